Source: an optimization exercise on an open RTL-to-GDS flow (aim: small area, a short achievable clock period and few clock cycles per item). Production flows keep margins and buffers that such runs may drop.
At most, simulation tests tie the RTL to the original design; equivalence was not proved.
The runs stand in the order in which they began. Some may have run side by side, so a run need not build on the results above it, and the first need not be the original design.
Not every run is shown, and edits may drop behaviour that the tests do not exercise.
The RTL of runs 2, 3, 5, 9 and 15 was laid out without a check of its function.

[flow/config.mk]
export PLATFORM = sky130hd
export DESIGN_NAME = sneva_alu
export DESIGN_NICKNAME = sneva_alu
export VERILOG_FILES = /design/flow/design.v
export SDC_FILE = /design/flow/constraint.sdc
export NUM_CORES = 4
export LEC_CHECK = 0
export CAP_MARGIN = 20
export CORE_MARGIN = 2
export CORE_UTILIZATION = 40
export SLEW_MARGIN = 20
[flow/constraint.sdc]
create_clock -name core_clock -period 85.0 [get_ports {clk}]
set_input_delay 17.0000 -clock core_clock [delete_from_list [all_inputs] [get_ports {clk}]]
set_output_delay 17.0000 -clock core_clock [all_outputs]
set_load 0.01 [all_outputs]
[flow/design.v]
module add32 (
    input  wire [31:0] a,
    input  wire [31:0] b,
    input  wire        cin,
    output wire [31:0] s,
    output wire        cout
);
  wire [32:0] c;
  assign c[0] = cin;
  genvar i;
  generate
    for (i = 0; i < 32; i = i + 1) begin : g_bit
      assign s[i]   = a[i] ^ b[i] ^ c[i];
      assign c[i+1] = (a[i] & b[i]) | (c[i] & (a[i] ^ b[i]));
    end
  endgenerate
  assign cout = c[32];
endmodule
module carry32 (
    input  wire [31:0] a,
    input  wire [31:0] b,
    output wire        cout
);
  wire [32:0] c;
  assign c[0] = 1'b0;
  genvar i;
  generate
    for (i = 0; i < 32; i = i + 1) begin : g_bit
      assign c[i+1] = (a[i] & b[i]) | (c[i] & (a[i] | b[i]));
    end
  endgenerate
  assign cout = c[32];
endmodule
module sneva_alu (
    input  wire        clk,
    input  wire        rst_n,        
    input  wire        in_valid,
    output wire        in_ready,
    input  wire [3:0]  in_op,
    input  wire [31:0] in_a,
    input  wire [31:0] in_b,
    output reg         out_valid,
    output wire [31:0] out_result,
    output reg         out_carry
);
  reg        rdy;         
  reg        s_valid;     
  reg        busy;        
  reg        div2;        
  reg [3:0]  op;
  reg [31:0] x;           
  reg [32:0] y;           
  reg        yb;          
  reg [5:0]  cnt;         
  reg [31:0] z;           
  assign in_ready   = rdy;
  assign out_result = z;
  wire op_mul = (op == 4'd2);
  wire op_div = (op == 4'd3);
  wire active = s_valid | busy;
  wire bm1 = y[0] ^ yb;
  wire bm2 = (y[1] & ~y[0] & ~yb) | (~y[1] & y[0] & yb);
  reg sel_y, sel_x1, sel_x2, inv, cin;
  always @(*) begin
    sel_y = 1'b0; sel_x1 = 1'b0; sel_x2 = 1'b0; inv = 1'b0; cin = 1'b0;
    case (op)
      4'd0:  begin sel_y = 1'b1; end
      4'd2:  begin sel_x1 = bm1; sel_x2 = bm2; inv = y[1]; cin = y[1]; end
      4'd4:  begin sel_x1 = 1'b1; end
      4'd6:  begin sel_x1 = 1'b1; cin = x[31]; end
      default: begin sel_y = 1'b1; inv = 1'b1; cin = 1'b1; end   
    endcase
  end
  wire [31:0] a_in = op_mul ? (s_valid ? 32'd0 : z) : x;
  wire [31:0] b_in = (({32{sel_y}} & y[31:0]) | ({32{sel_x1}} & x) |
                      ({32{sel_x2}} & {x[30:0], 1'b0})) ^ {32{inv}};
  wire [31:0] sum;
  wire        cout;
  add32 u_add (.a(a_in), .b(b_in), .cin(cin), .s(sum), .cout(cout));
  wire cy;
  carry32 u_cy (.a(x), .b(y[31:0]), .cout(cy));
  wire mul_term  = (y[31:1] == 31'd0) | (x[29:0] == 30'd0);   
  wire mul_term2 = (y[31:3] == 29'd0) | (x[27:0] == 28'd0);   
  wire ge        = cout & ~y[32];                             
  wire go        = ge & ~cnt[5];                              
  wire cnt_is1   = (cnt == 6'd1);
  wire mulact = active & op_mul;
  wire divact = active & op_div;
  wire done_mul = mulact & mul_term;
  wire done_div = divact & (div2 ? cnt_is1 : (~go & (cnt == 6'd0)));
  wire done = (s_valid & ~op_mul & ~op_div) | done_mul | done_div;
  wire final_next = (mulact & ~mul_term & mul_term2) |
                    (divact & ~div2 & ~go & cnt_is1) |
                    (divact & div2 & (cnt == 6'd2));
  reg [31:0] logic_r;
  always @(*) begin
    case (op[2:0])
      3'd0: logic_r = x & y[31:0];
      3'd1: logic_r = x | y[31:0];
      3'd2: logic_r = x ^ y[31:0];
      3'd3: logic_r = ~(x | y[31:0]);
      3'd4: logic_r = ~(x & y[31:0]);
      default: logic_r = ~(x ^ y[31:0]);
    endcase
  end
  reg [31:0] z_next;
  always @(*) begin
    case (op)
      4'd3:  z_next = div2 ? {z[30:0], ge} : 32'd0;
      4'd5:  z_next = {1'b0, x[31:1]};
      4'd7:  z_next = {x[0], x[31:1]};
      4'd8, 4'd9, 4'd10, 4'd11, 4'd12, 4'd13: z_next = logic_r;
      4'd14: z_next = {31'd0, ~cout};
      4'd15: z_next = {31'd0, x == y[31:0]};
      default: z_next = sum;   
    endcase
  end
  always @(posedge clk or negedge rst_n) begin
    if (!rst_n) begin
      rdy       <= 1'b1;
      s_valid   <= 1'b0;
      busy      <= 1'b0;
      div2      <= 1'b0;
      out_valid <= 1'b0;
    end else begin
      s_valid   <= in_valid & rdy;
      busy      <= (mulact | divact) & ~done;
      div2      <= divact & ~done & (div2 | ~go);
      out_valid <= done;
      if (rdy) rdy <= ~(in_valid & (in_op[3:1] == 3'b001));
      else     rdy <= done | final_next;
    end
  end
  always @(posedge clk) begin
    op <= rdy ? in_op : op;
    if (rdy) begin
      x   <= in_a;
      y   <= {1'b0, in_b};
      yb  <= 1'b0;
      cnt <= 6'd0;
    end else if (op[0]) begin   
      if (div2 & ge) x <= sum;
      y   <= (~div2 & go) ? {y[31:0], 1'b0} : {1'b0, y[32:1]};
      cnt <= (~div2 & go) ? cnt + 6'd1 : (div2 ? cnt - 6'd1 : cnt);
    end else begin              
      x  <= {x[29:0], 2'b00};
      y  <= {2'b00, y[32:2]};
      yb <= y[1];
    end
    z <= z_next;
    if (s_valid) out_carry <= cy;
  end
endmodule
[flow/run.sh]
#!/bin/bash
# synth_recipe.tcl (not shown) runs the flow's synth.tcl, then flattens the netlist and writes it again
# the make line also repeats each setting of config.mk as NAME=value (left out here)
make -C /OpenROAD-flow-scripts/flow DESIGN_CONFIG=/design/flow/config.mk WORK_HOME=/design/flow/orfs CLKGATE_MAP_FILE= SYNTH_SCRIPT=/design/flow/synth_recipe.tcl finish
==> results.txt, run 1 <==
The run finished with no timing, DRC or antenna violations. Top flip-flop cell by instance count after synthesis: sky130_fd_sc_hd__dfxtp_1. Counting flops with an async set or reset pin after synthesis yields a share of 4.39%. The final route contains 9,887 vias. After detailed routing, the number of vias per cell comes to 5.98. The critical path goes through clkdlybuf4s50_1. Setup slack closes at 65.89 ns. The clock root buffer master is sky130_fd_sc_hd__clkbuf_16. The type of the setup path with the least slack is reg -> out. On the critical path the largest part of the delay comes from flip-flops. For this run the aggregate overflow at the end of global routing stands at 0.

The logs give 2.11 ns for the critical path data arrival time and 9,398 for the number of global-route vias before repair. The die height is 164 um, and the number of nets at the end of the flow is 1,481. Number of flip-flops and latches in the synthesized netlist: 114.

The number of warning messages in the yosys log is 1. Cells fill 47.6% of the core in the end. The number of remaining DRC errors came out at 0.

After detailed routing, the total wire length is 32,900 um. A synthesized cell averages 8.04 um2. The area fraction of the dominant cell type after synthesis is 14.1%. The slowest stage of the critical path is the sky130_fd_sc_hd__dfstp_4 cell. The tools report the count of pins on the block boundary as 106. The share of the clock period used by the worst path was 22.5%.

The worst setup path is launched from a register. Prior to clock tree synthesis, the placed netlist has a worst setup slack of 66.30 ns. In this run the worst setup path begins at rdy. Fill cells in the final layout number 2,493. The count of instances resized after the clock tree is built was 0; the timing-limited maximum frequency was 52.3 MHz. STA classifies the critical path endpoint as an output port. The die outline width is 164 um. For this configuration, the core starts out at a cell density of 40.7%. The pre-antenna-repair detailed-routing pass consisted of 9 iterations. The largest single stage delay on the critical path is 1.02 ns.

Setup repair after global routing left no endpoint under its margin. First-pass GRT wire length: 52,100 um. The clock-pin transition on the worst setup and hold timing paths was 0.06 ns; the headroom to the max-slew limit was 34.3%. The later pin in the worst-skew pair is clocked with a latency of 0.44 ns. 0 antenna diodes ended up in the layout. Once layout is done, the placed cells without fillers occupy 12,000 um2. The longest clock path from root to sink contains 2 buffers. For this run, the register share of the synthesized area comes to 26.2%. Number of max-slew violations in the final report: 0. The run gives 4 as the number of levels the H-tree was split into.

Compared with the post-synthesis result, the final layout area differs by 17.0%. For this block, the initial DRC count from the detailed router was 1,048. After detailed routing, the average wire length per cell comes to 19.9 um. Of all cell types, the one taking the most synthesized area is sky130_fd_sc_hd__dfxtp_1.

Counting flops with a built-in enable in the synthesized netlist gives 37. At the worst endpoint, the required time is 68.00 ns. Number of placement rows: 58. The run gives 0 as the post-CTS setup buffer count. After synthesis, the most frequently instantiated cells are 162 x sky130_fd_sc_hd__o21ai_0, 137 x sky130_fd_sc_hd__nand2_1, 108 x sky130_fd_sc_hd__a21oi_1. The clock period could shrink to 19.11 ns. Clock skew on the completed layout was measured at 0.0103 ns. The source of the worst hold timing path was cnt[5]. The tools report the number of CTS-inserted buffers as 17.

In the post-synthesis netlist, the biggest area contributors are sky130_fd_sc_hd__dfxtp_1 14%, sky130_fd_sc_hd__edfxtp_1 11%, sky130_fd_sc_hd__ha_1 8.4%, sky130_fd_sc_hd__o21ai_0 7.9%, sky130_fd_sc_hd__fa_1 6.3%. CTS saw 114 sinks. By instance count, the leading cell after synthesis is sky130_fd_sc_hd__o21ai_0. The number of buffer and inverter stages on the critical path works out to 1. The highest fanout seen on the critical path came out at 79. The detail route stage leaves a number of antenna-violating nets equal to 0. The tools report the total global routing track utilization as 24.8%. Cells with a size suffix above 1 make up 4.99% of the layout. The critical register-to-register path startpoint was op[0]. The synthesized netlist net count was 1,446; the maximum number of pins on one net before global-route repair was 120.

The final hold violation count is 0. The number of distinct library cell variants in the gate-level netlist after synthesis is 52, and the final HPWL from detailed placement is 21,700 um. The number of buffer cells added on primary ports was 105. The min-delay analysis places its worst path in the category reg -> reg. The run gives 1,274 as the cell count after synthesis. TritonCTS built the clock tree. For the setup violation total in the final timing report, the log shows 0. Slew at the pin closest to its max-slew limit: 0.983 ns. Full die area: 26,900 um2.

After synthesis the cells add up to 10,200 um2. The count of maximum capacitance violations came out at 0. The logs give 11,400 um2 for the cell area after placement and 0 for the number of antenna violations at the first check in global routing.

The logs give 0.883 for the weighted congestion at the end of routability-driven global placement and 25,200 um2 for the core area. After clock tree synthesis, the flow added hold-fix buffers numbering 0. Setup total negative slack on the finished layout was measured at 0 ns.
==> routing by layer <==
metal  vias up  wire length (um)  track usage (%)
met5         -                 0                0
met4         0               646             8.81
met3        48              2070             3.33
met2       359             15300             39.8
met1      4766             14900             34.2
li1       4714                 -                -
==> cells by family after synthesis <==
group                      after synthesis  share of synthesized area (%)
xor gates and xnor gates                70                           5.99
buffers and inverters                  191                           7.82
AOI/OAI and AO/OA                      467                           28.7
DFF                                    114                           26.2
adders and majority gates              101                           14.7
muxes                                    4                          0.391
and+or+nand+nor                        327                           16.3
==> registers in the layout, indices dropped and copies added (netlist names) <==
| signal | flops |
|---|---|
| y | 33 |
| yb | 1 |
| out_carry | 1 |
| busy | 1 |
| rdy | 1 |
| out_valid | 1 |
| op | 4 |
| x | 32 |
| s_valid | 1 |
| z | 32 |
| cnt | 6 |
| div2 | 1 |
==> final timing paths <==
kind                              to  slack, ns  depth (start not counted)
min in group asynchronous  out_valid      16.78                          1
setup / recovery            in_ready      65.89                          1
max in group asynchronous        rdy      67.97                          1
hold / removal                cnt[5]       0.53                          2
setup reg to reg               x[13]      67.09                         41
hold reg to reg               cnt[5]       0.53                          2
==> area by class of cell <==
cell class              count  area [um2]  share of cell area, %
flip-flops and latches    114        2680                   22.4
multi-input cells         969        6800                   56.7
clock buffers              22         474                   3.96
clock inverters            10         106                  0.887
inverters                  82         308                   2.57
well taps                 330         413                   3.44
repair buffers            125        1200                   10.1
==> worst reg2reg max path: cells and delay by family, from the launching register on <==
kind	cells	cell delay [ns]
fa+ha+maj	30	13.35
xor+xnor	1	0.14
compound gates	2	1.15
flops	1	0.32
buf+inv	5	1.97
simple gates	3	0.64
==> through the flow <==
step,hold slack [ns],std cells
floorplan,0.449,1274
global placement,0.502,1620
detailed placement,0.520,1620
CTS,0.531,1652
global route,0.552,1652
finish,0.526,1652
==> cells in the final DEF, fill, tap and decap left out, types with 19 or more instances in the layout <==
cell type / n
sky130_fd_sc_hd__fa_1: 32
sky130_fd_sc_hd__nand2_1: 137
sky130_fd_sc_hd__o211ai_1: 32
sky130_fd_sc_hd__a221oi_1: 33
sky130_fd_sc_hd__o21ai_0: 162
sky130_fd_sc_hd__edfxtp_1: 37
sky130_fd_sc_hd__a22oi_1: 31
sky130_fd_sc_hd__clkdlybuf4s50_1: 105
sky130_fd_sc_hd__nor2b_1: 33
sky130_fd_sc_hd__a21oi_1: 108
sky130_fd_sc_hd__ha_1: 69
sky130_fd_sc_hd__a211oi_1: 33
sky130_fd_sc_hd__nor2_1: 26
sky130_fd_sc_hd__nor3b_1: 30
sky130_fd_sc_hd__dfxtp_1: 72
sky130_fd_sc_hd__inv_1: 82
sky130_fd_sc_hd__and3_1: 28
sky130_fd_sc_hd__nor4_1: 24
sky130_fd_sc_hd__buf_4: 19
sky130_fd_sc_hd__xor2_1: 63
sky130_fd_sc_hd__a222oi_1: 31
Testbench counts, summed over its fixed seeds: cycles 77,895, items 32,000.
Power of run 1 is not shown: the default activity estimate is doubtful for this run.
==> run 2, diff against run 1 <==
--- a/flow/design.v
+++ b/flow/design.v
@@ -44,6 +44,7 @@
     output reg         out_carry
 );
   reg        rdy;         
+  reg        rdy_n;       
   reg        s_valid;     
   reg        busy;        
   reg        div2;        
@@ -53,7 +54,7 @@
   reg        yb;          
   reg [5:0]  cnt;         
   reg [31:0] z;           
-  assign in_ready   = rdy;
+  assign in_ready   = ~rdy_n;
   assign out_result = z;
   wire op_mul = (op == 4'd2);
   wire op_div = (op == 4'd3);
@@ -92,17 +93,24 @@
   wire final_next = (mulact & ~mul_term & mul_term2) |
                     (divact & ~div2 & ~go & cnt_is1) |
                     (divact & div2 & (cnt == 6'd2));
-  reg [31:0] logic_r;
+  reg [3:0] tt;   
   always @(*) begin
     case (op[2:0])
-      3'd0: logic_r = x & y[31:0];
-      3'd1: logic_r = x | y[31:0];
-      3'd2: logic_r = x ^ y[31:0];
-      3'd3: logic_r = ~(x | y[31:0]);
-      3'd4: logic_r = ~(x & y[31:0]);
-      default: logic_r = ~(x ^ y[31:0]);
+      3'd0: tt = 4'b1000;   
+      3'd1: tt = 4'b1110;   
+      3'd2: tt = 4'b0110;   
+      3'd3: tt = 4'b0001;   
+      3'd4: tt = 4'b0111;   
+      default: tt = 4'b1001;   
     endcase
   end
+  wire [31:0] logic_r;
+  genvar gi;
+  generate
+    for (gi = 0; gi < 32; gi = gi + 1) begin : g_logic
+      assign logic_r[gi] = x[gi] ? (y[gi] ? tt[3] : tt[2]) : (y[gi] ? tt[1] : tt[0]);
+    end
+  endgenerate
   reg [31:0] z_next;
   always @(*) begin
     case (op)
@@ -111,13 +119,15 @@
       4'd7:  z_next = {x[0], x[31:1]};
       4'd8, 4'd9, 4'd10, 4'd11, 4'd12, 4'd13: z_next = logic_r;
       4'd14: z_next = {31'd0, ~cout};
-      4'd15: z_next = {31'd0, x == y[31:0]};
+      4'd15: z_next = {31'd0, sum == 32'd0};   
       default: z_next = sum;   
     endcase
   end
+  wire rdy_next = rdy ? ~(in_valid & (in_op[3:1] == 3'b001)) : (done | final_next);
   always @(posedge clk or negedge rst_n) begin
     if (!rst_n) begin
       rdy       <= 1'b1;
+      rdy_n     <= 1'b0;
       s_valid   <= 1'b0;
       busy      <= 1'b0;
       div2      <= 1'b0;
@@ -127,8 +137,8 @@
       busy      <= (mulact | divact) & ~done;
       div2      <= divact & ~done & (div2 | ~go);
       out_valid <= done;
-      if (rdy) rdy <= ~(in_valid & (in_op[3:1] == 3'b001));
-      else     rdy <= done | final_next;
+      rdy       <= rdy_next;
+      rdy_n     <= ~rdy_next;
     end
   end
   always @(posedge clk) begin
--- a/flow/config.mk
+++ b/flow/config.mk
@@ -8,4 +8,7 @@
 export CAP_MARGIN = 20
 export CORE_MARGIN = 2
 export CORE_UTILIZATION = 40
+export CTS_BUF_LIST = sky130_fd_sc_hd__clkbuf_8
+export CTS_CLUSTER_DIAMETER = 100
+export CTS_CLUSTER_SIZE = 30
 export SLEW_MARGIN = 20
==> run 2 against run 1 <==
Effect of this change: area after synthesis down 1.9%; final cell count is 0.42% lower; non-clock buffer count fell by 4; core utilization down 0.76 points; first-iteration DRC count increased by 28%; clock skew down 0.00072 ns; synthesized cell count is 4.9% higher; cell area is 4.4% lower; via count rose by 3.9%; clock-buffer cell count decreased by 2; sequential cell count up 1; routed wire length increased by 1.8%; critical path type unchanged.
==> results.txt, run 2 <==
The depth of the most critical reg-to-reg path came out at 48 (+17%). Setup repair after global routing left no endpoint under its margin. For the setup violation total in the final timing report, the log shows 0 (unchanged).

sky130_fd_sc_hd__o21ai_1 is the most common cell in the netlist. The die outline width is 162 um (-0.95%). More flip-flops sit in one register than any other, and that register is y. The post-CTS setup buffer count was 0 (unchanged); the antenna violation net count after detailed routing was 0 (unchanged). The longest individual stage delay on the worst path is 0.57 ns (-0.45 ns). The top cell types in the final layout, fill and taps aside, are 202 x sky130_fd_sc_hd__o21ai_1, 174 x sky130_fd_sc_hd__nand2_1, 128 x sky130_fd_sc_hd__a21oi_1. Cell count after synthesis: 1,337 (+4.9%). Ranked by total cell area, the synthesized netlist is headed by sky130_fd_sc_hd__dfxtp_1 14%, sky130_fd_sc_hd__edfxtp_1 11%, sky130_fd_sc_hd__o21ai_1 10%, sky130_fd_sc_hd__nand2_1 6.5%, sky130_fd_sc_hd__a21oi_1 6.4%. STA classifies the critical path startpoint as a register. Traced cell by cell, the critical path runs through clkdlybuf4s50_1. For the synthesized netlist net count, the log shows 1,445 (-0.069%). The data required time at the worst endpoint came out at 68.00 ns (about the same). The final cell count without fillers is 1,645 (-0.42%), and the final HPWL from detailed placement is 21,600 um (-0.44%). The tools report the first-pass GRT wire length as 53,600 um (+2.8%). The tools report the kind of end point of the critical path as an output port. The overall routed net length is 33,500 um (+1.8%), and the number of antenna violations at the first check in global routing is 0 (unchanged).

Post-synthesis cell type with the largest combined area: sky130_fd_sc_hd__dfxtp_1. The number of warning messages in the yosys log is 1 (unchanged). The type of the setup path with the least slack was reg -> out. The worst register-to-register path begins at op[0]. The length of the first detailed-routing pass in iterations came out at 8 (-1). The full die area is 26,400 um2 (-1.9%), and the total global routing track utilization is 25.6% (+0.80 points). The slowest stage of the critical path belongs to the cell sky130_fd_sc_hd__clkdlybuf4s50_1. The run gives 2,443 (-2.0%) as the layout filler cell count. The die height was 162 um (-0.95%). The number of CTS-inserted buffers was 17 (unchanged).

The run gives 0.47 ns (+0.03 ns) as the clock insertion delay at the later pin of the skew report. The highest fanout seen on the critical path is 3 (-96%). The count of instances resized after the clock tree is built was 0 (unchanged); the total negative slack for setup checks was 0 ns (unchanged). The min-delay analysis places its worst path in the category reg -> reg. The run gives 10.3k (+3.9%) as the via count. The core area was 24,500 um2 (-2.9%); the weighted congestion at the end of routability-driven global placement was 0.900 (+1.9%). The logs give 41.1% (+0.38 points) for the effective utilization at floorplan and 0 (unchanged) for the number of max-slew violations in the final report. For the number of distinct library cell variants in the gate-level netlist after synthesis, the log shows 61 (+17%). The endpoint identified for the worst register-to-register timing path is cnt[4]. The minimum clock period was 18.47 ns (-0.639 ns); the CTS sink count was 115 (+0.88%). The DRC violation total after the first TritonRoute iteration was 1,344 (+28%). Detailed-route vias per instance: 6.25 (+4.4%). The count of pins on the block boundary is 106 (unchanged).

TritonCTS built the clock tree. The final hold violation count came out at 0 (unchanged). The logs give 2 (unchanged) for the maximum clock insertion buffer count and 26.9% (+0.77 points) for the fraction of the yosys area taken by sequential cells. The number of global-route vias before repair is 9,470 (+0.77%), and the clock tree skew after final layout is 0.00963 ns (-0.000721 ns). The share of the clock period used by the worst path is 21.7% (-0.75 points). Source of the worst hold timing path: cnt[4]. The number of synthesized flops with an enable pin is 37 (unchanged), and the area growth from synthesis to layout is 14.1%.

The tools report the clock root buffer master as sky130_fd_sc_hd__clkbuf_8. The number of flip-flops and latches in the synthesized netlist came out at 115 (+0.88%). The area of the mapped netlist is 10,000 um2 (-1.9%). The run gives 54.1 MHz (+3.5%) as the timing-limited maximum frequency. The number of buffer and inverter stages on the critical path works out to 1 (unchanged). The critical path data arrival time came out at 1.47 ns (-0.64 ns).

The number of levels the H-tree was split into is 4 (unchanged). The number of placement rows is 57 (-1.7%), and the number of flip-flops in the largest register is 33 (unchanged). The logs give 0 (unchanged) for the total congestion overflow after global routing and 239 (+99%) for the maximum number of pins on one net before global-route repair. By count the netlist is led by 202 x sky130_fd_sc_hd__o21ai_1, 174 x sky130_fd_sc_hd__nand2_1, 143 x sky130_fd_sc_hd__clkbuf_1. The largest registers in the layout are y x33, x x32, z x32.

The fraction of layout cells with a size suffix above 1 is 4.69% (-0.30 points). The worst hold path terminates at cnt[4]. The synthesized area per cell is 7.51 um2 (-6.6%). The clock-pin transition on the worst setup and hold timing paths was 0.08 ns (+0.02 ns); the slew at the pin closest to its max-slew limit was 1.01 ns (+0.0260 ns). Grouping stages by cell kind, the critical path spends the most delay in buffers and inverters.

The leading cell type in the layout, fill and taps excluded was sky130_fd_sc_hd__o21ai_1. The flow ran to the end and the layout has no timing, DRC or antenna violations. The area fraction of the dominant cell type after synthesis is 14.3% (+0.28 points), and the number of remaining DRC errors is 0 (unchanged). The total of hold buffers inserted after clock tree synthesis is 0 (unchanged), and the worst hold path depth is 2 (unchanged).

The logs give 67.07 ns (-0.02 ns) for the setup slack of the most critical reg-to-reg path and 1,416 (-4.4%) for the number of nets at the end of the flow. The top flip-flop cell by instance count after synthesis is sky130_fd_sc_hd__dfxtp_1. The number of buffer cells added on primary ports is 105 (unchanged), and the share of synthesized flip-flops with an asynchronous set or reset is 5.22% (+0.83 points).

Count of maximum capacitance violations: 0 (unchanged). The antenna diode count was 0 (unchanged); the wire length per cell was 20.4 um (+2.2%). For the headroom to the max-slew limit, the log shows 32.7% (-1.6 points). The tools report the cell total after placement as 1,612 (-0.49%).
[run 2: cell count changes after synthesis, moves of 38 or more]
| cell | change |
|---|---|
| sky130_fd_sc_hd__o21ai_1 | +192 |
| sky130_fd_sc_hd__inv_1 | -73 |
| sky130_fd_sc_hd__buf_2 | -38 |
| sky130_fd_sc_hd__nand3_1 | +58 |
| sky130_fd_sc_hd__o21ai_0 | -129 |
| sky130_fd_sc_hd__clkbuf_1 | +90 |
| sky130_fd_sc_hd__ha_1 | -64 |
[run 2: cell families (layout without fill, tap and decap cells)]
| group | count (synthesis) | in the layout | share of synthesized area, % |
|---|---|---|---|
| compound gates | 507 | 507 | 30.2 |
| xor+xnor | 70 | 70 | 6.10 |
| fa+ha+maj | 44 | 44 | 7.70 |
| buf+inv | 182 | 166 | 6.98 |
| flops | 115 | 115 | 26.9 |
| mux | 33 | 33 | 3.29 |
| simple gates | 386 | 386 | 18.8 |
[run 2: final cells by class]
class | count | area, um2 | share of cell area (%)
multi-input combinational | 1040 | 6670 | 58.2
sequential | 115 | 2710 | 23.6
clock inverter | 12 | 161 | 1.41
tap | 324 | 405 | 3.54
inverter | 13 | 48.8 | 0.426
clock buffer | 20 | 275 | 2.40
timing repair buffer | 121 | 1190 | 10.4
[run 2: metrics by stage]
step	setup WS, ns	hold slack [ns]	utilization [%]	area (um2)
after floorplan	67.58	0.449	-	10000
after detailed placement	66.89	0.531	45.0	11000
after global placement	67.03	0.515	45.0	11000
after CTS	66.51	0.549	46.8	11400
after global routing	66.21	0.600	46.8	11500
final	66.53	0.551	46.8	11500
[run 2: worst min-delay path: stages, from the launching register on]
cell and delay (ns):
sky130_fd_sc_hd__dfxtp_1 0.36, sky130_fd_sc_hd__xor2_1 0.08, sky130_fd_sc_hd__nor2_1 0.07
[run 2: worst max-delay path by stage]
stage	from	end	cells past startpoint
after global routing	op[0]	cnt[4]	48
final	z[0]	out_result[0]	1
after CTS	z[0]	out_result[0]	1
after floorplan	rdy_n	in_ready	1
after global placement	z[0]	out_result[0]	1
after detailed placement	op[0]	cnt[4]	47
[run 2: metal layers]
layer	up-vias	wire, um	global-route usage (%)	part of all wire, %
met3	56	2680	3.95	8.0
met4	0	755	8.65	2.3
met5	-	0	0	0
met2	458	15100	39.6	45
li1	4863	-	-	-
met1	4897	14900	36.5	45
Power of run 2 is not shown: the default activity estimate is doubtful for this run.
==> run 3, diff against run 2 <==
==> flow/flow/run.sh (new file) <==
#!/bin/bash
# Standard layout, with the port buffers made from the smallest plain buffer.
set -e
export BUFFER_PORTS_ARGS="-buffer_cell sky130_fd_sc_hd__buf_1"
bash standard.sh > standard.log 2>&1
==> flow/standard.sh (new file) <==
#!/bin/bash
# synth_recipe.tcl (not shown) runs the flow's synth.tcl, then flattens the netlist and writes it again
# the make line also repeats each setting of config.mk as NAME=value (left out here)
make -C /OpenROAD-flow-scripts/flow DESIGN_CONFIG=/design/flow/config.mk WORK_HOME=/design/flow/orfs CLKGATE_MAP_FILE= SYNTH_SCRIPT=/design/flow/synth_recipe.tcl "${@:-finish}"
removed: flow/run.sh
==> run 3 against run 2 <==
Effect of this change: fmax about the same; area after synthesis unchanged; first-iteration DRC count decreased by 2.4%; synthesized cell count unchanged; sequential share of layout area increased by 1.6 points; clock skew increased by 0.0064 ns; core utilization decreased by 2.9 points; worst hold slack improved by 0.0025 ns; die area unchanged; global-route usage decreased by 1.3 points; sequential cell count unchanged; still clean; critical path depth increased by 44.
==> results.txt, run 3 <==
Highest fanout seen on the critical path: 59 (+56). The class of the most critical hold timing path was reg -> reg. Setup repair after global routing left no endpoint under its margin. In the synthesized netlist, the cells that appear most often are 202 x sky130_fd_sc_hd__o21ai_1, 174 x sky130_fd_sc_hd__nand2_1, 143 x sky130_fd_sc_hd__clkbuf_1. The count of pins on the block boundary is 106 (unchanged), and the detailed-route vias per instance is 6.17 (-1.2%). The clock root buffer master was sky130_fd_sc_hd__clkbuf_8. The longest individual stage delay on the worst path was 0.67 ns (+0.10 ns). The run gives 32,300 um (-3.6%) as the overall routed net length.

sky130_fd_sc_hd__dfxtp_1 takes more of the synthesized area than any other cell. The minimum clock period is 18.46 ns (-0.0144 ns). The number of distinct library cell variants in the gate-level netlist after synthesis is 61 (unchanged), and the area of the mapped netlist is 10,000 um2 (unchanged). The cell count after synthesis is 1,337 (unchanged). The tools report the capturing point of the worst reg2reg path as x[11]. The number of flip-flops and latches in the synthesized netlist is 115 (unchanged). In the layout the commonest cells are 202 x sky130_fd_sc_hd__o21ai_1, 174 x sky130_fd_sc_hd__nand2_1, 128 x sky130_fd_sc_hd__a21oi_1. The run gives 26.9% (unchanged) as the fraction of the yosys area taken by sequential cells. The worst hold path depth was 2 (unchanged); the post-route core utilization was 44.0% (-2.9 points). The logs give 0 (unchanged) for the total of hold buffers inserted after clock tree synthesis and 1,416 (unchanged) for the number of nets at the end of the flow.

The worst setup path is launched from a register. The critical path starts at op[1]. The die outline width is 162 um (unchanged), and the number of global-route vias before repair is 8,974 (-5.2%).

Number of synthesized flops with an enable pin: 37 (unchanged). The number of remaining DRC errors is 0 (unchanged), and the post-CTS setup buffer count is 0 (unchanged). The run gives 4 (unchanged) as the number of levels the H-tree was split into. The weighted congestion at the end of routability-driven global placement came out at 0.840 (-6.7%). The area fraction of the dominant cell type after synthesis works out to 14.3% (unchanged). The layout filler cell count is 2,500 (+2.3%). Critical register-to-register path startpoint: op[1].

Number of flip-flops in the largest register: 33 (unchanged). Leading cell type in the layout, fill and taps excluded: sky130_fd_sc_hd__o21ai_1. The CTS sink count was 115 (unchanged); the maximum clock insertion buffer count was 2 (unchanged). The run gives 0 ns (unchanged) as the total negative slack for setup checks. The via count came out at 10.1k (-1.2%).

The timing-limited maximum frequency was 54.2 MHz (about the same). Yosys instantiated no cell more often than sky130_fd_sc_hd__o21ai_1. The maximum number of pins on one net before global-route repair is 221 (-7.5%), and the antenna violation net count after detailed routing is 0 (unchanged).

The logs give 0.47 ns (about the same) for the clock insertion delay at the later pin of the skew report and 9 (+1) for the length of the first detailed-routing pass in iterations. The slowest stage of the critical path belongs to the cell sky130_fd_sc_hd__a21o_1. The share of synthesized flip-flops with an asynchronous set or reset works out to 5.22% (unchanged).

The run gives 0 (unchanged) as the number of max-slew violations in the final report. The critical path is of the reg -> reg type. The fraction of layout cells with a size suffix above 1 was 4.92% (+0.23 points); the full die area was 26,400 um2 (unchanged). In the final layout, the registers with the most flip-flops are y x33, x x32, z x32. The depth of the most critical reg-to-reg path was 45 (-6.3%). The DRC violation total after the first TritonRoute iteration came out at 1,312 (-2.4%). Number of warning messages in the yosys log: 1 (unchanged). The run finished with no timing, DRC or antenna violations. The number of buffer cells added on primary ports was 105 (unchanged). In the synthesized netlist the dominant register cell turns out to be sky130_fd_sc_hd__dfxtp_1. Compared with the post-synthesis result, the final layout area differs by 7.04%.

The number of antenna violations at the first check in global routing came out at 0 (unchanged). By area the synthesized netlist is led by sky130_fd_sc_hd__dfxtp_1 14%, sky130_fd_sc_hd__edfxtp_1 11%, sky130_fd_sc_hd__o21ai_1 10%, sky130_fd_sc_hd__nand2_1 6.5%, sky130_fd_sc_hd__a21oi_1 6.4%. The library cell appearing most often on the critical path was sky130_fd_sc_hd__fa_1. The wire length per cell is 19.6 um (-3.6%).

The slew at the pin closest to its max-slew limit is 1.09 ns (+0.0857 ns). The total congestion overflow after global routing was 0 (unchanged); the core area was 24,500 um2 (unchanged). The clock-pin transition on the worst setup and hold timing paths was 0.08 ns (about the same). The total global routing track utilization was 24.3% (-1.3 points). Share of the clock period used by the worst path: 21.7% (about the same). TritonCTS built the clock tree.

The synthesized area per cell is 7.51 um2 (unchanged). The tools report the clock tree skew after final layout as 0.0160 ns (+0.00637 ns). The setup slack of the most critical reg-to-reg path is 66.54 ns (-0.53 ns). The logs give 41.1% (unchanged) for the effective utilization at floorplan and 17 (unchanged) for the number of CTS-inserted buffers. Largest register by flop count: y. The synthesized netlist net count is 1,445 (unchanged). The run gives 26.8% (-5.9 points) as the headroom to the max-slew limit. The logs give 21,000 um (-2.8%) for the final HPWL from detailed placement and 0 (unchanged) for the antenna diode count. The first-pass GRT wire length came out at 51,000 um (-4.8%). The count of maximum capacitance violations was 0 (unchanged); the setup violation total in the final timing report was 0 (unchanged).

The kind of end point of the critical path is a register. The data required time at the worst endpoint is 85.14 ns (+17.14 ns). The logs give 57 (unchanged) for the number of placement rows and 0 (unchanged) for the final hold violation count. The tools report the count of instances resized after the clock tree is built as 0 (unchanged).

In this run the most critical hold path is launched from cnt[4]. Die height: 162 um (unchanged). The worst hold endpoint was cnt[4]. The run gives 18.60 ns (+17.13 ns) as the critical path data arrival time.
-- run 3: area by class of cell --
cell class	count	area (um2)	area share [%]
tap	324	405	3.77
sequential	115	2710	25.2
clock buffer	17	234	2.18
multi-input combinational	1040	6670	62.0
timing repair buffer	121	527	4.90
clock inverter	15	159	1.48
inverter	13	48.8	0.454
-- run 3: routing by layer --
metal / global-route usage (%) / up-vias / wire length [um]
met3: 4.46 / 33 / 2460
met5: 0 / - / 0
met2: 38.9 / 418 / 14900
li1: - / 4858 / -
met4: 6.40 / 0 / 447
met1: 33.9 / 4837 / 14600
-- run 3: worst max-delay path: cells and delay by family (launching register included) --
family	cells	cell delay, ns
fa+ha+maj	31	13.87
simple gates	4	0.85
xor+xnor	1	0.25
flops	1	0.33
buf+inv	7	1.95
compound gates	2	0.81
-- run 3: how the worst max path moves through the flow --
stage / to / cells after the start / slack [ns]
after floorplan: in_ready / 1 / 67.58
after global placement: x[16] / 43 / 66.73
after global routing: x[7] / 45 / 65.61
after detailed placement: x[10] / 43 / 66.49
after CTS: x[11] / 43 / 66.40
final: x[11] / 45 / 66.54
-- run 3: cell families (layout without fill, tap and decap cells) --
kind of cell             count (synthesis)  after routing  synth area share, %
multiplexers                            33             33                 3.29
AO/OA/AOI/OAI                          507            507                 30.2
AND/OR/NAND/NOR                        386            386                 18.8
flip-flops                             115            115                 26.9
buffers and inverters                  182            166                 6.98
XOR/XNOR                                70             70                 6.10
adder cells (fa/ha/maj)                 44             44                 7.70
-- run 3: metrics by stage --
step,cell area [um2],hold WS [ns],std cells,setup WS (ns)
final,10800,0.553,1645,66.54
after global routing,10800,0.589,1645,65.61
after CTS,10800,0.562,1645,66.40
after detailed placement,10400,0.537,1613,66.49
after global placement,10400,0.519,1613,66.73
after floorplan,10000,0.449,1337,67.58
Power of run 3 is not shown: the default activity estimate is doubtful for this run.
==> run 4, diff against run 3 <==
--- a/flow/design.v
+++ b/flow/design.v
@@ -51,7 +51,6 @@
   reg [3:0]  op;
   reg [31:0] x;           
   reg [32:0] y;           
-  reg        yb;          
   reg [5:0]  cnt;         
   reg [31:0] z;           
   assign in_ready   = ~rdy_n;
@@ -59,22 +58,17 @@
   wire op_mul = (op == 4'd2);
   wire op_div = (op == 4'd3);
   wire active = s_valid | busy;
-  wire bm1 = y[0] ^ yb;
-  wire bm2 = (y[1] & ~y[0] & ~yb) | (~y[1] & y[0] & yb);
-  reg sel_y, sel_x1, sel_x2, inv, cin;
-  always @(*) begin
-    sel_y = 1'b0; sel_x1 = 1'b0; sel_x2 = 1'b0; inv = 1'b0; cin = 1'b0;
-    case (op)
-      4'd0:  begin sel_y = 1'b1; end
-      4'd2:  begin sel_x1 = bm1; sel_x2 = bm2; inv = y[1]; cin = y[1]; end
-      4'd4:  begin sel_x1 = 1'b1; end
-      4'd6:  begin sel_x1 = 1'b1; cin = x[31]; end
-      default: begin sel_y = 1'b1; inv = 1'b1; cin = 1'b1; end   
-    endcase
-  end
-  wire [31:0] a_in = op_mul ? (s_valid ? 32'd0 : z) : x;
-  wire [31:0] b_in = (({32{sel_y}} & y[31:0]) | ({32{sel_x1}} & x) |
-                      ({32{sel_x2}} & {x[30:0], 1'b0})) ^ {32{inv}};
+  reg c_ax;     
+  reg c_az;     
+  reg c_y;      
+  reg c_x1;     
+  reg c_x2;     
+  reg c_inv;    
+  reg c_rot;    
+  wire [31:0] a_in = ({32{c_ax}} & x) | ({32{c_az}} & z);
+  wire [31:0] b_in = (({32{c_y}} & y[31:0]) | ({32{c_x1}} & x) |
+                      ({32{c_x2}} & {x[30:0], 1'b0})) ^ {32{c_inv}};
+  wire        cin  = c_inv | (c_rot & x[31]);
   wire [31:0] sum;
   wire        cout;
   add32 u_add (.a(a_in), .b(b_in), .cin(cin), .s(sum), .cout(cout));
@@ -123,6 +117,13 @@
       default: z_next = sum;   
     endcase
   end
+  wire nb_y1 = rdy ? in_b[1] : y[3];
+  wire nb_y0 = rdy ? in_b[0] : y[2];
+  wire nb_yb = rdy ? 1'b0    : y[1];
+  wire nb_m1 = nb_y0 ^ nb_yb;
+  wire nb_m2 = (nb_y1 & ~nb_y0 & ~nb_yb) | (~nb_y1 & nb_y0 & nb_yb);
+  wire in_mul = (in_op == 4'd2);
+  wire in_sh  = (in_op == 4'd4) | (in_op == 4'd6);
   wire rdy_next = rdy ? ~(in_valid & (in_op[3:1] == 3'b001)) : (done | final_next);
   always @(posedge clk or negedge rst_n) begin
     if (!rst_n) begin
@@ -146,7 +147,6 @@
     if (rdy) begin
       x   <= in_a;
       y   <= {1'b0, in_b};
-      yb  <= 1'b0;
       cnt <= 6'd0;
     end else if (op[0]) begin   
       if (div2 & ge) x <= sum;
@@ -155,9 +155,21 @@
     end else begin              
       x  <= {x[29:0], 2'b00};
       y  <= {2'b00, y[32:2]};
-      yb <= y[1];
     end
     z <= z_next;
+    if (rdy) begin
+      c_ax  <= ~in_mul;
+      c_y   <= ~in_mul & ~in_sh;
+      c_x1  <= in_sh | (in_mul & nb_m1);
+      c_x2  <= in_mul & nb_m2;
+      c_inv <= (in_mul & nb_y1) | ~(in_mul | in_sh | (in_op == 4'd0));
+      c_rot <= (in_op == 4'd6);
+    end else if (op_mul) begin
+      c_x1  <= nb_m1;
+      c_x2  <= nb_m2;
+      c_inv <= nb_y1;
+    end
+    c_az <= mulact & ~done;
     if (s_valid) out_carry <= cy;
   end
 endmodule
--- a/flow/config.mk
+++ b/flow/config.mk
@@ -5,6 +5,7 @@
 export SDC_FILE = /design/flow/constraint.sdc
 export NUM_CORES = 4
 export LEC_CHECK = 0
+export ABC_AREA = 1
 export CAP_MARGIN = 20
 export CORE_MARGIN = 2
 export CORE_UTILIZATION = 40
==> run 4 against run 3 <==
Effect of this change: worst hold slack got worse by 0.059 ns; first-iteration DRC count fell by 30%; die area shrank 11%; routed wire length decreased by 4.4%; critical path depth is 44 lower; clock-buffer cell count grew 1; critical endpoint is now out_result[3].
==> results.txt, run 4 <==
The run gives 2 (unchanged) as the maximum clock insertion buffer count. Routing usage on met2: 40.8% (+1.9 points). The number of placement rows came out at 54 (-5.3%).

Number of flip-flops and latches in the synthesized netlist: 121 (+5.2%). The longest individual stage delay on the worst path was 0.44 ns (-0.23 ns); the antenna diode count was 0 (unchanged). The critical path starts at z[3]. The weighted congestion at the end of routability-driven global placement was 0.870 (+3.6%); the first-pass GRT wire length was 49,400 um (-3.2%). The CTS sink count is 121 (+5.2%). The class of the most critical hold timing path is reg -> reg. For the antenna violation net count after detailed routing, the log shows 0 (unchanged).

The number of warning messages in the yosys log came out at 1 (unchanged). The area of the mapped netlist came out at 8940 um2 (-11%). Traced cell by cell, the critical path runs through buf_1.

The basic-gate share of the synthesized area counting and, or, nand and nor cells came out at 18.9% (+0.15 points). The fraction of the yosys area taken by sequential cells came out at 32.3% (+5.3 points). By area, the combinational part of the netlist is dominated by compound AO/OA/AOI/OAI gates. The slew at the pin closest to its max-slew limit is 1.07 ns (-0.0212 ns), and the length of the first detailed-routing pass in iterations is 6 (-3). The area fraction of the dominant cell type after synthesis is 16.1% (+1.8 points), and the data required time at the worst endpoint is 68.00 ns (-17.14 ns).

The effective utilization at floorplan is 40.8% (-0.23 points), and the setup violation total in the final timing report is 0 (unchanged). Post-synthesis cell type with the largest combined area: sky130_fd_sc_hd__dfxtp_1. The adder and majority cell fraction of the synthesized area was 7.87% (+0.17 points). The met3 track demand over resource in global routing came out at 5.47% (+1.0 points). The library cells used most frequently in the layout, excluding fill and tap cells, are 213 x sky130_fd_sc_hd__nand2_1, 193 x sky130_fd_sc_hd__a21oi_1, 143 x sky130_fd_sc_hd__nor2_1. The tools report the number of remaining DRC errors as 0 (unchanged). The slowest cell on the critical path is sky130_fd_sc_hd__dfxtp_1. The most common cell in the synthesized netlist is sky130_fd_sc_hd__nand2_1.

The clock-pin transition on the worst setup and hold timing paths was 0.08 ns (about the same). The top flip-flop cell by instance count after synthesis was sky130_fd_sc_hd__dfxtp_1. The kind of end point of the critical path is an output port. The count of instances resized after the clock tree is built is 0 (unchanged). The number of CTS-inserted buffers came out at 17 (unchanged).

Final hold violation count: 0 (unchanged). For the full die area, the log shows 23,600 um2 (-11%). The run gives 0.0129 ns (-0.00304 ns) as the clock tree skew after final layout. Overall routed net length: 30,900 um (-4.4%). The number of max-slew violations in the final report was 0 (unchanged); the cell count after synthesis was 1,247 (-6.7%). The xor/xnor share of the synthesized area is 3.23% (-2.9 points). The number of buffer cells added on primary ports works out to 105 (unchanged). The number of levels the H-tree was split into came out at 4 (unchanged).

The tools report the post-CTS setup buffer count as 0 (unchanged). Sorting the synthesized cells by how often they occur yields 213 x sky130_fd_sc_hd__nand2_1, 194 x sky130_fd_sc_hd__a21oi_1, 146 x sky130_fd_sc_hd__nor2_1. The number of flip-flops in the largest register came out at 33 (unchanged).

Ranked by total cell area, the synthesized netlist is headed by sky130_fd_sc_hd__dfxtp_1 16%, sky130_fd_sc_hd__edfxtp_1 14%, sky130_fd_sc_hd__a21oi_1 11%, sky130_fd_sc_hd__nand2_1 8.9%, sky130_fd_sc_hd__fa_1 7.2%. For the clock insertion delay at the later pin of the skew report, the log shows 0.47 ns (about the same). The core area was 21,900 um2 (-11%). The largest registers in the layout are y x33, x x32, z x32. The run gives 0 (unchanged) as the number of antenna violations at the first check in global routing.

For the number of nets at the end of the flow, the log shows 1,420 (+0.28%). The run gives 2880 um2 (+6.5%) as the register area. The timing-limited maximum frequency was 55.3 MHz (+2.1%); the die height was 153 um (-5.5%). The logs give 106 (unchanged) for the count of pins on the block boundary and 87 (-61%) for the maximum number of pins on one net before global-route repair.

The worst hold path begins at cnt[5]. Fraction of layout cells with a size suffix above 1: 5.36% (+0.44 points). The number of distinct library cell variants in the gate-level netlist after synthesis came out at 41 (-33%). The highest fanout seen on the critical path was 3 (-95%). The headroom to the max-slew limit came out at 28.0% (+1.1 points). The flow ran to the end and the layout has no timing, DRC or antenna violations. The critical path data arrival time is 1.08 ns (-17.52 ns), and the via count is 9,432 (-7.0%). The number of global-route vias before repair came out at 8,947 (-0.30%). Cell type group with the largest total delay on the critical path: flip-flops.

The number of synthesized flops with an enable pin was 43 (+16%); the area growth from synthesis to layout was 12.4%. The share of synthesized flip-flops with an asynchronous set or reset was 4.96% (-0.26 points); the total congestion overflow after global routing was 0 (unchanged). Total negative slack for setup checks: 0 ns (unchanged).

The share of synthesized area spent on multiplexers works out to 0% (-3.3 points). The met1 capacity usage during global routing is 36.7% (+2.8 points). The global routing stage identified its most utilized layer as met2. The sort of element at the start of the critical path is a register. The critical register-to-register path startpoint was c_x1. The tools report the DRC violation total after the first TritonRoute iteration as 916 (-30%). The minimum clock period was 18.08 ns (-0.382 ns); the post-route core utilization was 45.9% (+2.0 points). The total global routing track utilization was 26.2% (+1.8 points). Setup repair after global routing left no endpoint under its margin. The total of hold buffers inserted after clock tree synthesis is 0 (unchanged), and the synthesized area per cell is 7.17 um2 (-4.6%).

The tree is rooted in a sky130_fd_sc_hd__clkbuf_8. The final HPWL from detailed placement is 20,900 um (-0.56%), and the layout filler cell count is 2,355 (-5.8%). The share of the clock period used by the worst path was 21.3% (-0.45 points).

The wire length per cell came out at 19.2 um (-2.0%). The number of buffer and inverter stages on the critical path is 1 (-6). The leading cell type in the layout, fill and taps excluded was sky130_fd_sc_hd__nand2_1. The die outline width works out to 153 um (-5.5%).

TritonCTS built the clock tree. The compound-gate portion of the synthesized area is 28.0% (-2.2 points). The count of maximum capacitance violations was 0 (unchanged); the total area of multi-input combinational cells was 5220 um2 (-22%). The largest register by flop count is y. The detailed-route vias per instance is 5.88 (-4.7%). The setup path with the least slack is of type reg -> out.

The tools report the synthesized netlist net count as 1,355 (-6.2%).
[run 4: cell count changes in the layout (fill, tap and decap cells not counted), moves of 31 or more]
cell / delta
sky130_fd_sc_hd__nor3b_1: -31
sky130_fd_sc_hd__nand3_1: -49
sky130_fd_sc_hd__o21ai_1: -190
sky130_fd_sc_hd__nand2_1: +39
sky130_fd_sc_hd__mux2i_1: -33
sky130_fd_sc_hd__and3_1: -31
sky130_fd_sc_hd__inv_1: +132
sky130_fd_sc_hd__xor2_1: -34
sky130_fd_sc_hd__a222oi_1: -36
sky130_fd_sc_hd__nor2_1: +116
sky130_fd_sc_hd__o221ai_1: +32
sky130_fd_sc_hd__o21ai_0: +33
sky130_fd_sc_hd__a21oi_1: +65
[run 4: final timing paths]
check | end | slack [ns] | cells past startpoint
setup / recovery | out_result[3] | 66.92 | 1
hold / removal | cnt[5] | 0.49 | 2
setup reg to reg | y[1] | 67.34 | 46
hold reg to reg | cnt[5] | 0.49 | 2
max in group asynchronous | rdy | 68.34 | 1
min in group asynchronous | rdy_n | 16.38 | 1
[run 4: cells by family after synthesis]
group / count (synthesis)
fa+ha+maj: 37
buf+inv: 230
simple gates: 416
compound gates: 410
flops: 121
xor+xnor: 33
[run 4: layout make-up]
| cell class | count | area share [%] |
|---|---|---|
| multi-input combinational | 896 | 51.9 |
| sequential | 121 | 28.7 |
| inverter | 154 | 5.75 |
| timing repair buffer | 122 | 5.39 |
| tap | 280 | 3.49 |
| clock buffer | 18 | 2.47 |
| clock inverter | 14 | 2.28 |
[run 4: layer usage]
metal / vias to the layer above / part of all wire (%)
li1: 4457 / -
met1: 4489 / 45
met2: 433 / 45
met3: 53 / 8.4
met4: 0 / 1.7
met5: - / 0
[run 4: through the flow]
| step | hold slack, ns | instance area (um2) | setup slack, ns | instances |
|---|---|---|---|---|
| after global placement | 0.476 | 9550 | 66.99 | 1572 |
| after floorplan | 0.455 | 8940 | 67.22 | 1247 |
| after global routing | 0.516 | 10000 | 66.68 | 1605 |
| after CTS | 0.496 | 10000 | 66.92 | 1605 |
| after detailed placement | 0.484 | 9570 | 66.97 | 1573 |
| final | 0.495 | 10000 | 66.92 | 1605 |
Testbench counts for the RTL of run 4, summed over its fixed seeds: cycles 77,895, items 32,000.
Power of run 4 is not shown: the default activity estimate is doubtful for this run.
==> run 5, diff against run 4 <==
--- a/flow/design.v
+++ b/flow/design.v
@@ -58,17 +58,26 @@
   wire op_mul = (op == 4'd2);
   wire op_div = (op == 4'd3);
   wire active = s_valid | busy;
-  reg c_ax;     
-  reg c_az;     
-  reg c_y;      
-  reg c_x1;     
-  reg c_x2;     
-  reg c_inv;    
-  reg c_rot;    
+  reg       c_ax;    
+  reg       c_az;    
+  reg [3:0] c_t;     
+  reg       c_x2;    
+  reg       c_cin;   
+  reg       c_rot;   
   wire [31:0] a_in = ({32{c_ax}} & x) | ({32{c_az}} & z);
-  wire [31:0] b_in = (({32{c_y}} & y[31:0]) | ({32{c_x1}} & x) |
-                      ({32{c_x2}} & {x[30:0], 1'b0})) ^ {32{c_inv}};
-  wire        cin  = c_inv | (c_rot & x[31]);
+  wire [31:0] b_in;
+  genvar gi;
+  generate
+    for (gi = 0; gi < 32; gi = gi + 1) begin : g_bin
+      wire lut = x[gi] ? (y[gi] ? c_t[3] : c_t[2]) : (y[gi] ? c_t[1] : c_t[0]);
+      if (gi == 0) begin : g0
+        assign b_in[gi] = lut;
+      end else begin : gn
+        assign b_in[gi] = lut ^ (c_x2 & x[gi-1]);
+      end
+    end
+  endgenerate
+  wire        cin  = c_cin | (c_rot & x[31]);
   wire [31:0] sum;
   wire        cout;
   add32 u_add (.a(a_in), .b(b_in), .cin(cin), .s(sum), .cout(cout));
@@ -87,31 +96,12 @@
   wire final_next = (mulact & ~mul_term & mul_term2) |
                     (divact & ~div2 & ~go & cnt_is1) |
                     (divact & div2 & (cnt == 6'd2));
-  reg [3:0] tt;   
-  always @(*) begin
-    case (op[2:0])
-      3'd0: tt = 4'b1000;   
-      3'd1: tt = 4'b1110;   
-      3'd2: tt = 4'b0110;   
-      3'd3: tt = 4'b0001;   
-      3'd4: tt = 4'b0111;   
-      default: tt = 4'b1001;   
-    endcase
-  end
-  wire [31:0] logic_r;
-  genvar gi;
-  generate
-    for (gi = 0; gi < 32; gi = gi + 1) begin : g_logic
-      assign logic_r[gi] = x[gi] ? (y[gi] ? tt[3] : tt[2]) : (y[gi] ? tt[1] : tt[0]);
-    end
-  endgenerate
   reg [31:0] z_next;
   always @(*) begin
     case (op)
       4'd3:  z_next = div2 ? {z[30:0], ge} : 32'd0;
       4'd5:  z_next = {1'b0, x[31:1]};
       4'd7:  z_next = {x[0], x[31:1]};
-      4'd8, 4'd9, 4'd10, 4'd11, 4'd12, 4'd13: z_next = logic_r;
       4'd14: z_next = {31'd0, ~cout};
       4'd15: z_next = {31'd0, sum == 32'd0};   
       default: z_next = sum;   
@@ -158,16 +148,26 @@
     end
     z <= z_next;
     if (rdy) begin
-      c_ax  <= ~in_mul;
-      c_y   <= ~in_mul & ~in_sh;
-      c_x1  <= in_sh | (in_mul & nb_m1);
+      c_ax  <= ~in_mul & ~in_op[3] | (in_op[3:1] == 3'b111);   
       c_x2  <= in_mul & nb_m2;
-      c_inv <= (in_mul & nb_y1) | ~(in_mul | in_sh | (in_op == 4'd0));
+      c_cin <= (in_mul & nb_y1) | ~(in_mul | in_sh | (in_op == 4'd0) | (in_op[3] & ~(in_op[3:1] == 3'b111)));
       c_rot <= (in_op == 4'd6);
+      case (in_op)
+        4'd0, 4'd5, 4'd7: c_t <= 4'b1010;                
+        4'd2:  c_t <= {{2{nb_m1 ^ nb_y1}}, {2{nb_y1}}};   
+        4'd4, 4'd6: c_t <= 4'b1100;                      
+        4'd8:  c_t <= 4'b1000;                           
+        4'd9:  c_t <= 4'b1110;                           
+        4'd10: c_t <= 4'b0110;                           
+        4'd11: c_t <= 4'b0001;                           
+        4'd12: c_t <= 4'b0111;                           
+        4'd13: c_t <= 4'b1001;                           
+        default: c_t <= 4'b0101;                         
+      endcase
     end else if (op_mul) begin
-      c_x1  <= nb_m1;
+      c_t   <= {{2{nb_m1 ^ nb_y1}}, {2{nb_y1}}};
       c_x2  <= nb_m2;
-      c_inv <= nb_y1;
+      c_cin <= nb_y1;
     end
     c_az <= mulact & ~done;
     if (s_valid) out_carry <= cy;
==> run 5 against run 4 <==
Effect of this change: fmax shrank 1.2%; still clean; critical path type is now in -> reg; clock skew is 0.0021 ns lower; register-to-register slack improved by 0.09 ns; highest routed layer unchanged; worst setup slack got worse by 0.23 ns; area after synthesis shrank 1.8%; non-clock buffer count is 2 lower; global-route usage shrank 1.0 points; worst hold slack improved by 0.015 ns; critical endpoint is now c_t[2].
==> results.txt, run 5 <==
The leading cell type in the layout, fill and taps excluded is sky130_fd_sc_hd__nand2_1. The run gives 0 (unchanged) as the total of hold buffers inserted after clock tree synthesis. For the number of distinct library cell variants in the gate-level netlist after synthesis, the log shows 40 (-2.4%).

The setup path with the least slack is of type in -> reg. The die height was 152 um (-0.89%). The run gives 33.5% (+1.3 points) as the fraction of the yosys area taken by sequential cells. Worst hold path depth: 1 (-1). For the area of the mapped netlist, the log shows 8780 um2 (-1.8%). The run gives 34.6% (-2.2 points) as the met1 capacity usage during global routing.

The sort of element at the start of the critical path is an input port. CTS sink count: 123 (+1.7%). The tools report the met3 track demand over resource in global routing as 4.88% (-0.59 points).

Number of antenna violations at the first check in global routing: 0 (unchanged). The clock insertion delay at the later pin of the skew report was 0.46 ns (about the same). The clock-pin transition on the worst setup and hold timing paths is 0.09 ns (about the same). The number of synthesized flops with an enable pin is 45 (+4.7%), and the clock tree skew after final layout is 0.0108 ns (-0.00213 ns).

The number of remaining DRC errors is 0 (unchanged). For the number of global-route vias before repair, the log shows 8,586 (-4.0%). The run gives 106 (unchanged) as the count of pins on the block boundary. The run finished with no timing, DRC or antenna violations.

For the weighted congestion at the end of routability-driven global placement, the log shows 0.862 (-0.91%). The tools report the number of warning messages in the yosys log as 1 (unchanged). The number of levels the H-tree was split into came out at 4 (unchanged).

The maximum number of pins on one net before global-route repair is 92 (+5.7%), and the number of CTS-inserted buffers is 17 (unchanged). The effective utilization at floorplan is 40.5% (-0.37 points), and the final HPWL from detailed placement is 19,700 um (-5.7%). The minimum clock period was 18.31 ns (+0.227 ns); the wire length per cell was 18.1 um (-5.8%). The critical path data arrival time came out at 18.52 ns (+17.44 ns). The register area is 2940 um2 (+2.1%).

The share of the clock period used by the worst path was 21.5% (+0.27 points); the slew at the pin closest to its max-slew limit was 1.07 ns (-0.00515 ns). The antenna violation net count after detailed routing is 0 (unchanged), and the number of flip-flops and latches in the synthesized netlist is 123 (+1.7%). TritonCTS built the clock tree.

For the post-CTS setup buffer count, the log shows 0 (unchanged). The slowest cell on the critical path was sky130_fd_sc_hd__o32ai_1. The synthesized area per cell came out at 7.06 um2 (-1.5%). The root buffer cell chosen for the clock tree is sky130_fd_sc_hd__clkbuf_8. The kind of end point of the critical path is a register. The run gives 0 (unchanged) as the count of instances resized after the clock tree is built. The logs give 1,420 (unchanged) for the number of nets at the end of the flow and 0 (unchanged) for the total congestion overflow after global routing.

The post-synthesis cell type with the largest combined area is sky130_fd_sc_hd__dfxtp_1. Leaving out fill and tap cells, the most frequent cells in the layout are 220 x sky130_fd_sc_hd__nand2_1, 156 x sky130_fd_sc_hd__a21oi_1, 153 x sky130_fd_sc_hd__nor2_1. For the core area, the log shows 21,700 um2 (-0.93%). The class of the most critical hold timing path is reg -> reg. The area growth from synthesis to layout works out to 12.0%. The data required time at the worst endpoint was 85.21 ns (+17.21 ns); the fraction of layout cells with a size suffix above 1 was 5.13% (-0.23 points).

Largest register by flop count: y. The number of flip-flops in the largest register was 33 (unchanged); the number of max-slew violations in the final report was 0 (unchanged). The via count is 9,147 (-3.0%).

The largest registers in the layout are y x33, x x32, z x32. The count of maximum capacitance violations is 0 (unchanged). The antenna diode count is 0 (unchanged). The share of synthesized flip-flops with an asynchronous set or reset is 4.88% (-0.081 points). The depth of the most critical reg-to-reg path is 48 (+4.3%), and the final hold violation count is 0 (unchanged). The run gives 39.5% (-1.3 points) as the routing usage on met2. The detailed-route vias per instance is 5.70 (-3.0%), and the total negative slack for setup checks is 0 ns (unchanged). The area fraction of the dominant cell type after synthesis works out to 16.4% (+0.30 points).

The tools report the number of placement rows as 54 (unchanged). The longest individual stage delay on the worst path came out at 0.34 ns (-0.10 ns). The peak-usage layer in the global routing report is met2. The die outline width was 152 um (-0.89%).

The library cell appearing most often on the critical path was sky130_fd_sc_hd__nand2_1. The first-pass GRT wire length came out at 46,700 um (-5.4%). Cell count after synthesis: 1,243 (-0.32%). Ranked by total cell area, the synthesized netlist is headed by sky130_fd_sc_hd__dfxtp_1 16%, sky130_fd_sc_hd__edfxtp_1 15%, sky130_fd_sc_hd__nand2_1 9.4%, sky130_fd_sc_hd__a21oi_1 8.9%, sky130_fd_sc_hd__o21ai_0 8.2%.

The maximum clock insertion buffer count was 2 (unchanged). Counting instances in the post-synthesis netlist gives the leading cell types as 220 x sky130_fd_sc_hd__nand2_1, 156 x sky130_fd_sc_hd__a21oi_1, 156 x sky130_fd_sc_hd__nor2_1. The number of buffer cells added on primary ports is 105 (unchanged), and the highest fanout seen on the critical path is 4 (+1). The run gives 54.6 MHz (-1.2%) as the timing-limited maximum frequency. Setup repair after global routing left no endpoint under its margin. The run gives 23,100 um2 (-1.8%) as the full die area. The logs give 904 (-1.3%) for the DRC violation total after the first TritonRoute iteration and 1,351 (-0.30%) for the synthesized netlist net count. The run gives 5 (-1) as the length of the first detailed-routing pass in iterations. The setup violation total in the final timing report was 0 (unchanged); the overall routed net length was 29,100 um (-5.8%). Walking the worst path, the cells encountered are buf_1, nand2_1, nand2_1, and3_1, or2_2, xor2_1, nand2_1, o21ai_0, o32ai_1, inv_1.

The setup slack of the most critical reg-to-reg path is 67.43 ns (+0.09 ns). The top flip-flop cell by instance count after synthesis is sky130_fd_sc_hd__dfxtp_1. The tools report the total area of multi-input combinational cells as 5120 um2 (-2.0%). The headroom to the max-slew limit is 28.8% (+0.79 points). The most common cell in the synthesized netlist was sky130_fd_sc_hd__nand2_1. The run gives 2,283 (-3.1%) as the layout filler cell count. The total global routing track utilization came out at 25.1% (-1.0 points).
-- run 5: cell types whose count changed after synthesis, sizes merged, moves of 28 or more --
cell,delta
o221ai,-31
xnor2,+28
a21oi,-38
o21ai,+66
o22ai,+42
a221oi,-53
inv,-33
-- run 5: final timing paths --
kind | start | to
min in group asynchronous | rst_n | out_valid
min reg2reg | cnt[0] | cnt[0]
min | cnt[0] | cnt[0]
max reg2reg | c_ax | cnt[4]
max | in_b[1] | c_t[2]
max in group asynchronous | rst_n | rdy
-- run 5: cell type report --
type	instances	area share (%)
Timing Repair Buffer	120	5.23
Tap cell	280	3.57
Sequential cell	123	30.0
Clock inverter	14	1.96
Clock buffer	18	2.52
Multi-Input combinational cell	931	52.1
Inverter	119	4.69
-- run 5: routing by layer --
layer	up-vias	part of all wire [%]	wire length, um
met5	-	0	0
met4	0	2.7	799
met3	58	7.5	2200
met2	403	45	13100
met1	4303	45	13000
li1	4383	-	-
-- run 5: critical path, delay by kind of cell --
family	cells	cell delay (ns)
AND/OR/NAND/NOR	5	0.72
buffers and inverters	2	0.14
AO/OA/AOI/OAI	2	0.47
XOR/XNOR	1	0.18
-- run 5: logic make-up (layout without fill, tap and decap cells) --
family | after synthesis | count (layout) | share of synthesized area, %
compound gates | 403 | 403 | 25.6
xor+xnor | 34 | 34 | 3.39
fa+ha+maj | 37 | 37 | 8.01
buf+inv | 189 | 271 | 8.24
flops | 123 | 123 | 33.5
simple gates | 457 | 457 | 21.2
-- run 5: stage by stage --
step / worst slack (ns) / util, % / cells / instance area (um2) / hold slack (ns)
floorplan: 66.62 / - / 1243 / 8780 / 0.451
global placement: 66.41 / 43.2 / 1572 / 9370 / 0.493
detailed placement: 66.28 / 43.2 / 1572 / 9370 / 0.497
CTS: 66.76 / 45.2 / 1604 / 9810 / 0.515
global route: 66.56 / 45.3 / 1605 / 9830 / 0.542
finish: 66.69 / 45.3 / 1605 / 9830 / 0.510
Power of run 5 is not shown: the default activity estimate is doubtful for this run.
==> run 6, diff against run 5 <==
--- a/flow/design.v
+++ b/flow/design.v
@@ -107,9 +107,9 @@
       default: z_next = sum;   
     endcase
   end
-  wire nb_y1 = rdy ? in_b[1] : y[3];
-  wire nb_y0 = rdy ? in_b[0] : y[2];
-  wire nb_yb = rdy ? 1'b0    : y[1];
+  wire nb_y1 = y[3];
+  wire nb_y0 = y[2];
+  wire nb_yb = y[1];
   wire nb_m1 = nb_y0 ^ nb_yb;
   wire nb_m2 = (nb_y1 & ~nb_y0 & ~nb_yb) | (~nb_y1 & nb_y0 & nb_yb);
   wire in_mul = (in_op == 4'd2);
@@ -149,12 +149,12 @@
     z <= z_next;
     if (rdy) begin
       c_ax  <= ~in_mul & ~in_op[3] | (in_op[3:1] == 3'b111);   
-      c_x2  <= in_mul & nb_m2;
-      c_cin <= (in_mul & nb_y1) | ~(in_mul | in_sh | (in_op == 4'd0) | (in_op[3] & ~(in_op[3:1] == 3'b111)));
+      c_x2  <= in_mul & in_b[1] & ~in_b[0];
+      c_cin <= (in_mul & in_b[1]) | ~(in_mul | in_sh | (in_op == 4'd0) | (in_op[3] & ~(in_op[3:1] == 3'b111)));
       c_rot <= (in_op == 4'd6);
       case (in_op)
         4'd0, 4'd5, 4'd7: c_t <= 4'b1010;                
-        4'd2:  c_t <= {{2{nb_m1 ^ nb_y1}}, {2{nb_y1}}};   
+        4'd2:  c_t <= {{2{in_b[0] ^ in_b[1]}}, {2{in_b[1]}}};   
         4'd4, 4'd6: c_t <= 4'b1100;                      
         4'd8:  c_t <= 4'b1000;                           
         4'd9:  c_t <= 4'b1110;                           
--- a/flow/config.mk
+++ b/flow/config.mk
@@ -9,7 +9,7 @@
 export CAP_MARGIN = 20
 export CORE_MARGIN = 2
 export CORE_UTILIZATION = 40
-export CTS_BUF_LIST = sky130_fd_sc_hd__clkbuf_8
-export CTS_CLUSTER_DIAMETER = 100
-export CTS_CLUSTER_SIZE = 30
+export CTS_BUF_LIST = sky130_fd_sc_hd__clkbuf_4 sky130_fd_sc_hd__clkbuf_8
+export CTS_CLUSTER_DIAMETER = 500
+export CTS_CLUSTER_SIZE = 100
 export SLEW_MARGIN = 20
==> run 6 against run 5 <==
Effect of this change: clock-buffer cell count did not move; sequential share of layout area rose by 0.28 points; die area fell by 0.12%; cell area fell by 0.93%; final cell count fell by 1.2%; via count fell by 0.89%; worst setup slack improved by 0.24 ns; sequential cell count did not move; synthesized cell count fell by 1.5%; area after synthesis fell by 0.13%; global-route usage fell by 0.45 points; fmax rose by 1.3%.
==> results.txt, run 6 <==
For the count of instances resized after the clock tree is built, the log shows 0 (unchanged). The fraction of layout cells with a size suffix above 1 is 5.44% (+0.30 points), and the die outline width is 152 um (about the same). The commonest cells after synthesis are 195 x sky130_fd_sc_hd__nand2_1, 157 x sky130_fd_sc_hd__nor2_1, 156 x sky130_fd_sc_hd__a21oi_1. The timing-limited maximum frequency came out at 55.4 MHz (+1.3%).

The tools report the total of hold buffers inserted after clock tree synthesis as 0 (unchanged). More flip-flops sit in one register than any other, and that register is y. For the count of maximum capacitance violations, the log shows 0 (unchanged). The number of buffer cells added on primary ports works out to 105 (unchanged). The clock tree skew after final layout was 0.0152 ns (+0.00436 ns). TritonCTS built the clock tree.

On the critical path, the stage with the largest delay is an instance of sky130_fd_sc_hd__dfxtp_1. Number of flip-flops and latches in the synthesized netlist: 123 (unchanged). The data required time at the worst endpoint is 68.00 ns (-17.21 ns), and the share of the clock period used by the worst path is 21.3% (-0.28 points). The number of placement rows was 54 (unchanged); the clock-pin transition on the worst setup and hold timing paths was 0.08 ns (about the same). The logs give 1 (unchanged) for the number of warning messages in the yosys log and 0 (unchanged) for the setup violation total in the final timing report.

The run gives 33.6% (+0.043 points) as the fraction of the yosys area taken by sequential cells. The highest fanout seen on the critical path was 3 (-1); the number of flip-flops in the largest register was 33 (unchanged). The longest individual stage delay on the worst path is 0.44 ns (+0.10 ns), and the slew at the pin closest to its max-slew limit is 1.15 ns (+0.0823 ns). The run gives 46,100 um (-1.3%) as the first-pass GRT wire length. Critical path data arrival time: 1.06 ns (-17.46 ns). The type of the setup path with the least slack is reg -> out. The tools report the headroom to the max-slew limit as 23.3% (-5.5 points). For the cell count after synthesis, the log shows 1,224 (-1.5%).

The wire length per cell was 18.0 um (-0.51%). The number of CTS-inserted buffers was 17 (unchanged); the area fraction of the dominant cell type after synthesis was 16.4% (+0.021 points). For the maximum number of pins on one net before global-route repair, the log shows 89 (-3.3%). The synthesized netlist net count was 1,333 (-1.3%). The number of buffer and inverter stages on the critical path came out at 1 (-1). The post-synthesis cell type with the largest combined area was sky130_fd_sc_hd__dfxtp_1. The most common cell in the synthesized netlist is sky130_fd_sc_hd__nand2_1. Sort of element at the start of the critical path: a register.

In the layout the commonest cells are 195 x sky130_fd_sc_hd__nand2_1, 156 x sky130_fd_sc_hd__a21oi_1, 155 x sky130_fd_sc_hd__nor2_1. Relative to the synthesized area, the layout overhead comes to 11.1%. The detailed-route vias per instance came out at 5.72 (+0.30%). The run gives 123 (unchanged) as the CTS sink count.

The core area is 21,700 um2 (unchanged). Setup repair after global routing left no endpoint under its margin. The antenna diode count is 0 (unchanged).

In the synthesized netlist the dominant register cell turns out to be sky130_fd_sc_hd__dfxtp_1. The number of nets at the end of the flow is 1,402 (-1.3%). The tools report the area of the mapped netlist as 8760 um2 (-0.13%). Number of antenna violations at the first check in global routing: 0 (unchanged). The class of the most critical hold timing path is reg -> reg. The share of synthesized flip-flops with an asynchronous set or reset works out to 4.88% (unchanged). The tools report the clock root buffer master as sky130_fd_sc_hd__clkbuf_8.

The run finished with no timing, DRC or antenna violations. Number of max-slew violations in the final report: 0 (unchanged). Kind of end point of the critical path: an output port. The run gives 0 (unchanged) as the antenna violation net count after detailed routing. The length of the first detailed-routing pass in iterations came out at 6 (+1).

Cell type group with the largest total delay on the critical path: flip-flops. The total global routing track utilization is 24.7% (-0.45 points), and the via count is 9,066 (-0.89%). Final hold violation count: 0 (unchanged). The number of synthesized flops with an enable pin is 45 (unchanged), and the DRC violation total after the first TritonRoute iteration is 981 (+8.5%). The logs give 2 (unchanged) for the maximum clock insertion buffer count and 0 (unchanged) for the total congestion overflow after global routing. Effective utilization at floorplan: 40.4% (-0.052 points). The minimum clock period was 18.06 ns (-0.242 ns); the overall routed net length was 28,600 um (-1.7%). The run gives 0.46 ns (about the same) as the clock insertion delay at the later pin of the skew report.

The run gives 106 (unchanged) as the count of pins on the block boundary. After synthesis, the cell types taking the most area are sky130_fd_sc_hd__dfxtp_1 16%, sky130_fd_sc_hd__edfxtp_1 15%, sky130_fd_sc_hd__a21oi_1 8.9%, sky130_fd_sc_hd__nand2_1 8.4%, sky130_fd_sc_hd__o21ai_0 8.1%. Weighted congestion at the end of routability-driven global placement: 0.861 (about the same). Traced cell by cell, the critical path runs through buf_1.

The die height works out to 152 um (about the same). The largest registers in the layout are y x33, x x32, z x32. For the full die area, the log shows 23,100 um2 (-0.12%). For the number of remaining DRC errors, the log shows 0 (unchanged).

The synthesized area per cell is 7.16 um2 (+1.4%), and the post-CTS setup buffer count is 0 (unchanged). The logs give 4 (unchanged) for the number of levels the H-tree was split into and 19,700 um (about the same) for the final HPWL from detailed placement. Leaving out fill and tap cells, the most frequent cell in the layout is sky130_fd_sc_hd__nand2_1. The tools report the number of global-route vias before repair as 8,423 (-1.9%). The number of distinct library cell variants in the gate-level netlist after synthesis was 46 (+15%). Total negative slack for setup checks: 0 ns (unchanged).
[run 6: worst paths after layout]
path                         start        endpoint  slack, ns  cells after the start
setup reg to reg              c_ax           y[19]      67.53                     47
hold reg to reg            s_valid       out_carry       0.52                      0
max in group asynchronous    rst_n             rdy      68.33                      1
setup / recovery             z[27]  out_result[27]      66.94                      1
min in group asynchronous    rst_n           rdy_n      16.39                      1
hold / removal             s_valid       out_carry       0.52                      0
[run 6: kinds of logic after synthesis]
family,count (synthesis),synth area share (%)
and+or+nand+nor,436,20.5
AOI/OAI and AO/OA,408,26.1
buffers and inverters,184,8.08
DFF,123,33.6
adders and majority gates,38,8.17
xor gates and xnor gates,35,3.50
[run 6: final cells by class]
type,count,area [um2]
clock buffer,18,241
clock inverter,14,123
fill,2271,12000
inverter,113,438
multi-input combinational,917,5120
sequential,123,2940
tap,280,350
timing repair buffer,121,514
[run 6: layer usage]
layer	track usage [%]	vias up	part of all wire, %
met3	5.02	43	7.5
met2	38.2	384	45
li1	-	4366	-
met1	34.7	4273	45
met4	8.14	0	2.1
met5	0	-	0
[run 6: metrics by stage]
step	hold WS [ns]	setup slack, ns	instance area, um2	cells	utilization (%)
after floorplan	0.456	67.14	8760	1224	-
after global placement	0.479	66.83	9370	1554	43.2
after detailed placement	0.504	66.77	9370	1554	43.2
after CTS	0.524	66.92	9730	1586	44.9
after global routing	0.538	66.80	9730	1586	44.9
final	0.517	66.94	9730	1586	44.9
Testbench counts for the RTL of run 6, summed over its fixed seeds: cycles 77,895, items 32,000.
Power of run 6 is not shown: the default activity estimate is doubtful for this run.
==> run 7, diff against run 6 <==
--- a/flow/config.mk
+++ b/flow/config.mk
@@ -9,7 +9,7 @@
 export CAP_MARGIN = 20
 export CORE_MARGIN = 2
 export CORE_UTILIZATION = 40
-export CTS_BUF_LIST = sky130_fd_sc_hd__clkbuf_4 sky130_fd_sc_hd__clkbuf_8
-export CTS_CLUSTER_DIAMETER = 500
-export CTS_CLUSTER_SIZE = 100
+export CTS_BUF_LIST = sky130_fd_sc_hd__clkbuf_8
+export CTS_CLUSTER_DIAMETER = 100
+export CTS_CLUSTER_SIZE = 30
 export SLEW_MARGIN = 20
==> run 7 against run 6 <==
Effect of this change: via count about the same; sequential cell count unchanged; non-clock buffer count unchanged; final cell count unchanged; clock-buffer cell count decreased by 1; sequential share of layout area about the same; fmax about the same; core utilization about the same; worst hold slack about the same; routed wire length about the same; clock skew decreased by 0.0016 ns; largest cell class unchanged; critical path depth unchanged.
==> results.txt, run 7 <==
The kind of cell with the highest combined delay along the critical path is flip-flops. Top flip-flop cell by instance count after synthesis: sky130_fd_sc_hd__dfxtp_1. The area fraction of the dominant cell type after synthesis came out at 16.4% (unchanged). The tools report the clock insertion delay at the later pin of the skew report as 0.46 ns (about the same). The worst hold path depth is 0 (unchanged). The path class of the tightest hold or removal check is reg -> reg. The run gives 0 (unchanged) as the count of maximum capacitance violations. The largest register by flop count is y.

The depth of the most critical reg-to-reg path was 47 (unchanged). The tools report the count of pins on the block boundary as 106 (unchanged). Antenna diode count: 0 (unchanged). The library cells used most frequently in the layout, excluding fill and tap cells, are 195 x sky130_fd_sc_hd__nand2_1, 156 x sky130_fd_sc_hd__a21oi_1, 155 x sky130_fd_sc_hd__nor2_1. The number of warning messages in the yosys log is 1 (unchanged). The endpoint identified for the worst register-to-register timing path is y[19]. The sort of element at the start of the critical path was a register. The final HPWL from detailed placement was 19,700 um (unchanged).

For the effective utilization at floorplan, the log shows 40.4% (unchanged). The core area is 21,700 um2 (unchanged), and the number of levels the H-tree was split into is 4 (unchanged). Leading cell type in the layout, fill and taps excluded: sky130_fd_sc_hd__nand2_1. The detailed-route vias per instance was 5.72 (about the same); the total of hold buffers inserted after clock tree synthesis was 0 (unchanged). The critical register-to-register path startpoint was c_ax.

The antenna violation net count after detailed routing was 0 (unchanged). Walking the worst path, the cells encountered are buf_1. The run gives 1,402 (unchanged) as the number of nets at the end of the flow. The flow ran to the end and the layout has no timing, DRC or antenna violations. The logs give 0 (unchanged) for the post-CTS setup buffer count and 0.517 ns (+0.000137 ns) for the worst hold margin. The number of synthesized flops with an enable pin was 45 (unchanged); the number of remaining DRC errors was 0 (unchanged). The area growth from synthesis to layout came out at 11.0% (about the same). Setup repair after global routing left no endpoint under its margin.

The total area of multi-input combinational cells was 5120 um2 (unchanged). The fraction of layout cells with a size suffix above 1 was 5.36% (-0.077 points). Yosys attributes the largest share of cell area to sky130_fd_sc_hd__dfxtp_1 16%, sky130_fd_sc_hd__edfxtp_1 15%, sky130_fd_sc_hd__a21oi_1 8.9%, sky130_fd_sc_hd__nand2_1 8.4%, sky130_fd_sc_hd__o21ai_0 8.1%.

The logs give 1,333 (unchanged) for the synthesized netlist net count and 68.00 ns (about the same) for the data required time at the worst endpoint. The path with the worst hold slack has its endpoint at out_carry. The critical path data arrival time was 1.07 ns (about the same).

For the final hold violation count, the log shows 0 (unchanged). The total global routing track utilization is 24.7% (unchanged), and the number of CTS-inserted buffers is 17 (unchanged). The logs give 8,423 (unchanged) for the number of global-route vias before repair and 46 (unchanged) for the number of distinct library cell variants in the gate-level netlist after synthesis. The slew at the pin closest to its max-slew limit was 1.16 ns (+0.00949 ns). The tools report the fraction of the yosys area taken by sequential cells as 33.6% (unchanged). The cell total after placement is 1,554 (unchanged), and the area of the mapped netlist is 8760 um2 (unchanged). The run gives 0 (unchanged) as the number of max-slew violations in the final report. TritonCTS built the clock tree.

The first-pass GRT wire length is 46,100 um (unchanged). The longest individual stage delay on the worst path came out at 0.45 ns (about the same). The full die area is 23,100 um2 (unchanged). The tools report the kind of end point of the critical path as an output port.

The wire length per cell was 18.0 um (about the same); the number of buffer and inverter stages on the critical path was 1 (unchanged). The number of buffer cells added on primary ports is 105 (unchanged), and the headroom to the max-slew limit is 22.6% (-0.63 points). Most common cell in the synthesized netlist: sky130_fd_sc_hd__nand2_1. For the register area, the log shows 2940 um2 (unchanged). The worst hold path begins at s_valid. The maximum number of pins on one net before global-route repair was 89 (unchanged).

The final cell count without fillers was 1,586 (unchanged). In the synthesized netlist, the cells that appear most often are 195 x sky130_fd_sc_hd__nand2_1, 157 x sky130_fd_sc_hd__nor2_1, 156 x sky130_fd_sc_hd__a21oi_1. The worst setup path is of the reg -> out kind.

In this run the clock root is driven by a sky130_fd_sc_hd__clkbuf_8. The die height is 152 um (unchanged). The number of placement rows was 54 (unchanged).

The overall routed net length was 28,600 um (about the same); the die outline width was 152 um (unchanged). The minimum clock period is 18.07 ns (+0.0102 ns), and the total congestion overflow after global routing is 0 (unchanged). The run gives 5 (-1) as the length of the first detailed-routing pass in iterations. For the setup slack of the most critical reg-to-reg path, the log shows 67.52 ns (about the same). The count of instances resized after the clock tree is built came out at 0 (unchanged).

The post-route core utilization was 44.9% (about the same). The total negative slack for setup checks was 0 ns (unchanged); the synthesized area per cell was 7.16 um2 (unchanged). The setup violation total in the final timing report was 0 (unchanged); the DRC violation total after the first TritonRoute iteration was 981 (unchanged).

The clock-pin transition on the worst setup and hold timing paths works out to 0.08 ns (about the same). The number of flip-flops in the largest register was 33 (unchanged). Weighted congestion at the end of routability-driven global placement: 0.861 (unchanged). The share of synthesized flip-flops with an asynchronous set or reset came out at 4.88% (unchanged). The number of flip-flops and latches in the synthesized netlist was 123 (unchanged); the cell count after synthesis was 1,224 (unchanged).

The share of the clock period used by the worst path came out at 21.3% (about the same). For the timing-limited maximum frequency, the log shows 55.3 MHz (about the same). The slowest stage of the critical path belongs to the cell sky130_fd_sc_hd__dfxtp_1.

Of all cell types, the one taking the most synthesized area is sky130_fd_sc_hd__dfxtp_1. In the final layout, the registers with the most flip-flops are y x33, x x32, z x32. The highest fanout seen on the critical path is 3 (unchanged), and the layout filler cell count is 2,271 (unchanged). The maximum clock insertion buffer count was 2 (unchanged); the clock tree skew after final layout was 0.0136 ns (-0.00157 ns). The run gives 9,067 (+0.011%) as the via count.

The CTS sink count is 123 (unchanged), and the number of antenna violations at the first check in global routing is 0 (unchanged).
==> run 7: worst max path at each step <==
| stage | to | startpoint | cells after the start | slack, ns |
|---|---|---|---|---|
| 2_1_floorplan | c_t[1] | in_op[2] | 6 | 67.14 |
| 3_3_place_gp | c_t[3] | in_op[2] | 7 | 66.83 |
| 3_5_place_dp | c_t[1] | in_op[3] | 7 | 66.77 |
| 4_1_cts | out_result[27] | z[27] | 1 | 66.92 |
| 5_1_grt | y[19] | c_ax | 47 | 66.80 |
| 6_report | out_result[27] | z[27] | 1 | 66.93 |
==> run 7: cell type report <==
type | instances | area share, %
timing repair buffer | 121 | 5.28
sequential | 123 | 30.3
inverter | 113 | 4.50
clock buffer | 17 | 2.40
tap | 280 | 3.60
multi-input combinational | 917 | 52.7
clock inverter | 15 | 1.30
==> run 7: cells by family after synthesis <==
logic type | after synthesis | share of synthesized area (%)
xor+xnor | 35 | 3.50
simple gates | 436 | 20.5
flops | 123 | 33.6
buf+inv | 184 | 8.08
fa+ha+maj | 38 | 8.17
compound gates | 408 | 26.1
==> run 7: through the flow <==
stage | cell area (um2) | setup WS (ns)
2_1_floorplan | 8760 | 67.14
3_3_place_gp | 9370 | 66.83
3_5_place_dp | 9370 | 66.77
4_1_cts | 9730 | 66.92
5_1_grt | 9730 | 66.80
6_report | 9730 | 66.93
==> run 7: routing by layer <==
| metal | global-route usage (%) | vias to the layer above | share of wire [%] |
|---|---|---|---|
| met5 | 0 | - | 0 |
| met4 | 8.14 | 0 | 2.2 |
| met3 | 5.02 | 43 | 7.6 |
| met2 | 38.2 | 399 | 45 |
| met1 | 34.7 | 4260 | 45 |
| li1 | - | 4365 | - |
Power of run 7 is not shown: the default activity estimate is doubtful for this run.
==> run 8, diff against run 7 <==
--- a/flow/config.mk
+++ b/flow/config.mk
@@ -6,10 +6,11 @@
 export NUM_CORES = 4
 export LEC_CHECK = 0
 export ABC_AREA = 1
-export CAP_MARGIN = 20
+export CAP_MARGIN = 5
 export CORE_MARGIN = 2
 export CORE_UTILIZATION = 40
 export CTS_BUF_LIST = sky130_fd_sc_hd__clkbuf_8
 export CTS_CLUSTER_DIAMETER = 100
 export CTS_CLUSTER_SIZE = 30
-export SLEW_MARGIN = 20
+export GPL_TIMING_DRIVEN = 0
+export SLEW_MARGIN = 5
==> run 8 against run 7 <==
Effect of this change: clock skew is essentially flat; sequential cell count is the same; die area is the same; routed wire length grew 21%; final cell count grew 3.5%; fmax shrank 0.12%; worst hold slack lost 0.018 ns; cell area grew 1.8%; sequential share of layout area shrank 0.54 points; first-iteration DRC count grew 8.9%; via count grew 5.9%; critical path depth is the same; largest cell class unchanged.
==> results.txt, run 8 <==
The flow ran to the end and the layout has no timing, DRC or antenna violations. The maximum clock insertion buffer count is 2 (unchanged). The post-synthesis cell type with the largest combined area was sky130_fd_sc_hd__dfxtp_1. Among all flip-flop cells after synthesis, the most frequent one is sky130_fd_sc_hd__dfxtp_1. The tools report the core area as 21,700 um2 (unchanged). The die height is 152 um (unchanged), and the share of the clock period used by the worst path is 21.3% (+0.026 points). The maximum number of pins on one net before global-route repair was 18 (-80%); the setup violation total in the final timing report was 0 (unchanged). The share of synthesized flip-flops with an asynchronous set or reset works out to 4.88% (unchanged). The length of the first detailed-routing pass in iterations came out at 6 (+1). The count of instances resized after the clock tree is built was 0 (unchanged). The number of warning messages in the yosys log was 1 (unchanged); the die outline width was 152 um (unchanged).

The synthesized area per cell was 7.16 um2 (unchanged); the longest individual stage delay on the worst path was 0.45 ns (about the same). The run gives 0 (unchanged) as the total of hold buffers inserted after clock tree synthesis. The logs give 0 (unchanged) for the total congestion overflow after global routing and 0.0139 ns (+0.000259 ns) for the clock tree skew after final layout. The cell count after synthesis was 1,224 (unchanged). For the number of placement rows, the log shows 54 (unchanged). The highest metal layer carrying signal wires in the routed design is met4. The highest fanout seen on the critical path came out at 3 (unchanged). The critical path is of the reg -> out type.

The run gives 68.00 ns (about the same) as the data required time at the worst endpoint. TritonCTS built the clock tree. Ranked by total cell area, the synthesized netlist is headed by sky130_fd_sc_hd__dfxtp_1 16%, sky130_fd_sc_hd__edfxtp_1 15%, sky130_fd_sc_hd__a21oi_1 8.9%, sky130_fd_sc_hd__nand2_1 8.4%, sky130_fd_sc_hd__o21ai_0 8.1%. The commonest cells after synthesis are 195 x sky130_fd_sc_hd__nand2_1, 157 x sky130_fd_sc_hd__nor2_1, 156 x sky130_fd_sc_hd__a21oi_1.

The kind of end point of the critical path is an output port. The number of antenna violations at the first check in global routing is 0 (unchanged), and the total negative slack for setup checks is 0 ns (unchanged). The class of the most critical hold timing path was reg -> reg. The number of buffer and inverter stages on the critical path works out to 1 (unchanged). The fraction of layout cells with a size suffix above 1 works out to 3.67% (-1.7 points). For the number of levels the H-tree was split into, the log shows 4 (unchanged). The largest registers in the layout are y x33, x x32, z x32. The number of distinct library cell variants in the gate-level netlist after synthesis came out at 46 (unchanged). The clock-pin transition on the worst setup and hold timing paths works out to 0.07 ns (about the same).

Number of global-route vias before repair: 9,185 (+9.0%). The tools report the post-route worst setup slack as 66.90 ns (-0.0221 ns). Most common cell in the synthesized netlist: sky130_fd_sc_hd__nand2_1. The tools report the clock root buffer master as sky130_fd_sc_hd__clkbuf_8. The logs give 66.75 ns (-0.0242 ns) for the pre-CTS worst setup slack and 40.4% (unchanged) for the effective utilization at floorplan. The area of the mapped netlist was 8760 um2 (unchanged). The first-pass GRT wire length was 52,600 um (+14%). The antenna violation net count after detailed routing was 0 (unchanged). The slew at the pin closest to its max-slew limit is 0.999 ns (-0.161 ns), and the post-CTS setup buffer count is 0 (unchanged).

Number of remaining DRC errors: 0 (unchanged). The via count was 9,606 (+5.9%); the area growth from synthesis to layout was 13.0%. Number of buffer cells added on primary ports: 105 (unchanged). The largest register by flop count is y.

The cell type group with the largest total delay on the critical path was flip-flops. Routed wire length on met2: 15,500 um (+19%). Leaving out fill and tap cells, the most frequent cells in the layout are 194 x sky130_fd_sc_hd__nand2_1, 157 x sky130_fd_sc_hd__nor2_1, 156 x sky130_fd_sc_hd__a21oi_1.

Number of synthesized flops with an enable pin: 45 (unchanged). Area fraction of the dominant cell type after synthesis: 16.4% (unchanged). The count of maximum capacitance violations is 0 (unchanged), and the minimum clock period is 18.10 ns (+0.0221 ns).

Detailed-route vias per instance: 5.85 (+2.3%). Slowest cell on the critical path: sky130_fd_sc_hd__dfxtp_1. For the number of CTS-inserted buffers, the log shows 17 (unchanged). The run gives 1,333 (unchanged) as the synthesized netlist net count. The tools report the final HPWL from detailed placement as 25,600 um (+30%). The signal on the critical path passes through buf_1. The critical path data arrival time was 1.10 ns (+0.03 ns).

The CTS sink count was 123 (unchanged). The final hold violation count came out at 0 (unchanged). The count of pins on the block boundary is 106 (unchanged). The weighted congestion at the end of routability-driven global placement was 0.989 (+15%). Setup repair after global routing left no endpoint under its margin.

Number of flip-flops in the largest register: 33 (unchanged). The tools report the total global routing track utilization as 29.4% (+4.7 points). Leading cell type in the layout, fill and taps excluded: sky130_fd_sc_hd__nand2_1.

The wire length on met1 is 14,700 um (+15%). The number of flip-flops and latches in the synthesized netlist works out to 123 (unchanged). The logs give 33.6% (unchanged) for the fraction of the yosys area taken by sequential cells and 2960 um (+37%) for the routed wire length on met3. The wire length per cell was 21.1 um (+17%); the full die area was 23,100 um2 (unchanged).

The DRC violation total after the first TritonRoute iteration is 1,068 (+8.9%), and the antenna diode count is 0 (unchanged). For the headroom to the max-slew limit, the log shows 32.8% (+10 points). Sort of element at the start of the critical path: a register. The clock insertion delay at the later pin of the skew report is 0.47 ns (about the same).

The number of max-slew violations in the final report was 0 (unchanged). For the timing-limited maximum frequency, the log shows 55.3 MHz (-0.12%). The logs give 34,600 um (+21%) for the overall routed net length and 1,458 (+4.0%) for the number of nets at the end of the flow.
run 8: cell counts after synthesis:
No cell type changed its count.
run 8: final timing paths:
path	slack (ns)	endpoint	start	cells after the start
hold reg to reg	0.50	cnt[2]	cnt[2]	1
min in group asynchronous	16.39	rdy_n	rst_n	1
max in group asynchronous	68.33	rdy	rst_n	1
setup reg to reg	67.01	y[24]	c_ax	49
hold / removal	0.50	cnt[2]	cnt[2]	1
setup / recovery	66.90	out_result[29]	z[29]	1
run 8: metal layers:
metal / up-vias / track usage, %
met4: 0 / 13.8
li1: 4476 / -
met1: 4559 / 39.3
met5: - / 0
met3: 92 / 6.42
met2: 479 / 45.4
run 8: metrics by stage:
step / std cells / instance area, um2 / hold WS [ns] / utilization [%]
6_report: 1642 / 9910 / 0.499 / 45.7
2_1_floorplan: 1224 / 8760 / 0.456 / -
5_1_grt: 1642 / 9910 / 0.536 / 45.7
4_1_cts: 1642 / 9910 / 0.504 / 45.7
3_5_place_dp: 1610 / 9550 / 0.486 / 44.0
3_3_place_gp: 1609 / 9510 / 0.479 / 43.8
run 8: kinds of logic after synthesis:
group	Yosys count	share of synthesized area, %
XOR/XNOR	35	3.50
AO/OA/AOI/OAI	408	26.1
adder cells (fa/ha/maj)	38	8.17
buffers and inverters	184	8.08
AND/OR/NAND/NOR	436	20.5
flip-flops	123	33.6
run 8: cell type report:
type	count	area [um2]
multi-input cells	917	5120
flip-flops and latches	123	2940
fillers	2351	11800
plain buffers	71	270
well taps	280	350
inverters	113	438
clock buffers	18	248
repair buffers	106	422
clock inverters	14	115
Power of run 8 is not shown: the default activity estimate is doubtful for this run.
==> run 9, diff against run 8 <==
--- a/flow/design.v
+++ b/flow/design.v
@@ -19,10 +19,11 @@
 module carry32 (
     input  wire [31:0] a,
     input  wire [31:0] b,
+    input  wire        cin,
     output wire        cout
 );
   wire [32:0] c;
-  assign c[0] = 1'b0;
+  assign c[0] = cin;
   genvar i;
   generate
     for (i = 0; i < 32; i = i + 1) begin : g_bit
@@ -82,24 +83,29 @@
   wire        cout;
   add32 u_add (.a(a_in), .b(b_in), .cin(cin), .s(sum), .cout(cout));
   wire cy;
-  carry32 u_cy (.a(x), .b(y[31:0]), .cout(cy));
+  carry32 u_cy (.a(x), .b(busy ? ~{y[30:0], 1'b0} : y[31:0]), .cin(busy), .cout(cy));
   wire mul_term  = (y[31:1] == 31'd0) | (x[29:0] == 30'd0);   
   wire mul_term2 = (y[31:3] == 29'd0) | (x[27:0] == 28'd0);   
   wire ge        = cout & ~y[32];                             
-  wire go        = ge & ~cnt[5];                              
+  wire ge2       = cy & ~y[32] & ~y[31];                      
   wire cnt_is1   = (cnt == 6'd1);
+  wire d1     = busy & op_div & ~div2;
+  wire sh2    = d1 & ge2 & ~cnt[5] & ~(&cnt[4:0]);             
+  wire sh1end = d1 & ~sh2 & ge & ~cnt[5];                      
+  wire back   = d1 & ~sh2 & ~sh1end;
+  wire qstep  = div2 | sh1end;                                 
   wire mulact = active & op_mul;
   wire divact = active & op_div;
   wire done_mul = mulact & mul_term;
-  wire done_div = divact & (div2 ? cnt_is1 : (~go & (cnt == 6'd0)));
+  wire done_div = divact & (s_valid ? ~ge : (div2 & cnt_is1));
   wire done = (s_valid & ~op_mul & ~op_div) | done_mul | done_div;
   wire final_next = (mulact & ~mul_term & mul_term2) |
-                    (divact & ~div2 & ~go & cnt_is1) |
+                    ((sh1end | back) & cnt_is1) |
                     (divact & div2 & (cnt == 6'd2));
   reg [31:0] z_next;
   always @(*) begin
     case (op)
-      4'd3:  z_next = div2 ? {z[30:0], ge} : 32'd0;
+      4'd3:  z_next = qstep ? {z[30:0], ge} : 32'd0;
       4'd5:  z_next = {1'b0, x[31:1]};
       4'd7:  z_next = {x[0], x[31:1]};
       4'd14: z_next = {31'd0, ~cout};
@@ -126,7 +132,7 @@
     end else begin
       s_valid   <= in_valid & rdy;
       busy      <= (mulact | divact) & ~done;
-      div2      <= divact & ~done & (div2 | ~go);
+      div2      <= divact & ~done & (div2 | sh1end | back);
       out_valid <= done;
       rdy       <= rdy_next;
       rdy_n     <= ~rdy_next;
@@ -139,9 +145,9 @@
       y   <= {1'b0, in_b};
       cnt <= 6'd0;
     end else if (op[0]) begin   
-      if (div2 & ge) x <= sum;
-      y   <= (~div2 & go) ? {y[31:0], 1'b0} : {1'b0, y[32:1]};
-      cnt <= (~div2 & go) ? cnt + 6'd1 : (div2 ? cnt - 6'd1 : cnt);
+      if (qstep & ge) x <= sum;
+      y   <= s_valid ? {y[31:0], 1'b0} : (sh2 ? {y[30:0], 2'b00} : {1'b0, y[32:1]});
+      cnt <= s_valid ? 6'd1 : (sh2 ? cnt + 6'd2 : (div2 ? cnt - 6'd1 : cnt));
     end else begin              
       x  <= {x[29:0], 2'b00};
       y  <= {2'b00, y[32:2]};
==> flow/flow/run.sh (replaced) <==
#!/bin/bash
# Standard layout, with two changes: the port buffers are the smallest plain
# buffer, and synthesis maps with an ABC area script (flow/abc_area.script)
# that leaves out ABC's buffering and gate upsizing.
set -e
rm -rf scripts_abc
cp -r "$FLOW_HOME/scripts" scripts_abc
cp flow/abc_area.script scripts_abc/abc_area.script
export SCRIPTS_DIR="$PWD/scripts_abc"
export BUFFER_PORTS_ARGS="-buffer_cell sky130_fd_sc_hd__buf_1"
bash standard.sh > standard.log 2>&1
==> flow/flow/abc_area.script (new file) <==
strash
dc2
dch -f
&get -n
&nf -R 1000
&put
topo
--- a/flow/config.mk
+++ b/flow/config.mk
@@ -6,11 +6,10 @@
 export NUM_CORES = 4
 export LEC_CHECK = 0
 export ABC_AREA = 1
-export CAP_MARGIN = 5
+export CAP_MARGIN = 20
 export CORE_MARGIN = 2
 export CORE_UTILIZATION = 40
 export CTS_BUF_LIST = sky130_fd_sc_hd__clkbuf_8
 export CTS_CLUSTER_DIAMETER = 100
 export CTS_CLUSTER_SIZE = 30
-export GPL_TIMING_DRIVEN = 0
-export SLEW_MARGIN = 5
+export SLEW_MARGIN = 20
==> run 9 against run 8 <==
Effect of this change: still clean; non-clock buffer count is 56 lower; critical path depth stayed put; synthesized cell count is 22% lower; sequential share of layout area is 0.76 points lower; die area is 1.1% higher; fmax is 0.25% higher.
==> results.txt, run 9 <==
The flow ran to the end and the layout has no timing, DRC or antenna violations. The share of the clock period used by the worst path was 21.2% (-0.054 points); the number of nets at the end of the flow was 1,203 (-17%). The run gives 13,200 um (-15%) as the routed wire length on met2. The depth of the most critical reg-to-reg path works out to 42 (-14%). The antenna violation net count after detailed routing came out at 0 (unchanged). Total of hold buffers inserted after clock tree synthesis: 0 (unchanged).

The layout filler cell count is 2,137 (-9.1%). The run gives 0.46 ns (about the same) as the clock insertion delay at the later pin of the skew report. In the post-synthesis netlist, the biggest area contributors are sky130_fd_sc_hd__dfxtp_1 16%, sky130_fd_sc_hd__edfxtp_1 15%, sky130_fd_sc_hd__mux4_2 8.1%, sky130_fd_sc_hd__fa_1 7.2%, sky130_fd_sc_hd__nand2_1 6.2%. Timing-limited maximum frequency: 55.4 MHz (+0.25%). Type of the setup path with the least slack: reg -> out.

Cell type group with the largest total delay on the critical path: flip-flops. The logs give 68.00 ns (about the same) for the data required time at the worst endpoint and 1660 um (-44%) for the routed wire length on met3. The wire length on met1 was 12,100 um (-18%); the CTS sink count was 123 (unchanged). The worst setup path is launched from a register. The wire length per cell works out to 19.8 um (-6.2%). The worst setup path is captured at an output port. The run gives 0 (unchanged) as the post-CTS setup buffer count.

The critical path goes through buf_1. The number of flip-flops and latches in the synthesized netlist works out to 123 (unchanged). The area growth from synthesis to layout is 14.8%. The number of remaining DRC errors was 0 (unchanged); the number of flip-flops in the largest register was 33 (unchanged). The minimum clock period was 18.05 ns (-0.0459 ns). In this run the clock root is driven by a sky130_fd_sc_hd__clkbuf_8.

The logs give 4 (unchanged) for the number of levels the H-tree was split into and 5 (-1) for the length of the first detailed-routing pass in iterations. Headroom to the max-slew limit: 30.2% (-2.6 points). The run gives 952 (-22%) as the cell count after synthesis. The logs give 23.5% (-5.9 points) for the total global routing track utilization and 0.0168 ns (+0.00295 ns) for the clock tree skew after final layout.

The maximum number of pins on one net before global-route repair was 79 (+61); the final hold violation count was 0 (unchanged). The clock-pin transition on the worst setup and hold timing paths is 0.08 ns (about the same), and the antenna diode count is 0 (unchanged). The detailed-route vias per instance was 6.03 (+3.1%); the fraction of layout cells with a size suffix above 1 was 7.78% (+4.1 points). The run gives 7,950 (-13%) as the number of global-route vias before repair. The number of CTS-inserted buffers was 17 (unchanged); the number of distinct library cell variants in the gate-level netlist after synthesis was 48 (+4.3%). The run gives 18,100 um (-29%) as the final HPWL from detailed placement. The tools report the full die area as 23,400 um2 (+1.1%). The number of buffer and inverter stages on the critical path was 1 (unchanged); the count of instances resized after the clock tree is built was 0 (unchanged).

The synthesized netlist net count was 1,063 (-20%); the area of the mapped netlist was 8860 um2 (+1.1%). Total negative slack for setup checks: 0 ns (unchanged). The core area is 21,800 um2 (+0.31%), and the number of max-slew violations in the final report is 0 (unchanged). The top flip-flop cell by instance count after synthesis is sky130_fd_sc_hd__dfxtp_1. The first-pass GRT wire length was 44,200 um (-16%).

The area fraction of the dominant cell type after synthesis was 16.3% (-0.18 points); the overall routed net length was 27,400 um (-21%). The highest signal layer in the routed design was met4. The run gives 54 (unchanged) as the number of placement rows. TritonCTS built the clock tree. The library cells used most frequently in the layout, excluding fill and tap cells, are 146 x sky130_fd_sc_hd__nand2_1, 108 x sky130_fd_sc_hd__a21oi_1, 105 x sky130_fd_sc_hd__buf_1. The number of synthesized flops with an enable pin was 45 (unchanged); the slew at the pin closest to its max-slew limit was 1.05 ns (+0.0474 ns). The leading cell type in the layout, fill and taps excluded was sky130_fd_sc_hd__nand2_1.

Die outline width: 153 um (+0.55%). The largest registers in the layout are y x33, x x32, z x32. The class of the most critical hold timing path is reg -> reg. The setup violation total in the final timing report came out at 0 (unchanged). The share of synthesized flip-flops with an asynchronous set or reset was 4.88% (unchanged); the cell area after placement was 9760 um2 (+2.2%). Synthesized area per cell: 9.31 um2 (+30%). Among all stages on the critical path, the largest delay is contributed by sky130_fd_sc_hd__dfxtp_1. Ranked by flip-flop count, first place goes to y. The worst hold path depth was 2 (+1).

Setup repair after global routing left no endpoint under its margin. The die height is 153 um (+0.55%). The number of antenna violations at the first check in global routing was 0 (unchanged); the maximum clock insertion buffer count was 2 (unchanged). The weighted congestion at the end of routability-driven global placement is 0.798 (-19%), and the highest fanout seen on the critical path is 3 (unchanged). The final cell area excluding filler cells was 10,200 um2 (+2.7%). The tools report the effective utilization at floorplan as 40.7% (+0.33 points). The tools report the critical path data arrival time as 1.05 ns (-0.05 ns).

sky130_fd_sc_hd__dfxtp_1 takes more of the synthesized area than any other cell. Total congestion overflow after global routing: 0 (unchanged). The count of pins on the block boundary is 106 (unchanged), and the worst hold margin is 0.491 ns (-0.00789 ns). The tools report the DRC violation total after the first TritonRoute iteration as 731 (-32%).

Sorting the synthesized cells by how often they occur yields 146 x sky130_fd_sc_hd__nand2_1, 108 x sky130_fd_sc_hd__a21oi_1, 98 x sky130_fd_sc_hd__o21ai_0. The number of buffer cells added on primary ports came out at 105 (unchanged). The fraction of the yosys area taken by sequential cells is 33.2% (-0.37 points), and the count of maximum capacitance violations is 0 (unchanged). The cell count along the critical path was 1 (unchanged); the via count was 8,353 (-13%). The most common cell in the synthesized netlist is sky130_fd_sc_hd__nand2_1. The longest individual stage delay on the worst path works out to 0.42 ns (-0.03 ns).

The tools report the number of warning messages in the yosys log as 1 (unchanged).
## run 9: changes by cell type after synthesis, moves of 45 or more
cell	delta
sky130_fd_sc_hd__inv_1	-100
sky130_fd_sc_hd__clkbuf_1	-65
sky130_fd_sc_hd__a21oi_1	-48
sky130_fd_sc_hd__nand2_1	-49
sky130_fd_sc_hd__mux2i_1	+45
sky130_fd_sc_hd__nor2_1	-106
sky130_fd_sc_hd__clkinv_1	+48
## run 9: worst paths after layout
check | start | end | slack [ns]
worst max-delay path | z[30] | out_result[30] | 66.95
worst min-delay path | z[11] | z[12] | 0.49
worst max register to register | c_t[0] | x[11] | 67.33
worst min register to register | z[11] | z[12] | 0.49
max in group asynchronous | rst_n | rdy | 68.29
min in group asynchronous | rst_n | out_valid | 16.41
## run 9: stage by stage
stage / setup slack, ns / std cells / utilization (%)
after global placement: 66.65 / 1353 / 44.8
after global routing: 66.63 / 1385 / 46.8
after floorplan: 67.07 / 952 / -
after detailed placement: 66.64 / 1353 / 44.8
after CTS: 66.92 / 1385 / 46.7
final: 66.95 / 1385 / 46.8
## run 9: area by class of cell
cell class                      instances  area, um2  share of cell area [%]
Clock buffer                           18        248                    2.44
Clock inverter                         14        163                    1.60
Inverter                               49        184                    1.81
Multi-Input combinational cell        780       5770                    56.7
Sequential cell                       123       2950                    29.0
Tap cell                              280        350                    3.44
Timing Repair Buffer                  121        514                    5.05
## run 9: layer usage
layer,up-vias,global-route usage (%)
met5,-,0
met3,33,4.79
met1,4104,32.1
li1,3935,-
met2,281,38.3
met4,0,6.26
## run 9: cell families after synthesis
kind of cell	synth area share, %
flops	33.2
compound gates	22.7
fa+ha+maj	11.6
simple gates	13.8
buf+inv	2.08
mux	13.2
xor+xnor	3.36
Power of run 9 is not shown: the default activity estimate is doubtful for this run.
==> run 10, diff against run 9 <==
==> flow/design.v: back to that of run 6 <==
==> run 10 against run 9 <==
Effect of this change: highest routed layer unchanged; still clean on timing, DRC and antenna; sequential share of layout area is 2.6 points higher; critical path type unchanged; via count is 12% lower; global-route usage is 0.84 points lower; critical path depth stayed put.
==> results.txt, run 10 <==
The tools report the post-CTS setup buffer count as 0 (unchanged). The tools report the maximum number of pins on one net before global-route repair as 89 (+13%). The number of flip-flops and latches in the synthesized netlist works out to 123 (unchanged). Traced cell by cell, the critical path runs through buf_1. The area growth from synthesis to layout was 16.0%; the total negative slack for setup checks was 0 ns (unchanged). The run gives 19,600 um2 (-10%) as the core area. The timing-limited maximum frequency came out at 55.4 MHz (about the same).

By count the netlist is led by 162 x sky130_fd_sc_hd__nand2_1, 77 x sky130_fd_sc_hd__o21ai_0, 76 x sky130_fd_sc_hd__a21oi_1. The cell total after placement was 1,210 (-11%). The compound-gate portion of the synthesized area was 22.6% (about the same). The run gives 0.46 ns (about the same) as the clock insertion delay at the later pin of the skew report.

The number of flip-flops in the largest register came out at 33 (unchanged). The xor/xnor share of the synthesized area was 3.70% (+0.34 points). The most common cell in the synthesized netlist is sky130_fd_sc_hd__nand2_1. Of all cell types, the one taking the most synthesized area is sky130_fd_sc_hd__dfxtp_1.

The final hold violation count was 0 (unchanged); the number of buffer cells added on primary ports was 105 (unchanged). The share of synthesized flip-flops with an asynchronous set or reset is 4.88% (unchanged). The via count was 7,352 (-12%); the full die area was 21,300 um2 (-8.9%).

The cell count along the critical path was 1 (unchanged); the count of pins on the block boundary was 106 (unchanged). Number of warning messages in the yosys log: 1 (unchanged). The number of buffer and inverter stages on the critical path was 1 (unchanged); the wire length per cell was 19.3 um (-2.4%).

The detailed-route vias per instance was 5.92 (-1.8%); the share of synthesized area spent on multiplexers was 12.8% (-0.39 points). The minimum clock period is 18.07 ns (+0.0164 ns). Largest register by flop count: y.

Number of remaining DRC errors: 0 (unchanged). The clock tree skew after final layout is 0.0164 ns (-0.000383 ns). The highest fanout seen on the critical path is 3 (unchanged), and the maximum clock insertion buffer count is 2 (unchanged). The final cell count without fillers was 1,242 (-10%).

The slowest stage of the critical path is the sky130_fd_sc_hd__dfxtp_1 cell. The synthesized netlist net count was 937 (-12%). Setup repair after global routing left no endpoint under its margin. The run gives 38,600 um (-13%) as the first-pass GRT wire length. Weighted congestion at the end of routability-driven global placement: 0.864 (+8.4%). The clock-pin transition on the worst setup and hold timing paths came out at 0.08 ns (about the same).

The effective utilization at floorplan came out at 41.1% (+0.36 points). The run finished with no timing, DRC or antenna violations. The worst hold path depth is 1 (-1), and the length of the first detailed-routing pass in iterations is 8 (+3). The adder and majority cell fraction of the synthesized area is 8.89% (-2.7 points).

The basic-gate share of the synthesized area counting and, or, nand and nor cells works out to 13.3% (-0.56 points). The share of the clock period used by the worst path is 21.3% (about the same), and the synthesized area per cell is 9.72 um2 (+4.4%). The tools report the DRC violation total after the first TritonRoute iteration as 791 (+8.2%). Number of placement rows: 51 (-5.6%). The setup violation total in the final timing report came out at 0 (unchanged).

The library cell used most frequently in the layout, excluding fill and tap cells, is sky130_fd_sc_hd__nand2_1. By startpoint and endpoint, the worst setup path is classified as reg -> out. Number of antenna violations at the first check in global routing: 0 (unchanged). For the worst hold margin, the log shows 0.510 ns (+0.0185 ns). The number of synthesized flops with an enable pin is 45 (unchanged). Data required time at the worst endpoint: 68.00 ns (about the same). The slew at the pin closest to its max-slew limit came out at 1.04 ns (-0.00634 ns). The die outline width is 146 um (-4.6%), and the CTS sink count is 123 (unchanged). Number of distinct library cell variants in the gate-level netlist after synthesis: 50 (+4.2%). The die height is 146 um (-4.6%), and the number of levels the H-tree was split into is 4 (unchanged). The tools report the count of instances resized after the clock tree is built as 0 (unchanged). TritonCTS built the clock tree.

In the final layout, the registers with the most flip-flops are y x33, x x32, z x32. The number of global-route vias before repair came out at 7,073 (-11%). The final cell area excluding filler cells is 9340 um2 (-8.2%), and the number of nets at the end of the flow is 1,073 (-11%).

The cell type group with the largest total delay on the critical path was flip-flops. The total global routing track utilization is 22.7% (-0.84 points), and the number of CTS-inserted buffers is 17 (unchanged). The area of the mapped netlist was 8050 um2 (-9.2%). Sorting the synthesized cells by area gives the leading types as sky130_fd_sc_hd__dfxtp_1 18%, sky130_fd_sc_hd__edfxtp_1 17%, sky130_fd_sc_hd__mux4_2 9.0%, sky130_fd_sc_hd__fa_1 8.0%, sky130_fd_sc_hd__nand2_1 7.6%. The longest individual stage delay on the worst path was 0.43 ns (about the same).

STA classifies the critical path startpoint as a register. The fraction of layout cells with a size suffix above 1 works out to 8.39% (+0.61 points). In the layout the commonest cells are 161 x sky130_fd_sc_hd__nand2_1, 105 x sky130_fd_sc_hd__buf_1, 77 x sky130_fd_sc_hd__o21ai_0. The count of maximum capacitance violations was 0 (unchanged); the depth of the most critical reg-to-reg path was 41 (-2.4%). The area fraction of the dominant cell type after synthesis is 17.9% (+1.6 points). In this run the clock root is driven by a sky130_fd_sc_hd__clkbuf_8. The kind of end point of the critical path is an output port. The most used flip-flop cell after synthesis is sky130_fd_sc_hd__dfxtp_1. The cell count after synthesis was 828 (-13%).

The critical path data arrival time is 1.07 ns (+0.02 ns). The class of the most critical hold timing path is reg -> reg. For the antenna violation net count after detailed routing, the log shows 0 (unchanged). Total of hold buffers inserted after clock tree synthesis: 0 (unchanged). Overall routed net length: 24,000 um (-12%). The cell area after placement is 8880 um2 (-9.0%). The total congestion overflow after global routing was 0 (unchanged); the layout filler cell count was 1,905 (-11%). The fraction of the yosys area taken by sequential cells was 36.6% (+3.3 points); the antenna diode count was 0 (unchanged).

The main combinational cell family by area after synthesis was compound AO/OA/AOI/OAI gates. The headroom to the max-slew limit is 30.7% (+0.42 points), and the final HPWL from detailed placement is 16,400 um (-9.8%). The number of max-slew violations in the final report is 0 (unchanged).
==> run 10: path summary, 6_finish.rpt <==
path | start | endpoint | slack, ns
setup / recovery | z[30] | out_result[30] | 66.93
hold / removal | cnt[4] | cnt[4] | 0.51
setup reg to reg | c_t[3] | x[5] | 67.57
hold reg to reg | cnt[4] | cnt[4] | 0.51
max in group asynchronous | rst_n | rdy | 68.31
min in group asynchronous | rst_n | out_valid | 16.40
==> run 10: layer usage <==
| layer | wire length, um | GRT usage, % | vias up | share of wire [%] |
|---|---|---|---|---|
| met1 | 10600 | 31.2 | 3552 | 44 |
| li1 | - | - | 3492 | - |
| met2 | 11300 | 36.5 | 274 | 47 |
| met5 | 0 | 0 | - | 0 |
| met4 | 418 | 6.47 | 0 | 1.7 |
| met3 | 1600 | 4.58 | 34 | 6.7 |
==> run 10: area by class of cell <==
cell class,instances,area (um2),area share [%]
clock buffer,17,234,2.50
clock inverter,15,223,2.38
inverter,45,169,1.81
multi-input combinational,660,4950,53.0
sequential,123,2950,31.6
tap,265,332,3.55
timing repair buffer,117,484,5.18
==> run 10: kinds of logic (layout without fill, tap and decap cells) <==
kind of cell,after synthesis,count (layout)
compound gates,277,277
xor+xnor,34,34
buf+inv,45,194
flops,123,123
fa+ha+maj,38,38
mux,63,63
simple gates,248,248
==> run 10: stage by stage <==
step                      worst slack, ns  utilization (%)
after floorplan                     67.09                -
after global placement              66.68             45.3
after detailed placement            66.58             45.3
after CTS                           66.93             47.7
after global routing                66.78             47.7
final                               66.93             47.7
Testbench counts for the RTL of run 10, summed over its fixed seeds: cycles 77,895, items 32,000.
Power of run 10 is not shown: the default activity estimate is doubtful for this run.
==> run 11, diff against run 10 <==
==> flow/flow/abc_area.script (replaced) <==
strash
&get -n
&st
&syn2
&dch
&nf -R 1000
&put
topo
--- a/flow/config.mk
+++ b/flow/config.mk
@@ -8,7 +8,7 @@
 export ABC_AREA = 1
 export CAP_MARGIN = 20
 export CORE_MARGIN = 2
-export CORE_UTILIZATION = 40
+export CORE_UTILIZATION = 65
 export CTS_BUF_LIST = sky130_fd_sc_hd__clkbuf_8
 export CTS_CLUSTER_DIAMETER = 100
 export CTS_CLUSTER_SIZE = 30
==> run 11 against run 10 <==
Effect of this change: still clean; register-to-register slack got worse by 0.34 ns; first-iteration DRC count rose by 13%; fmax hardly changed; non-clock buffer count is 1 higher; clock skew is 0.0035 ns lower; routed wire length fell by 0.58%; die area decreased by 36%; critical path depth did not move; synthesized cell count increased by 8.3%; largest cell class unchanged.
==> results.txt, run 11 <==
The count of instances resized after the clock tree is built is 0 (unchanged). The tools report the sort of element at the start of the critical path as a register. The area of the mapped netlist came out at 8240 um2 (+2.3%). Highest signal layer in the routed design: met4.

The logs give 13,600 um2 (-36%) for the full die area and 0.45 ns (about the same) for the clock insertion delay at the later pin of the skew report. The count of maximum capacitance violations was 0 (unchanged); the final HPWL from detailed placement was 15,900 um (-2.8%). Traced cell by cell, the critical path runs through buf_1. The tools report the total congestion overflow after global routing as 0 (unchanged). The clock tree skew after final layout came out at 0.0130 ns (-0.00345 ns). The logs give 8970 um2 (+0.97%) for the cell area after placement and 55.4 MHz (about the same) for the timing-limited maximum frequency. The type of the setup path with the least slack was reg -> out. On the critical path the largest part of the delay comes from flip-flops. The tools report the setup slack of the most critical reg-to-reg path as 67.23 ns (-0.34 ns). The cell count along the critical path was 1 (unchanged); the total global routing track utilization was 35.7% (+13 points).

The maximum number of pins on one net before global-route repair was 131 (+47%); the total negative slack for setup checks was 0 ns (unchanged). The run gives 0.530 ns (+0.0204 ns) as the worst hold margin. The slew at the pin closest to its max-slew limit came out at 1.11 ns (+0.0660 ns).

The overall routed net length is 23,900 um (-0.58%), and the clock-pin transition on the worst setup and hold timing paths is 0.07 ns (about the same). The longest individual stage delay on the worst path came out at 0.41 ns (-0.02 ns). The antenna violation net count after detailed routing came out at 0 (unchanged). The number of flip-flops in the largest register was 33 (unchanged); the number of antenna violations at the first check in global routing was 0 (unchanged). The number of buffer and inverter stages on the critical path was 1 (unchanged).

Yosys instantiated no cell more often than sky130_fd_sc_hd__nand2_1. Ranked by flip-flop count, first place goes to y. The logs give 969 (-49%) for the layout filler cell count and 12,500 um2 (-36%) for the core area. The wire length per cell is 19.6 um (+1.3%), and the data required time at the worst endpoint is 68.00 ns (about the same).

The maximum clock insertion buffer count is 2 (unchanged), and the number of buffer cells added on primary ports is 105 (unchanged). The most used flip-flop cell after synthesis is sky130_fd_sc_hd__dfxtp_1. The first-pass GRT wire length was 37,800 um (-2.0%); the number of warning messages in the yosys log was 1 (unchanged).

The worst setup path is captured at an output port. The top cell types in the final layout, fill and taps aside, are 169 x sky130_fd_sc_hd__nand2_1, 105 x sky130_fd_sc_hd__buf_1, 87 x sky130_fd_sc_hd__nor2_1. The length of the first detailed-routing pass in iterations was 5 (-3); the final cell count without fillers was 1,219 (-1.9%). The minimum clock period was 18.06 ns (-0.00880 ns). The startpoint identified for the worst hold timing path is cnt[4]. Number of levels the H-tree was split into: 4 (unchanged). The logs give 1,187 (-1.9%) for the cell total after placement and 0 (unchanged) for the number of remaining DRC errors. Setup repair after global routing left no endpoint under its margin.

The effective utilization at floorplan was 65.8% (+25 points); the die outline width was 117 um (-20%). The share of synthesized flip-flops with an asynchronous set or reset was 4.88% (unchanged). The run gives 9400 um2 (+0.64%) as the final cell area excluding filler cells. The run gives 106 (unchanged) as the count of pins on the block boundary.

The flow ran to the end and the layout has no timing, DRC or antenna violations. The via count was 8,150 (+11%). Yosys attributes the largest share of cell area to sky130_fd_sc_hd__dfxtp_1 17%, sky130_fd_sc_hd__edfxtp_1 16%, sky130_fd_sc_hd__mux4_2 8.7%, sky130_fd_sc_hd__fa_1 7.8%, sky130_fd_sc_hd__nand2_1 7.7%. The share of the clock period used by the worst path was 21.2% (about the same). Wire length on met1: 9380 um (-12%).

For the post-CTS setup buffer count, the log shows 0 (unchanged). The library cell used most frequently in the layout, excluding fill and tap cells, is sky130_fd_sc_hd__nand2_1. Number of distinct library cell variants in the gate-level netlist after synthesis: 49 (-2.0%). The slowest stage of the critical path belongs to the cell sky130_fd_sc_hd__dfxtp_1. The depth of the most critical reg-to-reg path is 46 (+12%), and the weighted congestion at the end of routability-driven global placement is 0.902 (+4.4%). The final hold violation count was 0 (unchanged).

For the CTS sink count, the log shows 123 (unchanged). The tools report the cell count after synthesis as 897 (+8.3%). The area fraction of the dominant cell type after synthesis is 17.5% (-0.40 points). For the routed wire length on met2, the log shows 11,800 um (+4.1%). In the final layout, the registers with the most flip-flops are y x33, x x32, z x32.

The tree is rooted in a sky130_fd_sc_hd__clkbuf_8. The total of hold buffers inserted after clock tree synthesis is 0 (unchanged). Routed wire length on met3: 1990 um (+24%). TritonCTS built the clock tree.

The number of flip-flops and latches in the synthesized netlist came out at 123 (unchanged). For the number of global-route vias before repair, the log shows 7,515 (+6.2%). The highest fanout seen on the critical path was 3 (unchanged).

The tightest min-delay check is of the reg -> reg type. Fraction of the yosys area taken by sequential cells: 35.7% (-0.82 points). The number of nets at the end of the flow was 1,143 (+6.5%). The number of CTS-inserted buffers was 17 (unchanged). The number of placement rows was 41 (-20%).

Of all cell types, the one taking the most synthesized area is sky130_fd_sc_hd__dfxtp_1. The setup violation total in the final timing report was 0 (unchanged). The startpoint identified for the worst register-to-register timing path is c_t[0]. Critical path data arrival time: 1.06 ns (about the same). The area growth from synthesis to layout is 14.2%. The antenna diode count is 0 (unchanged), and the fraction of layout cells with a size suffix above 1 is 7.93% (-0.47 points).

The die height came out at 117 um (-20%). The worst hold path depth is 1 (unchanged). The synthesized area per cell is 9.18 um2 (-5.6%), and the detailed-route vias per instance is 6.69 (+13%).

Worst hold endpoint: cnt[4]. Number of max-slew violations in the final report: 0 (unchanged). The capturing point of the worst reg2reg path was cnt[4].

Number of synthesized flops with an enable pin: 45 (unchanged). Ranked by instance count, the synthesized netlist is headed by 170 x sky130_fd_sc_hd__nand2_1, 88 x sky130_fd_sc_hd__nor2_1, 84 x sky130_fd_sc_hd__o21ai_0. The headroom to the max-slew limit came out at 26.2% (-4.4 points). For the synthesized netlist net count, the log shows 1,006 (+7.4%).

The tools report the DRC violation total after the first TritonRoute iteration as 893 (+13%).
## run 11: cell count changes in the layout (fill, tap and decap cells not counted), moves of 4 or more
cell	delta
sky130_fd_sc_hd__nor2_1	+62
sky130_fd_sc_hd__a21oi_1	-30
sky130_fd_sc_hd__a222oi_1	-30
sky130_fd_sc_hd__clkinv_1	-30
sky130_fd_sc_hd__nor2b_1	+30
sky130_fd_sc_hd__a22oi_1	+29
sky130_fd_sc_hd__mux2i_1	-27
sky130_fd_sc_hd__o31ai_1	+27
sky130_fd_sc_hd__nand3_1	+20
sky130_fd_sc_hd__nand2_1	+8
sky130_fd_sc_hd__o21ai_0	+6
sky130_fd_sc_hd__and3_1	-4
## run 11: worst register-to-register path, delay by kind of cell, from the launching register on
family,cells,cell delay [ns]
compound gates,3,0.27
fa+ha+maj,32,14.31
buf+inv,4,0.32
flops,1,0.81
mux,1,0.63
simple gates,6,1.30
## run 11: per-layer routing
metal / vias up / global-route usage [%]
met1: 3942 / 46.8
li1: 3680 / -
met2: 456 / 59.2
met3: 72 / 7.63
met5: - / 0
met4: 0 / 12.9
## run 11: worst max-delay path by stage
stage,to,startpoint,slack (ns)
2_1_floorplan,c_x2,in_op[2],67.20
3_3_place_gp,c_t[1],in_op[1],66.87
3_5_place_dp,c_t[2],in_op[3],66.78
4_1_cts,cnt[4],c_t[0],66.91
5_1_grt,cnt[4],c_t[1],66.49
6_report,out_result[0],z[0],66.94
## run 11: cell families (layout without fill, tap and decap cells)
group                    Yosys count  in the layout  share of synthesized area [%]
AO/OA/AOI/OAI                    275            275                           21.6
buffers and inverters             14            164                          0.638
XOR/XNOR                          37             37                           3.93
flip-flops                       123            123                           35.7
multiplexers                      35             35                           9.11
adder cells (fa/ha/maj)           39             39                           8.81
AND/OR/NAND/NOR                  374            374                           20.2
## run 11: layout make-up
class | instances | area (um2) | share of cell area [%]
Clock buffer | 18 | 248 | 2.63
Clock inverter | 14 | 173 | 1.84
Inverter | 14 | 52.6 | 0.559
Multi-Input combinational cell | 760 | 5270 | 56.1
Sequential cell | 123 | 2950 | 31.4
Tap cell | 172 | 215 | 2.29
Timing Repair Buffer | 118 | 495 | 5.27
## run 11: stage by stage
| step | setup WS [ns] | util, % |
|---|---|---|
| after global routing | 66.49 | 75.1 |
| after detailed placement | 66.78 | 71.7 |
| after global placement | 66.87 | 71.7 |
| after CTS | 66.91 | 75.0 |
| final | 66.94 | 75.1 |
| after floorplan | 67.20 | - |
Power of run 11 is not shown: the default activity estimate is doubtful for this run.
==> run 12, diff against run 11 <==
==> flow/flow/abc_area.script (replaced) <==
strash
&get -n
&dch
&nf -R 1000
&put
topo
==> run 12 against run 11 <==
Effect of this change: via count shrank 4.1%; clock skew shrank 0.0033 ns; clock-buffer cell count grew 5; fmax is essentially flat; critical path depth is the same; final cell count shrank 5.5%; critical path type unchanged; largest cell class unchanged.
==> results.txt, run 12 <==
The die height was 116 um (about the same); the minimum clock period was 18.04 ns (-0.0163 ns). The cell type group with the largest total delay on the critical path is flip-flops. Top flip-flop cell by instance count after synthesis: sky130_fd_sc_hd__dfxtp_1. The clock root buffer master is sky130_fd_sc_hd__clkbuf_8.

The area fraction of the dominant cell type after synthesis works out to 17.5% (+0.029 points). For the via count, the log shows 7,813 (-4.1%). The tightest min-delay check is of the reg -> reg type.

For the count of instances resized after the clock tree is built, the log shows 0 (unchanged). The number of buffer cells added on primary ports is 105 (unchanged). For the post-CTS setup buffer count, the log shows 0 (unchanged).

The headroom to the max-slew limit was 29.5% (+3.3 points). The detailed-route vias per instance came out at 6.78 (+1.4%). For the total global routing track utilization, the log shows 35.6% (-0.13 points). STA classifies the critical path endpoint as an output port.

The tools report the full die area as 13,600 um2 (-0.16%). In the post-synthesis netlist, the biggest area contributors are sky130_fd_sc_hd__dfxtp_1 18%, sky130_fd_sc_hd__edfxtp_1 16%, sky130_fd_sc_hd__mux4_2 8.8%, sky130_fd_sc_hd__fa_1 7.8%, sky130_fd_sc_hd__nand2_1 6.3%. The largest registers in the layout are y x33, x x32, z x32. The number of distinct library cell variants in the gate-level netlist after synthesis is 46 (-6.1%).

The number of warning messages in the yosys log is 1 (unchanged). Clock-pin transition on the worst setup and hold timing paths: 0.07 ns (about the same). The routing usage on met2 came out at 56.8% (-2.4 points). The most common cell in the synthesized netlist was sky130_fd_sc_hd__nand2_1. For the number of CTS-inserted buffers, the log shows 17 (unchanged). CTS sink count: 123 (unchanged). The length of the first detailed-routing pass in iterations was 6 (+1). The logs give 8220 um2 (-0.17%) for the area of the mapped netlist and 879 (-1.6%) for the DRC violation total after the first TritonRoute iteration. The overall routed net length is 23,500 um (-1.6%), and the antenna diode count is 0 (unchanged). The synthesized netlist net count was 939 (-6.7%).

The share of the clock period used by the worst path came out at 21.2% (about the same). The share of synthesized flip-flops with an asynchronous set or reset came out at 4.88% (unchanged). Post-synthesis cell type with the largest combined area: sky130_fd_sc_hd__dfxtp_1. In the layout the commonest cells are 138 x sky130_fd_sc_hd__nand2_1, 105 x sky130_fd_sc_hd__buf_1, 82 x sky130_fd_sc_hd__o21ai_0.

The layout filler cell count was 952 (-1.8%); the highest fanout seen on the critical path was 3 (unchanged). The type of the setup path with the least slack was reg -> out. The count of maximum capacitance violations came out at 0 (unchanged). The maximum number of pins on one net before global-route repair was 72 (-45%).

The signal on the critical path passes through buf_1. Relative to the synthesized area, the layout overhead comes to 13.0%. The number of flip-flops and latches in the synthesized netlist was 123 (unchanged); the total negative slack for setup checks was 0 ns (unchanged). The weighted congestion at the end of routability-driven global placement came out at 0.883 (-2.2%). The number of remaining DRC errors is 0 (unchanged), and the slew at the pin closest to its max-slew limit is 1.06 ns (-0.0484 ns). Die outline width: 116 um (about the same).

The flow ran to the end and the layout has no timing, DRC or antenna violations. Counting instances in the post-synthesis netlist gives the leading cell types as 138 x sky130_fd_sc_hd__nand2_1, 82 x sky130_fd_sc_hd__o21ai_0, 72 x sky130_fd_sc_hd__dfxtp_1. Setup repair after global routing left no endpoint under its margin. The cell area after placement came out at 8940 um2 (-0.32%). The clock tree skew after final layout was 0.00970 ns (-0.00328 ns); the longest individual stage delay on the worst path was 0.41 ns (about the same). The run gives 41 (unchanged) as the number of placement rows. Count of pins on the block boundary: 106 (unchanged).

The setup violation total in the final timing report came out at 0 (unchanged). Timing-limited maximum frequency: 55.4 MHz (about the same). The largest register by flop count was y.

The worst setup path is launched from a register. The number of levels the H-tree was split into is 4 (unchanged), and the total of hold buffers inserted after clock tree synthesis is 0 (unchanged). Number of max-slew violations in the final report: 0 (unchanged). The wire length per cell was 20.4 um (+4.2%); the number of synthesized flops with an enable pin was 45 (unchanged).

The tools report the core area as 12,500 um2 (-0.41%). Leading cell type in the layout, fill and taps excluded: sky130_fd_sc_hd__nand2_1. The run gives 0 (unchanged) as the antenna violation net count after detailed routing. The met1 capacity usage during global routing is 47.7% (+0.85 points), and the fraction of layout cells with a size suffix above 1 is 7.35% (-0.58 points). The synthesized area per cell is 9.91 um2 (+7.9%), and the total congestion overflow after global routing is 0 (unchanged).

Fraction of the yosys area taken by sequential cells: 35.8% (+0.060 points). met2 is the most crowded layer. The logs give 1,076 (-5.9%) for the number of nets at the end of the flow and 830 (-7.5%) for the cell count after synthesis.

The tools report the final HPWL from detailed placement as 15,600 um (-1.9%). Number of buffer and inverter stages on the critical path: 1 (unchanged). The number of flip-flops in the largest register is 33 (unchanged), and the clock insertion delay at the later pin of the skew report is 0.45 ns (about the same).

The number of antenna violations at the first check in global routing was 0 (unchanged). For the final cell area excluding filler cells, the log shows 9290 um2 (-1.2%). The run gives 66.0% (+0.16 points) as the effective utilization at floorplan.

The critical path data arrival time is 1.04 ns (-0.02 ns). TritonCTS built the clock tree. The slowest stage of the critical path is the sky130_fd_sc_hd__dfxtp_1 cell. The logs give 7,257 (-3.4%) for the number of global-route vias before repair and 7.58% (-0.052 points) for the met3 track demand over resource in global routing. The maximum clock insertion buffer count was 2 (unchanged); the data required time at the worst endpoint was 68.00 ns (about the same). The logs give 0 (unchanged) for the final hold violation count and 37,200 um (-1.5%) for the first-pass GRT wire length.
==> run 12: cell type report <==
type                       instances  area, um2  area share, %
multi-input combinational        667       5140           55.3
timing repair buffer             118        492           5.29
tap                              172        215           2.32
inverter                          40        150           1.62
sequential                       123       2950           31.7
clock buffer                      23        317           3.41
clock inverter                     9       35.0          0.377
==> run 12: worst paths after layout <==
path | from | endpoint | slack [ns] | cells past startpoint
worst min register to register | s_valid | out_carry | 0.55 | 0
worst min-delay path | s_valid | out_carry | 0.55 | 0
worst max-delay path | z[22] | out_result[22] | 66.96 | 1
worst max register to register | c_t[2] | rdy | 67.18 | 46
min in group asynchronous | rst_n | rdy_n | 16.40 | 1
max in group asynchronous | rst_n | rdy | 68.32 | 1
==> run 12: kinds of logic after synthesis <==
family                   count (synthesis)  share of synthesized area (%)
multiplexers                            89                           16.1
buffers and inverters                   40                           1.83
AO/OA/AOI/OAI                          246                           19.8
adder cells (fa/ha/maj)                 40                           8.95
XOR/XNOR                                36                           3.83
AND/OR/NAND/NOR                        256                           13.6
flip-flops                             123                           35.8
==> run 12: stage by stage <==
step / cells / util, % / worst slack, ns / hold slack, ns
global route: 1152 / 74.5 / 66.44 / 0.562
global placement: 1120 / 71.7 / 66.76 / 0.513
detailed placement: 1120 / 71.7 / 66.67 / 0.512
CTS: 1152 / 74.5 / 66.95 / 0.537
finish: 1152 / 74.5 / 66.96 / 0.546
floorplan: 830 / - / 67.13 / 0.483
==> run 12: layer usage <==
metal | wire [um] | part of all wire [%]
met1 | 9420 | 40
met2 | 11100 | 47
met5 | 0 | 0
met3 | 2370 | 10
met4 | 600 | 2.6
Power of run 12 is not shown: the default activity estimate is doubtful for this run.
==> run 13, diff against run 12 <==
==> flow/flow/abc_area.script (replaced) <==
strash
dc2
dch -f
&get -n
&nf -R 1000
&put
topo
==> run 13 against run 12 <==
Effect of this change: highest routed layer unchanged; register-to-register slack better by 0.52 ns; clock-buffer cell count fell by 6; first-iteration DRC count is 15% higher; clock skew increased by 0.0011 ns; fmax hardly changed; still clean; worst setup slack lost 0.0062 ns; worst hold slack got worse by 0.039 ns; critical path depth is the same; global-route usage is 0.070 points higher; core utilization is 1.7 points higher.
==> results.txt, run 13 <==
The tools report the synthesized netlist net count as 937 (-0.21%). Count of pins on the block boundary: 106 (unchanged). The most common cell in the synthesized netlist is sky130_fd_sc_hd__nand2_1.

Detailed-route vias per instance: 6.76 (-0.37%). The tools report the number of nets at the end of the flow as 1,075 (-0.093%). The weighted congestion at the end of routability-driven global placement is 0.890 (+0.84%), and the CTS sink count is 123 (unchanged). The number of flip-flops in the largest register was 33 (unchanged). The sort of element at the start of the critical path was a register.

The number of buffer cells added on primary ports is 105 (unchanged), and the share of the clock period used by the worst path is 21.2% (about the same). The antenna violation net count after detailed routing is 0 (unchanged). The clock root buffer master is sky130_fd_sc_hd__clkbuf_8. The final HPWL from detailed placement was 15,100 um (-3.2%); the number of CTS-inserted buffers was 17 (unchanged). The tools report the maximum number of pins on one net before global-route repair as 84 (+17%). The area growth from synthesis to layout is 14.2%.

The tools report the DRC violation total after the first TritonRoute iteration as 1,012 (+15%). Post-route core utilization: 76.2% (+1.7 points). Overall routed net length: 22,900 um (-2.6%). The largest total area in the synthesized netlist belongs to sky130_fd_sc_hd__dfxtp_1.

The antenna diode count is 0 (unchanged), and the total global routing track utilization is 35.7% (+0.070 points). The logs give 0 (unchanged) for the count of instances resized after the clock tree is built and 0 (unchanged) for the number of max-slew violations in the final report. After synthesis, the most frequently instantiated cells are 162 x sky130_fd_sc_hd__nand2_1, 77 x sky130_fd_sc_hd__o21ai_0, 76 x sky130_fd_sc_hd__a21oi_1. Walking the worst path, the cells encountered are buf_1. The tools report the length of the first detailed-routing pass in iterations as 6 (unchanged). The area fraction of the dominant cell type after synthesis works out to 17.9% (+0.37 points).

The number of buffer and inverter stages on the critical path was 1 (unchanged); the via count was 7,750 (-0.81%). The total congestion overflow after global routing was 0 (unchanged); the timing-limited maximum frequency was 55.4 MHz (about the same). The run gives 43.9% (+14 points) as the headroom to the max-slew limit.

For the maximum clock insertion buffer count, the log shows 2 (unchanged). The number of flip-flops and latches in the synthesized netlist was 123 (unchanged); the final hold violation count was 0 (unchanged). The run gives 1 (unchanged) as the number of warning messages in the yosys log. The number of synthesized flops with an enable pin is 45 (unchanged), and the total of hold buffers inserted after clock tree synthesis is 0 (unchanged).

The fraction of layout cells with a size suffix above 1 works out to 8.48% (+1.1 points). The number of antenna violations at the first check in global routing is 0 (unchanged). The final cell count without fillers is 1,147 (-0.43%), and the number of distinct library cell variants in the gate-level netlist after synthesis is 50 (+8.7%).

Setup violation total in the final timing report: 0 (unchanged). Leading cell type in the layout, fill and taps excluded: sky130_fd_sc_hd__nand2_1. Clock insertion delay at the later pin of the skew report: 0.46 ns (about the same). The largest registers in the layout are y x33, x x32, z x32. The effective utilization at floorplan came out at 66.8% (+0.79 points).

The slowest stage of the critical path is the sky130_fd_sc_hd__dfxtp_1 cell. The layout filler cell count was 917 (-3.7%). The kind of cell with the highest combined delay along the critical path is flip-flops. The top cell types in the final layout, fill and taps aside, are 161 x sky130_fd_sc_hd__nand2_1, 105 x sky130_fd_sc_hd__buf_1, 77 x sky130_fd_sc_hd__o21ai_0.

For the number of placement rows, the log shows 40 (-2.4%). The highest fanout seen on the critical path is 3 (unchanged). The post-CTS setup buffer count is 0 (unchanged), and the fraction of the yosys area taken by sequential cells is 36.6% (+0.76 points). The critical path data arrival time is 1.05 ns (about the same). Clock-pin transition on the worst setup and hold timing paths: 0.08 ns (about the same). The flow ran to the end and the layout has no timing, DRC or antenna violations. The logs give 0 (unchanged) for the number of remaining DRC errors and 8050 um2 (-2.1%) for the area of the mapped netlist.

The minimum clock period was 18.05 ns (+0.00620 ns). The number of levels the H-tree was split into came out at 4 (unchanged). First-pass GRT wire length: 37,100 um (-0.43%). TritonCTS built the clock tree.

STA classifies the critical path endpoint as an output port. The cell count after synthesis came out at 828 (-0.24%). The largest register by flop count is y.

The slew at the pin closest to its max-slew limit is 0.837 ns (-0.221 ns), and the full die area is 13,300 um2 (-2.0%). For this run, the leading register cell type out of synthesis is sky130_fd_sc_hd__dfxtp_1. The count of maximum capacitance violations is 0 (unchanged). Sorting the synthesized cells by area gives the leading types as sky130_fd_sc_hd__dfxtp_1 18%, sky130_fd_sc_hd__edfxtp_1 17%, sky130_fd_sc_hd__mux4_2 9.0%, sky130_fd_sc_hd__fa_1 8.0%, sky130_fd_sc_hd__nand2_1 7.6%. The total negative slack for setup checks is 0 ns (unchanged), and the synthesized area per cell is 9.72 um2 (-1.8%).

Setup repair after global routing left no endpoint under its margin. The cell total after placement was 1,115 (-0.45%); the wire length per cell was 19.9 um (-2.2%). The clock tree skew after final layout is 0.0108 ns (+0.00108 ns). The tightest min-delay check is of the reg -> reg type. For the core area, the log shows 12,100 um2 (-3.2%). The die outline width came out at 115 um (-1.0%). The longest individual stage delay on the worst path came out at 0.40 ns (about the same). The critical path in this run is classified as reg -> out.

The share of synthesized flip-flops with an asynchronous set or reset is 4.88% (unchanged). The die height is 115 um (-1.0%), and the number of global-route vias before repair is 7,327 (+0.96%). The data required time at the worst endpoint was 68.00 ns (about the same).
[run 13: changes by cell type in the layout (fill, tap and decap cells not counted), sizes merged, moves of 6 or more]
cell / previous run / this run
a21oi: 22 / 76
a32oi: 32 / 1
a222oi: 0 / 30
mux2: 29 / 1
o22ai: 39 / 11
nor2: 53 / 26
nand2: 138 / 162
clkinv: 43 / 50
clkbuf: 23 / 17
[run 13: final cells by class]
type / count / area [um2] / area share (%)
Tap cell: 168 / 210 / 2.29
Multi-Input combinational cell: 660 / 4950 / 53.9
Inverter: 45 / 169 / 1.84
Sequential cell: 123 / 2950 / 32.1
Clock buffer: 17 / 234 / 2.55
Clock inverter: 15 / 176 / 1.92
Timing Repair Buffer: 119 / 499 / 5.43
[run 13: cells by family (layout without fill, tap and decap cells)]
family          Yosys count  after routing  share of synthesized area [%]
compound gates          277            277                           22.6
xor+xnor                 34             34                           3.70
fa+ha+maj                38             38                           8.89
buf+inv                  45            196                           2.10
flops                   123            123                           36.6
mux                      63             63                           12.8
simple gates            248            248                           13.3
[run 13: metrics by stage]
stage / instance area, um2 / setup slack [ns] / hold WS (ns)
2_1_floorplan: 8050 / 67.09 / 0.455
5_1_grt: 9190 / 66.90 / 0.533
3_5_place_dp: 8780 / 66.59 / 0.494
3_3_place_gp: 8780 / 66.73 / 0.475
6_report: 9190 / 66.95 / 0.507
4_1_cts: 9190 / 66.94 / 0.503
[run 13: final timing paths]
path	from	endpoint	slack [ns]	cells past startpoint
hold / removal	s_valid	out_carry	0.51	0
setup / recovery	z[0]	out_result[0]	66.95	1
min in group asynchronous	rst_n	busy	16.39	1
setup reg to reg	c_t[3]	x[18]	67.70	42
max in group asynchronous	rst_n	rdy	68.32	1
hold reg to reg	s_valid	out_carry	0.51	0
[run 13: routing by layer]
layer | wire length [um] | global-route usage (%)
met3 | 2020 | 8.59
met1 | 9050 | 46.5
met2 | 11100 | 58.2
met4 | 667 | 13.8
met5 | 0 | 0
Power of run 13 is not shown: the default activity estimate is doubtful for this run.
==> run 14, diff against run 13 <==
--- a/flow/flow/run.sh
+++ b/flow/flow/run.sh
@@ -1,7 +1,8 @@
 #!/bin/bash
 # Standard layout, with two changes: the port buffers are the smallest plain
 # buffer, and synthesis maps with an ABC area script (flow/abc_area.script)
-# that leaves out ABC's buffering and gate upsizing.
+# that restructures with &deepsyn and maps for area, leaving out ABC's buffering
+# and gate upsizing.
 set -e
 rm -rf scripts_abc
 cp -r "$FLOW_HOME/scripts" scripts_abc
==> flow/flow/abc_area.script (replaced) <==
strash
&get -n
&deepsyn -I 4 -J 50
&put
dch -f
&get -n
&nf -R 1000
&put
topo
==> run 14 against run 13 <==
Effect of this change: clock skew about the same; clock-buffer cell count increased by 1; die area decreased by 4.9%; largest cell class unchanged; cell area decreased by 5.1%; routed wire length increased by 1.7%.
==> results.txt, run 14 <==
After synthesis, the cell types taking the most area are sky130_fd_sc_hd__dfxtp_1 19%, sky130_fd_sc_hd__edfxtp_1 18%, sky130_fd_sc_hd__mux4_2 9.4%, sky130_fd_sc_hd__fa_1 8.4%, sky130_fd_sc_hd__a222oi_1 5.9%. The run gives 55.2 MHz (-0.36%) as the timing-limited maximum frequency. The logs give 85.19 ns (+17.19 ns) for the data required time at the worst endpoint and 26.2% (-18 points) for the headroom to the max-slew limit.

The worst hold margin came out at 0.472 ns (-0.0343 ns). The run gives 0 (unchanged) as the number of antenna violations at the first check in global routing. The fraction of the yosys area taken by sequential cells is 38.5% (+1.9 points). The number of max-slew violations in the final report was 0 (unchanged).

Kind of end point of the critical path: a register. The logs give 1,047 (-8.7%) for the final cell count without fillers and 1,314 (+30%) for the DRC violation total after the first TritonRoute iteration. For the final hold violation count, the log shows 0 (unchanged). For the count of pins on the block boundary, the log shows 106 (unchanged).

In the post-synthesis netlist, the cell with the most instances is sky130_fd_sc_hd__nor2_1. The run gives 1 (unchanged) as the number of warning messages in the yosys log. The run gives 123 (unchanged) as the CTS sink count.

The flow ran to the end and the layout has no timing, DRC or antenna violations. The antenna diode count came out at 0 (unchanged). The signal on the critical path passes through buf_1, clkinv_1, a41oi_1, o21ai_0, a21oi_1, nor2_1.

The clock insertion delay at the later pin of the skew report was 0.45 ns (about the same). The number of flip-flops and latches in the synthesized netlist came out at 123 (unchanged). The highest fanout seen on the critical path works out to 7 (+4).

The effective utilization at floorplan was 66.7% (-0.076 points). The library cell used most frequently in the layout, excluding fill and tap cells, is sky130_fd_sc_hd__nor2_1. The largest registers in the layout are y x33, x x32, z x32.

Minimum clock period: 18.11 ns (+0.0659 ns). The synthesized area per cell is 10.2 um2 (+4.4%), and the area of the mapped netlist is 7650 um2 (-5.0%). The number of distinct library cell variants in the gate-level netlist after synthesis is 46 (-8.0%), and the first-pass GRT wire length is 37,400 um (+0.86%). The logs give 15,000 um (-0.48%) for the final HPWL from detailed placement and 1,000 (-7.0%) for the number of nets at the end of the flow. The tools report the number of CTS-inserted buffers as 17 (unchanged). The area fraction of the dominant cell type after synthesis works out to 18.9% (+0.95 points). The logs give 59.6% (+1.4 points) for the routing usage on met2 and 862 (-8.0%) for the synthesized netlist net count.

The tools report the critical path data arrival time as 18.30 ns (+17.25 ns). The tightest min-delay check is of the reg -> reg type. The run gives 0 (unchanged) as the total of hold buffers inserted after clock tree synthesis. The logs give 37.9% (+2.2 points) for the total global routing track utilization and 0 (unchanged) for the antenna violation net count after detailed routing. The number of levels the H-tree was split into was 4 (unchanged); the detailed-route vias per instance was 7.16 (+6.0%). STA classifies the critical path startpoint as an input port. The number of buffer cells added on primary ports is 105 (unchanged). For the total negative slack for setup checks, the log shows 0 ns (unchanged). Counting instances in the post-synthesis netlist gives the leading cell types as 114 x sky130_fd_sc_hd__nor2_1, 77 x sky130_fd_sc_hd__nand2_1, 72 x sky130_fd_sc_hd__dfxtp_1.

The longest individual stage delay on the worst path is 0.40 ns (about the same), and the weighted congestion at the end of routability-driven global placement is 0.911 (+2.4%). The clock-pin transition on the worst setup and hold timing paths was 0.08 ns (about the same); the fraction of layout cells with a size suffix above 1 was 8.41% (-0.071 points). The clock tree skew after final layout was 0.0113 ns (+0.000482 ns); the wire length per cell was 22.2 um (+11%). The area growth from synthesis to layout is 14.1% (about the same), and the die outline width is 112 um (-2.5%). In the layout the commonest cells are 112 x sky130_fd_sc_hd__nor2_1, 105 x sky130_fd_sc_hd__buf_1, 77 x sky130_fd_sc_hd__nand2_1. Slowest cell on the critical path: sky130_fd_sc_hd__a41oi_1.

The top flip-flop cell by instance count after synthesis was sky130_fd_sc_hd__dfxtp_1. The run gives 51 (-39%) as the maximum number of pins on one net before global-route repair. Setup violation total in the final timing report: 0 (unchanged). Setup repair after global routing left no endpoint under its margin. Number of flip-flops in the largest register: 33 (unchanged). Slew at the pin closest to its max-slew limit: 1.11 ns (+0.270 ns).

The share of synthesized flip-flops with an asynchronous set or reset came out at 4.88% (unchanged). The logs give 753 (-9.1%) for the cell count after synthesis and 0 (unchanged) for the post-CTS setup buffer count. The length of the first detailed-routing pass in iterations was 9 (+3).

Largest register by flop count: y. The die height works out to 112 um (-2.5%). The number of synthesized flops with an enable pin was 45 (unchanged); the maximum clock insertion buffer count was 2 (unchanged). Full die area: 12,600 um2 (-4.9%). The critical path is of the in -> reg type.

The post-route core utilization was 76.1% (-0.13 points). The number of placement rows was 39 (-2.5%); the core area was 11,500 um2 (-4.9%). The number of global-route vias before repair is 7,184 (-2.0%). TritonCTS built the clock tree. The tree is rooted in a sky130_fd_sc_hd__clkbuf_8. The peak-usage layer in the global routing report was met2. The overall routed net length is 23,300 um (+1.7%). The count of instances resized after the clock tree is built came out at 0 (unchanged). The met3 track demand over resource in global routing is 7.29% (-1.3 points), and the number of remaining DRC errors is 0 (unchanged).

The share of the clock period used by the worst path is 21.3% (+0.078 points). The total congestion overflow after global routing was 0 (unchanged); the cell total after placement was 1,014 (-9.1%). Post-synthesis cell type with the largest combined area: sky130_fd_sc_hd__dfxtp_1. Via count: 7,501 (-3.2%).

The run gives 51.7% (+5.3 points) as the met1 capacity usage during global routing. For the count of maximum capacitance violations, the log shows 0 (unchanged).
==> run 14: changes by cell type in the layout (fill, tap and decap cells not counted), sizes merged, moves of 6 or more <==
cell | previous run | this run
a21oi | 76 | 21
a222oi | 30 | 45
mux2i | 30 | 1
nand2 | 162 | 77
nor2 | 26 | 114
nor2b | 0 | 6
nor3 | 8 | 17
o21ai | 77 | 17
o22ai | 11 | 56
==> run 14: path summary, 6_finish.rpt <==
check	startpoint	end	slack, ns	depth (start not counted)
setup / recovery	in_op[3]	c_t[1]	66.89	6
hold / removal	y[32]	y[30]	0.47	2
setup reg to reg	c_t[3]	y[1]	67.55	43
hold reg to reg	y[32]	y[30]	0.47	2
max in group asynchronous	rst_n	rdy	68.32	1
min in group asynchronous	rst_n	div2	16.40	1
==> run 14: stage by stage <==
stage	cell area, um2	setup slack [ns]
detailed placement	8320	66.55
global placement	8320	66.67
finish	8720	66.89
CTS	8710	66.93
floorplan	7650	67.06
global route	8720	66.86
==> run 14: cell families (layout without fill, tap and decap cells) <==
logic type,count (synthesis),in the layout,synth area share (%)
AOI/OAI and AO/OA,219,219,21.7
xor gates and xnor gates,33,33,3.78
adders and majority gates,38,38,9.36
buffers and inverters,46,197,2.26
DFF,123,123,38.5
muxes,33,33,9.56
and+or+nand+nor,261,261,14.9
==> run 14: layer usage <==
metal  share of wire [%]  vias to the layer above
li1                    -                     3267
met1                  37                     3566
met2                  48                      601
met3                  12                       67
met4                 2.9                        0
met5                   0                        -
==> run 14: critical path, delay by kind of cell <==
kind | cells | cell delay, ns
compound gates | 3 | 0.79
simple gates | 1 | 0.05
buf+inv | 2 | 0.46
==> run 14: layout make-up <==
cell class,count,area [um2]
Timing Repair Buffer,119,507
Clock buffer,18,248
Fill cell,859,2740
Inverter,46,173
Sequential cell,123,2940
Tap cell,143,179
Clock inverter,14,139
Multi-Input combinational cell,584,4530
Power of run 14 is not shown: the default activity estimate is doubtful for this run.
==> run 15, diff against run 14 <==
--- a/flow/design.v
+++ b/flow/design.v
@@ -65,19 +65,23 @@
   reg       c_cin;   
   reg       c_rot;   
   wire [31:0] a_in = ({32{c_ax}} & x) | ({32{c_az}} & z);
+  wire       mfirst = s_valid & op_mul;
+  wire [3:0] t_e    = mfirst ? {{2{y[0] ^ y[1]}}, {2{y[1]}}} : c_t;
+  wire       x2_e   = mfirst ? (y[1] & ~y[0]) : c_x2;
+  wire       cin_e  = mfirst ? y[1] : c_cin;
   wire [31:0] b_in;
   genvar gi;
   generate
     for (gi = 0; gi < 32; gi = gi + 1) begin : g_bin
-      wire lut = x[gi] ? (y[gi] ? c_t[3] : c_t[2]) : (y[gi] ? c_t[1] : c_t[0]);
+      wire lut = x[gi] ? (y[gi] ? t_e[3] : t_e[2]) : (y[gi] ? t_e[1] : t_e[0]);
       if (gi == 0) begin : g0
         assign b_in[gi] = lut;
       end else begin : gn
-        assign b_in[gi] = lut ^ (c_x2 & x[gi-1]);
+        assign b_in[gi] = lut ^ (x2_e & x[gi-1]);
       end
     end
   endgenerate
-  wire        cin  = c_cin | (c_rot & x[31]);
+  wire        cin  = cin_e | (c_rot & x[31]);
   wire [31:0] sum;
   wire        cout;
   add32 u_add (.a(a_in), .b(b_in), .cin(cin), .s(sum), .cout(cout));
@@ -149,12 +153,11 @@
     z <= z_next;
     if (rdy) begin
       c_ax  <= ~in_mul & ~in_op[3] | (in_op[3:1] == 3'b111);   
-      c_x2  <= in_mul & in_b[1] & ~in_b[0];
-      c_cin <= (in_mul & in_b[1]) | ~(in_mul | in_sh | (in_op == 4'd0) | (in_op[3] & ~(in_op[3:1] == 3'b111)));
+      c_x2  <= 1'b0;
+      c_cin <= ~(in_mul | in_sh | (in_op == 4'd0) | (in_op[3] & ~(in_op[3:1] == 3'b111)));
       c_rot <= (in_op == 4'd6);
       case (in_op)
         4'd0, 4'd5, 4'd7: c_t <= 4'b1010;                
-        4'd2:  c_t <= {{2{in_b[0] ^ in_b[1]}}, {2{in_b[1]}}};   
         4'd4, 4'd6: c_t <= 4'b1100;                      
         4'd8:  c_t <= 4'b1000;                           
         4'd9:  c_t <= 4'b1110;                           
==> run 15 against run 14 <==
Effect of this change: core utilization up 1.6 points; first-iteration DRC count up 11%; routed wire length up 1.0%; via count up 0.45%; highest routed layer unchanged; sequential cell count unchanged; cell area up 2.6%; critical endpoint is now rdy; non-clock buffer count down 3; worst setup slack worse by 0.90 ns; worst hold slack better by 0.0069 ns; area after synthesis up 1.3%.
==> results.txt, run 15 <==
The run gives 0 ns (unchanged) as the total negative slack for setup checks. For the maximum number of pins on one net before global-route repair, the log shows 57 (+12%). The cell area after placement was 8440 um2 (+1.5%).

The number of max-slew violations in the final report came out at 0 (unchanged). Slowest cell on the critical path: sky130_fd_sc_hd__edfxtp_1. The weighted congestion at the end of routability-driven global placement came out at 0.918 (+0.78%).

The die height was 113 um (+0.61%); the overall routed net length was 23,500 um (+1.0%). The number of flip-flops and latches in the synthesized netlist is 123 (unchanged). The post-route worst setup slack was 65.99 ns (-0.895 ns); the DRC violation total after the first TritonRoute iteration was 1,455 (+11%). Maximum clock insertion buffer count: 2 (unchanged). Longest individual stage delay on the worst path: 0.77 ns (+0.37 ns). The tools report the sort of element at the start of the critical path as a register. The run gives 0.479 ns (+0.00688 ns) as the worst hold margin.

The leading cell type in the layout, fill and taps excluded was sky130_fd_sc_hd__nand2_1. The tools report the clock root buffer master as sky130_fd_sc_hd__clkbuf_8. For the antenna diode count, the log shows 0 (unchanged). The number of synthesized flops with an enable pin was 44 (-2.2%).

The logs give 7740 um2 (+1.3%) for the area of the mapped netlist and 0.46 ns (about the same) for the clock insertion delay at the later pin of the skew report. The run gives 52.6 MHz (-4.7%) as the timing-limited maximum frequency. Of all cell types, the one taking the most synthesized area is sky130_fd_sc_hd__dfxtp_1.

The synthesized netlist net count was 883 (+2.4%); the die outline width was 113 um (+0.61%). The wire length per cell works out to 22.2 um (-0.11%). Share of synthesized flip-flops with an asynchronous set or reset: 4.88% (unchanged). The most common cell in the synthesized netlist was sky130_fd_sc_hd__nand2_1. Class of the most critical hold timing path: reg -> reg. The number of buffer and inverter stages on the critical path came out at 7 (+5). The logs give 1,018 (+1.8%) for the number of nets at the end of the flow and 37.1% (-0.85 points) for the total global routing track utilization.

Final HPWL from detailed placement: 15,500 um (+3.1%). The number of buffer cells added on primary ports is 105 (unchanged). The logs give 37.9% (-0.61 points) for the fraction of the yosys area taken by sequential cells and 1 (unchanged) for the number of warning messages in the yosys log. The CTS sink count is 123 (unchanged). The tools report the setup slack of the most critical reg-to-reg path as 65.99 ns (-1.56 ns).

More flip-flops sit in one register than any other, and that register is y. Post-CTS setup buffer count: 0 (unchanged). The number of global-route vias before repair came out at 7,456 (+3.8%).

The headroom to the max-slew limit came out at 38.2% (+12 points). The number of CTS-inserted buffers was 17 (unchanged); the clock tree skew after final layout was 0.0117 ns (+0.000405 ns). For the setup violation total in the final timing report, the log shows 0 (unchanged). The fraction of layout cells with a size suffix above 1 works out to 9.39% (+0.98 points).

The type of the setup path with the least slack was reg -> reg. The minimum clock period was 19.01 ns (+0.895 ns); the first-pass GRT wire length was 37,300 um (-0.32%). The final hold violation count came out at 0 (unchanged). The number of antenna violations at the first check in global routing is 0 (unchanged). The number of remaining DRC errors is 0 (unchanged). The antenna violation net count after detailed routing is 0 (unchanged), and the data required time at the worst endpoint is 85.40 ns (+0.21 ns). The number of flip-flops in the largest register is 33 (unchanged), and the share of the clock period used by the worst path is 22.4% (+1.1 points). Relative to the synthesized area, the layout overhead comes to 15.5%. The slew at the pin closest to its max-slew limit is 0.920 ns (-0.186 ns), and the count of pins on the block boundary is 106 (unchanged). The run gives 43 (-6.5%) as the number of distinct library cell variants in the gate-level netlist after synthesis.

Ranked by total cell area, the synthesized netlist is headed by sky130_fd_sc_hd__dfxtp_1 19%, sky130_fd_sc_hd__edfxtp_1 17%, sky130_fd_sc_hd__mux4_2 9.3%, sky130_fd_sc_hd__fa_1 8.3%, sky130_fd_sc_hd__a222oi_1 7.8%. Setup repair after global routing left no endpoint under its margin. Cell count after synthesis: 768 (+2.0%). Pre-CTS worst setup slack: 65.91 ns (-0.634 ns). Synthesized area per cell: 10.1 um2 (-0.70%). The largest registers in the layout are y x33, x x32, z x32. TritonCTS built the clock tree.

The cell family contributing the most delay on the critical path is adder cells. The register area came out at 2930 um2 (-0.34%). The highest fanout seen on the critical path was 31 (+24); the total congestion overflow after global routing was 0 (unchanged).

For the core area, the log shows 11,500 um2 (+0.43%). Counting instances in the post-synthesis netlist gives the leading cell types as 115 x sky130_fd_sc_hd__nand2_1, 94 x sky130_fd_sc_hd__nor2_1, 73 x sky130_fd_sc_hd__dfxtp_1. The library cell appearing most often on the critical path is sky130_fd_sc_hd__fa_1.

The total of hold buffers inserted after clock tree synthesis is 0 (unchanged), and the number of levels the H-tree was split into is 4 (unchanged). The clock-pin transition on the worst setup and hold timing paths works out to 0.07 ns (about the same). The top flip-flop cell by instance count after synthesis was sky130_fd_sc_hd__dfxtp_1. The tools report the final cell area excluding filler cells as 8950 um2 (+2.6%).

Length of the first detailed-routing pass in iterations: 24 (+15). In the layout the commonest cells are 115 x sky130_fd_sc_hd__nand2_1, 105 x sky130_fd_sc_hd__buf_1, 89 x sky130_fd_sc_hd__nor2_1. The tools report the critical path data arrival time as 19.41 ns (+1.11 ns). For the total area of multi-input combinational cells, the log shows 4690 um2 (+3.4%). The area fraction of the dominant cell type after synthesis came out at 18.9% (+0.021 points).

The count of instances resized after the clock tree is built was 0 (unchanged); the via count was 7,535 (+0.45%). The effective utilization at floorplan was 67.2% (+0.56 points). The run gives 12,800 um2 (+1.2%) as the full die area. Number of placement rows: 39 (unchanged).

Detailed-route vias per instance: 7.12 (-0.69%). The layout filler cell count came out at 828 (-3.6%). The tools report the kind of end point of the critical path as a register.

The run finished with no timing, DRC or antenna violations. The count of maximum capacitance violations came out at 0 (unchanged).
-- run 15: changes by cell type in the layout (fill, tap and decap cells not counted), sizes merged, moves of 3 or more --
cell | before | now
xnor2 | 31 | 3
nor2 | 114 | 94
buf | 119 | 116
clkinv | 52 | 58
inv | 5 | 2
a222oi | 45 | 60
o22ai | 56 | 42
ha | 6 | 12
nor3 | 17 | 7
nand2 | 77 | 115
xor2 | 2 | 29
nor4b | 3 | 0
nand2b | 2 | 6
-- run 15: path summary, 6_finish.rpt --
kind / start / cells after the start / endpoint
setup reg to reg: op[0] / 53 / rdy
hold / removal: c_x2 / 2 / c_x2
min in group asynchronous: rst_n / 1 / rdy_n
hold reg to reg: c_x2 / 2 / c_x2
setup / recovery: op[0] / 53 / rdy
max in group asynchronous: rst_n / 1 / rdy
-- run 15: worst register-to-register path, delay by kind of cell (launching register included) --
family / cells / cell delay, ns
adders and majority gates: 32 / 14.29
and+or+nand+nor: 7 / 1.52
AOI/OAI and AO/OA: 6 / 1.40
DFF: 1 / 0.77
buffers and inverters: 7 / 0.57
muxes: 1 / 0.40
-- run 15: cell families (layout without fill, tap and decap cells) --
group,count (synthesis),after routing,synth area share [%]
and+or+nand+nor,275,275,15.3
AOI/OAI and AO/OA,207,207,20.8
DFF,123,123,37.9
buffers and inverters,53,201,2.57
adders and majority gates,44,44,10.2
muxes,34,34,9.60
xor gates and xnor gates,32,32,3.62
-- run 15: cell type report --
cell class,instances,area share [%]
Clock buffer,20,3.08
Sequential cell,123,32.8
Inverter,53,2.22
Clock inverter,12,2.15
Timing Repair Buffer,116,5.33
Tap cell,143,2.00
Multi-Input combinational cell,592,52.4
-- run 15: through the flow --
step,cells,util (%)
after floorplan,768,-
after global placement,1027,73.3
after detailed placement,1027,73.3
after CTS,1059,77.4
after global routing,1059,77.7
final,1059,77.7
-- run 15: layer usage --
layer / vias up / routed length (um) / global-route usage (%)
met5: - / 0 / 0
met4: 0 / 1060 / 22.8
met3: 94 / 2310 / 6.27
met2: 525 / 11400 / 59.1
met1: 3626 / 8700 / 47.6
li1: 3290 / - / -
Power of run 15 is not shown: the default activity estimate is doubtful for this run.
==> run 16, diff against run 15 <==
--- a/flow/design.v
+++ b/flow/design.v
@@ -65,23 +65,19 @@
   reg       c_cin;   
   reg       c_rot;   
   wire [31:0] a_in = ({32{c_ax}} & x) | ({32{c_az}} & z);
-  wire       mfirst = s_valid & op_mul;
-  wire [3:0] t_e    = mfirst ? {{2{y[0] ^ y[1]}}, {2{y[1]}}} : c_t;
-  wire       x2_e   = mfirst ? (y[1] & ~y[0]) : c_x2;
-  wire       cin_e  = mfirst ? y[1] : c_cin;
   wire [31:0] b_in;
   genvar gi;
   generate
     for (gi = 0; gi < 32; gi = gi + 1) begin : g_bin
-      wire lut = x[gi] ? (y[gi] ? t_e[3] : t_e[2]) : (y[gi] ? t_e[1] : t_e[0]);
+      wire lut = x[gi] ? (y[gi] ? c_t[3] : c_t[2]) : (y[gi] ? c_t[1] : c_t[0]);
       if (gi == 0) begin : g0
         assign b_in[gi] = lut;
       end else begin : gn
-        assign b_in[gi] = lut ^ (x2_e & x[gi-1]);
+        assign b_in[gi] = lut ^ (c_x2 & x[gi-1]);
       end
     end
   endgenerate
-  wire        cin  = cin_e | (c_rot & x[31]);
+  wire        cin  = c_cin | (c_rot & x[31]);
   wire [31:0] sum;
   wire        cout;
   add32 u_add (.a(a_in), .b(b_in), .cin(cin), .s(sum), .cout(cout));
@@ -153,11 +149,12 @@
     z <= z_next;
     if (rdy) begin
       c_ax  <= ~in_mul & ~in_op[3] | (in_op[3:1] == 3'b111);   
-      c_x2  <= 1'b0;
-      c_cin <= ~(in_mul | in_sh | (in_op == 4'd0) | (in_op[3] & ~(in_op[3:1] == 3'b111)));
+      c_x2  <= in_mul & in_b[1] & ~in_b[0];
+      c_cin <= (in_mul & in_b[1]) | ~(in_mul | in_sh | (in_op == 4'd0) | (in_op[3] & ~(in_op[3:1] == 3'b111)));
       c_rot <= (in_op == 4'd6);
       case (in_op)
         4'd0, 4'd5, 4'd7: c_t <= 4'b1010;                
+        4'd2:  c_t <= {{2{in_b[0] ^ in_b[1]}}, {2{in_b[1]}}};   
         4'd4, 4'd6: c_t <= 4'b1100;                      
         4'd8:  c_t <= 4'b1000;                           
         4'd9:  c_t <= 4'b1110;                           
--- a/flow/config.mk
+++ b/flow/config.mk
@@ -9,7 +9,7 @@
 export CAP_MARGIN = 20
 export CORE_MARGIN = 2
 export CORE_UTILIZATION = 65
-export CTS_BUF_LIST = sky130_fd_sc_hd__clkbuf_8
+export CTS_BUF_LIST = sky130_fd_sc_hd__clkbuf_4
 export CTS_CLUSTER_DIAMETER = 100
 export CTS_CLUSTER_SIZE = 30
 export SLEW_MARGIN = 20
==> run 16 against run 15 <==
Effect of this change: die area fell by 1.2%; highest routed layer unchanged; global-route usage increased by 0.53 points; sequential cell count unchanged; final cell count is 1.1% lower; core utilization decreased by 2.6 points; register-to-register slack improved by 1.6 ns; cell area is 3.7% lower; fmax increased by 4.8%.
==> results.txt, run 16 <==
The run gives 38.5% (+0.61 points) as the fraction of the yosys area taken by sequential cells. The tools report the count of instances resized after the clock tree is built as 0 (unchanged). The worst setup path is of the reg -> out kind.

The critical path data arrival time was 1.14 ns (-18.27 ns); the total congestion overflow after global routing was 0 (unchanged). The worst setup path is launched from a register. The maximum clock insertion buffer count was 2 (unchanged). The tools report the timing-limited maximum frequency as 55.1 MHz (+4.8%). The commonest cells after synthesis are 114 x sky130_fd_sc_hd__nor2_1, 77 x sky130_fd_sc_hd__nand2_1, 72 x sky130_fd_sc_hd__dfxtp_1. The CTS sink count is 123 (unchanged), and the antenna violation net count after detailed routing is 0 (unchanged).

The synthesized netlist net count was 862 (-2.4%). TritonCTS built the clock tree. The overall routed net length was 23,000 um (-2.2%). The logs give 0 (unchanged) for the count of maximum capacitance violations and 4 (unchanged) for the number of levels the H-tree was split into. The number of buffer and inverter stages on the critical path came out at 1 (-6). Setup repair after global routing left no endpoint under its margin. The final hold violation count is 0 (unchanged), and the post-route core utilization is 75.1% (-2.6 points). The total of hold buffers inserted after clock tree synthesis came out at 0 (unchanged). By area the synthesized netlist is led by sky130_fd_sc_hd__dfxtp_1 19%, sky130_fd_sc_hd__edfxtp_1 18%, sky130_fd_sc_hd__mux4_2 9.4%, sky130_fd_sc_hd__fa_1 8.4%, sky130_fd_sc_hd__a222oi_1 5.9%.

In this run the clock root is driven by a sky130_fd_sc_hd__clkbuf_4. For the number of warning messages in the yosys log, the log shows 1 (unchanged). The full die area was 12,600 um2 (-1.2%).

The tools report the setup violation total in the final timing report as 0 (unchanged). Clock-pin transition on the worst setup and hold timing paths: 0.11 ns (+0.04 ns). Broken down by cell family, the worst path's largest delay share belongs to flip-flops. The logs give 46 (+7.0%) for the number of distinct library cell variants in the gate-level netlist after synthesis and 0 (unchanged) for the number of max-slew violations in the final report. The logs give 8610 um2 (-3.7%) for the final cell area excluding filler cells and 15,000 um (-3.0%) for the final HPWL from detailed placement. The via count was 7,484 (-0.68%). The synthesized area per cell is 10.2 um2 (+0.71%).

STA classifies the critical path endpoint as an output port. The wire length per cell came out at 22.0 um (-1.0%). In the layout the commonest cells are 112 x sky130_fd_sc_hd__nor2_1, 105 x sky130_fd_sc_hd__buf_1, 77 x sky130_fd_sc_hd__nand2_1.

The run gives 26.3% (-12 points) as the headroom to the max-slew limit. The largest individual stage delay along the critical path comes from the cell sky130_fd_sc_hd__dfxtp_1. The total global routing track utilization was 37.6% (+0.53 points); the minimum clock period was 18.14 ns (-0.873 ns). The share of the clock period used by the worst path works out to 21.3% (-1.0 points). The tools report the clock insertion delay at the later pin of the skew report as 0.54 ns (+0.08 ns). For this run, the leading register cell type out of synthesis is sky130_fd_sc_hd__dfxtp_1.

The weighted congestion at the end of routability-driven global placement is 0.911 (-0.77%). The number of buffer cells added on primary ports is 105 (unchanged). The area of the mapped netlist was 7650 um2 (-1.3%); the DRC violation total after the first TritonRoute iteration was 1,192 (-18%). The first-pass GRT wire length was 37,100 um (-0.44%); the number of flip-flops in the largest register was 33 (unchanged). The highest fanout seen on the critical path is 3 (-90%). The logs give 17 (unchanged) for the number of CTS-inserted buffers and 66.7% (-0.56 points) for the effective utilization at floorplan. The number of global-route vias before repair was 7,129 (-4.4%); the post-CTS setup buffer count was 0 (unchanged).

Number of flip-flops and latches in the synthesized netlist: 123 (unchanged). The run finished with no timing, DRC or antenna violations. The length of the first detailed-routing pass in iterations is 7 (-71%), and the pre-CTS worst setup slack is 66.55 ns (+0.634 ns). The logs give 0 (unchanged) for the number of remaining DRC errors and 753 (-2.0%) for the cell count after synthesis.

Die height: 112 um (-0.61%). The core area came out at 11,500 um2 (-0.42%). The maximum number of pins on one net before global-route repair came out at 51 (-11%).

The share of synthesized flip-flops with an asynchronous set or reset was 4.88% (unchanged); the number of nets at the end of the flow was 999 (-1.9%). The clock tree skew after final layout is 0.0145 ns (+0.00280 ns), and the number of placement rows is 39 (unchanged). The die outline width was 112 um (-0.61%). The library cell used most frequently in the layout, excluding fill and tap cells, is sky130_fd_sc_hd__nor2_1.

The post-synthesis cell type with the largest combined area was sky130_fd_sc_hd__dfxtp_1. The slew at the pin closest to its max-slew limit was 1.11 ns (+0.185 ns); the cell area after placement was 8320 um2 (-1.5%). The count of pins on the block boundary was 106 (unchanged). Walking the worst path, the cells encountered are buf_1. In the final layout, the registers with the most flip-flops are y x33, x x32, z x32.

The longest individual stage delay on the worst path was 0.43 ns (-0.34 ns). The tightest min-delay check is of the reg -> reg type. The post-route worst setup slack was 66.86 ns (+0.873 ns); the total negative slack for setup checks was 0 ns (unchanged). The fraction of layout cells with a size suffix above 1 works out to 8.75% (-0.64 points). The area growth from synthesis to layout is 12.6%. By instance count, the leading cell after synthesis is sky130_fd_sc_hd__nor2_1. The detailed-route vias per instance works out to 7.15 (+0.46%). Counting flops per register, the top entry is y. The number of synthesized flops with an enable pin was 45 (+2.3%); the number of antenna violations at the first check in global routing was 1 (+1).

The area fraction of the dominant cell type after synthesis is 18.9% (-0.021 points). The tools report the data required time at the worst endpoint as 68.00 ns (-17.40 ns).
run 16: cell types whose count changed after synthesis, moves of 14 or more:
cell                       before  now
sky130_fd_sc_hd__a222oi_1      60   45
sky130_fd_sc_hd__nor2_1        94  114
sky130_fd_sc_hd__xor2_1        29    2
sky130_fd_sc_hd__xnor2_1        3   31
sky130_fd_sc_hd__nand2_1      115   77
sky130_fd_sc_hd__o22ai_1       42   56
run 16: layout make-up:
class	instances	area, um2
Multi-Input combinational cell	584	4530
Sequential cell	123	2940
Fill cell	878	2850
Timing Repair Buffer	118	492
Tap cell	143	179
Inverter	46	173
Clock buffer	22	165
Clock inverter	10	124
Antenna cell	1	2.50
run 16: cell families (layout without fill, tap and decap cells):
logic type               after synthesis  in the layout  share of synthesized area, %
AND/OR/NAND/NOR                      261            261                          14.9
XOR/XNOR                              33             33                          3.78
buffers and inverters                 46            196                          2.26
flip-flops                           123            123                          38.5
AO/OA/AOI/OAI                        219            219                          21.7
multiplexers                          33             33                          9.56
adder cells (fa/ha/maj)               38             38                          9.36
other                                  0              1                             0
run 16: path summary, 6_finish.rpt:
path | start | endpoint | slack [ns] | depth (start not counted)
min | y[32] | y[30] | 0.48 | 2
max reg2reg | c_t[3] | y[1] | 67.57 | 43
max | z[0] | out_result[0] | 66.86 | 1
min reg2reg | y[32] | y[30] | 0.48 | 2
min in group asynchronous | rst_n | div2 | 16.30 | 1
max in group asynchronous | rst_n | rdy | 68.42 | 1
run 16: layer usage:
metal	routed length, um	vias to the layer above	global-route usage (%)
li1	-	3265	-
met1	8710	3549	51.5
met2	10800	595	58.9
met3	2720	75	7.67
met4	780	0	16.3
met5	0	-	0
run 16: metrics by stage:
stage / hold slack (ns) / instances
2_1_floorplan: 0.447 / 753
3_3_place_gp: 0.462 / 1014
3_5_place_dp: 0.468 / 1014
4_1_cts: 0.476 / 1046
5_1_grt: 0.494 / 1047
6_report: 0.483 / 1047
Testbench counts for the RTL of run 16, summed over its fixed seeds: cycles 77,895, items 32,000.
Power of run 16 is not shown: the default activity estimate is doubtful for this run.
==> run 17, diff against run 16 <==
--- a/flow/design.v
+++ b/flow/design.v
@@ -50,7 +50,7 @@
   reg        div2;        
   reg [3:0]  op;
   reg [31:0] x;           
-  reg [32:0] y;           
+  reg [34:0] y;           
   reg [5:0]  cnt;         
   reg [31:0] z;           
   assign in_ready   = ~rdy_n;
@@ -85,7 +85,7 @@
   carry32 u_cy (.a(x), .b(y[31:0]), .cout(cy));
   wire mul_term  = (y[31:1] == 31'd0) | (x[29:0] == 30'd0);   
   wire mul_term2 = (y[31:3] == 29'd0) | (x[27:0] == 28'd0);   
-  wire ge        = cout & ~y[32];                             
+  wire ge        = cout & ~(|y[34:32]);                       
   wire go        = ge & ~cnt[5];                              
   wire cnt_is1   = (cnt == 6'd1);
   wire mulact = active & op_mul;
@@ -136,15 +136,15 @@
     op <= rdy ? in_op : op;
     if (rdy) begin
       x   <= in_a;
-      y   <= {1'b0, in_b};
+      y   <= {3'b000, in_b};
       cnt <= 6'd0;
     end else if (op[0]) begin   
       if (div2 & ge) x <= sum;
-      y   <= (~div2 & go) ? {y[31:0], 1'b0} : {1'b0, y[32:1]};
-      cnt <= (~div2 & go) ? cnt + 6'd1 : (div2 ? cnt - 6'd1 : cnt);
+      y   <= (~div2 & go) ? {y[31:0], 3'b000} : {1'b0, y[34:1]};
+      cnt <= (~div2 & go) ? cnt + 6'd3 : (div2 ? cnt - 6'd1 : cnt);
     end else begin              
       x  <= {x[29:0], 2'b00};
-      y  <= {2'b00, y[32:2]};
+      y  <= {2'b00, y[34:2]};
     end
     z <= z_next;
     if (rdy) begin
==> run 17 against run 16 <==
Effect of this change: first-iteration DRC count is 15% higher; worst hold slack worse by 0.016 ns; core utilization is 0.47 points higher; synthesized cell count is 0.80% higher; non-clock buffer count is 2 lower; sequential cell count is 2 higher; fmax is 0.25% lower; critical path depth stayed put; routed wire length is 0.27% lower; area after synthesis is 0.46% higher; sequential share of layout area is 0.25 points higher; global-route usage is 0.92 points lower; critical path type unchanged.
==> results.txt, run 17 <==
By area, the combinational part of the netlist is dominated by compound AO/OA/AOI/OAI gates. The detailed-route vias per instance works out to 7.03 (-1.7%). The area of the mapped netlist is 7680 um2 (+0.46%). The fraction of layout cells with a size suffix above 1 was 8.60% (-0.15 points). The critical path goes through buf_1. Setup violation total in the final timing report: 0 (unchanged).

Final hold violation count: 0 (unchanged). Compound-gate portion of the synthesized area: 21.0% (-0.67 points). The tools report the number of CTS-inserted buffers as 17 (unchanged). sky130_fd_sc_hd__nor2_1 is the most common cell in the netlist. The CTS sink count is 125 (+1.6%).

The kind of end point of the critical path was an output port. STA classifies the critical path startpoint as a register. The die height came out at 113 um (+0.22%).

The tools report the critical path data arrival time as 1.18 ns (+0.04 ns). The number of synthesized flops with an enable pin was 45 (unchanged). The total negative slack for setup checks came out at 0 ns (unchanged). The final HPWL from detailed placement is 15,200 um (+1.1%). Area growth from synthesis to layout: 12.8%. The min-delay analysis places its worst path in the category reg -> reg.

The count of instances resized after the clock tree is built is 0 (unchanged), and the area fraction of the dominant cell type after synthesis is 19.3% (+0.44 points). The weighted congestion at the end of routability-driven global placement came out at 0.939 (+3.1%). The run gives 46 (unchanged) as the number of distinct library cell variants in the gate-level netlist after synthesis.

The DRC violation total after the first TritonRoute iteration is 1,369 (+15%), and the share of synthesized flip-flops with an asynchronous set or reset is 4.80% (-0.078 points). The clock insertion delay at the later pin of the skew report came out at 0.58 ns (+0.04 ns). The number of flip-flops and latches in the synthesized netlist was 125 (+1.6%). The number of nets at the end of the flow is 1,001 (+0.20%), and the full die area is 12,700 um2 (+0.44%). The number of placement rows was 39 (unchanged). The slew at the pin closest to its max-slew limit was 1.03 ns (-0.0774 ns); the worst hold margin was 0.467 ns (-0.0165 ns). The number of buffer cells added on primary ports was 105 (unchanged); the adder and majority cell fraction of the synthesized area was 8.99% (-0.37 points). The xor/xnor share of the synthesized area is 3.99% (+0.21 points). The worst setup path is of the reg -> out kind. The core area was 11,500 um2 (unchanged); the timing-limited maximum frequency was 55.0 MHz (-0.25%). The run finished with no timing, DRC or antenna violations. The run gives 6,883 (-3.5%) as the number of global-route vias before repair.

The first-pass GRT wire length is 36,300 um (-2.1%), and the synthesized area per cell is 10.1 um2 (-0.34%). The run gives 68.00 ns (about the same) as the data required time at the worst endpoint. The cell type group with the largest total delay on the critical path is flip-flops.

The number of levels the H-tree was split into was 4 (unchanged); the share of synthesized area spent on multiplexers was 9.51% (-0.044 points). The share of the clock period used by the worst path works out to 21.4% (+0.054 points). The wire length per cell is 21.8 um (-0.65%).

The count of pins on the block boundary was 106 (unchanged). The minimum clock period works out to 18.18 ns (+0.0457 ns). The total global routing track utilization was 36.7% (-0.92 points); the overall routed net length was 23,000 um (-0.27%).

The number of buffer and inverter stages on the critical path came out at 1 (unchanged). The largest total area in the synthesized netlist belongs to sky130_fd_sc_hd__dfxtp_1. In the final layout, the registers with the most flip-flops are y x35, x x32, z x32. The maximum number of pins on one net before global-route repair is 55 (+7.8%), and the clock tree skew after final layout is 0.0234 ns (+0.00896 ns). The slowest stage of the critical path belongs to the cell sky130_fd_sc_hd__dfxtp_1.

The clock-pin transition on the worst setup and hold timing paths works out to 0.12 ns (about the same). Sorting the synthesized cells by area gives the leading types as sky130_fd_sc_hd__dfxtp_1 19%, sky130_fd_sc_hd__edfxtp_1 18%, sky130_fd_sc_hd__mux4_2 9.4%, sky130_fd_sc_hd__fa_1 8.3%, sky130_fd_sc_hd__nor2_1 5.9%. The run gives 67.0% (+0.31 points) as the effective utilization at floorplan. TritonCTS built the clock tree. The length of the first detailed-routing pass in iterations was 7 (unchanged); the longest individual stage delay on the worst path was 0.40 ns (-0.03 ns). In the synthesized netlist the dominant register cell turns out to be sky130_fd_sc_hd__dfxtp_1. The logs give 0 (unchanged) for the number of remaining DRC errors and 2 (unchanged) for the maximum clock insertion buffer count.

The logs give 759 (+0.80%) for the cell count after synthesis and 8350 um2 (+0.29%) for the cell area after placement. The highest fanout seen on the critical path is 3 (unchanged). Number of flip-flops in the largest register: 35 (+6.1%).

The logs give 0 (unchanged) for the antenna violation net count after detailed routing and 0 (unchanged) for the number of max-slew violations in the final report. The fraction of the yosys area taken by sequential cells is 38.8% (+0.35 points), and the basic-gate share of the synthesized area counting and, or, nand and nor cells is 15.3% (+0.49 points). The run gives 8670 um2 (+0.62%) as the final cell area excluding filler cells. In the layout the commonest cells are 120 x sky130_fd_sc_hd__nor2_1, 105 x sky130_fd_sc_hd__buf_1, 76 x sky130_fd_sc_hd__nand2_1. The headroom to the max-slew limit was 31.5% (+5.2 points); the synthesized netlist net count was 866 (+0.46%). The number of antenna violations at the first check in global routing is 1 (unchanged). Setup repair after global routing left no endpoint under its margin. The total congestion overflow after global routing is 0 (unchanged). The count of maximum capacitance violations was 0 (unchanged). The die outline width is 113 um (+0.22%), and the number of warning messages in the yosys log is 1 (unchanged). The logs give 0 (unchanged) for the total of hold buffers inserted after clock tree synthesis and 7,386 (-1.3%) for the via count. The leading cell type in the layout, fill and taps excluded is sky130_fd_sc_hd__nor2_1. The run gives 0 (unchanged) as the post-CTS setup buffer count. The root buffer cell chosen for the clock tree is sky130_fd_sc_hd__clkbuf_4. By count the netlist is led by 121 x sky130_fd_sc_hd__nor2_1, 76 x sky130_fd_sc_hd__nand2_1, 74 x sky130_fd_sc_hd__dfxtp_1.

The largest register by flop count was y.
[run 17: cell types whose count changed after synthesis, moves of 3 or more]
| cell | change |
|---|---|
| sky130_fd_sc_hd__o32ai_1 | -3 |
| sky130_fd_sc_hd__nand3_1 | -5 |
| sky130_fd_sc_hd__o21ai_0 | +4 |
| sky130_fd_sc_hd__xor2_1 | +3 |
| sky130_fd_sc_hd__nor2_1 | +7 |
| sky130_fd_sc_hd__nor2b_1 | -4 |
| sky130_fd_sc_hd__a31oi_1 | -3 |
| sky130_fd_sc_hd__nor3b_1 | +4 |
[run 17: cell type report]
cell class | instances | area (um2)
Antenna cell | 1 | 2.50
Clock buffer | 23 | 173
Clock inverter | 9 | 144
Fill cell | 856 | 2800
Inverter | 47 | 176
Multi-Input combinational cell | 587 | 4530
Sequential cell | 125 | 2980
Tap cell | 143 | 179
Timing Repair Buffer | 116 | 477
[run 17: path summary, 6_finish.rpt]
path                        start            end  slack, ns  cells past startpoint
setup / recovery             z[0]  out_result[0]      66.82                      1
hold / removal              z[30]          z[31]       0.47                      2
setup reg to reg           c_t[3]          y[24]      67.23                     43
hold reg to reg             z[30]          z[31]       0.47                      2
max in group asynchronous   rst_n            rdy      68.45                      1
min in group asynchronous   rst_n      out_valid      16.27                      1
[run 17: kinds of logic after synthesis]
group                      Yosys count
and+or+nand+nor                    268
DFF                                125
AOI/OAI and AO/OA                  215
adders and majority gates           36
buffers and inverters               47
xor gates and xnor gates            35
muxes                               33
[run 17: layer usage]
layer / track usage, % / vias to the layer above / share of wire [%] / wire (um)
li1: - / 3265 / - / -
met5: 0 / - / 0 / 0
met2: 58.1 / 556 / 49 / 11100
met1: 49.9 / 3494 / 38 / 8660
met3: 8.25 / 71 / 11 / 2540
met4: 14.2 / 0 / 2.7 / 618
[run 17: through the flow]
| stage | worst slack, ns | instances | utilization, % |
|---|---|---|---|
| global route | 66.59 | 1051 | 75.6 |
| CTS | 66.81 | 1050 | 75.5 |
| global placement | 66.69 | 1018 | 72.8 |
| floorplan | 66.98 | 759 | - |
| detailed placement | 66.56 | 1018 | 72.8 |
| finish | 66.82 | 1051 | 75.6 |
Testbench counts for the RTL of run 17, summed over its fixed seeds: cycles 71,759, items 32,000.
Power of run 17 is not shown: the default activity estimate is doubtful for this run.
==> run 18, diff against run 17 <==
--- a/flow/design.v
+++ b/flow/design.v
@@ -50,7 +50,7 @@
   reg        div2;        
   reg [3:0]  op;
   reg [31:0] x;           
-  reg [34:0] y;           
+  reg [35:0] y;           
   reg [5:0]  cnt;         
   reg [31:0] z;           
   assign in_ready   = ~rdy_n;
@@ -85,7 +85,7 @@
   carry32 u_cy (.a(x), .b(y[31:0]), .cout(cy));
   wire mul_term  = (y[31:1] == 31'd0) | (x[29:0] == 30'd0);   
   wire mul_term2 = (y[31:3] == 29'd0) | (x[27:0] == 28'd0);   
-  wire ge        = cout & ~(|y[34:32]);                       
+  wire ge        = cout & ~(|y[35:32]);                       
   wire go        = ge & ~cnt[5];                              
   wire cnt_is1   = (cnt == 6'd1);
   wire mulact = active & op_mul;
@@ -136,15 +136,15 @@
     op <= rdy ? in_op : op;
     if (rdy) begin
       x   <= in_a;
-      y   <= {3'b000, in_b};
+      y   <= {4'b0000, in_b};
       cnt <= 6'd0;
     end else if (op[0]) begin   
       if (div2 & ge) x <= sum;
-      y   <= (~div2 & go) ? {y[31:0], 3'b000} : {1'b0, y[34:1]};
-      cnt <= (~div2 & go) ? cnt + 6'd3 : (div2 ? cnt - 6'd1 : cnt);
+      y   <= (~div2 & go) ? {y[31:0], 4'b0000} : {1'b0, y[35:1]};
+      cnt <= (~div2 & go) ? cnt + 6'd4 : (div2 ? cnt - 6'd1 : cnt);
     end else begin              
       x  <= {x[29:0], 2'b00};
-      y  <= {2'b00, y[34:2]};
+      y  <= {2'b00, y[35:2]};
     end
     z <= z_next;
     if (rdy) begin
==> run 18 against run 17 <==
Effect of this change: critical endpoint is now out_carry; die area rose by 0.51%; still clean; synthesized cell count rose by 1.3%; core utilization fell by 0.66 points; fmax rose by 0.20%.
==> results.txt, run 18 <==
The run finished with no timing, DRC or antenna violations. The antenna violation net count after detailed routing was 0 (unchanged); the number of global-route vias before repair was 7,277 (+5.7%). The cell count along the critical path is 1 (unchanged). The weighted congestion at the end of routability-driven global placement is 0.917 (-2.4%).

The logs give 7720 um2 (+0.52%) for the area of the mapped netlist and 0 (unchanged) for the post-CTS setup buffer count. The run gives 0 (unchanged) as the final hold violation count. The slowest cell on the critical path was sky130_fd_sc_hd__edfxtp_1.

The clock tree skew after final layout was 0.0146 ns (-0.00881 ns). The share of synthesized flip-flops with an asynchronous set or reset is 4.76% (-0.038 points), and the number of placement rows is 39 (unchanged). In the post-synthesis netlist, the biggest area contributors are sky130_fd_sc_hd__dfxtp_1 19%, sky130_fd_sc_hd__edfxtp_1 18%, sky130_fd_sc_hd__mux4_2 9.3%, sky130_fd_sc_hd__fa_1 8.3%, sky130_fd_sc_hd__nor2_1 6.5%. The depth of the most critical reg-to-reg path works out to 42 (-2.3%). Summed over all instances, the cell type with the most area after synthesis is sky130_fd_sc_hd__dfxtp_1.

The run gives 1.15 ns (-0.03 ns) as the critical path data arrival time. Minimum clock period: 18.15 ns (-0.0366 ns). The wire length per cell is 21.2 um (-3.0%).

The critical path goes through buf_1. The cell type group with the largest total delay on the critical path is flip-flops. For the DRC violation total after the first TritonRoute iteration, the log shows 1,187 (-13%).

In the synthesized netlist, the cells that appear most often are 134 x sky130_fd_sc_hd__nor2_1, 75 x sky130_fd_sc_hd__dfxtp_1, 67 x sky130_fd_sc_hd__o22ai_1. The via count came out at 7,468 (+1.1%). The run gives 0 (unchanged) as the number of max-slew violations in the final report. The area growth from synthesis to layout works out to 11.7%. The largest registers in the layout are y x36, x x32, z x32.

The data required time at the worst endpoint is 68.00 ns (about the same), and the die height is 113 um (+0.25%). Setup repair after global routing left no endpoint under its margin. The tools report the sort of element at the start of the critical path as a register. The number of remaining DRC errors is 0 (unchanged). The headroom to the max-slew limit was 29.4% (-2.1 points); the detailed-route vias per instance was 7.07 (+0.54%). The count of maximum capacitance violations was 0 (unchanged); the number of flip-flops and latches in the synthesized netlist was 126 (+0.80%). The setup path with the least slack is of type reg -> out. By instance count, the leading cell after synthesis is sky130_fd_sc_hd__nor2_1. The critical path ends at out_carry. The top cell types in the final layout, fill and taps aside, are 133 x sky130_fd_sc_hd__nor2_1, 105 x sky130_fd_sc_hd__buf_1, 75 x sky130_fd_sc_hd__dfxtp_1. The final cell count without fillers came out at 1,057 (+0.57%). The tools report the number of antenna violations at the first check in global routing as 0 (-1). The worst hold path belongs to the class reg -> reg. The first-pass GRT wire length is 36,400 um (+0.23%), and the synthesized netlist net count is 878 (+1.4%). STA classifies the critical path endpoint as an output port. The cell count after synthesis came out at 769 (+1.3%). The run gives 1,025 (+0.69%) as the cell total after placement. The maximum number of pins on one net before global-route repair came out at 66 (+20%). The number of buffer and inverter stages on the critical path is 1 (unchanged). Share of the clock period used by the worst path: 21.3% (-0.043 points).

Clock root buffer master: sky130_fd_sc_hd__clkbuf_4. TritonCTS built the clock tree. The run gives 0 (unchanged) as the setup violation total in the final timing report. For the number of levels the H-tree was split into, the log shows 4 (unchanged). The number of buffer cells added on primary ports was 105 (unchanged); the highest fanout seen on the critical path was 1 (-2).

The clock insertion delay at the later pin of the skew report was 0.56 ns (-0.02 ns); the full die area was 12,800 um2 (+0.51%). The length of the first detailed-routing pass in iterations was 19 (+12); the slew at the pin closest to its max-slew limit was 1.06 ns (+0.0317 ns). The number of flip-flops in the largest register came out at 36 (+2.9%). Leaving out fill and tap cells, the most frequent cell in the layout is sky130_fd_sc_hd__nor2_1. The maximum clock insertion buffer count was 2 (unchanged); the synthesized area per cell was 10.0 um2 (-0.79%). The fraction of the yosys area taken by sequential cells was 38.9% (+0.058 points). The run gives 67.36 ns (+0.13 ns) as the setup slack of the most critical reg-to-reg path.

Largest register by flop count: y. The area fraction of the dominant cell type after synthesis works out to 19.4% (+0.16 points). The run gives 106 (unchanged) as the count of pins on the block boundary. The tools report the timing-limited maximum frequency as 55.1 MHz (+0.20%). Among all flip-flop cells after synthesis, the most frequent one is sky130_fd_sc_hd__dfxtp_1. The logs give 0 (unchanged) for the total congestion overflow after global routing and 11,500 um2 (+0.43%) for the core area. The CTS sink count was 126 (+0.80%); the die outline width was 113 um (+0.25%). The count of instances resized after the clock tree is built was 0 (unchanged). The longest individual stage delay on the worst path came out at 0.44 ns (+0.04 ns).

The most critical setup path has its startpoint at out_carry. The number of CTS-inserted buffers is 17 (unchanged). The total negative slack for setup checks is 0 ns (unchanged), and the total global routing track utilization is 36.0% (-0.64 points). The worst register-to-register path ends at y[28]. The clock-pin transition on the worst setup and hold timing paths came out at 0.12 ns (about the same). Antenna diode count: 0 (-1). The worst register-to-register path begins at c_t[2]. The logs give 1,010 (+0.90%) for the number of nets at the end of the flow and 1 (unchanged) for the number of warning messages in the yosys log. The fraction of layout cells with a size suffix above 1 came out at 8.42% (-0.18 points). The overall routed net length came out at 22,400 um (-2.5%).

The number of distinct library cell variants in the gate-level netlist after synthesis was 47 (+2.2%). The number of synthesized flops with an enable pin is 45 (unchanged). The total of hold buffers inserted after clock tree synthesis came out at 0 (unchanged).

The effective utilization at floorplan is 67.0% (about the same), and the final HPWL from detailed placement is 15,300 um (+0.34%).
-- run 18: logic make-up after synthesis --
| family | Yosys count | share of synthesized area, % |
|---|---|---|
| compound gates | 225 | 21.2 |
| simple gates | 263 | 15.0 |
| xor+xnor | 32 | 3.63 |
| fa+ha+maj | 38 | 9.27 |
| mux | 33 | 9.48 |
| buf+inv | 52 | 2.53 |
| flops | 126 | 38.9 |
-- run 18: final cells by class --
cell class	instances	area, um2
clock inverter	13	119
inverter	52	195
sequential	126	3000
tap	143	179
multi-input combinational	591	4530
fill	869	2890
timing repair buffer	113	454
clock buffer	19	143
-- run 18: worst min-delay path by stage --
stage	start	end	slack [ns]	cells after the start
2_1_floorplan	cnt[5]	cnt[5]	0.45	1
3_3_place_gp	cnt[0]	cnt[0]	0.47	2
3_5_place_dp	z[0]	z[1]	0.48	2
4_1_cts	cnt[0]	cnt[0]	0.50	2
5_1_grt	cnt[0]	cnt[0]	0.52	2
6_report	cnt[0]	cnt[0]	0.50	2
-- run 18: per-stage QoR --
stage | util, % | worst slack (ns) | instance area (um2) | hold WS [ns]
5_1_grt | 74.9 | 66.62 | 8630 | 0.515
2_1_floorplan | - | 67.16 | 7720 | 0.454
6_report | 74.9 | 66.85 | 8630 | 0.497
3_5_place_dp | 72.7 | 66.70 | 8370 | 0.485
3_3_place_gp | 72.6 | 66.87 | 8360 | 0.467
4_1_cts | 74.9 | 66.84 | 8630 | 0.500
-- run 18: layer usage --
metal / GRT usage, % / up-vias / share of wire, %
li1: - / 3282 / -
met1: 47.7 / 3608 / 38
met2: 55.9 / 502 / 47
met3: 8.41 / 76 / 10
met4: 18.9 / 0 / 3.7
met5: 0 / - / 0
Testbench counts for the RTL of run 18, summed over its fixed seeds: cycles 71,453, items 32,000.
Power of run 18 is not shown: the default activity estimate is doubtful for this run.
==> run 19, diff against run 18 <==
--- a/flow/config.mk
+++ b/flow/config.mk
@@ -9,7 +9,7 @@
 export CAP_MARGIN = 20
 export CORE_MARGIN = 2
 export CORE_UTILIZATION = 65
-export CTS_BUF_LIST = sky130_fd_sc_hd__clkbuf_4
+export CTS_BUF_LIST = sky130_fd_sc_hd__clkbuf_8
 export CTS_CLUSTER_DIAMETER = 100
 export CTS_CLUSTER_SIZE = 30
 export SLEW_MARGIN = 20
==> run 19 against run 18 <==
Effect of this change: global-route usage increased by 0.53 points; critical endpoint unchanged; fmax increased by 0.59%; sequential share of layout area decreased by 0.47 points; clock skew decreased by 0.0016 ns; critical path depth unchanged.
==> results.txt, run 19 <==
The flow ran to the end and the layout has no timing, DRC or antenna violations. The die height came out at 113 um (unchanged). The register with the most flip-flops in the final layout is y.

Source of the worst hold timing path: cnt[0]. The data required time at the worst endpoint is 68.00 ns (about the same), and the weighted congestion at the end of routability-driven global placement is 0.917 (unchanged). Number of global-route vias before repair: 7,256 (-0.29%). The basic-gate share of the synthesized area counting and, or, nand and nor cells was 15.0% (unchanged); the longest individual stage delay on the worst path was 0.42 ns (-0.02 ns). The share of synthesized flip-flops with an asynchronous set or reset is 4.76% (unchanged), and the count of pins on the block boundary is 106 (unchanged). The count of maximum capacitance violations is 0 (unchanged), and the number of levels the H-tree was split into is 4 (unchanged). Final hold violation count: 0 (unchanged). Number of flip-flops in the largest register: 36 (unchanged). Sort of element at the start of the critical path: a register.

Slew at the pin closest to its max-slew limit: 1.06 ns (+0.00326 ns). The depth of the most critical reg-to-reg path was 42 (unchanged). The min-delay analysis places its worst path in the category reg -> reg.

Clock tree skew after final layout: 0.0130 ns (-0.00160 ns). The critical path goes through buf_1. TritonCTS built the clock tree.

The largest total area in the synthesized netlist belongs to sky130_fd_sc_hd__dfxtp_1. Clock insertion delay at the later pin of the skew report: 0.47 ns (-0.09 ns). Register area: 3000 um2 (unchanged). The DRC violation total after the first TritonRoute iteration was 1,135 (-4.4%).

The clock-pin transition on the worst setup and hold timing paths is 0.08 ns (-0.04 ns). For the final HPWL from detailed placement, the log shows 15,300 um (unchanged). The tools report the antenna violation net count after detailed routing as 0 (unchanged). The fraction of layout cells with a size suffix above 1 was 8.32% (-0.11 points); the minimum clock period was 18.04 ns (-0.107 ns).

The antenna diode count was 0 (unchanged); the detailed-route vias per instance was 7.10 (+0.55%). By count the netlist is led by 134 x sky130_fd_sc_hd__nor2_1, 75 x sky130_fd_sc_hd__dfxtp_1, 67 x sky130_fd_sc_hd__o22ai_1. The xor/xnor share of the synthesized area is 3.63% (unchanged), and the CTS sink count is 126 (unchanged). For the number of placement rows, the log shows 39 (unchanged).

For this run, the leading register cell type out of synthesis is sky130_fd_sc_hd__dfxtp_1. Worst hold endpoint: cnt[0]. The compound-gate portion of the synthesized area came out at 21.2% (unchanged). The wire length per cell is 21.5 um (+1.7%). For the number of CTS-inserted buffers, the log shows 17 (unchanged). The number of flip-flops and latches in the synthesized netlist was 126 (unchanged). The synthesized netlist net count came out at 878 (unchanged). Critical register-to-register path startpoint: c_t[3]. On the critical path, the stage with the largest delay is an instance of sky130_fd_sc_hd__edfxtp_1. The total congestion overflow after global routing is 0 (unchanged). The tree is rooted in a sky130_fd_sc_hd__clkbuf_8. The post-CTS setup buffer count came out at 0 (unchanged). The timing-limited maximum frequency was 55.4 MHz (+0.59%); the synthesized area per cell was 10.0 um2 (unchanged). The run gives 29.2% (-0.22 points) as the headroom to the max-slew limit. Adder and majority cell fraction of the synthesized area: 9.27% (unchanged).

The via count is 7,509 (+0.55%). Sorting the synthesized cells by area gives the leading types as sky130_fd_sc_hd__dfxtp_1 19%, sky130_fd_sc_hd__edfxtp_1 18%, sky130_fd_sc_hd__mux4_2 9.3%, sky130_fd_sc_hd__fa_1 8.3%, sky130_fd_sc_hd__nor2_1 6.5%. The total area of multi-input combinational cells is 4530 um2 (unchanged). The most common cell in the synthesized netlist is sky130_fd_sc_hd__nor2_1. The origin of the worst setup path is out_carry. The number of buffer cells added on primary ports is 105 (unchanged), and the number of nets at the end of the flow is 1,010 (unchanged). For the setup slack of the most critical reg-to-reg path, the log shows 67.33 ns (-0.03 ns). The die outline width is 113 um (unchanged).

Setup repair after global routing left no endpoint under its margin. The logs give 36.6% (+0.53 points) for the total global routing track utilization and 67.0% (unchanged) for the effective utilization at floorplan. The tools report the fraction of the yosys area taken by sequential cells as 38.9% (unchanged). The run gives 22,800 um (+1.7%) as the overall routed net length.

The run gives 47 (unchanged) as the number of distinct library cell variants in the gate-level netlist after synthesis. The logs give 1.04 ns (-0.11 ns) for the critical path data arrival time and 2 (unchanged) for the maximum clock insertion buffer count. The setup violation total in the final timing report came out at 0 (unchanged). The type of the setup path with the least slack is reg -> out.

Cell count after synthesis: 769 (unchanged). The number of max-slew violations in the final report was 0 (unchanged); the area growth from synthesis to layout was 13.3%. Core area: 11,500 um2 (unchanged). Number of remaining DRC errors: 0 (unchanged). The number of synthesized flops with an enable pin is 45 (unchanged). On the critical path the largest part of the delay comes from flip-flops. The tools report the kind of end point of the critical path as an output port. The length of the first detailed-routing pass in iterations came out at 17 (-2). The number of buffer and inverter stages on the critical path was 1 (unchanged). The worst hold path depth is 2 (unchanged).

The main combinational cell family by area after synthesis was compound AO/OA/AOI/OAI gates. In the layout the commonest cells are 133 x sky130_fd_sc_hd__nor2_1, 105 x sky130_fd_sc_hd__buf_1, 75 x sky130_fd_sc_hd__dfxtp_1. Total negative slack for setup checks: 0 ns (unchanged). The largest registers in the layout are y x36, x x32, z x32. The area fraction of the dominant cell type after synthesis was 19.4% (unchanged). The number of antenna violations at the first check in global routing came out at 0 (unchanged). Share of the clock period used by the worst path: 21.2% (-0.13 points). Leading cell type in the layout, fill and taps excluded: sky130_fd_sc_hd__nor2_1. The logs give 0 (unchanged) for the count of instances resized after the clock tree is built and 12,800 um2 (unchanged) for the full die area. The run gives 0 (unchanged) as the total of hold buffers inserted after clock tree synthesis. The highest fanout seen on the critical path is 1 (unchanged), and the maximum number of pins on one net before global-route repair is 66 (unchanged). The share of synthesized area spent on multiplexers was 9.48% (unchanged); the first-pass GRT wire length was 36,900 um (+1.4%).

Layout filler cell count: 854 (-1.7%). Number of warning messages in the yosys log: 1 (unchanged). Area of the mapped netlist: 7720 um2 (unchanged). The capturing point of the worst reg2reg path was y[28].
==> run 19: cell counts after synthesis <==
No cell type changed its count.
==> run 19: final cells by class <==
cell class                      instances  share of cell area (%)
Clock buffer                           19                    2.99
Clock inverter                         13                    1.36
Inverter                               52                    2.23
Multi-Input combinational cell        591                    51.8
Sequential cell                       126                    34.3
Tap cell                              143                    2.05
Timing Repair Buffer                  113                    5.19
==> run 19: logic make-up after synthesis <==
kind of cell             after synthesis
AO/OA/AOI/OAI                        225
XOR/XNOR                              32
adder cells (fa/ha/maj)               38
buffers and inverters                 52
flip-flops                           126
multiplexers                          33
AND/OR/NAND/NOR                      263
==> run 19: worst max path at each step <==
stage / end / slack [ns] / depth (start not counted)
3_5_place_dp: c_t[3] / 66.70 / 8
5_1_grt: y[27] / 66.62 / 42
2_1_floorplan: c_t[2] / 67.16 / 7
4_1_cts: out_carry / 66.96 / 1
6_report: out_carry / 66.96 / 1
3_3_place_gp: c_t[2] / 66.87 / 8
==> run 19: per-stage QoR <==
stage                     instances  setup slack (ns)  instance area [um2]  hold slack (ns)  utilization [%]
after floorplan                 769             67.16                 7720            0.454                -
after global placement         1025             66.87                 8360            0.467             72.6
after detailed placement       1025             66.70                 8370            0.485             72.7
after CTS                      1057             66.96                 8750            0.496             76.0
after global routing           1057             66.62                 8750            0.510             76.0
final                          1057             66.96                 8750            0.494             76.0
==> run 19: per-layer routing <==
| metal | routed length, um | track usage [%] |
|---|---|---|
| met1 | 8830 | 48.4 |
| met2 | 10700 | 57.1 |
| met3 | 2250 | 7.23 |
| met4 | 947 | 20.3 |
| met5 | 0 | 0 |
Power of run 19 is not shown: the default activity estimate is doubtful for this run.

-- port drivers added, routing unchanged --
Ports are ideal in the flow. The routed layouts listed here were re-timed in OpenROAD.
Step 1 sets driving cells, clkbuf_16 on the clock port and buf_2 on the other inputs (assumed; they add their load-dependent delay and slew).
Step 2 also shifts input and output timing later by t, the mid clock arrival at the registers, as if the neighbouring blocks saw the same clock.
a / b / c = no drivers / after step 1 / after step 2; a / b = the first two.
run | t, ns | setup slack, ns | worst setup path at the end | clock arrival spread, ns | worst slew at a driven data input, ns
run 1 | 0.483 | 65.887 / 65.838 / 66.321 | register to output | 0.010 / 0.010 | 0.04
run 2 | 0.505 | 66.526 / 66.482 / 66.987 | register to output | 0.010 / 0.010 | 0.04
run 3 | 0.509 | 66.540 / 66.540 / 66.540 | register to register | 0.016 / 0.016 | 0.03
run 4 | 0.502 | 66.922 / 66.880 / 66.956 | input to register | 0.013 / 0.013 | 0.04
run 5 | 0.506 | 66.695 / 66.722 / 66.216 | input to register | 0.011 / 0.011 | 0.04
run 6 | 0.495 | 66.936 / 66.893 / 66.767 | input to register | 0.015 / 0.015 | 0.04
run 7 | 0.497 | 66.926 / 66.883 / 66.766 | input to register | 0.014 / 0.014 | 0.04
run 8 | 0.502 | 66.904 / 66.861 / 66.726 | input to register | 0.014 / 0.013 | 0.03
run 9 | 0.490 | 66.950 / 66.908 / 66.638 | input to register | 0.017 / 0.017 | 0.03
run 10 | 0.491 | 66.934 / 66.896 / 66.571 | input to register | 0.016 / 0.017 | 0.04
run 11 | 0.481 | 66.942 / 66.904 / 66.748 | input to register | 0.013 / 0.013 | 0.04
run 12 | 0.486 | 66.959 / 66.921 / 66.607 | input to register | 0.010 / 0.010 | 0.04
run 13 | 0.498 | 66.952 / 66.913 / 66.567 | input to register | 0.011 / 0.011 | 0.04
run 14 | 0.485 | 66.887 / 66.899 / 66.414 | input to register | 0.011 / 0.011 | 0.04
run 15 | 0.493 | 65.991 / 65.991 / 65.991 | register to register | 0.011 / 0.012 | 0.04
run 16 | 0.570 | 66.864 / 66.828 / 66.432 | input to register | 0.015 / 0.015 | 0.04
run 17 | 0.609 | 66.818 / 66.781 / 66.458 | input to register | 0.024 / 0.023 | 0.04
run 18 | 0.583 | 66.855 / 66.821 / 66.673 | input to register | 0.014 / 0.015 | 0.03
run 19 | 0.498 | 66.961 / 66.925 / 66.657 | input to register | 0.013 / 0.013 | 0.03
After both steps setup and hold are still met in every run listed. For run 5, which loses most, drivers alone change the setup slack by +0.027 ns; drivers and shift together by -0.479 ns.
